Source: an optimization exercise on an open RTL-to-GDS flow (aim: small area). Production flows keep margins and buffers that such runs may drop. RTL that was checked went through simulation tests only; none was proved equivalent to the original. The runs stand in the order in which they began. Some may have run side by side, so a run need not build on the results above it, and the first need not be the original design. The series may have gaps, and a smaller design here may also do less where the tests do not look. For runs 1 to 3, only the layout was checked, not whether the RTL still works. In runs 8 to 14 the design's own scripts or RTL, not TritonCTS, make the clock network. The clock input has no modelled driver; a real chip could not lean on it and would need a root buffer or a full tree. No activity file was given, so power comes from the tool's default toggle rates.

$ cat flow/config.mk
export PLATFORM = sky130hd
export DESIGN_NAME = topLevel
export DESIGN_NICKNAME = topLevel
export VERILOG_FILES = /design/flow/design.v
export SDC_FILE = /design/flow/constraint.sdc
export NUM_CORES = 4
export LEC_CHECK = 0
export CAP_MARGIN = 20
export CORE_MARGIN = 2
export CORE_UTILIZATION = 40
export PLACE_DENSITY = 0.6
export SLEW_MARGIN = 20
$ cat flow/constraint.sdc
create_clock -name core_clock -period 10.0 [get_ports {clk}]
set_input_delay 2.0000 -clock core_clock [delete_from_list [all_inputs] [get_ports {clk}]]
set_output_delay 2.0000 -clock core_clock [all_outputs]
set_load 0.01 [all_outputs]
$ cat flow/design.v
module topLevel(clk, rst, sw, btn, out, led);
input[7:0] sw;
input btn;
wire[2:0] controlSignal;
wire songOut, freqOut;
wire btnPos, btnNeg;
reg songSelect;
wire strummerPos, strummerNeg;
input clk;
input rst;
output out;
output[7:0] led;
inputconditioner btnCond(clk, rst, btn, btnPos, btnNeg);
always @(posedge clk) begin
	if (rst) begin
		songSelect <= 0;
	end else if (btnPos) begin
		songSelect <= ~songSelect;
	end
end
inputconditioner conditioner(clk, rst, sw[0], strummerPos, strummerNeg);
controlSignalGen control(clk, rst, sw[7:1], strummerPos, strummerNeg, controlSignal, led[6:0]);
songGenerator songGen(clk, rst, songOut);
frequencyGen frequency(clk, rst, controlSignal, freqOut);
mux1bit mux(freqOut, songOut, songSelect, out);
assign led[7] = songSelect;
endmodule
module songGenerator(clk, rst, out);
input clk;
input rst;
output out;
reg[10:0] state;
parameter clkSpeed = 100000;
reg[3:0] noteTime;  
reg[31:0] clkDivider;
reg[31:0] counter;
reg loopCounter;
reg[1:0] nextCounter;
parameter eflat4Freq = 310;
parameter dflat4Freq = 276;
parameter dflat5Freq = 554;
parameter aflat4Freq = 414;
parameter gflat4Freq = 370;
parameter gflat5Freq = 740;
parameter f5Freq = 698;
always @(posedge clk) begin
	if (rst) begin
		state <= 0;
		noteTime = 1;
		clkDivider <= 0;
		counter <= 0;
		loopCounter = 0;
		nextCounter <= 0;
	end else if (counter == 0) begin
		case(state)
			0: begin
				noteTime = 1;
				clkDivider <= clkSpeed/dflat4Freq/2;
				state <= 1;
			end
			1: begin
				noteTime = 1;
				clkDivider <= clkSpeed/dflat5Freq/2;
				state <= 2;
			end
			2: begin
				noteTime = 1;
				clkDivider <= clkSpeed/aflat4Freq/2;
				state <= 3;
			end
			3: begin
				noteTime = 1;
				clkDivider <= clkSpeed/gflat4Freq/2;
				state <= 4;
			end
			4: begin
				noteTime = 1;
				clkDivider <= clkSpeed/gflat5Freq/2;
				state <= 5;
			end
			5: begin
				noteTime = 1;
				clkDivider <= clkSpeed/aflat4Freq/2;
				state <= 6;
			end
			6: begin
				noteTime = 1;
				clkDivider <= clkSpeed/f5Freq/2;
				state <= 7;
			end
			7: begin
				noteTime = 1;
				clkDivider <= clkSpeed/aflat4Freq/2;
				if (loopCounter == 1) begin
					if (nextCounter == 0) begin
						state <= 8;
						nextCounter <= 1;
					end 
					if (nextCounter == 1) begin
						state <= 9;
						nextCounter <= 2;
					end 
					if (nextCounter == 2) begin
						state <= 10;
						nextCounter <= 3;
					end 
					if (nextCounter == 3) begin
						state <= 0;
						nextCounter <= 4;
					end 
					loopCounter = 0;
				end else begin
					if (nextCounter == 0) begin
						state <= 0;
					end 
					if (nextCounter == 1) begin
						state <= 8;
					end 
					if (nextCounter == 2) begin
						state <= 9;
					end 
					if (nextCounter == 3) begin
						state <= 10;
					end 
					loopCounter = 1;
				end
			end
			8: begin
				noteTime = 1;
				clkDivider <= clkSpeed/eflat4Freq/2;
				state <= 1;
			end
			9: begin
				noteTime = 1;
				clkDivider <= clkSpeed/gflat4Freq/2;
				state <= 1;
			end
			10: begin
				noteTime = 1;
				clkDivider <= clkSpeed/dflat4Freq/2;
				state <= 1;
			end
		endcase
		counter <= clkSpeed*noteTime/4;
	end else begin
		counter <= counter-1;
	end
end
songFreqGen freqGen(clk, rst, clkDivider, out);
endmodule
module songFreqGen(clk, rst, clkDivider, out);
input clk;
input rst;
input[31:0] clkDivider;
output reg out;
reg[31:0] counter;
always @(posedge clk) begin
	if (rst) begin
		counter <= 0;
		out <= 0;
	end else if (counter == 0) begin
		counter <= clkDivider;
		out <= ~out;
	end else begin
		counter <= counter-1;
	end
end
endmodule
module controlSignalGen(clk, rst, switches, strummerPos, strummerNeg, controlSignal, led);
input[6:0] switches;
input strummerPos, strummerNeg, clk, rst;
output reg[2:0] controlSignal;
output reg[6:0] led;
wire strummerEdge;
or orgate(strummerEdge, strummerPos, strummerNeg);
always @(posedge clk) begin
	if (rst) begin
		controlSignal <= 0;
		led <= 0;
	end else if (strummerEdge) begin
		controlSignal <= 7;
		led <= {switches};
		case(switches)
			7'b1000000: begin
				controlSignal <= 6;
			end
			7'b0100000: begin
				controlSignal <= 5;
			end
			7'b0010000: begin
				controlSignal <= 4;
			end
			7'b0001000: begin
				controlSignal <= 3;
			end
			7'b0000100: begin
				controlSignal <= 2;
			end
			7'b0000010: begin
				controlSignal <= 1;
			end
			7'b0000001: begin
				controlSignal <= 0;
			end
		endcase
	end
end
endmodule
module frequencyGen(clk, rst, controlSignals, soundWave);
input clk;
input rst;
input[2:0] controlSignals;
output reg soundWave;
reg[16:0] clkDivider;
reg[19:0] counter;
parameter A = 3'd0;
parameter B = 3'd1;
parameter C = 3'd2;
parameter D = 3'd3;
parameter E = 3'd4;
parameter F = 3'd5;
parameter G = 3'd6;
parameter none = 3'd7;
parameter clkSpeed = 100000;  
parameter aFreq = 220;
parameter bFreq = 247;
parameter cFreq = 261;
parameter dFreq = 294;
parameter eFreq = 330;
parameter fFreq = 349;
parameter gFreq = 392;
always @(posedge clk) begin
	if (rst) begin
		counter <= 1;
		soundWave <= 0;
		clkDivider = 0;
	end else begin
	if (counter == 0) begin
		counter <= clkDivider;
		soundWave <= ~soundWave;
	end else begin
		counter <= counter-1;
	end
	case(controlSignals)
		A: begin
			clkDivider = clkSpeed/aFreq/2;
		end
		B: begin
			clkDivider = clkSpeed/bFreq/2;
		end
		C: begin
			clkDivider = clkSpeed/cFreq/2;
		end
		D: begin
			clkDivider = clkSpeed/dFreq/2;
		end
		E: begin
			clkDivider = clkSpeed/eFreq/2;
		end
		F: begin
			clkDivider = clkSpeed/fFreq/2;
		end
		G: begin
			clkDivider = clkSpeed/gFreq/2;
		end
		none: begin
			clkDivider = 2;  
		end
	endcase
	end
end
endmodule
module inputconditioner(clk, rst, noisysignal, positiveedge, negativeedge);
reg conditioned;
output reg positiveedge;
output reg negativeedge;
input clk, rst, noisysignal;
parameter counterwidth = 7;
parameter waittime = 100;
reg[counterwidth-1:0] counter;
reg synchronizer0;
reg synchronizer1;
always @(posedge clk ) begin
  if (rst) begin
    negativeedge <= 0;
    positiveedge <= 0;
    counter <= 0;
    conditioned <= 0;
    synchronizer1 = 0;
    synchronizer0 = 0;
  end else begin
    negativeedge <= 0;
    positiveedge <= 0;
    if(conditioned == synchronizer1)
        counter <= 0;
    else begin
        if( counter == waittime) begin
            counter <= 0;
            conditioned <= synchronizer1;
	    if (conditioned == 1)
		negativeedge <= 1;
	    else if (conditioned == 0)
		positiveedge <= 1;
        end
        else 
            counter <= counter+1;
    end
    synchronizer1 = synchronizer0;
    synchronizer0 = noisysignal;
  end
end
endmodule
module mux1bit(input0, input1, control, out);
input input0, input1;
input control;
output out;
wire mux_input[1:0];  
assign mux_input[0] = input0;  
assign mux_input[1] = input1;
assign out = mux_input[control];  
endmodule
$ cat flow/run.sh
#!/bin/bash
# synth_recipe.tcl (not shown) runs the flow's synth.tcl, then flattens the netlist and writes it again
# the make line also repeats each setting of config.mk as NAME=value (left out here)
make -C /OpenROAD-flow-scripts/flow DESIGN_CONFIG=/design/flow/config.mk WORK_HOME=/design/flow/orfs CLKGATE_MAP_FILE= SYNTH_SCRIPT=/design/flow/synth_recipe.tcl finish
==> results of run 1 <==
-- through the flow --
stage | utilization, % | instances
2_1_floorplan | - | 836
5_1_grt | 45.6 | 1070
6_report | 45.6 | 1070
3_3_place_gp | 42.3 | 1040
4_1_cts | 45.6 | 1070
3_5_place_dp | 42.3 | 1040
-- sequential cells by signal, indices dropped and copies added, names as in the netlist, 2 cells and up --
name and count:
songGen.nextCounter 2, songGen.clkDivider 8, songGen.freqGen.counter 32, songGen.state 4
conditioner.counter 7, frequency.clkDivider 8, frequency.counter 20, songGen.noteTime 4
control.controlSignal 3, songGen.counter 32, control.led 7, btnCond.counter 7
-- kinds of logic (layout without fill, tap and decap cells) --
kind of cell / Yosys count / in the layout / synth area share (%)
simple gates: 359 / 359 / 25.2
flops: 147 / 147 / 40.4
buf+inv: 71 / 76 / 4.09
mux: 7 / 7 / 0.980
xor+xnor: 98 / 98 / 11.8
fa+ha+maj: 36 / 36 / 6.19
compound gates: 118 / 118 / 11.3
-- cell usage after synthesis (22+ instances only) --
| library cell | instances |
|---|---|
| dfxtp_1 | 147 |
| nor2_1 | 132 |
| xnor2_1 | 59 |
| nand2_1 | 43 |
| xor2_1 | 39 |
| ha_1 | 36 |
| a21oi_1 | 33 |
| clkbuf_1 | 31 |
| nor3_1 | 31 |
| nor4_1 | 24 |
| inv_1 | 23 |
| or4_1 | 23 |
| nand3_1 | 22 |
-- cell type report --
cell class	count	area [um^2]
clock inverter	8	101
inverter	23	86.3
sequential	147	2940
tap	229	287
timing repair buffer	23	215
fill	1779	9730
clock buffer	22	484
multi-input combinational	618	4050
-- how the worst max path moves through the flow --
stage                             startpoint                                    end  slack, ns  depth (start not counted)
2_1_floorplan  songGen.state[1]$_SDFFE_PP0P_         songGen.counter[16]$_SDFF_PP0_       6.65                         15
3_3_place_gp                           sw[4]  control.controlSignal[1]$_SDFFE_PP0P_       6.31                          6
3_5_place_dp                           sw[4]  control.controlSignal[1]$_SDFFE_PP0P_       6.24                          6
4_1_cts        songGen.state[0]$_SDFFE_PP0P_         songGen.counter[16]$_SDFF_PP0_       6.27                         12
5_1_grt        songGen.state[0]$_SDFFE_PP0P_         songGen.counter[16]$_SDFF_PP0_       5.89                         12
6_report       songGen.state[0]$_SDFFE_PP0P_         songGen.counter[16]$_SDFF_PP0_       6.25                         14
-- worst register-to-register path, cell delays in order, from the launching register on --
cell,delay (ns)
dfxtp_1,0.62
a21o_1,0.22
and2_1,0.39
nand2_1,0.19
inv_1,0.17
ha_1,0.20
xnor2_1,0.08
ha_1,0.17
a21o_1,0.15
ha_1,0.33
a21oi_1,0.28
o2111ai_1,0.26
a41oi_1,0.30
xor2_1,0.17
a211oi_1,0.08
-- report_power, final --
part | internal [W] | switching (W)
logic | 0.000423 | 0.000563
registers | 0.000743 | 0.000149
clock network | 0.000391 | 0.000243
-- layer usage --
metal | global-route usage (%) | up-vias
li1 | - | 2935
met1 | 20.9 | 2558
met2 | 22.7 | 52
met3 | 3.80 | 20
met4 | 5.42 | 0
met5 | 0 | -
==> flow_summary_export.csv, run 1 <==
group,metric,value,unit
global_route,grt_pass1_wl,24.4,mm
critical_path,rr_endpoint,"songGen.counter[16]$_SDFF_PP0_",
critical_path,cp_cell_sequence,"a21o_1, and2_1, nand2_1, inv_1, ha_1, xnor2_1, ha_1, a21o_1, ha_1, a21oi_1, o2111ai_1, a41oi_1, xor2_1, a211oi_1",
final_layout,area_growth,12.2,%
routing,wl_met3,381,um
hold_path,worstHoldPathCells,1,
status,status,"complete, no violations",
critical_path,arrival,4.03,ns
logic_synthesis,syn-num-nets,883,
critical_path,rr_worst_depth,14,
global_route,track_usage,15.0,%
timing,setup_viol,0,
timing,worst_pin_slew,0.918,ns
power_and_ir_drop,ir_drop,0.135,mV
critical_path,r2r_start,"songGen.state[0]$_SDFFE_PP0P_",
cts,cts-resized-gates,0,
die,dieHeight,139,um
die,rows,49,
timing,setup_ws,6.25,ns
placed_design,io_buffers,19,
timing,timing.setup.tns,0,ns
timing,fin_crit,3.75,ns
routing,drtPass1Iterations,5,
cts,cts_root_buf,"clkbuf_16",
placed_design,place_area,7580,um^2
critical_path,cp_common_cell,"ha_1",
critical_path,path_delay_family,"compound AO/OA/AOI/OAI gates",
logic_synthesis,ys_types,59,
critical_path,crit_slowest_cell,"dfxtp_1",
routing,post-route-drc-count,0,
timing,period_share,37.5,%
final_layout,fin_area,8170,um^2
critical_path,cp.required,10.28,ns
routing,highest_layer,"met4",
cts,clock_path_buffers,2,
timing,clock.fmax,267,MHz
logic_synthesis,synth-seq-area-share,40.4,%
logic_synthesis,syn_inst,836,
final_layout,final_common_cell,"dfxtp_1",
logic_synthesis,synth_edf_count,0,
placed_design,dp_hpwl,9.30,mm
routing,dr_wl_met2,6.05,mm
final_layout,n_antenna_cell,0,
routing,drt-met1-wl,7.42,mm
power_and_ir_drop,p_per_area,308,nW/um^2
logic_synthesis,synth_area_leaders,"dfxtp_1 40%, xnor2_1 7.1%, nor2_1 6.8%",
routing,num_vias,5565,
critical_path,rrSetupSlack,6.25,ns
timing,grt_setup_unrepaired,"no",
logic_synthesis,netlist_area,7280,um^2
cts,htreeDepth,4,
logic_synthesis,async_reset_ff_share,0,%
final_layout,drive_above_1_share,5.95,%
cts,clk_pin_slew,0.06,ns
critical_path,crit_path_end_kind,"flip-flop",
logic_synthesis,synth_ff_type,"dfxtp_1",
routing,wirelength,14.1,mm
power_and_ir_drop,leakagePower,3.05,nW
logic_synthesis,synth_seq_cells,147,
die,die_w,139,um
timing,skew,0.00976,ns
hold_path,min_path_type,"reg -> reg",
cts,numCtsBuffers,17,
routing,postRouteAntennaNets,0,
hold_path,whs_endpoint,"btnCond.synchronizer1$_SDFF_PP0_",
global_route,grt_antenna_before_repair,0,
timing,drv_slew,0,
logic_synthesis,post_synth.cell_area_avg,8.71,um^2
global_route,grt_max_degree,71,
global_route,grt_pass1_vias,5120,
cts,cts_tree,"done",
cts,cts.sink_count,147,
timing,slew_headroom,38.8,%
critical_path,slowest_delay,0.62,ns
placed_design,gp_congestion,0.807,
placed_design,dp_slack,6.24,ns
timing,hold_viol,0,
critical_path,crit_type,"reg -> reg",
final_layout,final_cell_mix,"147 x dfxtp_1, 132 x nor2_1, 59 x xnor2_1",
die,start_util,40.7,%
global_route,grt-ovfl-total,0,
logic_synthesis,yosysWarnings,7,
routing,drtIter0Drc,216,
critical_path,crit_fanout,15,
cts,clk_latency,0.43,ns
power_and_ir_drop,total_power,0.00251,W
cts,postCtsSetupRepairBufs,0,
run,maxCapViolCount,0,
die,die_area,19300,um^2
routing,routed_via_density,5.20,
die,ios,20,
timing,hold_ws,0.436,ns
logic_synthesis,synth_top_area_share,40.4,%
critical_path,worstSetupStartpointType,"flip-flop",
cts,holdBufCountCts,0,
final_layout,final_nets,877,
critical_path,path_buf_inv,1,
routing,wire_per_inst,13.2,um
hold_path,min_from,"btnCond.synchronizer0$_SDFF_PP0_",
die,core-area,17900,um^2
logic_synthesis,yosys.area.top_type,"dfxtp_1",
==> run 2, diff against run 1 <==
==> flow/design.v (replaced) <==
module topLevel(clk, rst, sw, btn, out, led);
input clk;
input rst;
input [7:0] sw;
input btn;
output out;
output [7:0] led;
localparam [6:0] DB_IDLE = 7'd72;
reg b_s0, b_s1, b_c, b_e;
reg [6:0] b_n;
wire b_det = ~b_n[2] & ~b_n[3] & ~b_n[4] & ~b_n[5] & ~b_n[6];
wire b_diff = b_c ^ b_s1;
wire b_fire = b_diff & b_det;
always @(posedge clk) begin
	b_n <= (b_diff & ~b_det) ? {b_n[5:0], b_n[6] ^ b_n[5]} : DB_IDLE;
	if (rst) begin
		b_s0 <= 0; b_s1 <= 0; b_c <= 0; b_e <= 0;
	end else begin
		b_s0 <= btn;
		b_s1 <= b_s0;
		b_c <= b_c ^ b_fire;
		b_e <= b_fire & ~b_c;
	end
end
reg s_s0, s_s1, s_c, s_e;
reg [6:0] s_n;
wire s_det = ~s_n[2] & ~s_n[3] & ~s_n[4] & ~s_n[5] & ~s_n[6];
wire s_diff = s_c ^ s_s1;
wire s_fire = s_diff & s_det;
always @(posedge clk) begin
	s_n <= (s_diff & ~s_det) ? {s_n[5:0], s_n[6] ^ s_n[5]} : DB_IDLE;
	if (rst) begin
		s_s0 <= 0; s_s1 <= 0; s_c <= 0; s_e <= 0;
	end else begin
		s_s0 <= sw[0];
		s_s1 <= s_s0;
		s_c <= s_c ^ s_fire;
		s_e <= s_fire;
	end
end
reg songSelect;
always @(posedge clk) begin
	if (rst) songSelect <= 0;
	else if (b_e) songSelect <= ~songSelect;
end
reg v;
reg [6:0] ledr;
reg [2:0] cs;
always @(posedge clk) begin
	if (rst) begin
		v <= 0; ledr <= 0;
	end else begin
		if (s_e) begin
			v <= 1; ledr <= sw[7:1];
		end
	end
	if (!v) cs <= 0;
	else case (ledr)
		7'b0000001: cs <= 0;
		7'b0000010: cs <= 1;
		7'b0000100: cs <= 2;
		7'b0001000: cs <= 3;
		7'b0010000: cs <= 4;
		7'b0100000: cs <= 5;
		7'b1000000: cs <= 6;
		default:    cs <= 7;
	endcase
end
wire [7:0] fload = (cs[2] ? (cs[1] ? (cs[0] ? 8'd64 : 8'd139) : (cs[0] ? 8'd143 : 8'd13)) : (cs[1] ? (cs[0] ? 8'd222 : 8'd89) : (cs[0] ? 8'd43 : 8'd25)));
reg [7:0] fcnt;
reg fo;
wire f_det = ~fcnt[2] & ~fcnt[3] & ~fcnt[4] & ~fcnt[5] & ~fcnt[6] & ~fcnt[7];
always @(posedge clk) begin
	if (rst) begin
		fcnt <= 8'd128; fo <= 0;
	end else if (f_det) begin
		fcnt <= fload; fo <= ~fo;
	end else begin
		fcnt <= {fcnt[6:0], fcnt[7] ^ fcnt[5] ^ fcnt[4] ^ fcnt[3]};
	end
end
reg [14:0] tcnt;
reg [5:0] idx;    
wire t_det = ~tcnt[0] & tcnt[1] & ~tcnt[3] & ~tcnt[4] & ~tcnt[5] & ~tcnt[6] & ~tcnt[7] & ~tcnt[11] & ~tcnt[12] & ~tcnt[13] & ~tcnt[14];
always @(posedge clk) begin
	if (rst) begin
		tcnt <= 15'd1282; idx <= 6'd63;
	end else if (t_det) begin
		tcnt <= 15'd1258; idx <= idx + 6'd1;
	end else begin
		tcnt <= {tcnt[13:0], tcnt[14] ^ tcnt[7]};
	end
end
wire [7:0] sload = (idx[5] ? (idx[4] ? (idx[3] ? (idx[2] ? (idx[1] ? (idx[0] ? 8'd115 : 8'd145) : (idx[0] ? 8'd115 : 8'd26)) : (idx[1] ? (idx[0] ? 8'd13 : 8'd115) : (idx[0] ? 8'd131 : 8'd168))) : (idx[2] ? (idx[1] ? (idx[0] ? 8'd115 : 8'd145) : (idx[0] ? 8'd115 : 8'd26)) : (idx[1] ? (idx[0] ? 8'd13 : 8'd115) : (idx[0] ? 8'd131 : 8'd168)))) : (idx[3] ? (idx[2] ? (idx[1] ? (idx[0] ? 8'd115 : 8'd145) : (idx[0] ? 8'd115 : 8'd26)) : (idx[1] ? (idx[0] ? 8'd13 : 8'd115) : (idx[0] ? 8'd131 : 8'd13))) : (idx[2] ? (idx[1] ? (idx[0] ? 8'd115 : 8'd145) : (idx[0] ? 8'd115 : 8'd26)) : (idx[1] ? (idx[0] ? 8'd13 : 8'd115) : (idx[0] ? 8'd131 : 8'd13))))) : (idx[4] ? (idx[3] ? (idx[2] ? (idx[1] ? (idx[0] ? 8'd115 : 8'd145) : (idx[0] ? 8'd115 : 8'd26)) : (idx[1] ? (idx[0] ? 8'd13 : 8'd115) : (idx[0] ? 8'd131 : 8'd94))) : (idx[2] ? (idx[1] ? (idx[0] ? 8'd115 : 8'd145) : (idx[0] ? 8'd115 : 8'd26)) : (idx[1] ? (idx[0] ? 8'd13 : 8'd115) : (idx[0] ? 8'd131 : 8'd94)))) : (idx[3] ? (idx[2] ? (idx[1] ? (idx[0] ? 8'd115 : 8'd145) : (idx[0] ? 8'd115 : 8'd26)) : (idx[1] ? (idx[0] ? 8'd13 : 8'd115) : (idx[0] ? 8'd131 : 8'd168))) : (idx[2] ? (idx[1] ? (idx[0] ? 8'd115 : 8'd145) : (idx[0] ? 8'd115 : 8'd26)) : (idx[1] ? (idx[0] ? 8'd13 : 8'd115) : (idx[0] ? 8'd131 : 8'd168))))));
reg [7:0] scnt;
reg so;
wire g_det = ~scnt[0] & ~scnt[1] & scnt[2] & ~scnt[4] & ~scnt[6] & ~scnt[7];
always @(posedge clk) begin
	if (rst) begin
		scnt <= 8'd2; so <= 1;
	end else if (g_det) begin
		scnt <= sload; so <= ~so;
	end else begin
		scnt <= {scnt[6:0], scnt[7] ^ scnt[2]};
	end
end
assign out = songSelect ? so : fo;
assign led = {songSelect, ledr};
endmodule
==> run 2 against run 1 <==
  * Largest cell class is now sequential cells
  * Wire length down 67%
  * Critical path type is now reg -> out
  * Setup slack gained 0.23 ns
  * Still clean on timing, DRC and antenna
  * Critical path depth shrank 12
  * Synthesized area down 60%
  * Clock skew hardly changed
  * Hold slack got worse by 0.021 ns
==> flow_summary_export.csv, run 2 <==
group,metric,value,unit
status,status,"complete, no violations",
logic_synthesis,async_reset_ff_share,0,%
routing,routed_via_density,4.69,
logic_synthesis,ys_types,50,
critical_path,crit_fanout,3,
placed_design,gp_congestion,0.801,
cts,htreeDepth,3,
critical_path,arrival,1.52,ns
die,ios,20,
die,start_util,40.6,%
global_route,track_usage,13.3,%
timing,period_share,35.2,%
logic_synthesis,synth_ff_type,"dfxtp_1",
final_layout,final_nets,334,
die,die_w,89.1,um
critical_path,crit_type,"reg -> out",
logic_synthesis,synth.area.mux_share,5.31,%
die,dieHeight,89.1,um
logic_synthesis,netlist_area,2900,um^2
logic_synthesis,synthXorXnorAreaFrac,5.44,%
global_route,grt_max_degree,56,
power_and_ir_drop,leakagePower,1.31,nW
timing,hold_viol,0,
timing,grt_setup_unrepaired,"no",
cts,holdBufCountCts,0,
placed_design,io_buffers,19,
logic_synthesis,synth_seq_cells,73,
logic_synthesis,yosysWarnings,1,
run,maxCapViolCount,0,
routing,drtIter0Drc,92,
cts,cts_root_buf,"clkbuf_8",
critical_path,cp_cell_sequence,"mux2_2, clkdlybuf4s50_1",
cts,clk_pin_slew,0.07,ns
routing,wire_per_inst,11.2,um
power_and_ir_drop,ir_drop,0.127,mV
timing,slew_headroom,38.2,%
final_layout,top_regs,"tcnt x15, fcnt x8, scnt x8",
timing,timing.setup.tns,0,ns
routing,post-route-drc-count,0,
cts,cts_tree,"done",
critical_path,cp.required,8.00,ns
logic_synthesis,synth_top_family_by_area,"simple AND/OR/NAND/NOR gates",
cts,postCtsSetupRepairBufs,0,
timing,drv_slew,0,
cts,clk_latency,0.34,ns
final_layout,final_util,47.6,%
final_layout,n_antenna_cell,0,
routing,wirelength,4.68,mm
die,rows,31,
power_and_ir_drop,p_per_area,244,nW/um^2
global_route,grt_pass1_wl,8.02,mm
final_layout,final_common_cell,"dfxtp_1",
critical_path,worstSetupStartpointType,"flip-flop",
timing,skew,0.0101,ns
final_layout,area_growth,17.2,%
logic_synthesis,synthSimpleGateAreaFrac,20.2,%
routing,drtPass1Iterations,4,
final_layout,drive_above_1_share,8.81,%
logic_synthesis,synth_compound_area_share,10.1,%
logic_synthesis,syn-num-nets,319,
critical_path,slowest_delay,0.47,ns
logic_synthesis,synth_top_area_share,50.4,%
routing,num_vias,1954,
die,die_area,7940,um^2
routing,postRouteAntennaNets,0,
timing,setup_viol,0,
logic_synthesis,yosys.area.top_type,"dfxtp_1",
logic_synthesis,syn_inst,298,
logic_synthesis,synth-adder-area-share,4.32,%
final_layout,num-fill-cells,733,
final_layout,largest_reg_flops,15,
cts,cts.sink_count,73,
cts,numCtsBuffers,9,
critical_path,crit_slowest_cell,"clkdlybuf4s50_1",
final_layout,final_cell_mix,"73 x dfxtp_1, 43 x nor2_1, 18 x clkdlybuf4s50_1",
global_route,grt_pass1_vias,1814,
logic_synthesis,synth_edf_count,0,
logic_synthesis,post_synth.cell_area_avg,9.72,um^2
logic_synthesis,synth-seq-area-share,50.4,%
global_route,grt_antenna_before_repair,0,
logic_synthesis,yosys.cell_count.top_type,"dfxtp_1",
final_layout,top_register,"tcnt",
timing,clock.fmax,284,MHz
logic_synthesis,synth_area_leaders,"dfxtp_1 50%, nor2_1 5.6%, ha_1 4.3%",
cts,cts-resized-gates,0,
placed_design,dp_hpwl,3.12,mm
timing,fin_crit,3.52,ns
critical_path,crit_path_end_kind,"output pin",
die,core-area,7140,um^2
cts,clock_path_buffers,2,
global_route,grt-ovfl-total,0,
timing,worst_pin_slew,0.927,ns
hold_path,min_path_type,"reg -> reg",
logic_synthesis,synthTopCellsByCount,"73 x dfxtp_1, 43 x nor2_1, 16 x nor2b_1, 14 x a21oi_1, 13 x inv_1",
[run 2: cell count changes in the layout (fill, tap and decap cells not counted), moves of 11 or more]
cell,before,now
o31ai_1,11,0
nor4_1,23,4
xor2_1,39,6
or4_1,23,3
nand3_1,22,5
nor3_1,30,2
nand2_1,43,8
a211oi_1,21,3
a21oi_1,33,14
dfxtp_1,147,73
nor2_1,132,43
ha_1,36,10
clkbuf_16,17,0
xnor2_1,59,12
[run 2: worst max-delay path, delay by kind of cell, from the launching register on]
kind	cells	cell delay, ns
buffers and inverters	1	0.47
DFF	1	0.37
muxes	1	0.34
[run 2: report_power, final]
group / internal (W) / switching (W)
clock network: 0.000186 / 0.000103
logic: 0.0000842 / 0.0000833
registers: 0.000336 / 0.0000365
total: 0.000607 / 0.000222
[run 2: cell type report]
| cell class | count | area [um^2] | area share, % |
|---|---|---|---|
| multi-input cells | 197 | 1320 | 38.7 |
| clock inverters | 4 | 97.6 | 2.87 |
| well taps | 99 | 124 | 3.65 |
| inverters | 13 | 48.8 | 1.44 |
| clock buffers | 12 | 165 | 4.86 |
| repair buffers | 19 | 185 | 5.45 |
| flip-flops and latches | 73 | 1460 | 43.0 |
[run 2: final timing paths]
kind | startpoint | to | slack, ns | cells past startpoint
max reg2reg | fcnt[4]$_SDFF_PP0_ | fcnt[1]$_SDFF_PP0_ | 8.14 | 4
min reg2reg | tcnt[9]$_SDFF_PP0_ | tcnt[10]$_SDFF_PP1_ | 0.41 | 1
min | tcnt[9]$_SDFF_PP0_ | tcnt[10]$_SDFF_PP1_ | 0.41 | 1
max | songSelect$_SDFFE_PP0P_ | out | 6.48 | 2
[run 2: through the flow]
step	power, W	hold slack (ns)	instances	setup slack (ns)	area (um^2)
after floorplan	0.000515	0.386	298	6.99	2900
after global placement	0.000547	0.394	401	6.70	3130
after detailed placement	0.000548	0.407	401	6.72	3130
after CTS	0.000842	0.417	417	6.45	3400
after global routing	0.000882	0.436	417	6.42	3400
final	0.000829	0.415	417	6.48	3400
[run 2: logic make-up after synthesis]
logic type               Yosys count
multiplexers                      15
AND/OR/NAND/NOR                  110
AO/OA/AOI/OAI                     44
adder cells (fa/ha/maj)           10
flip-flops                        73
XOR/XNOR                          18
buffers and inverters             28
[run 2: metal layers]
metal | vias up | track usage, % | part of all wire (%)
li1 | 1038 | - | -
met1 | 887 | 15.6 | 49
met2 | 19 | 21.3 | 45
met3 | 10 | 4.43 | 3.2
met4 | 0 | 7.73 | 2.2
met5 | - | 0 | 0
==> run 3, diff against run 2 <==
--- a/flow/config.mk
+++ b/flow/config.mk
@@ -9,4 +9,5 @@
 export CORE_MARGIN = 2
-export CORE_UTILIZATION = 40
-export PLACE_DENSITY = 0.6
+export CORE_UTILIZATION = 70
+export CTS_BUF_LIST = sky130_fd_sc_hd__clkbuf_2 sky130_fd_sc_hd__clkbuf_4
+export PLACE_DENSITY = 0.85
 export SLEW_MARGIN = 20
==> run 3 against run 2 <==
  * Clock skew is 0.0059 ns higher
  * Clock power is 48% lower
  * Wire length up 4.4%
  * Sequential share of layout area grew 3.0 points
  * Core utilization rose by 32 points
  * Synthesized area unchanged
  * Combinational power rose by 2%
  * Register-to-register slack worse by 0.03 ns
  * Setup slack lost 0.086 ns
  * Count of clock-buffer cells in the layout fell by 1
  * Synthesized cell count unchanged
  * Fmax is 2.4% lower
==> flow_summary_export.csv, run 3 <==
group,metric,value,unit
status,status,"complete, no violations",
global_route,grt_pass1_wl,7.95,mm
cts,postCtsSetupRepairBufs,0,
logic_synthesis,synth_ff_type,"dfxtp_1",
die,ios,20,
hold_path,whs_endpoint,"s_n[2]$_SDFF_PN0_",
logic_synthesis,synth_edf_count,0,
logic_synthesis,synth_area_leaders,"dfxtp_1 50%, nor2_1 5.6%, ha_1 4.3%",
routing,drtPass1Iterations,4,
final_layout,final_cell_mix,"73 x dfxtp_1, 43 x nor2_1, 18 x clkdlybuf4s50_1",
critical_path,path_buf_inv,1,
timing,drv_slew,0,
logic_synthesis,netlist_area,2900,um^2
die,start_util,72.4,%
routing,routed_via_density,5.56,
cts,clk_pin_slew,0.11,ns
critical_path,rr_endpoint,"idx[3]$_SDFFE_PP1P_",
final_layout,top_regs,"tcnt x15, fcnt x8, scnt x8",
die,dieHeight,68.3,um
timing,skew,0.0160,ns
timing,worst_pin_slew,0.912,ns
hold_path,min_from,"s_n[1]$_SDFF_PN0_",
run,maxCapViolCount,0,
global_route,grt_pass1_vias,1838,
global_route,grt-ovfl-total,0,
critical_path,rrSetupSlack,8.11,ns
logic_synthesis,yosysWarnings,1,
placed_design,io_buffers,19,
timing,grt_setup_unrepaired,"no",
critical_path,crit_slowest_cell,"clkdlybuf4s50_1",
timing,slew_headroom,39.2,%
cts,holdBufCountCts,0,
hold_path,worstHoldPathCells,1,
cts,cts.sink_count,73,
routing,postRouteAntennaNets,0,
logic_synthesis,synth-seq-area-share,50.4,%
logic_synthesis,synth_seq_cells,73,
routing,drtIter0Drc,104,
critical_path,crit_type,"reg -> out",
logic_synthesis,synth_top_area_share,50.4,%
logic_synthesis,syn-num-nets,319,
global_route,grt_max_degree,56,
cts,cts-resized-gates,0,
logic_synthesis,synthTopCellsByCount,"73 x dfxtp_1, 43 x nor2_1, 16 x nor2b_1, 14 x a21oi_1, 13 x inv_1",
final_layout,top_register,"tcnt",
timing,clock.fmax,277,MHz
critical_path,r2r_start,"tcnt[4]$_SDFF_PP0_",
timing,period_share,36.1,%
routing,num_vias,2040,
cts,clock_path_buffers,2,
placed_design,dp_slack,6.72,ns
final_layout,n_antenna_cell,0,
logic_synthesis,syn_inst,298,
placed_design,dp_hpwl,3.34,mm
routing,wire_per_inst,13.3,um
final_layout,final_common_cell,"dfxtp_1",
cts,htreeDepth,3,
logic_synthesis,yosys.area.top_type,"dfxtp_1",
die,die_w,68.3,um
critical_path,rr_worst_depth,4,
global_route,grt_antenna_before_repair,0,
placed_design,gp_congestion,0.843,
power_and_ir_drop,ir_drop,0.153,mV
cts,numCtsBuffers,9,
final_layout,instances_no_fill,367,
critical_path,worstSetupStartpointType,"flip-flop",
critical_path,path_delay_family,"buffers and inverters",
timing,hold_viol,0,
critical_path,critPathLaunch,"songSelect$_SDFFE_PP0P_",
routing,post-route-drc-count,0,
cts,cts_tree,"done",
final_layout,area_growth,9.63,%
final_layout,final_util,79.4,%
power_and_ir_drop,p_per_area,219,nW/um^2
die,rows,23,
routing,wirelength,4.89,mm
die,die_area,4670,um^2
critical_path,arrival,1.61,ns
timing,fin_crit,3.61,ns
final_layout,largest_reg_flops,15,
logic_synthesis,yosys.cell_count.top_type,"dfxtp_1",
timing,setup_ws,6.39,ns
logic_synthesis,post_synth.cell_area_avg,9.72,um^2
power_and_ir_drop,leakagePower,1.24,nW
critical_path,cp.required,8.00,ns
die,core-area,4000,um^2
timing,hold_ws,0.425,ns
cts,cts_root_buf,"clkbuf_4",
hold_path,min_path_type,"reg -> reg",
placed_design,post-place-cells,352,
global_route,track_usage,23.8,%
final_layout,drive_above_1_share,7.89,%
final_layout,final_nets,334,
timing,timing.setup.tns,0,ns
cts,clk_latency,0.42,ns
logic_synthesis,async_reset_ff_share,0,%
logic_synthesis,ys_types,50,
critical_path,crit_path_end_kind,"output pin",
timing,setup_viol,0,
critical_path,crit_fanout,3,
critical_path,cp_cell_sequence,"mux2_2, clkdlybuf4s50_1",
critical_path,slowest_delay,0.47,ns
run 3: worst register-to-register path, cell delays in order, from the launching register on:
cell and delay, ns:
dfxtp_1 0.33, nor4_2 0.32, nand3_1 0.43, o31a_1 0.41, or3_1 0.30
run 3: stage by stage:
stage	total power, W	instance area [um^2]
finish	0.000695	3180
detailed placement	0.000553	3070
global route	0.000743	3180
floorplan	0.000515	2900
CTS	0.000701	3180
global placement	0.000542	3070
run 3: worst max path at each step:
stage | cells after the start | slack [ns] | end
5_1_grt | 2 | 6.32 | out
3_3_place_gp | 3 | 6.77 | tcnt[11]$_SDFF_PP0_
2_1_floorplan | 4 | 6.99 | fcnt[0]$_SDFF_PP0_
3_5_place_dp | 3 | 6.72 | tcnt[11]$_SDFF_PP0_
6_report | 2 | 6.39 | out
4_1_cts | 2 | 6.36 | out
run 3: cells by family (layout without fill, tap and decap cells):
group	count (synthesis)	in the layout	share of synthesized area, %
simple gates	110	110	20.2
flops	73	73	50.4
compound gates	44	44	10.1
buf+inv	28	47	4.19
xor+xnor	18	18	5.44
mux	15	15	5.31
fa+ha+maj	10	10	4.32
run 3: report_power, final:
part	leakage, nW	total, W	switching [W]	internal, W
Combinational	0.581	0.000172	0.0000869	0.0000847
Sequential	0.598	0.000374	0.0000376	0.000336
Clock	0.0618	0.000149	0.0000954	0.0000539
run 3: cell type report:
cell class | instances | area [um^2]
tap | 50 | 62.6
clock inverter | 4 | 21.3
fill | 296 | 823
multi-input combinational | 197 | 1320
inverter | 13 | 48.8
sequential | 73 | 1460
clock buffer | 11 | 82.6
timing repair buffer | 19 | 185
run 3: per-layer routing:
layer / global-route usage, % / wire, um / up-vias
met1: 28.0 / 2300 / 955
met2: 37.9 / 2300 / 33
met3: 9.21 / 137 / 13
met4: 11.3 / 146 / 0
met5: 0 / 0 / -
li1: - / - / 1039
==> run 4, diff against run 3 <==
==> flow/design.v (replaced) <==
module topLevel(clk, rst, sw, btn, out, led);
input clk;
input rst;
input [7:0] sw;
input btn;
output out;
output [7:0] led;
localparam [6:0] DB_IDLE = 7'd72;
reg b_s0_q;
wire b_s0 = b_s0_q ^ 1'd1;
reg b_s1_q;
wire b_s1 = b_s1_q ^ 1'd0;
reg b_c_q;
wire b_c = b_c_q ^ 1'd0;
reg b_e_q;
wire b_e = b_e_q ^ 1'd0;
reg [6:0] b_n_q;
wire [6:0] b_n = b_n_q ^ 7'd85;
wire b_det = ~b_n[1] & ~b_n[3] & ~b_n[4] & ~b_n[5] & ~b_n[6];
wire b_diff = b_c ^ b_s1;
wire b_fire = b_diff & b_det;
always @(posedge clk) begin
	b_n_q <= ((b_diff & ~b_det) ? {b_n[5:0], b_n[6] ^ b_n[5]} : DB_IDLE) ^ 7'd85;
	if (rst) begin
		b_s0_q <= 1'd1; b_s1_q <= 1'd0; b_c_q <= 1'd0; b_e_q <= 1'd0;
	end else begin
		b_s0_q <= btn ^ 1'd1;
		b_s1_q <= b_s0 ^ 1'd0;
		b_c_q <= b_c ^ b_fire ^ 1'd0;
		b_e_q <= (b_fire & ~b_c) ^ 1'd0;
	end
end
reg s_s0_q;
wire s_s0 = s_s0_q ^ 1'd1;
reg s_s1_q;
wire s_s1 = s_s1_q ^ 1'd0;
reg s_c_q;
wire s_c = s_c_q ^ 1'd0;
reg s_e_q;
wire s_e = s_e_q ^ 1'd0;
reg [6:0] s_n_q;
wire [6:0] s_n = s_n_q ^ 7'd85;
wire s_det = ~s_n[1] & ~s_n[3] & ~s_n[4] & ~s_n[5] & ~s_n[6];
wire s_diff = s_c ^ s_s1;
wire s_fire = s_diff & s_det;
always @(posedge clk) begin
	s_n_q <= ((s_diff & ~s_det) ? {s_n[5:0], s_n[6] ^ s_n[5]} : DB_IDLE) ^ 7'd85;
	if (rst) begin
		s_s0_q <= 1'd1; s_s1_q <= 1'd0; s_c_q <= 1'd0; s_e_q <= 1'd0;
	end else begin
		s_s0_q <= sw[0] ^ 1'd1;
		s_s1_q <= s_s0 ^ 1'd0;
		s_c_q <= s_c ^ s_fire ^ 1'd0;
		s_e_q <= (s_fire) ^ 1'd0;
	end
end
reg sel_q;
wire sel = sel_q ^ 1'd0;
always @(posedge clk) begin
	if (rst) sel_q <= 1'd0;
	else sel_q <= (sel ^ b_e) ^ 1'd0;
end
reg v_q;
wire v = v_q ^ 1'd0;
reg [6:0] ledr_q;
wire [6:0] ledr = ledr_q ^ 7'd0;
reg [2:0] cs_q;
wire [2:0] cs = cs_q ^ 3'd0;
reg [2:0] code;
always @(*) begin
	case (ledr)
		7'b0000001: code = 0;
		7'b0000010: code = 1;
		7'b0000100: code = 2;
		7'b0001000: code = 3;
		7'b0010000: code = 4;
		7'b0100000: code = 5;
		7'b1000000: code = 6;
		default:    code = 7;
	endcase
end
always @(posedge clk) begin
	if (rst) begin
		v_q <= 1'd0; ledr_q <= 7'd0;
	end else begin
		v_q <= (v | s_e) ^ 1'd0;
		ledr_q <= (s_e ? sw[7:1] : ledr) ^ 7'd0;
	end
	cs_q <= (v ? code : 3'd0) ^ 3'd0;
end
wire [7:0] fload = (cs[2] ? (cs[1] ? (cs[0] ? 8'd64 : 8'd139) : (cs[0] ? 8'd143 : 8'd13)) : (cs[1] ? (cs[0] ? 8'd222 : 8'd89) : (cs[0] ? 8'd43 : 8'd25)));
reg [7:0] fcnt_q;
wire [7:0] fcnt = fcnt_q ^ 8'd85;
reg fo_q;
wire fo = fo_q ^ 1'd0;
wire f_det = ~fcnt[2] & ~fcnt[3] & ~fcnt[4] & ~fcnt[5] & ~fcnt[6] & ~fcnt[7];
always @(posedge clk) begin
	if (rst) begin
		fcnt_q <= 8'd128 ^ 8'd85; fo_q <= 1'd0;
	end else begin
		fcnt_q <= (f_det ? fload : {fcnt[6:0], fcnt[7] ^ fcnt[5] ^ fcnt[4] ^ fcnt[3]}) ^ 8'd85;
		fo_q <= (fo ^ f_det) ^ 1'd0;
	end
end
reg [14:0] tcnt_q;
wire [14:0] tcnt = tcnt_q ^ 15'd21845;
reg [5:0] idx_q;
wire [5:0] idx = idx_q ^ 6'd0;
wire t_det = ~tcnt[0] & tcnt[1] & ~tcnt[3] & ~tcnt[4] & ~tcnt[5] & ~tcnt[6] & ~tcnt[7] & ~tcnt[11] & ~tcnt[12] & ~tcnt[13] & ~tcnt[14];
always @(posedge clk) begin
	if (rst) begin
		tcnt_q <= 15'd1282 ^ 15'd21845; idx_q <= 6'd63 ^ 6'd0;
	end else begin
		tcnt_q <= (t_det ? 15'd1258 : {tcnt[13:0], tcnt[14] ^ tcnt[7]}) ^ 15'd21845;
		idx_q <= (idx + t_det) ^ 6'd0;
	end
end
wire [7:0] sload = (idx[2] ? (idx[1] ? (idx[0] ? 8'd115 : 8'd145) : (idx[0] ? 8'd115 : 8'd26)) : (idx[1] ? (idx[0] ? 8'd13 : 8'd115) : (idx[0] ? 8'd131 : (idx[5] ? (idx[4] ? 8'd168 : 8'd13) : (idx[4] ? 8'd94 : 8'd168)))));
reg [7:0] scnt_q;
wire [7:0] scnt = scnt_q ^ 8'd85;
reg so_q;
wire so = so_q ^ 1'd0;
wire g_det = ~scnt[0] & ~scnt[1] & scnt[2] & ~scnt[4] & ~scnt[6] & ~scnt[7];
always @(posedge clk) begin
	if (rst) begin
		scnt_q <= 8'd2 ^ 8'd85; so_q <= 1'b1 ^ 1'd0;
	end else begin
		scnt_q <= (g_det ? sload : {scnt[6:0], scnt[7] ^ scnt[2]}) ^ 8'd85;
		so_q <= (so ^ g_det) ^ 1'd0;
	end
end
assign out = sel ? so : fo;
assign led = {sel, ledr};
endmodule
==> run 4 against run 3 <==
  * Still clean on timing, DRC and antenna
  * Synthesized cell count fell by 3.7%
  * Global-route usage fell by 0.22 points
  * Clock power rose by 19%
  * Hold slack got worse by 0.047 ns
  * Core utilization barely moved
  * Final area fell by 2.2%
  * Sequential share of layout area rose by 1.0 points
  * Critical path depth did not move
  * Largest cell class unchanged
==> flow_summary_export.csv, run 4 <==
group,metric,value,unit
run,maxCapViolCount,0,
timing,setup_viol,0,
critical_path,crit_fanout,3,
final_layout,final_common_cell,"dfxtp_1",
final_layout,area_growth,10.8,%
cts,cts_tree,"done",
power_and_ir_drop,ir_drop,0.144,mV
cts,clock_path_buffers,2,
global_route,grt_pass1_vias,1814,
cts,clk_pin_slew,0.12,ns
placed_design,io_buffers,19,
routing,num_vias,1966,
cts,cts-resized-gates,0,
timing,hold_ws,0.377,ns
cts,cts.sink_count,73,
logic_synthesis,synth_edf_count,0,
die,core-area,3910,um^2
logic_synthesis,syn-num-nets,308,
final_layout,final_cell_mix,"73 x dfxtp_1, 36 x nor2_1, 20 x nand2_1",
timing,hold_viol,0,
global_route,grt_antenna_before_repair,0,
timing,grt_setup_unrepaired,"no",
routing,drtIter0Drc,141,
status,status,"complete, no violations",
logic_synthesis,synth_seq_cells,73,
critical_path,cp_cell_sequence,"mux2_2, clkdlybuf4s50_1",
placed_design,gp_congestion,0.833,
cts,clk_latency,0.41,ns
final_layout,final_nets,320,
timing,drv_slew,0,
logic_synthesis,post_synth.cell_area_avg,9.77,um^2
final_layout,drive_above_1_share,8.25,%
power_and_ir_drop,p_per_area,208,nW/um^2
cts,cts_root_buf,"clkbuf_4",
placed_design,dp_hpwl,3.15,mm
timing,skew,0.0138,ns
timing,period_share,36.1,%
die,rows,23,
global_route,grt_max_degree,53,
hold_path,min_path_type,"reg -> reg",
critical_path,path_delay_family,"buffers and inverters",
timing,timing.setup.tns,0,ns
global_route,track_usage,23.5,%
critical_path,cp.required,8.00,ns
routing,routed_via_density,5.57,
routing,postRouteAntennaNets,0,
final_layout,n_antenna_cell,0,
final_layout,top_regs,"tcnt_q x15, fcnt_q x8, scnt_q x8",
routing,wire_per_inst,13.3,um
die,die_area,4530,um^2
timing,clock.fmax,277,MHz
logic_synthesis,async_reset_ff_share,0,%
placed_design,dp_slack,6.68,ns
critical_path,slowest_delay,0.47,ns
die,dieHeight,67.3,um
logic_synthesis,synth_ff_type,"dfxtp_1",
cts,htreeDepth,3,
cts,numCtsBuffers,9,
logic_synthesis,syn_inst,287,
logic_synthesis,yosys.area.top_type,"dfxtp_1",
logic_synthesis,synthTopCellsByCount,"73 x dfxtp_1, 36 x nor2_1, 20 x nand2_1, 12 x clkbuf_1",
logic_synthesis,ys_types,42,
logic_synthesis,netlist_area,2800,um^2
cts,holdBufCountCts,0,
critical_path,crit_type,"reg -> out",
cts,postCtsSetupRepairBufs,0,
logic_synthesis,synth-seq-area-share,52.1,%
final_layout,num-fill-cells,268,
routing,drtPass1Iterations,4,
critical_path,crit_path_end_kind,"output pin",
logic_synthesis,synth_top_area_share,52.1,%
final_layout,largest_reg_flops,15,
critical_path,worstSetupStartpointType,"flip-flop",
die,start_util,71.6,%
timing,setup_ws,6.39,ns
logic_synthesis,yosys.cell_count.top_type,"dfxtp_1",
logic_synthesis,yosysWarnings,1,
critical_path,arrival,1.61,ns
global_route,grt_pass1_wl,7.85,mm
routing,post-route-drc-count,0,
final_layout,register_area,1460,um^2
die,die_w,67.3,um
critical_path,crit_slowest_cell,"clkdlybuf4s50_1",
routing,wirelength,4.68,mm
die,ios,20,
global_route,grt-ovfl-total,0,
logic_synthesis,synth_area_leaders,"dfxtp_1 52%, nor2_1 4.8%, ha_1 4.5%",
timing,worst_pin_slew,0.456,ns
power_and_ir_drop,leakagePower,1.23,nW
timing,fin_crit,3.61,ns
final_layout,multiInputGateArea,1220,um^2
timing,slew_headroom,69.6,%
critical_path,path_buf_inv,1,
final_layout,top_register,"tcnt_q",
[run 4: cell types whose count changed after synthesis, sizes merged, moves of 6 or more]
cell / delta
nor2b: -16
nand2: +12
inv: -6
clkbuf: +8
nor2: -8
nand2b: +6
[run 4: stage by stage]
step | instances | power, W | area (um^2) | utilization [%]
after floorplan | 287 | 0.000450 | 2800 | -
after global placement | 338 | 0.000471 | 2970 | 76.0
after detailed placement | 338 | 0.000477 | 2970 | 76.0
after CTS | 353 | 0.000653 | 3110 | 79.4
after global routing | 353 | 0.000688 | 3110 | 79.4
final | 353 | 0.000648 | 3110 | 79.4
[run 4: cell type report]
| class | instances | share of cell area (%) |
|---|---|---|
| flip-flops and latches | 73 | 47.0 |
| multi-input cells | 188 | 39.4 |
| repair buffers | 20 | 6.36 |
| clock buffers | 9 | 2.17 |
| clock inverters | 6 | 2.17 |
| well taps | 50 | 2.01 |
| inverters | 7 | 0.845 |
[run 4: cell families (layout without fill, tap and decap cells)]
group | after synthesis | count (layout) | synth area share (%)
DFF | 73 | 73 | 52.1
and+or+nand+nor | 110 | 110 | 20.5
buffers and inverters | 26 | 42 | 4.19
AOI/OAI and AO/OA | 40 | 40 | 9.51
adders and majority gates | 10 | 10 | 4.46
xor gates and xnor gates | 18 | 18 | 5.62
muxes | 10 | 10 | 3.61
[run 4: path summary, 6_finish.rpt]
path,startpoint,endpoint,slack [ns],cells past startpoint
setup / recovery,sel_q$_SDFF_PP0_,out,6.39,2
hold / removal,tcnt_q[8]$_SDFF_PP0_,tcnt_q[9]$_SDFF_PP0_,0.38,1
setup reg to reg,tcnt_q[14]$_SDFF_PP1_,idx_q[5]$_SDFF_PP1_,7.94,7
hold reg to reg,tcnt_q[8]$_SDFF_PP0_,tcnt_q[9]$_SDFF_PP0_,0.38,1
[run 4: routing by layer]
| metal | GRT usage, % | routed length (um) |
|---|---|---|
| met1 | 28.3 | 2120 |
| met2 | 38.1 | 2270 |
| met3 | 7.33 | 204 |
| met4 | 11.7 | 93 |
| met5 | 0 | 0 |
[run 4: report_power, final]
part	total, W	leakage [nW]	internal [W]	switching, W
Sequential	0.000361	0.598	0.000331	0.0000299
Combinational	0.000110	0.560	0.0000550	0.0000545
Clock	0.000177	0.0688	0.0000761	0.000101
Total	0.000648	1.23	0.000462	0.000185
==> run 5, diff against run 4 <==
==> flow/flow/run.sh (new file) <==
#!/bin/bash
# Own layout flow: the standard flow (standard.sh), with
#  - synthesis unchanged except for the ABC script (area-oriented mapping, flow/abc_area.script);
#    registers, their names and cell types are those of the standard synthesis
#  - the port buffers made with buf_1
# Each tool's output goes to ORFS's own logs under orfs/logs; make's output to flow_make.log.
set -euo pipefail
W=$PWD
rm -rf "$W/scripts"
cp -r "$FLOW_HOME/scripts" "$W/scripts"
cp "$W/flow/abc_area.script" "$W/scripts/abc_area.script"
bash standard.sh SCRIPTS_DIR="$W/scripts" ABC_AREA=1 \
  "BUFFER_PORTS_ARGS=-buffer_cell sky130_fd_sc_hd__buf_1" finish > "$W/flow_make.log" 2>&1
==> flow/flow/abc_area.script (new file) <==
strash
&get -n
&st
&dch -f
&nf -a
&put
topo
==> flow/standard.sh (new file) <==
#!/bin/bash
# synth_recipe.tcl (not shown) runs the flow's synth.tcl, then flattens the netlist and writes it again
# the make line also repeats each setting of config.mk as NAME=value (left out here)
make -C /OpenROAD-flow-scripts/flow DESIGN_CONFIG=/design/flow/config.mk WORK_HOME=/design/flow/orfs CLKGATE_MAP_FILE= SYNTH_SCRIPT=/design/flow/synth_recipe.tcl "${@:-finish}"
removed: flow/run.sh
==> run 5 against run 4 <==
  * Hold slack better by 0.0086 ns
  * Global-route usage is 0.28 points lower
  * Flip-flop and latch count stayed put
  * Die area is 6.1% lower
  * Sequential power is 8.6% higher
  * Count of clock-buffer cells in the layout is 1 higher
  * Synthesized cell count is 7.7% lower
  * Critical path type unchanged
  * Still clean
  * Non-clock buffer count stayed put
  * Sequential share of layout area is 4.2 points higher
  * Fmax is 12% higher
==> flow_summary_export.csv, run 5 <==
group,metric,value,unit
final_layout,num-fill-cells,273,
timing,timing.setup.tns,0,ns
final_layout,fin_area,2850,um^2
logic_synthesis,yosys.cell_count.top_type,"dfxtp_1",
die,start_util,72.2,%
timing,fin_crit,3.24,ns
power_and_ir_drop,ir_drop,0.140,mV
logic_synthesis,netlist_area,2620,um^2
die,die_area,4250,um^2
routing,drtPass1Iterations,4,
power_and_ir_drop,power_switching,0.000220,W
logic_synthesis,async_reset_ff_share,0,%
power_and_ir_drop,clockPowerShare,20.8,%
cts,postCtsSetupRepairBufs,0,
timing,setup_ws,6.76,ns
final_layout,top_register,"tcnt_q",
cts,clock_path_buffers,2,
die,die_w,65.2,um
cts,htreeDepth,3,
final_layout,final_cell_mix,"73 x dfxtp_1, 36 x nor2_1, 28 x nand2_1",
timing,period_share,32.4,%
cts,clk_pin_slew,0.10,ns
status,status,"complete, no violations",
timing,grt_setup_unrepaired,"no",
global_route,grt_antenna_before_repair,0,
final_layout,final_util,78.5,%
timing,setup_viol,0,
logic_synthesis,synthTopCellsByCount,"73 x dfxtp_1, 36 x nor2_1, 28 x nand2_1, 16 x a21oi_1, 12 x o21ai_0",
critical_path,cp.required,8.00,ns
logic_synthesis,synth_ff_type,"dfxtp_1",
global_route,grt_pass1_vias,1756,
critical_path,arrival,1.24,ns
final_layout,area_growth,8.73,%
final_layout,final_nets,316,
power_and_ir_drop,combPwrFrac,22.0,%
placed_design,dp_slack,6.74,ns
critical_path,crit_type,"reg -> out",
timing,hold_viol,0,
timing,clock.fmax,309,MHz
routing,routed_via_density,5.43,
cts,cts.sink_count,73,
die,rows,22,
cts,clk_latency,0.41,ns
final_layout,final_common_cell,"dfxtp_1",
cts,numCtsBuffers,9,
routing,postRouteAntennaNets,0,
logic_synthesis,yosysWarnings,1,
logic_synthesis,ys_types,36,
power_and_ir_drop,switching_share,32.1,%
routing,drtIter0Drc,109,
routing,post-route-drc-count,0,
critical_path,worstSetupStartpointType,"flip-flop",
logic_synthesis,synth.area.mux_share,4.63,%
logic_synthesis,synthXorXnorAreaFrac,4.01,%
power_and_ir_drop,pwr-share-seq,57.2,%
placed_design,post-place-cells,332,
logic_synthesis,post_synth.cell_area_avg,9.90,um^2
critical_path,crit_path_end_kind,"output pin",
timing,worst_pin_slew,0.551,ns
final_layout,largest_reg_flops,15,
logic_synthesis,syn_inst,265,
logic_synthesis,synth_top_area_share,55.7,%
die,dieHeight,65.2,um
cts,cts-resized-gates,0,
global_route,grt-ovfl-total,0,
final_layout,drive_above_1_share,5.03,%
power_and_ir_drop,leakagePower,1.09,nW
die,core-area,3630,um^2
hold_path,min_path_type,"reg -> reg",
power_and_ir_drop,intPower,0.000466,W
logic_synthesis,synthSimpleGateAreaFrac,19.1,%
timing,drv_slew,0,
placed_design,gp_congestion,0.861,
cts,holdBufCountCts,0,
logic_synthesis,synth_top_family_by_area,"simple AND/OR/NAND/NOR gates",
logic_synthesis,synth_area_leaders,"dfxtp_1 56%, nor2_1 5.2%, ha_1 4.8%",
logic_synthesis,synth-seq-area-share,55.7,%
cts,cts_tree,"done",
placed_design,dp_hpwl,3.04,mm
timing,skew,0.0137,ns
logic_synthesis,synth_edf_count,0,
final_layout,n_antenna_cell,0,
run,maxCapViolCount,0,
final_layout,instances_no_fill,346,
final_layout,top_regs,"tcnt_q x15, fcnt_q x8, scnt_q x8",
timing,slew_headroom,63.0,%
critical_path,crit_fanout,3,
global_route,grt_max_degree,38,
power_and_ir_drop,p_per_area,240,nW/um^2
placed_design,io_buffers,19,
logic_synthesis,synth_compound_area_share,9.92,%
logic_synthesis,synth-adder-area-share,4.77,%
global_route,track_usage,23.3,%
routing,num_vias,1879,
logic_synthesis,synth_seq_cells,73,
routing,wire_per_inst,12.7,um
global_route,grt_pass1_wl,7.45,mm
die,ios,20,
routing,wirelength,4.41,mm
logic_synthesis,syn-num-nets,286,
cts,cts_root_buf,"clkbuf_4",
logic_synthesis,yosys.area.top_type,"dfxtp_1",
placed_design,place_area,2750,um^2
run 5: changes by cell type after synthesis, moves of 5 or more:
| cell | change |
|---|---|
| a21oi_1 | +5 |
| clkinv_1 | +11 |
| inv_1 | -7 |
| nand4b_1 | +5 |
| nand2_1 | +8 |
| clkbuf_1 | -12 |
| nand2b_1 | -9 |
| xor2_1 | -5 |
run 5: routing by layer:
layer / up-vias / track usage [%] / wire length, um
li1: 979 / - / -
met5: - / 0 / 0
met2: 36 / 37.6 / 2040
met1: 856 / 28.6 / 2130
met3: 8 / 5.14 / 154
met4: 0 / 13.3 / 84
run 5: per-stage QoR:
| stage | total power, W | hold WS, ns |
|---|---|---|
| 2_1_floorplan | 0.000506 | 0.343 |
| 3_5_place_dp | 0.000549 | 0.369 |
| 3_3_place_gp | 0.000539 | 0.347 |
| 6_report | 0.000686 | 0.386 |
| 5_1_grt | 0.000734 | 0.397 |
| 4_1_cts | 0.000690 | 0.380 |
run 5: area by class of cell:
class	instances	area (um^2)	area share, %
multi-input cells	180	1110	39.0
repair buffers	20	78.8	2.76
clock inverters	4	22.5	0.790
well taps	48	60.1	2.11
flip-flops and latches	73	1460	51.3
inverters	11	41.3	1.45
clock buffers	10	75.1	2.63
run 5: worst paths after layout:
kind,start,cells after the start,slack [ns],end
worst max register to register,tcnt_q[3]$_SDFF_PP0_,8,8.20,idx_q[4]$_SDFF_PP1_
worst min register to register,b_s0_q$_SDFF_PP1_,1,0.39,b_s1_q$_SDFF_PP0_
worst max-delay path,sel_q$_SDFF_PP0_,2,6.76,out
worst min-delay path,b_s0_q$_SDFF_PP1_,1,0.39,b_s1_q$_SDFF_PP0_
run 5: critical path, cell delays in order, from the launching register on:
cell     delay, ns
dfxtp_1       0.39
mux2_1        0.33
buf_1         0.13
run 5: cell families (layout without fill, tap and decap cells):
group	Yosys count	in the layout
simple gates	103	103
flops	73	73
compound gates	43	43
xor+xnor	12	12
mux	12	12
buf+inv	12	45
fa+ha+maj	10	10
run 5: power groups by stage:
stage / Sequential (W) / Clock, W / Combinational [W]
2_1_floorplan: 0.000384 / 0 / 0.000121
3_3_place_gp: 0.000396 / 0 / 0.000143
3_5_place_dp: 0.000398 / 0 / 0.000151
4_1_cts: 0.000392 / 0.000145 / 0.000153
5_1_grt: 0.000400 / 0.000159 / 0.000175
6_report: 0.000392 / 0.000143 / 0.000151
==> run 6, diff against run 5 <==
--- a/flow/flow/run.sh
+++ b/flow/flow/run.sh
@@ -12,2 +12,3 @@
 bash standard.sh SCRIPTS_DIR="$W/scripts" ABC_AREA=1 \
-  "BUFFER_PORTS_ARGS=-buffer_cell sky130_fd_sc_hd__buf_1" finish > "$W/flow_make.log" 2>&1
+  "BUFFER_PORTS_ARGS=-buffer_cell sky130_fd_sc_hd__buf_1" \
+  "CTS_ARGS=-sink_clustering_enable -repair_clock_nets -sink_clustering_size 80 -sink_clustering_max_diameter 500 -buf_list sky130_fd_sc_hd__clkbuf_16 -root_buf sky130_fd_sc_hd__clkbuf_16" RECOVER_POWER=100 finish > "$W/flow_make.log" 2>&1
==> run 6 against run 5 <==
  * The layout now fails its checks (capacitance limit, slew limit)
  * Synthesized cell count is the same
  * Core utilization rose by 4.1 points
  * Synthesized area unchanged
  * Cell count stayed put
  * First-iteration DRC count is 33% lower
  * Global-route usage grew 2.0 points
  * Clock power grew about 90%
  * Clock skew decreased by 0.010 ns
  * Critical path depth is 3 higher
==> flow_summary_export.csv, run 6 <==
group,metric,value,unit
power_and_ir_drop,clockPowerShare,33.0,%
logic_synthesis,syn-num-nets,286,
power_and_ir_drop,combPwrFrac,18.9,%
die,dieHeight,65.2,um
logic_synthesis,syn_inst,265,
timing,drv_slew,38,
critical_path,slowest_delay,1.17,ns
timing,slew_headroom,-8.11,%
cts,cts_root_buf,"clkbuf_16",
placed_design,place_area,2750,um^2
global_route,grt-ovfl-total,0,
logic_synthesis,yosys.cell_count.top_type,"dfxtp_1",
power_and_ir_drop,switching_share,29.3,%
final_layout,register_area,1460,um^2
cts,postCtsSetupRepairBufs,0,
logic_synthesis,yosys.area.top_type,"dfxtp_1",
placed_design,dp_hpwl,3.04,mm
critical_path,r2r_start,"tcnt_q[3]$_SDFF_PP0_",
global_route,grt_busiest_layer,"met2",
cts,clk_pin_slew,0.05,ns
cts,numCtsBuffers,9,
final_layout,n_antenna_cell,0,
final_layout,top_register,"tcnt_q",
critical_path,path_delay_family,"buffers and inverters",
die,core-area,3630,um^2
critical_path,worstSetupStartpointType,"input pin",
run,maxCapViolCount,1,
cts,cts.sink_count,73,
critical_path,crit_fanout,37,
global_route,grt_max_degree,38,
logic_synthesis,synth_ff_type,"dfxtp_1",
logic_synthesis,async_reset_ff_share,0,%
power_and_ir_drop,leakagePower,1.16,nW
power_and_ir_drop,pwr-share-seq,48.1,%
critical_path,crit_end,"tcnt_q[9]$_SDFF_PP0_",
timing,skew,0.00360,ns
routing,postRouteAntennaNets,0,
logic_synthesis,synth_edf_count,0,
routing,drtIter0Drc,73,
final_layout,largest_reg_flops,15,
cts,clk_latency,0.32,ns
final_layout,area_growth,14.5,%
final_layout,final_common_cell,"dfxtp_1",
timing,fin_crit,4.26,ns
timing,grt_setup_unrepaired,"no",
die,die_w,65.2,um
logic_synthesis,yosysWarnings,1,
logic_synthesis,synthTopCellsByCount,"73 x dfxtp_1, 36 x nor2_1, 28 x nand2_1, 16 x a21oi_1, 12 x o21ai_0",
power_and_ir_drop,p_per_area,273,nW/um^2
critical_path,crit_path_end_kind,"flip-flop",
die,start_util,72.2,%
cts,cts-resized-gates,0,
critical_path,critPathLaunch,"rst",
die,ios,20,
global_route,use_met3,9.25,%
placed_design,gp_congestion,0.861,
logic_synthesis,synth-seq-area-share,55.7,%
logic_synthesis,netlist_area,2620,um^2
placed_design,io_buffers,19,
final_layout,multiInputGateArea,1110,um^2
logic_synthesis,ys_types,36,
routing,wire_per_inst,14.0,um
global_route,track_usage,25.2,%
critical_path,crit_slowest_cell,"clkbuf_1",
timing,worst_pin_slew,1.62,ns
logic_synthesis,post_synth.cell_area_avg,9.90,um^2
cts,clock_path_buffers,2,
cts,cts_tree,"done",
power_and_ir_drop,total_power,0.000820,W
cts,htreeDepth,3,
global_route,grt_pass1_wl,7.91,mm
logic_synthesis,synth_top_area_share,55.7,%
routing,drtPass1Iterations,7,
timing,clock.fmax,235,MHz
global_route,grt_antenna_before_repair,0,
critical_path,rrSetupSlack,8.03,ns
final_layout,num-fill-cells,231,
routing,routed_via_density,5.71,
logic_synthesis,synth_area_leaders,"dfxtp_1 56%, nor2_1 5.2%, ha_1 4.8%",
hold_path,min_path_type,"reg -> reg",
die,rows,22,
power_and_ir_drop,intPower,0.000580,W
status,check-failures,"capacitance limit, slew limit",
global_route,gr-usage-met1,29.9,%
global_route,grt_pass1_vias,1814,
power_and_ir_drop,ir_drop,0.159,mV
final_layout,final_cell_mix,"73 x dfxtp_1, 36 x nor2_1, 28 x nand2_1",
timing,setup_viol,0,
critical_path,cp.required,10.21,ns
critical_path,path_buf_inv,3,
critical_path,crit_cells,5,
global_route,gr-usage-met2,40.7,%
critical_path,rr_endpoint,"idx_q[4]$_SDFF_PP1_",
routing,wirelength,4.85,mm
critical_path,arrival,4.47,ns
cts,holdBufCountCts,0,
status,status,"failed layout checks",
routing,num_vias,1977,
final_layout,final_nets,316,
final_layout,fin_area,3000,um^2
final_layout,drive_above_1_share,4.36,%
timing,timing.setup.tns,0,ns
timing,period_share,42.6,%
power_and_ir_drop,power_switching,0.000240,W
logic_synthesis,synth_seq_cells,73,
final_layout,top_regs,"tcnt_q x15, fcnt_q x8, scnt_q x8",
critical_path,crit_type,"in -> reg",
die,die_area,4250,um^2
critical_path,rr_worst_depth,8,
timing,hold_viol,0,
routing,post-route-drc-count,0,
critical_path,cp_cell_sequence,"buf_1, clkbuf_1, clkinv_1, nand2_1, nor2_1",
==> run 6: how the worst min path moves through the flow <==
stage	startpoint	to	slack, ns	cells after the start
after floorplan	s_n_q[2]$_DFF_P_	s_n_q[3]$_SDFF_PN1_	0.34	1
after global placement	s_n_q[2]$_DFF_P_	s_n_q[3]$_SDFF_PN1_	0.35	1
after detailed placement	s_n_q[2]$_DFF_P_	s_n_q[3]$_SDFF_PN1_	0.37	1
after CTS	s_n_q[2]$_DFF_P_	s_n_q[3]$_SDFF_PN1_	0.38	1
after global routing	b_n_q[0]$_DFF_P_	b_n_q[1]$_SDFF_PN0_	0.39	1
final	s_n_q[2]$_DFF_P_	s_n_q[3]$_SDFF_PN1_	0.37	1
==> run 6: cell families (layout without fill, tap and decap cells) <==
group	count (synthesis)	count (layout)	share of synthesized area, %
AND/OR/NAND/NOR	103	103	19.1
flip-flops	73	73	55.7
XOR/XNOR	12	12	4.01
AO/OA/AOI/OAI	43	43	9.92
buffers and inverters	12	45	1.86
multiplexers	12	12	4.63
adder cells (fa/ha/maj)	10	10	4.77
==> run 6: layout make-up <==
cell class | instances | area share [%]
clock buffers | 9 | 7.50
multi-input cells | 180 | 37.1
repair buffers | 20 | 2.50
well taps | 48 | 2.00
clock inverters | 5 | 0.875
flip-flops and latches | 73 | 48.7
inverters | 11 | 1.38
==> run 6: through the flow <==
step	cells	util [%]	setup slack [ns]	hold slack (ns)
2_1_floorplan	265	-	7.29	0.343
3_3_place_gp	332	75.8	6.77	0.347
3_5_place_dp	332	75.8	6.74	0.369
4_1_cts	346	82.7	6.84	0.376
5_1_grt	346	82.6	5.48	0.386
6_report	346	82.6	5.74	0.374
==> run 6: power by group through the flow <==
stage          clock, W  sequential [W]  combinational, W
2_1_floorplan         0        0.000384          0.000121
3_3_place_gp          0        0.000396          0.000143
3_5_place_dp          0        0.000398          0.000151
4_1_cts        0.000275        0.000394          0.000157
5_1_grt        0.000289        0.000402          0.000177
6_report       0.000271        0.000394          0.000155
==> run 6: routing by layer <==
metal  vias up  wire length [um]
met5         -                 0
met4         0               112
met3        10               224
met2        57              2310
met1       930              2210
li1        980                 -
==> run 7, diff against run 6 <==
--- a/flow/flow/run.sh
+++ b/flow/flow/run.sh
@@ -13,2 +13,2 @@
   "BUFFER_PORTS_ARGS=-buffer_cell sky130_fd_sc_hd__buf_1" \
-  "CTS_ARGS=-sink_clustering_enable -repair_clock_nets -sink_clustering_size 80 -sink_clustering_max_diameter 500 -buf_list sky130_fd_sc_hd__clkbuf_16 -root_buf sky130_fd_sc_hd__clkbuf_16" RECOVER_POWER=100 finish > "$W/flow_make.log" 2>&1
+  "CTS_ARGS=-sink_clustering_enable -repair_clock_nets -sink_clustering_size 40 -sink_clustering_max_diameter 300 -buf_list sky130_fd_sc_hd__clkbuf_8 -root_buf sky130_fd_sc_hd__clkbuf_8" RECOVER_POWER=100 finish > "$W/flow_make.log" 2>&1
==> run 7 against run 6 <==
  * The layout still fails its checks (capacitance limit, slew limit)
  * Via count shrank 3.0%
  * Setup slack better by 0.058 ns
  * Sequential power about the same
  * Global-route usage is 0.99 points lower
  * Synthesized area unchanged
  * Wire length is 6.7% lower
  * Die area did not move
  * Count of clock-buffer cells in the layout stayed put
  * Critical path type unchanged
==> flow_summary_export.csv, run 7 <==
group,metric,value,unit
status,status,"failed layout checks",
status,check-failures,"capacitance limit, slew limit",
timing,grt_setup_unrepaired,"no",
final_layout,area_growth,10.6,%
routing,num_vias,1917,
timing,hold_viol,0,
critical_path,slowest_delay,1.16,ns
timing,drv_slew,38,
placed_design,io_buffers,19,
die,rows,22,
critical_path,crit_type,"in -> reg",
final_layout,n_antenna_cell,0,
cts,cts_tree,"done",
routing,wire_per_inst,13.1,um
logic_synthesis,synth-seq-area-share,55.7,%
critical_path,crit_slowest_cell,"clkbuf_1",
cts,cts-resized-gates,0,
die,ios,20,
timing,slew_headroom,-8.63,%
routing,drtPass1Iterations,4,
critical_path,arrival,4.44,ns
cts,holdBufCountCts,0,
power_and_ir_drop,leakagePower,1.11,nW
global_route,use_met3,9.76,%
routing,post-route-drc-count,0,
logic_synthesis,yosysWarnings,1,
routing,routed_via_density,5.54,
logic_synthesis,yosys.area.top_type,"dfxtp_1",
final_layout,final_cell_mix,"73 x dfxtp_1, 36 x nor2_1, 28 x nand2_1",
timing,skew,0.00792,ns
timing,clock.fmax,238,MHz
logic_synthesis,yosys.cell_count.top_type,"dfxtp_1",
cts,clock_path_buffers,2,
timing,setup_viol,0,
logic_synthesis,synth_area_leaders,"dfxtp_1 56%, nor2_1 5.2%, ha_1 4.8%",
logic_synthesis,ys_types,36,
timing,hold_ws,0.377,ns
critical_path,crit_cells,5,
logic_synthesis,netlist_area,2620,um^2
power_and_ir_drop,p_per_area,251,nW/um^2
timing,timing.setup.tns,0,ns
critical_path,rr_worst_depth,8,
critical_path,rrSetupSlack,8.17,ns
timing,fin_crit,4.20,ns
die,die_area,4250,um^2
die,start_util,72.2,%
critical_path,cp.required,10.23,ns
critical_path,crit_path_end_kind,"flip-flop",
routing,postRouteAntennaNets,0,
global_route,grt_pass1_wl,7.76,mm
hold_path,worstHoldPathCells,1,
global_route,track_usage,24.2,%
global_route,gr-usage-met1,29.0,%
cts,numCtsBuffers,9,
run,maxCapViolCount,1,
routing,drtIter0Drc,71,
global_route,grt_max_degree,38,
logic_synthesis,synth_ff_type,"dfxtp_1",
final_layout,top_regs,"tcnt_q x15, fcnt_q x8, scnt_q x8",
cts,clk_latency,0.35,ns
global_route,grt_busiest_layer,"met2",
final_layout,top_register,"tcnt_q",
timing,period_share,42.0,%
cts,cts.sink_count,73,
final_layout,largest_reg_flops,15,
logic_synthesis,synth_edf_count,0,
logic_synthesis,async_reset_ff_share,0,%
global_route,grt_antenna_before_repair,0,
final_layout,final_nets,316,
logic_synthesis,syn_inst,265,
logic_synthesis,synth_top_area_share,55.7,%
global_route,gr-usage-met2,39.8,%
die,die_w,65.2,um
placed_design,dp_hpwl,3.04,mm
logic_synthesis,post_synth.cell_area_avg,9.90,um^2
power_and_ir_drop,ir_drop,0.171,mV
global_route,grt_pass1_vias,1798,
cts,clk_pin_slew,0.07,ns
die,dieHeight,65.2,um
critical_path,path_delay_family,"buffers and inverters",
timing,worst_pin_slew,1.63,ns
critical_path,crit_fanout,37,
die,core-area,3630,um^2
critical_path,cp_cell_sequence,"buf_1, clkbuf_1, clkinv_1, nand2_1, nor2_1",
hold_path,min_path_type,"reg -> reg",
critical_path,path_buf_inv,3,
global_route,grt-ovfl-total,0,
cts,postCtsSetupRepairBufs,0,
logic_synthesis,synthTopCellsByCount,"73 x dfxtp_1, 36 x nor2_1, 28 x nand2_1, 16 x a21oi_1, 12 x o21ai_0",
placed_design,gp_congestion,0.861,
final_layout,final_common_cell,"dfxtp_1",
cts,htreeDepth,3,
logic_synthesis,synth_seq_cells,73,
cts,cts_root_buf,"clkbuf_8",
critical_path,worstSetupStartpointType,"input pin",
logic_synthesis,syn-num-nets,286,
final_layout,drive_above_1_share,4.36,%
routing,wirelength,4.53,mm
## run 7: cell counts after synthesis
Identical to the previous run, type by type.
## run 7: power by group
group | switching, W | leakage [nW] | internal [W]
clock | 0.000100 | 0.0819 | 0.0000848
sequential | 0.0000464 | 0.599 | 0.000346
combinational | 0.0000797 | 0.432 | 0.0000705
## run 7: metal layers
metal  routed length (um)  up-vias  part of all wire [%]
met5                    0        -                     0
met4                   67        0                   1.5
met3                  185       10                   4.1
met2                 2130       40                    47
met1                 2150      891                    47
li1                     -      976                     -
## run 7: area by class of cell
type / count / area (um^2)
clock buffers: 9 / 124
flip-flops and latches: 73 / 1460
inverters: 11 / 41.3
repair buffers: 20 / 75.1
well taps: 48 / 60.1
multi-input cells: 180 / 1110
clock inverters: 5 / 26.3
fillers: 259 / 733
## run 7: stage by stage
step / util, % / power (W) / setup WS, ns / cell area, um^2 / instances
after floorplan: - / 0.000506 / 7.29 / 2620 / 265
final: 79.8 / 0.000728 / 5.80 / 2900 / 346
after CTS: 79.9 / 0.000732 / 6.81 / 2900 / 346
after global routing: 79.8 / 0.000777 / 5.49 / 2900 / 346
after detailed placement: 75.8 / 0.000549 / 6.74 / 2750 / 332
after global placement: 75.8 / 0.000539 / 6.77 / 2750 / 332
## run 7: worst paths after layout
check                             from               endpoint
setup / recovery                   rst  tcnt_q[10]$_SDFF_PP0_
hold / removal        s_n_q[2]$_DFF_P_    s_n_q[3]$_SDFF_PN1_
setup reg to reg  tcnt_q[3]$_SDFF_PP0_    idx_q[4]$_SDFF_PP1_
hold reg to reg       s_n_q[2]$_DFF_P_    s_n_q[3]$_SDFF_PN1_
## run 7: cell families (layout without fill, tap and decap cells)
family	count (synthesis)	in the layout	share of synthesized area (%)
flip-flops	73	73	55.7
buffers and inverters	12	45	1.86
AND/OR/NAND/NOR	103	103	19.1
adder cells (fa/ha/maj)	10	10	4.77
multiplexers	12	12	4.63
XOR/XNOR	12	12	4.01
AO/OA/AOI/OAI	43	43	9.92
==> run 8, diff against run 7 <==
--- a/flow/design.v
+++ b/flow/design.v
@@ -28,3 +28,3 @@
 		b_s1_q <= b_s0 ^ 1'd0;
-		b_c_q <= b_c ^ b_fire ^ 1'd0;
+		b_c_q <= (b_det ? b_s1 : b_c) ^ 1'd0;
 		b_e_q <= (b_fire & ~b_c) ^ 1'd0;
@@ -35,3 +35,3 @@
 reg s_s1_q;
-wire s_s1 = s_s1_q ^ 1'd0;
+wire s_s1 = s_s1_q ^ 1'd1;
 reg s_c_q;
@@ -48,7 +48,7 @@
 	if (rst) begin
-		s_s0_q <= 1'd1; s_s1_q <= 1'd0; s_c_q <= 1'd0; s_e_q <= 1'd0;
+		s_s0_q <= 1'd1; s_s1_q <= 1'd1; s_c_q <= 1'd0; s_e_q <= 1'd0;
 	end else begin
 		s_s0_q <= sw[0] ^ 1'd1;
-		s_s1_q <= s_s0 ^ 1'd0;
-		s_c_q <= s_c ^ s_fire ^ 1'd0;
+		s_s1_q <= s_s0 ^ 1'd1;
+		s_c_q <= (s_det ? s_s1 : s_c) ^ 1'd0;
 		s_e_q <= (s_fire) ^ 1'd0;
@@ -63,3 +63,3 @@
 reg v_q;
-wire v = v_q ^ 1'd0;
+wire v = v_q ^ 1'd1;
 reg [6:0] ledr_q;
@@ -67,3 +67,3 @@
 reg [2:0] cs_q;
-wire [2:0] cs = cs_q ^ 3'd0;
+wire [2:0] cs = cs_q ^ 3'd1;
 reg [2:0] code;
@@ -71,3 +71,3 @@
 	case (ledr)
-		7'b0000001: code = 0;
+		7'b0000001: code = 4;
 		7'b0000010: code = 1;
@@ -75,3 +75,3 @@
 		7'b0001000: code = 3;
-		7'b0010000: code = 4;
+		7'b0010000: code = 0;
 		7'b0100000: code = 5;
@@ -83,10 +83,10 @@
 	if (rst) begin
-		v_q <= 1'd0; ledr_q <= 7'd0;
+		v_q <= 1'd1; ledr_q <= 7'd0;
 	end else begin
-		v_q <= (v | s_e) ^ 1'd0;
+		v_q <= (v | s_e) ^ 1'd1;
 		ledr_q <= (s_e ? sw[7:1] : ledr) ^ 7'd0;
 	end
-	cs_q <= (v ? code : 3'd0) ^ 3'd0;
+	cs_q <= (v ? code : 3'd4) ^ 3'd1;
 end
-wire [7:0] fload = (cs[2] ? (cs[1] ? (cs[0] ? 8'd64 : 8'd139) : (cs[0] ? 8'd143 : 8'd13)) : (cs[1] ? (cs[0] ? 8'd222 : 8'd89) : (cs[0] ? 8'd43 : 8'd25)));
+wire [7:0] fload = (cs[2] ? (cs[1] ? (cs[0] ? 8'd30 : 8'd120) : (cs[0] ? 8'd159 : 8'd82)) : (cs[1] ? (cs[0] ? 8'd29 : 8'd76) : (cs[0] ? 8'd247 : 8'd80)));
 reg [7:0] fcnt_q;
@@ -94,10 +94,10 @@
 reg fo_q;
-wire fo = fo_q ^ 1'd0;
-wire f_det = ~fcnt[2] & ~fcnt[3] & ~fcnt[4] & ~fcnt[5] & ~fcnt[6] & ~fcnt[7];
+wire fo = fo_q ^ 1'd1;
+wire f_det = fcnt[0] & ~fcnt[1] & ~fcnt[2] & fcnt[3] & fcnt[5] & ~fcnt[7];
 always @(posedge clk) begin
 	if (rst) begin
-		fcnt_q <= 8'd128 ^ 8'd85; fo_q <= 1'd0;
+		fcnt_q <= 8'd60 ^ 8'd85; fo_q <= 1'd1;
 	end else begin
 		fcnt_q <= (f_det ? fload : {fcnt[6:0], fcnt[7] ^ fcnt[5] ^ fcnt[4] ^ fcnt[3]}) ^ 8'd85;
-		fo_q <= (fo ^ f_det) ^ 1'd0;
+		fo_q <= (fo ^ f_det) ^ 1'd1;
 	end
@@ -105,5 +105,5 @@
 reg [14:0] tcnt_q;
-wire [14:0] tcnt = tcnt_q ^ 15'd21845;
+wire [14:0] tcnt = tcnt_q ^ 15'd10922;
 reg [5:0] idx_q;
-wire [5:0] idx = idx_q ^ 6'd0;
+wire [5:0] idx = idx_q ^ 6'd63;
 wire t_det = ~tcnt[0] & tcnt[1] & ~tcnt[3] & ~tcnt[4] & ~tcnt[5] & ~tcnt[6] & ~tcnt[7] & ~tcnt[11] & ~tcnt[12] & ~tcnt[13] & ~tcnt[14];
@@ -111,9 +111,9 @@
 	if (rst) begin
-		tcnt_q <= 15'd1282 ^ 15'd21845; idx_q <= 6'd63 ^ 6'd0;
+		tcnt_q <= 15'd1282 ^ 15'd10922; idx_q <= 6'd63 ^ 6'd63;
 	end else begin
-		tcnt_q <= (t_det ? 15'd1258 : {tcnt[13:0], tcnt[14] ^ tcnt[7]}) ^ 15'd21845;
-		idx_q <= (idx + t_det) ^ 6'd0;
+		tcnt_q <= (t_det ? 15'd1258 : {tcnt[13:0], tcnt[14] ^ tcnt[7]}) ^ 15'd10922;
+		idx_q <= (idx + t_det) ^ 6'd63;
 	end
 end
-wire [7:0] sload = (idx[2] ? (idx[1] ? (idx[0] ? 8'd115 : 8'd145) : (idx[0] ? 8'd115 : 8'd26)) : (idx[1] ? (idx[0] ? 8'd13 : 8'd115) : (idx[0] ? 8'd131 : (idx[5] ? (idx[4] ? 8'd168 : 8'd13) : (idx[4] ? 8'd94 : 8'd168)))));
+wire [7:0] sload = (idx[2] ? (idx[1] ? (idx[0] ? 8'd188 : 8'd216) : (idx[0] ? 8'd188 : 8'd140)) : (idx[1] ? (idx[0] ? 8'd37 : 8'd188) : (idx[0] ? 8'd170 : (idx[5] ? (idx[4] ? 8'd229 : 8'd37) : (idx[4] ? 8'd97 : 8'd229)))));
 reg [7:0] scnt_q;
@@ -122,6 +122,6 @@
 wire so = so_q ^ 1'd0;
-wire g_det = ~scnt[0] & ~scnt[1] & scnt[2] & ~scnt[4] & ~scnt[6] & ~scnt[7];
+wire g_det = ~scnt[0] & ~scnt[1] & scnt[2] & scnt[3] & scnt[4] & ~scnt[6] & ~scnt[7];
 always @(posedge clk) begin
 	if (rst) begin
-		scnt_q <= 8'd2 ^ 8'd85; so_q <= 1'b1 ^ 1'd0;
+		scnt_q <= 8'd142 ^ 8'd85; so_q <= 1'b1 ^ 1'd0;
 	end else begin
==> flow/flow/run.sh (replaced) <==
#!/bin/bash
# Own layout flow: the standard flow (standard.sh) with these changes:
#  - synthesis is the standard one except for logic mapping: ABC runs the area script
#    flow/abc_area.script, and Yosys does not extract half/full adder cells
#    (ADDER_MAP_FILE empty), so ABC maps that logic too. The standard synthesis runs
#    first; if the registers of this synthesis (names and cell types) differ from the
#    standard synthesis's, the flow uses the standard synthesis's netlist instead.
#  - the port buffers are buf_1 cells.
#  - the clock tree is built by flow/clock_tree.tcl (4 clkbuf_8, one per cluster of
#    registers) in place of clock_tree_synthesis; the rest of the CTS step (placement
#    legalisation, timing repair) is ORFS's own.
# ORFS writes each tool's log under orfs/logs/ (the standard synthesis's under
# std_synth/logs/); make's own output goes to flow_make_*.log.
set -euo pipefail
W=$PWD
R=orfs/results/$FLOW_PLATFORM/topLevel/base

# standard synthesis, for its registers
bash standard.sh synth > "$W/flow_make_std_synth.log" 2>&1
python3 "$W/flow/flops.py" "$W/$R/1_2_yosys.v" > "$W/flops_standard.txt"
rm -rf "$W/std_synth"
mkdir -p "$W/std_synth"
cp -r "$W/orfs/logs" "$W/orfs/results" "$W/orfs/reports" "$W/std_synth/" 2>/dev/null || true
rm -rf "$W/orfs"

rm -rf "$W/scripts"
cp -r "$FLOW_HOME/scripts" "$W/scripts"
cp "$W/flow/abc_area.script" "$W/scripts/abc_area.script"
grep -q '^log_cmd clock_tree_synthesis {\*}\$cts_args$' "$W/scripts/cts.tcl"
sed -i 's|^log_cmd clock_tree_synthesis {\*}\$cts_args$|source $::env(OWN_CLOCK_TREE)|' "$W/scripts/cts.tcl"
export OWN_CLOCK_TREE="$W/flow/clock_tree.tcl" CLOCK_PORT=clk CLOCK_TREE_NBUF=4 \
  CLOCK_TREE_CELL=sky130_fd_sc_hd__clkbuf_8
ARGS=(SCRIPTS_DIR="$W/scripts" ABC_AREA=1 ADDER_MAP_FILE=
      "BUFFER_PORTS_ARGS=-buffer_cell sky130_fd_sc_hd__buf_1")

bash standard.sh "${ARGS[@]}" synth > "$W/flow_make_synth.log" 2>&1
python3 "$W/flow/flops.py" "$W/$R/1_2_yosys.v" > "$W/flops_own.txt"
if ! cmp -s "$W/flops_standard.txt" "$W/flops_own.txt"; then
  echo "registers differ from the standard synthesis's: using the standard synthesis" | tee "$W/synth_fallback.txt"
  rm -rf "$W/orfs"
  bash standard.sh synth > "$W/flow_make_synth.log" 2>&1
fi
bash standard.sh "${ARGS[@]}" finish > "$W/flow_make.log" 2>&1
==> flow/flow/abc_area.script (replaced) <==
strash
&get -n
&st
&dch
&nf -a -R 20
&put
topo
==> flow/flow/clock_tree.tcl (new file) <==
# Clock tree in place of clock_tree_synthesis: the clock port drives CLOCK_TREE_NBUF
# buffers of type CLOCK_TREE_CELL, each placed at the centre of one cluster of
# registers (k-means on the register positions) and driving that cluster's clock pins.
set db [ord::get_db]
set block [ord::get_db_block]
set clknet [[$block findBTerm $::env(CLOCK_PORT)] getNet]
set nbuf $::env(CLOCK_TREE_NBUF)
set master [$db findMaster $::env(CLOCK_TREE_CELL)]
set sinks {}
foreach it [$clknet getITerms] {
  set loc [[$it getInst] getLocation]
  lappend sinks [list [lindex $loc 0] [lindex $loc 1] $it]
}
set n [llength $sinks]
puts "clock tree: $n sinks, $nbuf x $::env(CLOCK_TREE_CELL)"
set sorted [lsort -integer -index 0 $sinks]
set cents {}
for {set b 0} {$b < $nbuf} {incr b} {
  set s [lindex $sorted [expr {int(($b + 0.5) * $n / $nbuf)}]]
  lappend cents [list [lindex $s 0] [lindex $s 1]]
}
for {set iter 0} {$iter < 50} {incr iter} {
  set groups {}
  for {set b 0} {$b < $nbuf} {incr b} { lappend groups {} }
  foreach s $sinks {
    set best -1
    set bd 1e18
    for {set b 0} {$b < $nbuf} {incr b} {
      set c [lindex $cents $b]
      set d [expr {abs([lindex $s 0] - [lindex $c 0]) + abs([lindex $s 1] - [lindex $c 1])}]
      if {$d < $bd} { set bd $d; set best $b }
    }
    lset groups $best [concat [lindex $groups $best] [list $s]]
  }
  set cents {}
  foreach g $groups {
    set sx 0
    set sy 0
    foreach s $g { incr sx [lindex $s 0]; incr sy [lindex $s 1] }
    set k [expr {max(1, [llength $g])}]
    lappend cents [list [expr {$sx / $k}] [expr {$sy / $k}]]
  }
}
for {set b 0} {$b < $nbuf} {incr b} {
  set grp [lindex $groups $b]
  if {[llength $grp] == 0} { continue }
  set net [odb::dbNet_create $block "clknet_own_$b"]
  $net setSigType CLOCK
  set inst [odb::dbInst_create $block $master "clkbuf_own_$b"]
  foreach s $grp {
    set it [lindex $s 2]
    $it disconnect
    $it connect $net
  }
  [$inst findITerm A] connect $clknet
  [$inst findITerm X] connect $net
  set c [lindex $cents $b]
  $inst setLocation [lindex $c 0] [lindex $c 1]
  $inst setPlacementStatus PLACED
  puts "clock tree: buffer $b drives [llength $grp] sinks"
}
$clknet setSigType CLOCK
set_propagated_clock [all_clocks]
==> flow/flow/flops.py (new file) <==
"""Print 'instance cell' for every flip-flop in a gate-level Verilog netlist, sorted."""
import re, sys
text = open(sys.argv[1]).read()
out = sorted(f"{m.group(2)} {m.group(1)}" for m in re.finditer(r'^\s*(sky130_fd_sc_hd__(?:df|edf|sdf)\w*)\s+(\S+)\s*\(', text, re.M))
print("\n".join(out))
==> run 8 against run 7 <==
  * The run now finishes clean
  * Via count decreased by 9.8%
  * Total power decreased by 24%
  * Combinational power decreased by 41%
  * Clock skew increased by 0.023 ns
  * Critical endpoint is now tcnt_q[0]$_SDFF_PP0_
  * Flip-flop and latch count unchanged
  * Fmax increased by 33%
==> flow_summary_export.csv, run 8 <==
group,metric,value,unit
status,status,"complete, no violations",
timing,worst_pin_slew,0.777,ns
timing,period_share,31.6,%
logic_synthesis,ys_types,35,
logic_synthesis,yosys.cell_count.top_type,"dfxtp_1",
power_and_ir_drop,pwr-share-seq,65.4,%
power_and_ir_drop,power_switching,0.000145,W
cts,holdBufCountCts,0,
run,maxCapViolCount,0,
routing,post-route-drc-count,0,
power_and_ir_drop,p_per_area,211,nW/um^2
logic_synthesis,synthTopCellsByCount,"73 x dfxtp_1, 40 x nor2_1, 26 x nand2_1, 17 x o21ai_0, 12 x nand3_1",
routing,routed_via_density,5.44,
global_route,grt-ovfl-total,0,
final_layout,largest_reg_flops,15,
logic_synthesis,synth_edf_count,0,
logic_synthesis,async_reset_ff_share,0,%
timing,timing.setup.tns,0,ns
critical_path,crit_fanout,34,
die,core-area,3340,um^2
placed_design,dp_hpwl,2.60,mm
cts,clk_latency,0.17,ns
timing,skew,0.0311,ns
logic_synthesis,synth_ff_type,"dfxtp_1",
global_route,grt_pass1_wl,6.64,mm
routing,wirelength,3.72,mm
global_route,grt_pass1_vias,1602,
routing,num_vias,1730,
cts,postCtsSetupRepairBufs,0,
power_and_ir_drop,switching_share,26.2,%
routing,wire_per_inst,11.7,um
die,dieHeight,63.1,um
logic_synthesis,synth_area_leaders,"dfxtp_1 60%, nor2_1 6.1%, nand2_1 4.0%",
die,start_util,73.3,%
timing,hold_viol,0,
final_layout,n_antenna_cell,0,
timing,setup_ws,6.84,ns
critical_path,arrival,3.23,ns
logic_synthesis,netlist_area,2440,um^2
final_layout,final_nets,285,
power_and_ir_drop,leakagePower,0.950,nW
global_route,track_usage,19.6,%
routing,drtIter0Drc,71,
die,ios,20,
die,die_area,3980,um^2
final_layout,area_growth,7.52,%
power_and_ir_drop,combPwrFrac,16.0,%
timing,clock.fmax,316,MHz
timing,setup_viol,0,
die,die_w,63.1,um
timing,grt_setup_unrepaired,"no",
critical_path,crit_type,"in -> reg",
power_and_ir_drop,intPower,0.000408,W
critical_path,worstSetupStartpointType,"input pin",
final_layout,top_regs,"tcnt_q x15, fcnt_q x8, scnt_q x8",
cts,cts-resized-gates,0,
critical_path,crit_path_end_kind,"flip-flop",
logic_synthesis,yosysWarnings,1,
global_route,grt_max_degree,35,
final_layout,top_register,"tcnt_q",
final_layout,final_cell_mix,"73 x dfxtp_1, 40 x nor2_1, 26 x nand2_1",
logic_synthesis,post_synth.cell_area_avg,9.82,um^2
logic_synthesis,synth_seq_cells,73,
logic_synthesis,syn-num-nets,260,
timing,fin_crit,3.16,ns
hold_path,min_path_type,"reg -> reg",
power_and_ir_drop,ir_drop,0.175,mV
routing,drtPass1Iterations,4,
power_and_ir_drop,clockPowerShare,18.7,%
logic_synthesis,syn_inst,249,
logic_synthesis,yosys.area.top_type,"dfxtp_1",
final_layout,final_common_cell,"dfxtp_1",
die,rows,21,
logic_synthesis,synth-seq-area-share,59.8,%
placed_design,dp_slack,6.66,ns
timing,drv_slew,0,
timing,slew_headroom,47.7,%
routing,postRouteAntennaNets,0,
cts,clk_pin_slew,0.12,ns
final_layout,drive_above_1_share,1.84,%
critical_path,cp.required,10.07,ns
global_route,grt_antenna_before_repair,0,
placed_design,io_buffers,19,
logic_synthesis,synth_top_area_share,59.8,%
placed_design,gp_congestion,0.809,
run 8: changes by cell type in the layout (fill, tap and decap cells not counted), moves of 3 or more:
cell      before  now
a21oi_1       16   11
clkbuf_8       9    4
clkinv_1      11    4
clkinv_2       3    0
ha_1          10    0
mux2i_1       11    8
nand3_1        9   12
nor2_1        36   40
o21ai_0       12   17
xor2_1         3    6
run 8: cell families (layout without fill, tap and decap cells):
family                 after synthesis  count (layout)  share of synthesized area (%)
AND/OR/NAND/NOR                    112             112                           22.4
AO/OA/AOI/OAI                       38              38                           9.01
buffers and inverters                5              28                          0.921
multiplexers                         8               8                           3.28
flip-flops                          73              73                           59.8
XOR/XNOR                            13              13                           4.66
run 8: power by group through the flow:
stage	Clock, W	Combinational, W	Sequential (W)
after floorplan	0	0.0000721	0.000359
after global placement	0	0.0000849	0.000367
after detailed placement	0	0.0000883	0.000368
after CTS	0.000105	0.0000889	0.000361
after global routing	0.000115	0.000104	0.000368
final	0.000103	0.0000884	0.000362
run 8: worst paths after layout:
kind | startpoint | end | slack, ns | depth (start not counted)
min reg2reg | s_n_q[2]$_DFF_P_ | s_n_q[3]$_SDFF_PN1_ | 0.38 | 1
max reg2reg | tcnt_q[1]$_SDFF_PP0_ | idx_q[5]$_SDFF_PP0_ | 8.11 | 6
max | rst | tcnt_q[0]$_SDFF_PP0_ | 6.84 | 5
min | s_n_q[2]$_DFF_P_ | s_n_q[3]$_SDFF_PN1_ | 0.38 | 1
run 8: worst max-delay path, stage by stage:
cell,delay (ns)
buf_1,0.07
buf_4,0.33
clkinv_1,0.47
nand2_1,0.29
nor2_1,0.07
run 8: area by class of cell:
type | instances | area (um^2)
inverter | 4 | 15.0
sequential | 73 | 1460
tap | 46 | 57.6
timing repair buffer | 20 | 78.8
multi-input combinational | 171 | 961
buffer | 4 | 55.1
fill | 221 | 708
run 8: layer usage:
layer / up-vias / share of wire [%] / global-route usage (%)
met5: - / 0 / 0
met4: 0 / 0.22 / 2.78
met3: 2 / 4.6 / 1.61
met2: 35 / 45 / 33.6
met1: 782 / 50 / 27.8
li1: 911 / - / -
run 8: metrics by stage:
| stage | cell area [um^2] | total power [W] | instances | hold WS [ns] | utilization (%) |
|---|---|---|---|---|---|
| after floorplan | 2440 | 0.000431 | 249 | 0.343 | - |
| after global placement | 2570 | 0.000452 | 314 | 0.354 | 77.1 |
| after detailed placement | 2570 | 0.000456 | 314 | 0.354 | 77.1 |
| after CTS | 2630 | 0.000555 | 318 | 0.382 | 78.8 |
| after global routing | 2630 | 0.000587 | 318 | 0.396 | 78.8 |
| final | 2630 | 0.000554 | 318 | 0.377 | 78.8 |
==> run 9, diff against run 8 <==
--- a/flow/flow/run.sh
+++ b/flow/flow/run.sh
@@ -7,3 +7,4 @@
 #    standard synthesis's, the flow uses the standard synthesis's netlist instead.
-#  - the port buffers are buf_1 cells.
+#  - the port buffers are buf_1 cells, but buf_2 for an input that drives more than 16
+#    pins (flow/port_buffers.tcl).
 #  - the clock tree is built by flow/clock_tree.tcl (4 clkbuf_8, one per cluster of
@@ -30,2 +31,5 @@
 sed -i 's|^log_cmd clock_tree_synthesis {\*}\$cts_args$|source $::env(OWN_CLOCK_TREE)|' "$W/scripts/cts.tcl"
+grep -q '^    buffer_ports {\*}\[env_var_or_empty BUFFER_PORTS_ARGS\]$' "$W/scripts/global_place.tcl"
+sed -i 's|^    buffer_ports {\*}\[env_var_or_empty BUFFER_PORTS_ARGS\]$|&\n    source $::env(OWN_PORT_BUFFERS)|' "$W/scripts/global_place.tcl"
+export OWN_PORT_BUFFERS="$W/flow/port_buffers.tcl" PORT_BUFFER_MAX_FANOUT=16
 export OWN_CLOCK_TREE="$W/flow/clock_tree.tcl" CLOCK_PORT=clk CLOCK_TREE_NBUF=4 \
==> flow/flow/port_buffers.tcl (new file) <==
# After buffer_ports: an input port buffer (buf_1) that drives many pins becomes a
# buf_2, so that the net needs no further buffering.
set block [ord::get_db_block]
foreach bt [$block getBTerms] {
  if {[$bt getIoType] != "INPUT"} { continue }
  set net [$bt getNet]
  if {$net == "NULL"} { continue }
  foreach it [$net getITerms] {
    set inst [$it getInst]
    if {[[$inst getMaster] getName] != "sky130_fd_sc_hd__buf_1"} { continue }
    set out [[$inst findITerm X] getNet]
    if {$out == "NULL"} { continue }
    set fanout [expr {[llength [$out getITerms]] - 1}]
    if {$fanout > $::env(PORT_BUFFER_MAX_FANOUT)} {
      puts "port [$bt getName]: buffer [$inst getName] drives $fanout pins, now sky130_fd_sc_hd__buf_2"
      replace_cell [$inst getName] sky130_fd_sc_hd__buf_2
    }
  }
}
==> run 9 against run 8 <==
  * Clock skew down 0.017 ns
  * Synthesized area unchanged
  * Highest routed layer unchanged
  * Final area down 0.24%
  * First-iteration DRC count up 34%
  * Via count down 1.0%
  * Core utilization down 0.19 points
  * Critical path type unchanged
  * Global-route usage up 0.55 points
  * Clock power about the same
==> flow_summary_export.csv, run 9 <==
group,metric,value,unit
logic_synthesis,synth_edf_count,0,
hold_path,whs_endpoint,"s_n_q[3]$_SDFF_PN1_",
routing,drtIter0Drc,95,
critical_path,crit_type,"in -> reg",
final_layout,top_regs,"tcnt_q x15, fcnt_q x8, scnt_q x8",
logic_synthesis,yosys.cell_count.top_type,"dfxtp_1",
global_route,grt-ovfl-total,0,
die,dieHeight,63.1,um
logic_synthesis,synthTopCellsByCount,"73 x dfxtp_1, 40 x nor2_1, 26 x nand2_1, 17 x o21ai_0, 12 x nand3_1",
routing,routed_via_density,5.40,
run,maxCapViolCount,0,
critical_path,slowest_delay,0.58,ns
timing,hold_viol,0,
die,start_util,73.3,%
power_and_ir_drop,ir_drop,0.188,mV
timing,skew,0.0142,ns
final_layout,top_register,"tcnt_q",
hold_path,min_from,"s_n_q[2]$_DFF_P_",
die,die_w,63.1,um
logic_synthesis,post_synth.cell_area_avg,9.82,um^2
global_route,grt_pass1_vias,1655,
final_layout,largest_reg_flops,15,
critical_path,rrSetupSlack,8.07,ns
final_layout,area_growth,7.27,%
cts,cts-resized-gates,0,
routing,dr_wl_met2,1.83,mm
global_route,grt_max_degree,35,
critical_path,rr_worst_depth,6,
timing,clock.fmax,296,MHz
final_layout,drive_above_1_share,1.85,%
logic_synthesis,ys_types,35,
timing,timing.setup.tns,0,ns
routing,num_vias,1712,
final_layout,final_common_cell,"dfxtp_1",
timing,slew_headroom,42.6,%
timing,setup_viol,0,
cts,clk_pin_slew,0.11,ns
logic_synthesis,syn_inst,249,
routing,wire_per_inst,12.3,um
critical_path,cp.required,10.06,ns
die,rows,21,
logic_synthesis,netlist_area,2440,um^2
final_layout,register_area,1460,um^2
die,die_area,3980,um^2
routing,postRouteAntennaNets,0,
global_route,grt_antenna_before_repair,0,
power_and_ir_drop,leakagePower,0.948,nW
final_layout,n_antenna_cell,0,
cts,holdBufCountCts,0,
timing,period_share,33.7,%
placed_design,io_buffers,19,
logic_synthesis,yosys.area.top_type,"dfxtp_1",
die,core-area,3340,um^2
routing,wl_met3,117,um
final_layout,multiInputGateArea,961,um^2
power_and_ir_drop,total_power,0.000554,W
routing,drtPass1Iterations,4,
final_layout,final_nets,284,
global_route,track_usage,20.1,%
logic_synthesis,syn-num-nets,260,
timing,worst_pin_slew,0.854,ns
critical_path,crit_path_end_kind,"flip-flop",
final_layout,num-fill-cells,258,
timing,grt_setup_unrepaired,"no",
routing,highest_layer,"met4",
hold_path,min_path_type,"reg -> reg",
logic_synthesis,synth_ff_type,"dfxtp_1",
critical_path,cp_cell_sequence,"buf_2, clkinv_1, nand2_1, nor2_1",
routing,wirelength,3.90,mm
critical_path,r2r_start,"tcnt_q[1]$_SDFF_PP0_",
logic_synthesis,synth_area_leaders,"dfxtp_1 60%, nor2_1 6.1%, nand2_1 4.0%",
logic_synthesis,synth_seq_cells,73,
logic_synthesis,async_reset_ff_share,0,%
critical_path,rr_endpoint,"idx_q[5]$_SDFF_PP0_",
global_route,grt_pass1_wl,6.89,mm
logic_synthesis,synth-seq-area-share,59.8,%
routing,post-route-drc-count,0,
power_and_ir_drop,p_per_area,211,nW/um^2
placed_design,gp_congestion,0.818,
routing,drt-met1-wl,1.92,mm
hold_path,worstHoldPathCells,1,
critical_path,arrival,3.44,ns
final_layout,final_cell_mix,"73 x dfxtp_1, 40 x nor2_1, 26 x nand2_1",
timing,drv_slew,0,
logic_synthesis,synth_top_area_share,59.8,%
cts,postCtsSetupRepairBufs,0,
status,status,"complete, no violations",
cts,clk_latency,0.16,ns
critical_path,crit_slowest_cell,"clkinv_1",
critical_path,crit_fanout,34,
critical_path,worstSetupStartpointType,"input pin",
timing,fin_crit,3.37,ns
placed_design,dp_hpwl,2.82,mm
die,ios,20,
logic_synthesis,yosysWarnings,1,
run 9: cell counts after synthesis:
Identical to the previous run, type by type.
run 9: how the worst max path moves through the flow:
stage / end / startpoint / slack [ns] / cells after the start
3_5_place_dp: tcnt_q[4]$_SDFF_PP0_ / rst / 6.45 / 4
5_1_grt: tcnt_q[4]$_SDFF_PP0_ / rst / 6.47 / 4
4_1_cts: tcnt_q[4]$_SDFF_PP0_ / rst / 6.64 / 4
2_1_floorplan: out / sel_q$_SDFF_PP0_ / 7.40 / 1
3_3_place_gp: tcnt_q[0]$_SDFF_PP0_ / rst / 6.49 / 4
6_report: tcnt_q[4]$_SDFF_PP0_ / rst / 6.63 / 4
run 9: per-layer routing:
metal	vias up	global-route usage (%)
met5	-	0
met4	0	1.94
met3	4	1.61
met2	22	36.8
met1	782	27.0
li1	904	-
run 9: cells by family (layout without fill, tap and decap cells):
group | after synthesis | in the layout | synth area share (%)
AOI/OAI and AO/OA | 38 | 38 | 9.01
xor gates and xnor gates | 13 | 13 | 4.66
DFF | 73 | 73 | 59.8
muxes | 8 | 8 | 3.28
and+or+nand+nor | 112 | 112 | 22.4
buffers and inverters | 5 | 27 | 0.921
run 9: per-stage QoR:
stage               area, um^2  utilization, %  std cells  setup WS, ns  hold WS (ns)
global route              2620            78.6        317          6.47         0.404
detailed placement        2570            76.9        313          6.45         0.355
finish                    2620            78.6        317          6.63         0.375
global placement          2570            76.9        313          6.49         0.346
floorplan                 2440               -        249          7.40         0.343
CTS                       2620            78.6        317          6.64         0.376
run 9: critical path, delay by kind of cell:
family                 cells  cell delay [ns]
buffers and inverters      2             1.05
AND/OR/NAND/NOR            2             0.38
run 9: cell type report:
cell class                      instances  area share (%)
Buffer                                  4            2.10
Inverter                                4           0.573
Multi-Input combinational cell        171            36.6
Sequential cell                        73            55.7
Tap cell                               46            2.19
Timing Repair Buffer                   19            2.77
run 9: where the power goes:
group | switching, W | internal (W) | leakage (nW)
logic | 0.0000499 | 0.0000393 | 0.320
clock network | 0.0000657 | 0.0000372 | 0.0288
registers | 0.0000299 | 0.000332 | 0.599
==> run 10, diff against run 9 <==
--- a/flow/design.v
+++ b/flow/design.v
@@ -39,5 +39,5 @@
 reg s_e_q;
-wire s_e = s_e_q ^ 1'd0;
+wire s_e = s_e_q ^ 1'd1;
 reg [6:0] s_n_q;
-wire [6:0] s_n = s_n_q ^ 7'd85;
+wire [6:0] s_n = s_n_q ^ 7'd42;
 wire s_det = ~s_n[1] & ~s_n[3] & ~s_n[4] & ~s_n[5] & ~s_n[6];
@@ -46,5 +46,5 @@
 always @(posedge clk) begin
-	s_n_q <= ((s_diff & ~s_det) ? {s_n[5:0], s_n[6] ^ s_n[5]} : DB_IDLE) ^ 7'd85;
+	s_n_q <= ((s_diff & ~s_det) ? {s_n[5:0], s_n[6] ^ s_n[5]} : DB_IDLE) ^ 7'd42;
 	if (rst) begin
-		s_s0_q <= 1'd1; s_s1_q <= 1'd1; s_c_q <= 1'd0; s_e_q <= 1'd0;
+		s_s0_q <= 1'd1; s_s1_q <= 1'd1; s_c_q <= 1'd0; s_e_q <= 1'd1;
 	end else begin
@@ -53,3 +53,3 @@
 		s_c_q <= (s_det ? s_s1 : s_c) ^ 1'd0;
-		s_e_q <= (s_fire) ^ 1'd0;
+		s_e_q <= (s_fire) ^ 1'd1;
 	end
@@ -67,3 +67,6 @@
 reg [2:0] cs_q;
-wire [2:0] cs = cs_q ^ 3'd1;
+wire [2:0] cs = cs_q ^ 3'd5;
+wire led_ld = s_e & ~rst;
+wire led_hd = ~s_e & ~rst;
+always @(posedge clk) ledr_q <= (({7{led_ld}} & sw[7:1]) | ({7{led_hd}} & ledr)) ^ 7'd0;
 reg [2:0] code;
@@ -73,7 +76,7 @@
 		7'b0000010: code = 1;
-		7'b0000100: code = 2;
+		7'b0000100: code = 0;
 		7'b0001000: code = 3;
-		7'b0010000: code = 0;
+		7'b0010000: code = 6;
 		7'b0100000: code = 5;
-		7'b1000000: code = 6;
+		7'b1000000: code = 2;
 		default:    code = 7;
@@ -83,10 +86,9 @@
 	if (rst) begin
-		v_q <= 1'd1; ledr_q <= 7'd0;
+		v_q <= 1'd1;
 	end else begin
 		v_q <= (v | s_e) ^ 1'd1;
-		ledr_q <= (s_e ? sw[7:1] : ledr) ^ 7'd0;
 	end
-	cs_q <= (v ? code : 3'd4) ^ 3'd1;
+	cs_q <= (v ? code : 3'd4) ^ 3'd5;
 end
-wire [7:0] fload = (cs[2] ? (cs[1] ? (cs[0] ? 8'd30 : 8'd120) : (cs[0] ? 8'd159 : 8'd82)) : (cs[1] ? (cs[0] ? 8'd29 : 8'd76) : (cs[0] ? 8'd247 : 8'd80)));
+wire [7:0] fload = (cs[2] ? (cs[1] ? (cs[0] ? 8'd92 : 8'd69) : (cs[0] ? 8'd184 : 8'd100)) : (cs[1] ? (cs[0] ? 8'd252 : 8'd141) : (cs[0] ? 8'd152 : 8'd124)));
 reg [7:0] fcnt_q;
@@ -95,8 +97,8 @@
 wire fo = fo_q ^ 1'd1;
-wire f_det = fcnt[0] & ~fcnt[1] & ~fcnt[2] & fcnt[3] & fcnt[5] & ~fcnt[7];
+wire f_det = ~fcnt[0] & fcnt[1] & ~fcnt[2] & ~fcnt[3] & fcnt[4] & fcnt[6] & ~fcnt[7];
 always @(posedge clk) begin
 	if (rst) begin
-		fcnt_q <= 8'd60 ^ 8'd85; fo_q <= 1'd1;
+		fcnt_q <= 8'd185 ^ 8'd85; fo_q <= 1'd1;
 	end else begin
-		fcnt_q <= (f_det ? fload : {fcnt[6:0], fcnt[7] ^ fcnt[5] ^ fcnt[4] ^ fcnt[3]}) ^ 8'd85;
+		fcnt_q <= (f_det ? fload : {fcnt[6:0], fcnt[7] ^ (fcnt[0] | fcnt[4])}) ^ 8'd85;
 		fo_q <= (fo ^ f_det) ^ 1'd1;
--- a/flow/flow/run.sh
+++ b/flow/flow/run.sh
@@ -9,4 +9,5 @@
 #    pins (flow/port_buffers.tcl).
-#  - the clock tree is built by flow/clock_tree.tcl (4 clkbuf_8, one per cluster of
-#    registers) in place of clock_tree_synthesis; the rest of the CTS step (placement
+#  - the clock tree is built by flow/clock_tree.tcl (4 clkbuf_8, one per balanced
+#    cluster of registers, upsized to clkbuf_16 where the estimated clock-pin slew is
+#    over 116 ps) in place of clock_tree_synthesis; the rest of the CTS step (placement
 #    legalisation, timing repair) is ORFS's own.
@@ -35,3 +36,4 @@
 export OWN_CLOCK_TREE="$W/flow/clock_tree.tcl" CLOCK_PORT=clk CLOCK_TREE_NBUF=4 \
-  CLOCK_TREE_CELL=sky130_fd_sc_hd__clkbuf_8
+  CLOCK_TREE_CELL=sky130_fd_sc_hd__clkbuf_8 CLOCK_TREE_BIG_CELL=sky130_fd_sc_hd__clkbuf_16 \
+  CLOCK_TREE_MAX_SLEW_PS=116
 ARGS=(SCRIPTS_DIR="$W/scripts" ABC_AREA=1 ADDER_MAP_FILE=
--- a/flow/flow/clock_tree.tcl
+++ b/flow/flow/clock_tree.tcl
@@ -2,3 +2,6 @@
 # buffers of type CLOCK_TREE_CELL, each placed at the centre of one cluster of
-# registers (k-means on the register positions) and driving that cluster's clock pins.
+# registers and driving that cluster's clock pins. The clusters are k-means clusters
+# of the register positions, each of at most ceil(registers / buffers) registers.
+# A buffer whose clock pins' estimated slew exceeds CLOCK_TREE_MAX_SLEW_PS is upsized
+# to CLOCK_TREE_BIG_CELL.
 set db [ord::get_db]
@@ -14,3 +17,4 @@
 set n [llength $sinks]
-puts "clock tree: $n sinks, $nbuf x $::env(CLOCK_TREE_CELL)"
+set cap [expr {($n + $nbuf - 1) / $nbuf}]
+puts "clock tree: $n sinks, $nbuf x $::env(CLOCK_TREE_CELL), at most $cap sinks each"
 set sorted [lsort -integer -index 0 $sinks]
@@ -21,14 +25,25 @@
 }
-for {set iter 0} {$iter < 50} {incr iter} {
-  set groups {}
-  for {set b 0} {$b < $nbuf} {incr b} { lappend groups {} }
-  foreach s $sinks {
-    set best -1
-    set bd 1e18
+for {set iter 0} {$iter < 60} {incr iter} {
+  # capacity-limited assignment: closest (sink, centre) pairs first
+  set pairs {}
+  for {set i 0} {$i < $n} {incr i} {
+    set s [lindex $sinks $i]
     for {set b 0} {$b < $nbuf} {incr b} {
       set c [lindex $cents $b]
-      set d [expr {abs([lindex $s 0] - [lindex $c 0]) + abs([lindex $s 1] - [lindex $c 1])}]
-      if {$d < $bd} { set bd $d; set best $b }
+      lappend pairs [list [expr {abs([lindex $s 0] - [lindex $c 0]) + abs([lindex $s 1] - [lindex $c 1])}] $i $b]
     }
-    lset groups $best [concat [lindex $groups $best] [list $s]]
+  }
+  set pairs [lsort -integer -index 0 $pairs]
+  set owner [lrepeat $n -1]
+  set count [lrepeat $nbuf 0]
+  foreach p $pairs {
+    lassign $p d i b
+    if {[lindex $owner $i] >= 0 || [lindex $count $b] >= $cap} { continue }
+    lset owner $i $b
+    lset count $b [expr {[lindex $count $b] + 1}]
+  }
+  set groups [lrepeat $nbuf {}]
+  for {set i 0} {$i < $n} {incr i} {
+    set b [lindex $owner $i]
+    lset groups $b [concat [lindex $groups $b] [list [lindex $sinks $i]]]
   }
@@ -43,2 +58,3 @@
 }
+set bufs {}
 for {set b 0} {$b < $nbuf} {incr b} {
@@ -59,2 +75,3 @@
   $inst setPlacementStatus PLACED
+  lappend bufs [list $inst $net]
   puts "clock tree: buffer $b drives [llength $grp] sinks"
@@ -63 +80,18 @@
 set_propagated_clock [all_clocks]
+estimate_parasitics -placement
+foreach bn $bufs {
+  lassign $bn inst net
+  set worst 0
+  foreach it [$net getITerms] {
+    if {[$it isOutputSignal]} { continue }
+    set pin [get_pins [[$it getInst] getName]/[[$it getMTerm] getName]]
+    set s [get_property $pin slew_max]
+    if {$s > $worst} { set worst $s }
+  }
+  set worst_ps [expr {$worst * 1000.0}]
+  puts [format "clock tree: [$inst getName] worst estimated clock pin slew %.1f ps" $worst_ps]
+  if {$worst_ps > $::env(CLOCK_TREE_MAX_SLEW_PS)} {
+    puts "clock tree: [$inst getName] becomes $::env(CLOCK_TREE_BIG_CELL)"
+    replace_cell [$inst getName] $::env(CLOCK_TREE_BIG_CELL)
+  }
+}
==> run 10 against run 9 <==
  * Still clean on timing, DRC and antenna
  * Clock skew down 0.0035 ns
  * First-iteration DRC count up 47%
  * Hold slack about the same
  * Register-to-register slack worse by 0.61 ns
  * Cell count down 2.8%
  * Final area down 1.8%
  * Critical path depth unchanged
  * Wire length up 2.1%
==> flow_summary_export.csv, run 10 <==
group,metric,value,unit
logic_synthesis,synth-seq-area-share,61.2,%
power_and_ir_drop,leakagePower,0.966,nW
power_and_ir_drop,clockPowerShare,18.9,%
power_and_ir_drop,power_switching,0.000142,W
final_layout,drive_above_1_share,2.29,%
placed_design,gp_congestion,0.800,
logic_synthesis,yosysWarnings,1,
final_layout,multiInputGateArea,910,um^2
timing,clock.fmax,311,MHz
global_route,grt-ovfl-total,0,
timing,timing.setup.tns,0,ns
logic_synthesis,synth_edf_count,0,
timing,skew,0.0106,ns
global_route,grt_pass1_vias,1686,
logic_synthesis,synth_seq_cells,73,
cts,postCtsSetupRepairBufs,0,
run,maxCapViolCount,0,
logic_synthesis,yosys.area.top_type,"dfxtp_1",
final_layout,register_area,1460,um^2
final_layout,num-fill-cells,246,
logic_synthesis,syn-num-nets,250,
critical_path,crit_fanout,28,
logic_synthesis,synth_ff_type,"dfxtp_1",
routing,wirelength,3.99,mm
timing,hold_ws,0.376,ns
logic_synthesis,yosys.cell_count.top_type,"dfxtp_1",
die,die_area,3900,um^2
final_layout,largest_reg_flops,15,
routing,postRouteAntennaNets,0,
power_and_ir_drop,p_per_area,212,nW/um^2
global_route,grt_pass1_wl,7.18,mm
die,die_w,62.4,um
logic_synthesis,syn_inst,239,
status,status,"complete, no violations",
timing,setup_viol,0,
logic_synthesis,synth_top_area_share,61.2,%
logic_synthesis,synthTopCellsByCount,"73 x dfxtp_1, 34 x nor2_1, 27 x nand2_1, 13 x o21ai_0, 11 x nand3_1",
timing,hold_viol,0,
die,dieHeight,62.4,um
timing,slew_headroom,42.6,%
critical_path,crit_slowest_cell,"clkinv_1",
placed_design,io_buffers,19,
routing,num_vias,1734,
final_layout,final_cell_mix,"73 x dfxtp_1, 34 x nor2_1, 27 x nand2_1",
global_route,grt_antenna_before_repair,0,
logic_synthesis,post_synth.cell_area_avg,10.0,um^2
cts,cts-resized-gates,0,
cts,clk_pin_slew,0.10,ns
critical_path,cp_cell_sequence,"buf_2, clkinv_1, nand2_1, nor2_1",
logic_synthesis,ys_types,34,
timing,worst_pin_slew,0.854,ns
power_and_ir_drop,combPwrFrac,15.2,%
power_and_ir_drop,pwr-share-seq,65.9,%
routing,drtIter0Drc,140,
global_route,grt_max_degree,29,
critical_path,cp.required,10.06,ns
logic_synthesis,netlist_area,2390,um^2
logic_synthesis,synth_area_leaders,"dfxtp_1 61%, nor2_1 5.3%, nand2_1 4.2%",
power_and_ir_drop,ir_drop,0.231,mV
power_and_ir_drop,total_power,0.000547,W
routing,drtPass1Iterations,4,
critical_path,slowest_delay,0.52,ns
power_and_ir_drop,switching_share,26.0,%
logic_synthesis,async_reset_ff_share,0,%
critical_path,crit_type,"in -> reg",
power_and_ir_drop,intPower,0.000404,W
die,start_util,72.2,%
critical_path,arrival,3.27,ns
die,ios,20,
cts,holdBufCountCts,0,
timing,fin_crit,3.22,ns
critical_path,worstSetupStartpointType,"input pin",
final_layout,top_regs,"tcnt_q x15, fcnt_q x8, scnt_q x8",
hold_path,min_path_type,"reg -> reg",
final_layout,final_common_cell,"dfxtp_1",
timing,period_share,32.2,%
final_layout,final_nets,275,
final_layout,top_register,"tcnt_q",
final_layout,area_growth,7.75,%
final_layout,n_antenna_cell,0,
die,core-area,3310,um^2
critical_path,crit_path_end_kind,"flip-flop",
placed_design,dp_hpwl,2.84,mm
routing,post-route-drc-count,0,
timing,drv_slew,0,
routing,wire_per_inst,12.9,um
die,rows,21,
cts,clk_latency,0.16,ns
timing,grt_setup_unrepaired,"no",
global_route,track_usage,21.7,%
routing,routed_via_density,5.63,
==> run 10: per-layer routing <==
metal	routed length, um	vias to the layer above	global-route usage [%]
li1	-	886	-
met1	1770	812	27.3
met2	2030	28	41.1
met3	114	8	1.62
met4	76	0	3.89
met5	0	-	0
==> run 10: final cells by class <==
| type | count | share of cell area, % |
|---|---|---|
| multi-input combinational | 162 | 35.3 |
| timing repair buffer | 20 | 3.11 |
| tap | 46 | 2.24 |
| buffer | 4 | 2.14 |
| inverter | 3 | 0.437 |
| sequential | 73 | 56.8 |
==> run 10: through the flow <==
step	instances	area (um^2)	setup slack, ns	utilization (%)
4_1_cts	308	2570	6.78	77.8
3_5_place_dp	304	2520	6.60	76.1
5_1_grt	308	2570	6.59	77.8
6_report	308	2570	6.78	77.8
3_3_place_gp	304	2520	6.65	76.1
2_1_floorplan	239	2390	7.40	-
==> run 10: worst max-delay path: cells and delay by family <==
kind	cells	cell delay, ns
simple gates	2	0.33
buf+inv	2	0.93
==> run 10: power by group through the flow <==
stage,Clock (W),Combinational (W),Sequential [W]
finish,0.000104,0.0000830,0.000360
global route,0.000116,0.0000987,0.000366
global placement,0,0.0000797,0.000364
detailed placement,0,0.0000825,0.000366
floorplan,0,0.0000680,0.000356
CTS,0.000106,0.0000840,0.000359
==> run 10: logic make-up (layout without fill, tap and decap cells) <==
family | Yosys count | after routing | share of synthesized area (%)
buf+inv | 4 | 27 | 0.785
xor+xnor | 13 | 13 | 4.76
simple gates | 109 | 109 | 22.5
mux | 1 | 1 | 0.419
compound gates | 39 | 39 | 10.4
flops | 73 | 73 | 61.2
==> run 10: path summary, 6_finish.rpt <==
path,from,end,slack (ns),cells past startpoint
worst max register to register,tcnt_q[1]$_SDFF_PP0_,idx_q[5]$_SDFF_PP0_,7.46,6
worst max-delay path,rst,tcnt_q[0]$_SDFF_PP0_,6.78,4
worst min register to register,s_n_q[0]$_SDFF_PN0_,s_n_q[1]$_DFF_P_,0.38,1
worst min-delay path,s_n_q[0]$_SDFF_PN0_,s_n_q[1]$_DFF_P_,0.38,1
==> run 11, diff against run 10 <==
--- a/flow/config.mk
+++ b/flow/config.mk
@@ -7,7 +7,6 @@
 export LEC_CHECK = 0
-export CAP_MARGIN = 20
+export CAP_MARGIN = 5
 export CORE_MARGIN = 2
 export CORE_UTILIZATION = 70
-export CTS_BUF_LIST = sky130_fd_sc_hd__clkbuf_2 sky130_fd_sc_hd__clkbuf_4
 export PLACE_DENSITY = 0.85
-export SLEW_MARGIN = 20
+export SLEW_MARGIN = 5
==> run 11 against run 10 <==
  * Final area unchanged
  * First-iteration DRC count did not move
  * Total power unchanged
  * Global-route usage stayed put
  * Sequential share of layout area stayed put
  * Core utilization unchanged
  * Critical endpoint unchanged
  * Largest cell class unchanged
==> flow_summary_export.csv, run 11 <==
group,metric,value,unit
routing,drtIter0Drc,140,
critical_path,slowest_delay,0.52,ns
global_route,track_usage,21.7,%
timing,slew_headroom,42.6,%
critical_path,worstSetupStartpointType,"input pin",
global_route,use_met3,1.62,%
cts,clk_pin_slew,0.10,ns
die,ios,20,
hold_path,min_from,"s_n_q[0]$_SDFF_PN0_",
timing,setup_viol,0,
critical_path,r2r_start,"tcnt_q[1]$_SDFF_PP0_",
status,status,"complete, no violations",
final_layout,n_antenna_cell,0,
final_layout,top_register,"tcnt_q",
power_and_ir_drop,power_switching,0.000142,W
global_route,grt_busiest_layer,"met2",
global_route,gr-usage-met2,41.1,%
final_layout,drive_above_1_share,2.29,%
cts,postCtsSetupRepairBufs,0,
critical_path,path_delay_family,"buffers and inverters",
final_layout,final_cell_mix,"73 x dfxtp_1, 34 x nor2_1, 27 x nand2_1",
critical_path,crit_slowest_cell,"clkinv_1",
critical_path,cp_cell_sequence,"buf_2, clkinv_1, nand2_1, nor2_1",
routing,routed_via_density,5.63,
global_route,gr-usage-met1,27.3,%
logic_synthesis,synth-seq-area-share,61.2,%
global_route,grt-ovfl-total,0,
die,die_area,3900,um^2
power_and_ir_drop,leakagePower,0.966,nW
placed_design,dp_hpwl,2.84,mm
timing,skew,0.0106,ns
routing,num_vias,1734,
die,die_w,62.4,um
critical_path,crit_fanout,28,
timing,grt_setup_unrepaired,"no",
hold_path,min_path_type,"reg -> reg",
global_route,grt_antenna_before_repair,0,
logic_synthesis,yosys.area.top_type,"dfxtp_1",
final_layout,final_nets,275,
logic_synthesis,yosysWarnings,1,
die,rows,21,
logic_synthesis,netlist_area,2390,um^2
power_and_ir_drop,p_per_area,212,nW/um^2
critical_path,arrival,3.27,ns
global_route,grt_pass1_wl,7.18,mm
routing,wirelength,3.99,mm
cts,cts-resized-gates,0,
logic_synthesis,syn_inst,239,
global_route,grt_max_degree,29,
timing,period_share,32.2,%
timing,drv_slew,0,
logic_synthesis,ys_types,34,
timing,fin_crit,3.22,ns
routing,post-route-drc-count,0,
power_and_ir_drop,clockPowerShare,18.9,%
timing,clock.fmax,311,MHz
die,start_util,72.2,%
timing,worst_pin_slew,0.854,ns
logic_synthesis,synth_edf_count,0,
power_and_ir_drop,ir_drop,0.231,mV
power_and_ir_drop,combPwrFrac,15.2,%
routing,drtPass1Iterations,4,
critical_path,path_buf_inv,2,
logic_synthesis,synthTopCellsByCount,"73 x dfxtp_1, 34 x nor2_1, 27 x nand2_1, 13 x o21ai_0, 11 x nand3_1",
final_layout,top_regs,"tcnt_q x15, fcnt_q x8, scnt_q x8",
timing,hold_viol,0,
run,maxCapViolCount,0,
timing,timing.setup.tns,0,ns
critical_path,cp.required,10.06,ns
global_route,grt_pass1_vias,1686,
critical_path,crit_type,"in -> reg",
logic_synthesis,synth_ff_type,"dfxtp_1",
final_layout,register_area,1460,um^2
logic_synthesis,synth_seq_cells,73,
placed_design,io_buffers,19,
power_and_ir_drop,pwr-share-seq,65.9,%
final_layout,final_common_cell,"dfxtp_1",
final_layout,multiInputGateArea,910,um^2
final_layout,num-fill-cells,246,
power_and_ir_drop,switching_share,26.0,%
routing,wire_per_inst,12.9,um
final_layout,final_util,77.8,%
timing,setup_ws,6.78,ns
placed_design,gp_congestion,0.800,
cts,clk_latency,0.16,ns
die,dieHeight,62.4,um
critical_path,crit_path_end_kind,"flip-flop",
die,core-area,3310,um^2
logic_synthesis,async_reset_ff_share,0,%
placed_design,dp_slack,6.60,ns
critical_path,critPathLaunch,"rst",
logic_synthesis,yosys.cell_count.top_type,"dfxtp_1",
final_layout,largest_reg_flops,15,
logic_synthesis,post_synth.cell_area_avg,10.0,um^2
logic_synthesis,synth_area_leaders,"dfxtp_1 61%, nor2_1 5.3%, nand2_1 4.2%",
logic_synthesis,syn-num-nets,250,
power_and_ir_drop,intPower,0.000404,W
cts,holdBufCountCts,0,
logic_synthesis,synth_top_area_share,61.2,%
routing,postRouteAntennaNets,0,
final_layout,area_growth,7.75,%
run 11: cell counts after synthesis:
No cell type changed its count.
run 11: area by class of cell:
type / count / area share (%)
sequential: 73 / 56.8
multi-input combinational: 162 / 35.3
timing repair buffer: 20 / 3.11
tap: 46 / 2.24
buffer: 4 / 2.14
inverter: 3 / 0.437
run 11: power groups by stage:
stage,Clock [W],Combinational (W),Sequential [W]
after floorplan,0,0.0000680,0.000356
after global placement,0,0.0000797,0.000364
after detailed placement,0,0.0000825,0.000366
after CTS,0.000106,0.0000840,0.000359
after global routing,0.000116,0.0000987,0.000366
final,0.000104,0.0000830,0.000360
run 11: logic make-up (layout without fill, tap and decap cells):
| kind of cell | after synthesis | in the layout | synth area share (%) |
|---|---|---|---|
| mux | 1 | 1 | 0.419 |
| flops | 73 | 73 | 61.2 |
| simple gates | 109 | 109 | 22.5 |
| buf+inv | 4 | 27 | 0.785 |
| xor+xnor | 13 | 13 | 4.76 |
| compound gates | 39 | 39 | 10.4 |
run 11: per-stage QoR:
step	instance area [um^2]	total power, W	hold WS, ns	cells
finish	2570	0.000547	0.376	308
global route	2570	0.000580	0.395	308
CTS	2570	0.000549	0.377	308
detailed placement	2520	0.000448	0.354	304
global placement	2520	0.000444	0.345	304
floorplan	2390	0.000424	0.343	239
run 11: worst paths after layout:
kind	end	slack, ns	depth (start not counted)
worst min register to register	s_n_q[1]$_DFF_P_	0.38	1
worst min-delay path	s_n_q[1]$_DFF_P_	0.38	1
worst max-delay path	tcnt_q[0]$_SDFF_PP0_	6.78	4
worst max register to register	idx_q[5]$_SDFF_PP0_	7.46	6
run 11: per-layer routing:
layer  up-vias  routed length, um
li1        886                  -
met1       812               1770
met2        28               2030
met3         8                114
met4         0                 76
met5         -                  0
==> run 12, diff against run 11 <==
--- a/flow/design.v
+++ b/flow/design.v
@@ -76,7 +76,7 @@
 		7'b0000010: code = 1;
-		7'b0000100: code = 0;
-		7'b0001000: code = 3;
+		7'b0000100: code = 3;
+		7'b0001000: code = 2;
 		7'b0010000: code = 6;
 		7'b0100000: code = 5;
-		7'b1000000: code = 2;
+		7'b1000000: code = 0;
 		default:    code = 7;
@@ -92,3 +92,3 @@
 end
-wire [7:0] fload = (cs[2] ? (cs[1] ? (cs[0] ? 8'd92 : 8'd69) : (cs[0] ? 8'd184 : 8'd100)) : (cs[1] ? (cs[0] ? 8'd252 : 8'd141) : (cs[0] ? 8'd152 : 8'd124)));
+wire [7:0] fload = (cs[2] ? (cs[1] ? (cs[0] ? 8'd92 : 8'd69) : (cs[0] ? 8'd184 : 8'd100)) : (cs[1] ? (cs[0] ? 8'd124 : 8'd252) : (cs[0] ? 8'd152 : 8'd141)));
 reg [7:0] fcnt_q;
==> flow/flow/abc_area.script (replaced) <==
strash
&get -n
&st
&dch
&nf -a -R 20
&put
strash
&get -n
&st
&dch
&nf -a -R 20
&put
topo
--- a/flow/config.mk
+++ b/flow/config.mk
@@ -7,6 +7,7 @@
 export LEC_CHECK = 0
-export CAP_MARGIN = 5
+export CAP_MARGIN = 20
 export CORE_MARGIN = 2
 export CORE_UTILIZATION = 70
+export CTS_BUF_LIST = sky130_fd_sc_hd__clkbuf_2 sky130_fd_sc_hd__clkbuf_4
 export PLACE_DENSITY = 0.85
-export SLEW_MARGIN = 5
+export SLEW_MARGIN = 20
==> run 12 against run 11 <==
  * Critical path depth stayed put
  * Sequential share of layout area is 0.64 points higher
  * Flip-flop and latch count stayed put
  * Cell count is 0.32% lower
  * Synthesized cell count is 0.42% lower
  * Die area is 1.1% lower
  * Hold slack better by 0.0019 ns
  * Clock power hardly changed
  * Final area is 1.1% lower
==> flow_summary_export.csv, run 12 <==
group,metric,value,unit
status,status,"complete, no violations",
critical_path,path_delay_family,"buffers and inverters",
cts,cts-resized-gates,0,
logic_synthesis,synth-seq-area-share,61.9,%
timing,hold_viol,0,
final_layout,area_growth,7.84,%
final_layout,largest_reg_flops,15,
power_and_ir_drop,pwr-share-seq,65.4,%
timing,clock.fmax,314,MHz
routing,drtIter0Drc,101,
critical_path,crit_path_end_kind,"flip-flop",
timing,grt_setup_unrepaired,"no",
timing,worst_pin_slew,0.644,ns
final_layout,num-fill-cells,210,
timing,drv_slew,0,
critical_path,cp.required,10.05,ns
timing,period_share,31.8,%
logic_synthesis,synth-adder-area-share,0,%
routing,post-route-drc-count,0,
logic_synthesis,yosys.cell_count.top_type,"dfxtp_1",
critical_path,path_buf_inv,2,
logic_synthesis,synthTopCellsByCount,"73 x dfxtp_1, 33 x nor2_1, 24 x nand2_1, 17 x o21ai_0, 11 x nand3_1",
critical_path,cp_cell_sequence,"buf_2, clkinv_1, nand2_1, nor2_1",
power_and_ir_drop,switching_share,25.7,%
global_route,track_usage,21.1,%
logic_synthesis,synth_top_family_by_area,"simple AND/OR/NAND/NOR gates",
cts,clk_pin_slew,0.10,ns
cts,clk_latency,0.16,ns
run,maxCapViolCount,0,
hold_path,min_path_type,"reg -> reg",
die,die_area,3850,um^2
power_and_ir_drop,intPower,0.000406,W
critical_path,crit_fanout,29,
logic_synthesis,synth_compound_area_share,12.2,%
logic_synthesis,ys_types,32,
critical_path,arrival,3.24,ns
power_and_ir_drop,p_per_area,214,nW/um^2
critical_path,slowest_delay,0.48,ns
power_and_ir_drop,power_switching,0.000140,W
timing,setup_viol,0,
cts,holdBufCountCts,0,
power_and_ir_drop,ir_drop,0.178,mV
final_layout,final_cell_mix,"73 x dfxtp_1, 33 x nor2_1, 24 x nand2_1",
logic_synthesis,yosysWarnings,1,
placed_design,place_area,2490,um^2
final_layout,fin_area,2550,um^2
power_and_ir_drop,combPwrFrac,15.8,%
final_layout,final_nets,274,
timing,slew_headroom,56.6,%
logic_synthesis,synth.area.mux_share,0.424,%
logic_synthesis,post_synth.cell_area_avg,9.92,um^2
placed_design,io_buffers,19,
critical_path,crit_slowest_cell,"clkinv_1",
cts,postCtsSetupRepairBufs,0,
logic_synthesis,synth_ff_type,"dfxtp_1",
critical_path,crit_type,"in -> reg",
routing,wire_per_inst,12.4,um
routing,wirelength,3.81,mm
final_layout,top_regs,"tcnt_q x15, fcnt_q x8, scnt_q x8",
final_layout,top_register,"tcnt_q",
logic_synthesis,synth_area_leaders,"dfxtp_1 62%, nor2_1 5.2%, nand2_1 3.8%",
placed_design,dp_hpwl,2.77,mm
timing,fin_crit,3.18,ns
die,rows,21,
final_layout,final_common_cell,"dfxtp_1",
logic_synthesis,syn_inst,238,
timing,skew,0.00579,ns
global_route,grt-ovfl-total,0,
logic_synthesis,yosys.area.top_type,"dfxtp_1",
global_route,grt_pass1_wl,6.36,mm
die,dieHeight,62.1,um
final_layout,n_antenna_cell,0,
routing,postRouteAntennaNets,0,
logic_synthesis,syn-num-nets,249,
logic_synthesis,synthXorXnorAreaFrac,4.08,%
routing,drtPass1Iterations,4,
routing,routed_via_density,5.62,
die,core-area,3280,um^2
placed_design,gp_congestion,0.827,
global_route,grt_antenna_before_repair,0,
logic_synthesis,netlist_area,2360,um^2
logic_synthesis,synth_edf_count,0,
critical_path,worstSetupStartpointType,"input pin",
logic_synthesis,synthSimpleGateAreaFrac,20.2,%
routing,num_vias,1724,
timing,timing.setup.tns,0,ns
global_route,grt_max_degree,30,
power_and_ir_drop,clockPowerShare,18.7,%
global_route,grt_pass1_vias,1532,
final_layout,drive_above_1_share,2.30,%
die,ios,20,
logic_synthesis,async_reset_ff_share,0,%
logic_synthesis,synth_top_area_share,61.9,%
die,die_w,62.1,um
die,start_util,71.9,%
power_and_ir_drop,leakagePower,0.954,nW
logic_synthesis,synth_seq_cells,73,
==> run 12: worst register-to-register path, stage by stage (launching register included) <==
cell	delay, ns
dfxtp_1	0.32
or4_1	0.52
nor4_1	0.24
buf_4	0.20
nand3_1	0.15
or3_1	0.38
xnor2_1	0.15
nor2_1	0.05
==> run 12: kinds of logic (layout without fill, tap and decap cells) <==
family                 Yosys count  after routing
XOR/XNOR                        11             11
multiplexers                     1              1
buffers and inverters            6             29
flip-flops                      73             73
AND/OR/NAND/NOR                101            101
AO/OA/AOI/OAI                   46             46
==> run 12: power by group through the flow <==
stage	combinational (W)	sequential (W)	clock (W)
3_5_place_dp	0.0000868	0.000364	0
5_1_grt	0.000102	0.000364	0.000115
3_3_place_gp	0.0000831	0.000363	0
4_1_cts	0.0000870	0.000357	0.000104
2_1_floorplan	0.0000665	0.000356	0
6_report	0.0000864	0.000357	0.000102
==> run 12: stage by stage <==
step	total power [W]	setup slack, ns	utilization, %	hold WS, ns	cells
2_1_floorplan	0.000423	7.40	-	0.343	238
3_3_place_gp	0.000446	6.70	75.8	0.345	303
3_5_place_dp	0.000450	6.65	75.8	0.354	303
4_1_cts	0.000548	6.84	77.5	0.378	307
5_1_grt	0.000581	6.66	77.5	0.398	307
6_report	0.000546	6.82	77.5	0.377	307
==> run 12: path summary, 6_finish.rpt <==
check,slack [ns],cells after the start,endpoint,startpoint
setup / recovery,6.82,4,tcnt_q[0]$_SDFF_PP0_,rst
hold / removal,0.38,1,tcnt_q[11]$_SDFF_PP1_,tcnt_q[10]$_SDFF_PP1_
setup reg to reg,7.88,7,idx_q[5]$_SDFF_PP0_,tcnt_q[1]$_SDFF_PP0_
hold reg to reg,0.38,1,tcnt_q[11]$_SDFF_PP1_,tcnt_q[10]$_SDFF_PP1_
==> run 12: per-layer routing <==
layer | global-route usage (%) | share of wire (%)
met5 | 0 | 0
met1 | 28.9 | 48
met4 | 3.34 | 1.3
met2 | 36.6 | 47
met3 | 2.28 | 3.5
==> run 12: final cells by class <==
class                   count  area (um^2)  area share (%)
flip-flops and latches     73         1460            57.4
multi-input cells         159          873            34.3
repair buffers             20         80.1            3.14
well taps                  46         57.6            2.26
plain buffers               4         55.1            2.16
inverters                   5         18.8           0.737
==> run 13, diff against run 12 <==
==> flow/config.mk (replaced) <==
export PLATFORM = sky130hd
export DESIGN_NAME = topLevel
export DESIGN_NICKNAME = topLevel
export VERILOG_FILES = /design/flow/design.v
export SDC_FILE = /design/flow/constraint.sdc
export NUM_CORES = 4
export LEC_CHECK = 0
export CAP_MARGIN = 10
export CORE_MARGIN = 2
export CORE_UTILIZATION = 80
export PLACE_DENSITY = 0.9
export SLEW_MARGIN = 10
==> run 13 against run 12 <==
  * Still clean on timing, DRC and antenna
  * Synthesized cell count did not move
  * Critical path depth did not move
  * Total power rose by 0.90%
  * Sequential share of layout area rose by 0.43 points
  * Final area fell by 0.74%
  * Register-to-register slack barely moved
  * Global-route usage rose by 5.6 points
  * Die area fell by 12%
  * Synthesized area did not move
  * Hold slack got worse by 0.0017 ns
  * Sequential power barely moved
  * Core utilization rose by 13 points
  * Critical path type unchanged
  * Largest cell class unchanged
==> flow_summary_export.csv, run 13 <==
group,metric,value,unit
die,die_area,3400,um^2
routing,drtPass1Iterations,4,
critical_path,rr_endpoint,"idx_q[5]$_SDFF_PP0_",
hold_path,min_path_type,"reg -> reg",
logic_synthesis,synth_area_leaders,"dfxtp_1 62%, nor2_1 5.2%, nand2_1 3.8%",
critical_path,rrSetupSlack,7.88,ns
status,status,"complete, no violations",
timing,slew_headroom,53.8,%
final_layout,top_regs,"tcnt_q x15, fcnt_q x8, scnt_q x8",
routing,wl_met3,186,um
critical_path,cp.required,10.05,ns
routing,postRouteAntennaNets,0,
timing,timing.setup.tns,0,ns
routing,drtIter0Drc,113,
logic_synthesis,post_synth.cell_area_avg,9.92,um^2
final_layout,largest_reg_flops,15,
timing,hold_viol,0,
logic_synthesis,synth_seq_cells,73,
routing,dr_wl_met2,2.05,mm
timing,skew,0.00895,ns
routing,post-route-drc-count,0,
cts,postCtsSetupRepairBufs,0,
critical_path,crit_fanout,29,
die,start_util,84.9,%
placed_design,dp_hpwl,2.99,mm
logic_synthesis,netlist_area,2360,um^2
global_route,grt_antenna_before_repair,0,
power_and_ir_drop,total_power,0.000551,W
logic_synthesis,ys_types,32,
logic_synthesis,yosys.cell_count.top_type,"dfxtp_1",
final_layout,final_common_cell,"dfxtp_1",
hold_path,worstHoldPathCells,1,
final_layout,final_nets,274,
critical_path,r2r_start,"tcnt_q[1]$_SDFF_PP0_",
final_layout,drive_above_1_share,2.30,%
placed_design,gp_congestion,0.839,
run,maxCapViolCount,0,
routing,highest_layer,"met4",
timing,grt_setup_unrepaired,"no",
logic_synthesis,synth_edf_count,0,
global_route,track_usage,26.7,%
placed_design,io_buffers,19,
logic_synthesis,yosysWarnings,1,
timing,drv_slew,0,
global_route,grt_pass1_wl,7.32,mm
power_and_ir_drop,leakagePower,0.954,nW
timing,period_share,31.7,%
critical_path,rr_worst_depth,6,
die,dieHeight,58.3,um
routing,num_vias,1789,
die,die_w,58.3,um
logic_synthesis,synthTopCellsByCount,"73 x dfxtp_1, 33 x nor2_1, 24 x nand2_1, 17 x o21ai_0, 11 x nand3_1",
global_route,grt-ovfl-total,0,
final_layout,top_register,"tcnt_q",
timing,fin_crit,3.17,ns
logic_synthesis,yosys.area.top_type,"dfxtp_1",
critical_path,arrival,3.22,ns
timing,worst_pin_slew,0.687,ns
cts,clk_latency,0.16,ns
cts,cts-resized-gates,0,
die,rows,19,
die,core-area,2780,um^2
timing,setup_viol,0,
power_and_ir_drop,ir_drop,0.228,mV
routing,routed_via_density,6.13,
global_route,grt_pass1_vias,1813,
critical_path,worstSetupStartpointType,"input pin",
final_layout,final_cell_mix,"73 x dfxtp_1, 33 x nor2_1, 24 x nand2_1",
final_layout,area_growth,7.05,%
logic_synthesis,async_reset_ff_share,0,%
global_route,grt_max_degree,30,
hold_path,min_from,"tcnt_q[9]$_SDFF_PP1_",
cts,holdBufCountCts,0,
routing,drt-met1-wl,1.82,mm
timing,clock.fmax,315,MHz
logic_synthesis,syn_inst,238,
cts,clk_pin_slew,0.10,ns
critical_path,crit_type,"in -> reg",
power_and_ir_drop,p_per_area,218,nW/um^2
logic_synthesis,synth_top_area_share,61.9,%
critical_path,crit_path_end_kind,"flip-flop",
routing,wire_per_inst,14.2,um
logic_synthesis,synth_ff_type,"dfxtp_1",
hold_path,whs_endpoint,"tcnt_q[10]$_SDFF_PP1_",
logic_synthesis,synth-seq-area-share,61.9,%
final_layout,n_antenna_cell,0,
logic_synthesis,syn-num-nets,249,
routing,wirelength,4.16,mm
die,ios,20,
[run 13: worst max-delay path by stage]
stage                     slack, ns        startpoint              endpoint
after floorplan                7.40  sel_q$_SDFF_PP0_                   out
after global placement         6.71               rst  tcnt_q[0]$_SDFF_PP0_
after detailed placement       6.64               rst  tcnt_q[0]$_SDFF_PP0_
after CTS                      6.82               rst  tcnt_q[0]$_SDFF_PP0_
after global routing           6.68               rst  tcnt_q[0]$_SDFF_PP0_
final                          6.83               rst  tcnt_q[0]$_SDFF_PP0_
[run 13: final cells by class]
cell class | instances | area [um^2]
buffer | 4 | 55.1
fill | 121 | 254
inverter | 5 | 18.8
multi-input combinational | 159 | 873
sequential | 73 | 1460
tap | 31 | 38.8
timing repair buffer | 20 | 80.1
[run 13: logic make-up after synthesis]
| kind of cell | Yosys count | share of synthesized area [%] |
|---|---|---|
| AO/OA/AOI/OAI | 46 | 12.2 |
| XOR/XNOR | 11 | 4.08 |
| buffers and inverters | 6 | 1.11 |
| flip-flops | 73 | 61.9 |
| multiplexers | 1 | 0.424 |
| AND/OR/NAND/NOR | 101 | 20.2 |
[run 13: critical path, cell delays in order]
cell	delay, ns
buf_2	0.42
clkinv_1	0.48
nand2_1	0.25
nor2_1	0.07
[run 13: power breakdown]
part | total (W) | switching, W | internal (W) | leakage, nW
clock | 0.000103 | 0.0000662 | 0.0000372 | 0.0288
sequential | 0.000359 | 0.0000280 | 0.000331 | 0.600
combinational | 0.0000887 | 0.0000512 | 0.0000375 | 0.326
total | 0.000551 | 0.000145 | 0.000406 | 0.954
[run 13: per-layer routing]
| layer | vias to the layer above | track usage (%) |
|---|---|---|
| li1 | 893 | - |
| met1 | 831 | 33.9 |
| met2 | 55 | 49.1 |
| met3 | 10 | 1.76 |
| met4 | 0 | 6.98 |
| met5 | - | 0 |
[run 13: through the flow]
step	util [%]	hold WS (ns)	worst slack [ns]	std cells	instance area, um^2
2_1_floorplan	-	0.343	7.40	238	2360
3_3_place_gp	88.9	0.345	6.71	288	2470
3_5_place_dp	88.9	0.354	6.64	288	2470
4_1_cts	90.9	0.379	6.82	292	2530
5_1_grt	90.9	0.398	6.68	292	2530
6_report	90.9	0.376	6.83	292	2530
==> run 14, diff against run 13 <==
--- a/flow/config.mk
+++ b/flow/config.mk
@@ -7,3 +7,3 @@
 export LEC_CHECK = 0
-export CAP_MARGIN = 10
+export CAP_MARGIN = 20
 export CORE_MARGIN = 2
@@ -11,2 +11,2 @@
 export PLACE_DENSITY = 0.9
-export SLEW_MARGIN = 10
+export SLEW_MARGIN = 20
==> run 14 against run 13 <==
  * Highest routed layer unchanged
  * Critical path depth did not move
  * Still clean
  * Flip-flop and latch count did not move
  * Largest power group unchanged
  * Global-route usage unchanged
  * Largest cell class unchanged
  * Critical endpoint unchanged
==> flow_summary_export.csv, run 14 <==
group,metric,value,unit
final_layout,multiInputGateArea,873,um^2
final_layout,largest_reg_flops,15,
final_layout,register_area,1460,um^2
critical_path,slowest_delay,0.48,ns
critical_path,crit_path_end_kind,"flip-flop",
die,rows,19,
timing,slew_headroom,53.8,%
logic_synthesis,yosys.area.top_type,"dfxtp_1",
global_route,grt_pass1_wl,7.32,mm
global_route,track_usage,26.7,%
routing,wire_per_inst,14.2,um
die,ios,20,
timing,period_share,31.7,%
timing,clock.fmax,315,MHz
logic_synthesis,syn_inst,238,
routing,drtPass1Iterations,4,
logic_synthesis,synth_seq_cells,73,
logic_synthesis,synth_ff_type,"dfxtp_1",
logic_synthesis,post_synth.cell_area_avg,9.92,um^2
logic_synthesis,yosys.cell_count.top_type,"dfxtp_1",
final_layout,num-fill-cells,121,
final_layout,final_common_cell,"dfxtp_1",
cts,postCtsSetupRepairBufs,0,
timing,hold_ws,0.376,ns
timing,worst_pin_slew,0.687,ns
final_layout,area_growth,7.05,%
cts,clk_pin_slew,0.10,ns
power_and_ir_drop,clockPowerShare,18.8,%
power_and_ir_drop,total_power,0.000551,W
timing,fin_crit,3.17,ns
logic_synthesis,synthTopCellsByCount,"73 x dfxtp_1, 33 x nor2_1, 24 x nand2_1, 17 x o21ai_0, 11 x nand3_1",
critical_path,worstSetupStartpointType,"input pin",
die,die_w,58.3,um
die,dieHeight,58.3,um
routing,wirelength,4.16,mm
critical_path,cp.required,10.05,ns
power_and_ir_drop,p_per_area,218,nW/um^2
routing,routed_via_density,6.13,
logic_synthesis,synth_edf_count,0,
placed_design,io_buffers,19,
timing,drv_slew,0,
routing,post-route-drc-count,0,
power_and_ir_drop,intPower,0.000406,W
placed_design,dp_hpwl,2.99,mm
timing,skew,0.00895,ns
critical_path,cp_cell_sequence,"buf_2, clkinv_1, nand2_1, nor2_1",
global_route,grt_pass1_vias,1813,
global_route,grt_antenna_before_repair,0,
global_route,grt_max_degree,30,
power_and_ir_drop,power_switching,0.000145,W
final_layout,final_nets,274,
critical_path,crit_type,"in -> reg",
logic_synthesis,synth_area_leaders,"dfxtp_1 62%, nor2_1 5.2%, nand2_1 3.8%",
final_layout,final_cell_mix,"73 x dfxtp_1, 33 x nor2_1, 24 x nand2_1",
timing,grt_setup_unrepaired,"no",
power_and_ir_drop,combPwrFrac,16.1,%
status,status,"complete, no violations",
timing,setup_viol,0,
final_layout,n_antenna_cell,0,
final_layout,drive_above_1_share,2.30,%
die,core-area,2780,um^2
logic_synthesis,synth-seq-area-share,61.9,%
logic_synthesis,async_reset_ff_share,0,%
timing,hold_viol,0,
hold_path,min_path_type,"reg -> reg",
global_route,grt-ovfl-total,0,
final_layout,top_register,"tcnt_q",
logic_synthesis,netlist_area,2360,um^2
power_and_ir_drop,leakagePower,0.954,nW
critical_path,crit_slowest_cell,"clkinv_1",
routing,postRouteAntennaNets,0,
cts,holdBufCountCts,0,
routing,num_vias,1789,
routing,drtIter0Drc,113,
logic_synthesis,yosysWarnings,1,
die,die_area,3400,um^2
power_and_ir_drop,ir_drop,0.228,mV
run,maxCapViolCount,0,
logic_synthesis,ys_types,32,
timing,timing.setup.tns,0,ns
final_layout,top_regs,"tcnt_q x15, fcnt_q x8, scnt_q x8",
die,start_util,84.9,%
cts,clk_latency,0.16,ns
placed_design,gp_congestion,0.839,
logic_synthesis,syn-num-nets,249,
power_and_ir_drop,pwr-share-seq,65.1,%
critical_path,crit_fanout,29,
power_and_ir_drop,switching_share,26.4,%
logic_synthesis,synth_top_area_share,61.9,%
critical_path,arrival,3.22,ns
cts,cts-resized-gates,0,
## run 14: worst paths after layout
path                            slack (ns)  cells past startpoint                  from               endpoint
worst max-delay path                  6.83                      4                   rst   tcnt_q[0]$_SDFF_PP0_
worst min-delay path                  0.38                      1  tcnt_q[9]$_SDFF_PP1_  tcnt_q[10]$_SDFF_PP1_
worst max register to register        7.88                      6  tcnt_q[1]$_SDFF_PP0_    idx_q[5]$_SDFF_PP0_
worst min register to register        0.38                      1  tcnt_q[9]$_SDFF_PP1_  tcnt_q[10]$_SDFF_PP1_
## run 14: final cells by class
cell class,instances,area share [%]
Timing Repair Buffer,20,3.17
Tap cell,31,1.53
Sequential cell,73,57.8
Multi-Input combinational cell,159,34.6
Inverter,5,0.743
Buffer,4,2.18
## run 14: logic make-up (layout without fill, tap and decap cells)
family	after synthesis	after routing	synth area share (%)
compound gates	46	46	12.2
flops	73	73	61.9
xor+xnor	11	11	4.08
simple gates	101	101	20.2
buf+inv	6	29	1.11
mux	1	1	0.424
## run 14: critical path, delay by kind of cell
family	cells	cell delay, ns
simple gates	2	0.32
buf+inv	2	0.90
## run 14: per-stage QoR
step                      setup slack (ns)  cells  area [um^2]  util, %
after floorplan                       7.40    238         2360        -
after detailed placement              6.64    288         2470     88.9
final                                 6.83    292         2530     90.9
after CTS                             6.82    292         2530     90.9
after global routing                  6.68    292         2530     90.9
after global placement                6.71    288         2470     88.9
## run 14: metal layers
| metal | wire length [um] | track usage [%] | up-vias |
|---|---|---|---|
| met5 | 0 | 0 | - |
| met4 | 110 | 6.98 | 0 |
| met3 | 186 | 1.76 | 10 |
| met2 | 2050 | 49.1 | 55 |
| met1 | 1820 | 33.9 | 831 |
| li1 | - | - | 893 |
## run 14: power groups by stage
stage	Sequential, W	Combinational (W)	Clock, W
2_1_floorplan	0.000356	0.0000665	0
3_3_place_gp	0.000363	0.0000834	0
3_5_place_dp	0.000365	0.0000891	0
4_1_cts	0.000358	0.0000888	0.000104
5_1_grt	0.000363	0.000104	0.000116
6_report	0.000359	0.0000887	0.000103

==> port drivers added, routing unchanged <==
In the flow no input, the clock included, has a driving cell. The finished layouts below were timed again as built, in two steps. Step 1 assumes that a clkbuf_16 drives the clock port and a buf_2 every other input. Step 2 adds t to the input delays and takes it off the output delays; t is the mean of the earliest and latest rising clock arrival at the registers after step 1. Input paths then give back, and output paths get back, about the clock's delay inside the block. a / b / c = ideal ports / drivers / drivers and shift; a / b = the first two.
run	t, ns	setup slack, ns	worst setup path at the end	worst slew at a driven data input, ns
run 1	0.463	6.250 / 6.250 / 6.224	input to register	0.04
run 2	0.368	6.477 / 6.447 / 6.710	input to register	0.03
run 3	0.437	6.392 / 6.363 / 6.745	input to register	0.04
run 4	0.430	6.385 / 6.356 / 6.674	input to register	0.03
run 5	0.426	6.762 / 6.735 / 6.726	input to register	0.03
run 6	0.353	5.738 / 5.748 / 5.395	input to register	0.04
run 7	0.367	5.796 / 5.798 / 5.430	input to register	0.03
run 8	0.205	6.840 / 6.870 / 6.665	input to register	0.03
run 9	0.212	6.627 / 6.661 / 6.449	input to register	0.03
run 10	0.207	6.783 / 6.812 / 6.605	input to register	0.04
run 11	0.207	6.783 / 6.812 / 6.605	input to register	0.04
run 12	0.209	6.816 / 6.849 / 6.640	input to register	0.03
run 13	0.207	6.829 / 6.860 / 6.653	input to register	0.03
run 14	0.207	6.829 / 6.860 / 6.653	input to register	0.03
The setup slack of run 7, which loses most, moves by +0.002 ns with the drivers and by -0.366 ns with both steps.
